Source: an optimization exercise on an open RTL-to-GDS flow (aim: small area). Production flows keep margins and buffers that such runs may drop.
At most, simulation tests tie the RTL to the original design; equivalence was not proved.
The runs stand in the order in which they began. Some may have run side by side, so a run need not build on the results above it, and the first need not be the original design.
The series may have gaps, and a smaller design here may also do less where the tests do not look.
The RTL of runs 3, 4, 11, 12 and 19 was laid out without a check of its function.
The clock cells of runs 16 to 23 come from the design's own scripts or RTL, not from TritonCTS.
The flow treats the clock pin as an ideal source. Dropping or thinning the clock tree relies on that and would not hold on a real chip.
Power is estimated from default activity; no workload was simulated.

[run.sh]
#!/bin/bash
# synth_recipe.tcl (not shown) runs the flow's synth.tcl, then flattens the netlist and writes it again
# the make line also repeats each setting of config.mk as NAME=value (left out here)
make -C /OpenROAD-flow-scripts/flow DESIGN_CONFIG=/design/flow/config.mk WORK_HOME=/design/flow/orfs CLKGATE_MAP_FILE= SYNTH_SCRIPT=/design/flow/synth_recipe.tcl finish
[config.mk]
export PLATFORM = sky130hd
export DESIGN_NAME = top_module
export DESIGN_NICKNAME = top_module
export VERILOG_FILES = /design/flow/design.v
export SDC_FILE = /design/flow/constraint.sdc
export NUM_CORES = 4
export LEC_CHECK = 0
export CAP_MARGIN = 20
export CORE_MARGIN = 2
export CORE_UTILIZATION = 40
export SLEW_MARGIN = 20
[constraint.sdc]
create_clock -name core_clock -period 10.0 [get_ports {clk}]
set_input_delay 2.0000 -clock core_clock [delete_from_list [all_inputs] [get_ports {clk}]]
set_output_delay 2.0000 -clock core_clock [all_outputs]
set_load 0.01 [all_outputs]
[design.v]
`timescale 1ns / 1ps
module btn_debounce(
	input wire clk,		 
	input wire rst,		 
	input wire btn,		 
	output reg press	 
    );
	parameter DELAY_TIME = 20;	 
	reg btn_r0;		 
	reg btn_r1;		 
	wire btn_nedge;	 
	reg [4:0] delay_cnt;	 
	reg delay_flag;			 
	always @(posedge clk)
	if(rst)
	begin
		btn_r0 <= 1'b0;
		btn_r1 <= 1'b0;
	end
	else
	begin
		btn_r0 <= btn;		 
		btn_r1 <= btn_r0;	 
	end
	assign btn_nedge = ~btn_r0 & btn_r1;	 
	always @(posedge clk)
	if(rst)
		delay_flag <= 1'b0;
	else
	begin
		if(btn_nedge)
		begin	 
			delay_flag <= 1'b1;
		end
		if(delay_cnt == DELAY_TIME - 1)
		begin	 
			delay_flag <= 1'b0;
		end
	end
	always @(posedge clk)
	if(rst)
		delay_cnt <= 0;
	else
	begin
		if(delay_flag)
		begin
			if(delay_cnt == DELAY_TIME - 1)
			begin	 
				delay_cnt <= 0;
			end
			else	
			begin	 
				delay_cnt <= delay_cnt + 1;
			end
		end	
	end
	always @(posedge clk)
	if(rst)
		press <= 1'b0;
	else
	begin
		if(delay_cnt == DELAY_TIME - 1)
		begin	 
			press <= ~btn_r0;
		end
		else
		begin	 
			press <= 1'b0;
		end
	end
endmodule
`timescale 1ns / 1ps
module call(
	input wire clk,
	input wire rst,
	output reg call_state,
	input wire press_call
    );
	always @(posedge clk)
	if(rst)
		call_state <= 1'b0;
	else
	begin
		if(press_call)
		begin
			call_state <= ~call_state;
		end
	end
endmodule
`timescale 1ns / 1ps
module door(
	input wire clk,
	input wire rst,
	output reg door_state,
	input wire[1:0] direction,
	input wire[4:0] state,
	input wire door_open_sw,
	input wire door_close_sw
    );
	parameter max=2000;  
	reg[10:0] n;
	always @(posedge clk)
	if(rst)
	begin
		door_state <= 1'b0;
		n <= 0;
	end
	else
	begin
		if(direction == 2'b00)
		begin
			if(door_open_sw && door_close_sw)	 
				door_state <= 1;
			else if(door_open_sw)	 
				door_state <= 1;
			else if(door_close_sw)	 
				door_state <= 0;
		end
		if(n == max)
		begin
			n <= 0;
			case(state)
			5'b00000: 
				begin
					if(door_open_sw == 0)
						door_state <= 0;
				end
			5'b00001: 
				begin
					door_state <= 1;
				end
			5'b00010: 
				begin
				end
			5'b00011: 
				begin
				end
			5'b00100: 
				begin
				end
			5'b00101: 
				begin
				end
			5'b00110: 
				begin
					door_state <= 1;
				end
			5'b00111: 
				begin
				end
			5'b01000: 
				begin
				end
			5'b01001: 
				begin
				end
			5'b01010: 
				begin
				end
			5'b01011: 
				begin
					door_state <= 1;
				end
			5'b01100: 
				begin
				end
			5'b01101: 
				begin
				end
			5'b01110: 
				begin
				end
			5'b01111: 
				begin
				end
			5'b10000: 
				begin
					door_state <= 1;
				end
			endcase
		end
		else n <= n + 1;
	end
endmodule
`timescale 1ns / 1ps
module display_seg(
	input wire clk,
	input wire rst,
	output reg[10:0] display_floor,
	input wire[1:0] now_floor,
	input wire[1:0] direction,
	input wire door_state,
	input wire[1:0] pointer
    );
	reg count;
	reg[2:0] select;
    parameter T1MS=1;    
	always @(posedge clk)
	if(rst)
	begin
		display_floor <= 11'b1110_1001111;
	end
	else
	begin
		case(select)
		0:
			begin
				case(now_floor)
				2'b00:	 
					begin
					display_floor <= 11'b1110_1001111;
					end
				2'b01:	 
					begin
					display_floor <= 11'b1110_0010010;
					end
				2'b10:	 
					begin
					display_floor <= 11'b1110_0000110;
					end
				2'b11:	 
					begin
					display_floor <= 11'b1110_1001100;
					end
				endcase
			end
		1:
			begin
				case(pointer)
				2'b00:
					begin
					display_floor <= 11'b1111_1111111;
					end
				2'b01:
					begin
					display_floor <= 11'b1101_0011101;
					end
				2'b10:
					begin
					display_floor <= 11'b1101_1100011;
					end
				endcase
			end
		2:
			begin
				if(door_state == 0)	 
				begin
					display_floor <= 11'b1011_0110001;
				end
				else				 
				begin
					display_floor <= 11'b1011_0000001;
				end
			end
		3:
			begin
				case(direction)
				2'b00:	 
					begin
					display_floor <= 11'b0111_1111110;
					end
				2'b01:	 
					begin
					display_floor <= 11'b0111_0111111;
					end
				2'b10:	 
					begin
					display_floor <= 11'b0111_1110111;
					end
				endcase
			end
		endcase
	end
	always@(posedge clk)
	if(rst)
	begin
		count <= 0;
		select <= 0;
	end
	else
	begin
		count <= count + 1;
		if(count == T1MS)
			begin
			count <= 0;
			select <= select + 1;
			if(select == 4)
				select <= 0;
			end
	end
endmodule
`timescale 1ns / 1ps
module in_btn(
	input wire clk,
	input wire rst,
	input wire press1,
	input wire press2,
	input wire press3,
	input wire press4,
	output reg press_in1,
	output reg press_in2,
	output reg press_in3,
	output reg press_in4,
	input wire[4:0] state
    );
	parameter max=2000;  
	reg[10:0] n;
	always @(posedge clk)
	if(rst)
	begin
		press_in1 <= 1'b0;
		press_in2 <= 1'b0;
		press_in3 <= 1'b0;
		press_in4 <= 1'b0;
		n <= 0;
	end
	else
	begin
		if(press1)
			press_in1 <= ~press_in1;
		if(press2)
			press_in2 <= ~press_in2;
		if(press3)
			press_in3 <= ~press_in3;
		if(press4)
			press_in4 <= ~press_in4;
		if(n == max)
		begin
			n <= 0;
			case(state)
			5'b00000: 
				begin
				end
			5'b00001: 
				begin
				press_in1 <= 0;
				end
			5'b00010: 
				begin
				end
			5'b00011: 
				begin
				end
			5'b00100: 
				begin
				end
			5'b00101: 
				begin
				end
			5'b00110: 
				begin
				press_in2 <= 0;
				end
			5'b00111: 
				begin
				end
			5'b01000: 
				begin
				end
			5'b01001: 
				begin
				end
			5'b01010: 
				begin
				end
			5'b01011: 
				begin
				press_in3 <= 0;
				end
			5'b01100: 
				begin
				end
			5'b01101: 
				begin
				end
			5'b01110: 
				begin
				end
			5'b01111: 
				begin
				end
			5'b10000: 
				begin
				press_in4 <= 0;
				end
			endcase
		end
		else n <= n + 1;
	end
endmodule
`timescale 1ns / 1ps
module out_btn(
	input wire clk,
	input wire rst,
	output reg press_out1_up,
	output reg press_out2_up,
	output reg press_out2_down,
	output reg press_out3_up,
	output reg press_out3_down,
	output reg press_out4_down,
	input wire out1_up_sw,
	input wire out2_up_sw,
	input wire out2_down_sw,
	input wire out3_up_sw,
	input wire out3_down_sw,
	input wire out4_down_sw,
	input wire led_out_test_sw,
	input wire[4:0] state,
	input wire[1:0]	pointer,
	input wire[3:0] request_total,
	input wire press_in1,
	input wire press_in2, 
	input wire press_in3, 
	input wire press_in4
    );
	reg[5:0] last_state;	 
	parameter max=2000;  
	reg[10:0] n;
	always @(posedge clk)
	if(rst)
	begin
		press_out1_up <= 1'b0;
		press_out2_up <= 1'b0;
		press_out2_down <= 1'b0;
		press_out3_up <= 1'b0;
		press_out3_down <= 1'b0;
		press_out4_down <= 1'b0;
		last_state <= 6'b000000;
		n <= 0;
	end
	else
	begin
		if(last_state[5] != out1_up_sw)
			press_out1_up <= ~press_out1_up;
		if(last_state[4] != out2_up_sw)
			press_out2_up <= ~press_out2_up;
		if(last_state[3] != out2_down_sw)
			press_out2_down <= ~press_out2_down;
		if(last_state[2] != out3_up_sw)
			press_out3_up <= ~press_out3_up;
		if(last_state[1] != out3_down_sw)
			press_out3_down <= ~press_out3_down;
		if(last_state[0] != out4_down_sw)
			press_out4_down <= ~press_out4_down;
		last_state <= {out1_up_sw,out2_up_sw,out2_down_sw,out3_up_sw,out3_down_sw,out4_down_sw};
		if(led_out_test_sw)
		begin
			press_out1_up <= 0;
			press_out2_up <= 0;
			press_out2_down <= 0;
			press_out3_up <= 0;
			press_out3_down <= 0;
			press_out4_down <= 0;
		end
		if(n == max)
		begin
			n <= 0;
			case(state)
			5'b00000: 
				begin
				end
			5'b00001: 
				begin
					press_out1_up <= 0;
				end
			5'b00010: 
				begin
				end
			5'b00011: 
				begin
				end
			5'b00100: 
				begin
				end
			5'b00101: 
				begin
				end
			5'b00110: 
				begin
					if(press_out2_up == 0 && press_out2_down == 1 && (request_total == 4 ||
						(press_out3_up == 0 && press_out3_down == 1  && request_total == 6)))
						press_out2_down <= 0;
					if(press_out2_up == 1 && press_out2_down == 0 && (request_total == 4 ||
						(press_out3_up == 1 && press_out3_down == 0 && request_total == 6)))
						press_out2_up <= 0;
					if(pointer == 2'b10)
						press_out2_down <= 0;
					if(pointer == 2'b01)
						press_out2_up <= 0;
					if(pointer == 2'b00)
					begin
						press_out2_down <= 0;
						press_out2_up <= 0;
					end
				end
			5'b00111: 
				begin
				end
			5'b01000: 
				begin
				end
			5'b01001: 
				begin
				end
			5'b01010: 
				begin
				end
			5'b01011: 
				begin
					if(press_out3_up == 0 && press_out3_down == 1 && (request_total == 2 ||
						(request_total == 6 && press_out2_up == 0 && press_out2_down == 1)))
						press_out3_down <= 0;
					if(press_out3_up == 1 && press_out3_down == 0 && (request_total == 2 ||
						(request_total == 6 && press_out2_up == 1 && press_out2_down == 0)))
						press_out3_up <= 0;
					if(pointer == 2'b10)
						press_out3_down <= 0;
					if(pointer == 2'b01)
						press_out3_up <= 0;
					if(pointer == 2'b00)
					begin
						press_out3_down <= 0;
						press_out3_up <= 0;
					end
				end
			5'b01100: 
				begin
				end
			5'b01101: 
				begin
				end
			5'b01110: 
				begin
				end
			5'b01111: 
				begin
				end
			5'b10000: 
				begin
					press_out4_down <= 0;
				end
			endcase
		end
		else n <= n + 1;
	end
endmodule
`timescale 1ns / 1ps
module led(
	input wire clk,
	input wire rst,
	input wire press_in1,
	input wire press_in2, 
	input wire press_in3, 
	input wire press_in4,
	output reg led1,
	output reg led2,
	output reg led3,
	output reg led4,
	input wire[4:0] state,
	input wire door_open_sw,
	input wire door_close_sw,
	output reg door_open_led,
	output reg door_close_led,
	input wire call_state,
	output reg call_led1,
	output reg call_led2,
	input wire press_out1_up,
	input wire press_out2_up,
	input wire press_out2_down,
	input wire press_out3_up,
	input wire press_out3_down,
	input wire press_out4_down,
	output reg out1_up_led,
	output reg out2_up_led,
	output reg out2_down_led,
	output reg out3_up_led,
	output reg out3_down_led,
	output reg out4_down_led
    );
	parameter max=2000;  
	reg[10:0] n;
	parameter max_5HZ = 200;	 
	reg[7:0] n_5HZ;
	reg clk_5HZ;
	reg clk_5HZ_d;	 
	always @(posedge clk)
	if(rst)
	begin
		out1_up_led <= 1'b0;
		out2_up_led <= 1'b0;
		out2_down_led <= 1'b0;
		out3_up_led <= 1'b0;
		out3_down_led <= 1'b0;
		out4_down_led <= 1'b0;
	end
	else
	begin
		if(press_out1_up == 1)
			out1_up_led <= 1;
		else
			out1_up_led <= 0;
		if(press_out2_up == 1)
			out2_up_led <= 1;
		else
			out2_up_led <= 0;
		if(press_out2_down == 1)
			out2_down_led <= 1;
		else
			out2_down_led <= 0;
		if(press_out3_up == 1)
			out3_up_led <= 1;
		else
			out3_up_led <= 0;
		if(press_out3_down == 1)
			out3_down_led <= 1;
		else
			out3_down_led <= 0;
		if(press_out4_down == 1)
			out4_down_led <= 1;
		else
			out4_down_led <= 0;
	end
	always @(posedge clk)
	if(rst)
	begin
		n_5HZ <= 0;
		clk_5HZ <= 1'b0;
		clk_5HZ_d <= 1'b0;
	end
	else
	begin
		clk_5HZ_d <= clk_5HZ;
		if(n_5HZ == max_5HZ)
		begin
			clk_5HZ <= ~clk_5HZ;
			n_5HZ <= 0;
		end
		else
		begin
			n_5HZ <= n_5HZ + 1;
		end
	end
	always @(posedge clk)
	if(rst)
	begin
		call_led1 <= 1'b0;
		call_led2 <= 1'b0;
	end
	else if(clk_5HZ & ~clk_5HZ_d)
	begin
		if(call_state == 1)
		begin
			if(call_led1 == 0 && call_led2 == 0)
			begin
				call_led1 <= 1;
				call_led2 <= 0;
			end
			else
			begin
				call_led1 <= ~call_led1;
				call_led2 <= ~call_led2;
			end
		end
		else
		begin
			call_led1 <= 0;
			call_led2 <= 0;
		end
	end
	always @(posedge clk)
	if(rst)
	begin
		led1 <= 1'b0;
		led2 <= 1'b0;
		led3 <= 1'b0;
		led4 <= 1'b0;
		door_open_led <= 1'b0;
		door_close_led <= 1'b0;
		n <= 0;
	end
	else
	begin
		led1 <= press_in1;
		led2 <= press_in2;
		led3 <= press_in3;
		led4 <= press_in4;
		if(door_open_sw)
			door_open_led <= 1;
		else
			door_open_led <= 0;
		if(door_close_sw)
			door_close_led <= 1;
		else
			door_close_led <= 0;
		if(n == max)
		begin
			n <= 0;
			case(state)
			5'b00000: 
				begin
				end
			5'b00001: 
				begin
					led1 <= 0;
				end
			5'b00010: 
				begin
				end
			5'b00011: 
				begin
				end
			5'b00100: 
				begin
				end
			5'b00101: 
				begin
				end
			5'b00110: 
				begin
					led2 <= 0;
				end
			5'b00111: 
				begin
				end
			5'b01000: 
				begin
				end
			5'b01001: 
				begin
				end
			5'b01010: 
				begin
				end
			5'b01011: 
				begin
					led3 <= 0;
				end
			5'b01100: 
				begin
				end
			5'b01101: 
				begin
				end
			5'b01110: 
				begin
				end
			5'b01111: 
				begin
				end
			5'b10000: 
				begin
					led4 <= 0;
				end
			endcase
		end
		else n <= n + 1;
	end
endmodule
`timescale 1ns / 1ps
module state(
	input wire clk,
	input wire rst,
	(* fsm_encoding = "none" *) output reg[1:0] now_floor,
	(* fsm_encoding = "none" *) output reg[4:0] state,
	(* fsm_encoding = "none" *) output reg[1:0] direction,
	input wire door_state,
	(* fsm_encoding = "none" *) output reg[1:0]	pointer,
	input wire press_out1_up,
	input wire press_out2_up,
	input wire press_out2_down,
	input wire press_out3_up,
	input wire press_out3_down,
	input wire press_out4_down,
	output reg[3:0] request_total,
	input wire press_in1,
	input wire press_in2, 
	input wire press_in3, 
	input wire press_in4
    );
	parameter max=2000;  
	reg[10:0] n;
	wire [3:0] request_now = {press_in1 | press_out1_up, press_in2 | press_out2_up | press_out2_down,
					press_in3 | press_out3_up | press_out3_down, press_in4 | press_out4_down};
	function [4:0] jump_state;
	input [1:0] floor;
		begin
		case(floor)
		2'b00:	 
			begin
			case(now_floor)
			2'b00:
				begin
				jump_state = 5'b00001;
				end
			2'b01:
				begin
				jump_state = 5'b00010;
				end
			2'b10:
				begin
				jump_state = 5'b00011;
				end
			2'b11:
				begin
				jump_state = 5'b00100;
				end
			endcase
			end
		2'b01:	 
			begin
			case(now_floor)
			2'b00:
				begin
				jump_state = 5'b00101;
				end
			2'b01:
				begin
				jump_state = 5'b00110;
				end
			2'b10:
				begin
				jump_state = 5'b00111;
				end
			2'b11:
				begin
				jump_state = 5'b01000;
				end
			endcase
			end
		2'b10:	 
			begin
			case(now_floor)
			2'b00:
				begin
				jump_state = 5'b01001;
				end
			2'b01:
				begin
				jump_state = 5'b01010;
				end
			2'b10:
				begin
				jump_state = 5'b01011;
				end
			2'b11:
				begin
				jump_state = 5'b01100;
				end
			endcase
			end
		2'b11:	 
			begin
			case(now_floor)
			2'b00:
				begin
				jump_state = 5'b01101;
				end
			2'b01:
				begin
				jump_state = 5'b01110;
				end
			2'b10:
				begin
				jump_state = 5'b01111;
				end
			2'b11:
				begin
				jump_state = 5'b10000;
				end
			endcase
			end
		endcase
		end
	endfunction
	always @(posedge clk)
	if(rst)
	begin
		now_floor <= 2'b00;
		state <= 5'b00000;
		direction <= 2'b00;
		pointer <= 2'b00;
		request_total <= 4'b0000;
		n <= 0;
	end
	else
	begin
		if(press_in1 || press_out1_up)
		begin
			if(direction == 2'b00 && door_state == 0)
			begin
				if(now_floor > 0)	 
					direction <= 2'b10;
			end
			if(pointer == 2'b00)
			begin
				if(now_floor > 0)	 
					pointer <= 2'b10;
				else 
				begin
					if(press_out1_up == 1)
						pointer <= 2'b01;
				end
			end
		end
		if(press_in2 || press_out2_up || press_out2_down)
		begin
			if(direction == 2'b00 && door_state == 0)
			begin
				if(now_floor == 0)	 
					direction <= 2'b01;
				if(now_floor > 1)	 
					direction <= 2'b10;
			end
			if(pointer == 2'b00)
			begin
				if(now_floor == 0)	 
					pointer <= 2'b01;
				else if(now_floor > 1)	 
					pointer <= 2'b10;
				else
				begin
					if(press_out2_down == 1)
						pointer <= 2'b10;
					if(press_out2_up == 1)
						pointer <= 2'b01;
				end
			end
		end
		if(press_in3 || press_out3_up || press_out3_down)
		begin
			if(direction == 2'b00 && door_state == 0)
			begin
				if(now_floor == 3)	 
					direction <= 2'b10;
				if(now_floor < 2)	 
					direction <= 2'b01;
			end
			if(pointer == 2'b00)
			begin
				if(now_floor == 3)	 
					pointer <= 2'b10;
				else if(now_floor < 2)	 
					pointer <= 2'b01;
				else
				begin
					if(press_out3_down == 1)
						pointer <= 2'b10;
					if(press_out3_up == 1)
						pointer <= 2'b01;
				end
			end
		end
		if(press_in4 || press_out4_down)
		begin
			if(direction == 2'b00 && door_state == 0)
			begin
				if(now_floor < 3)	 
					direction <= 2'b01;
			end
			if(pointer == 2'b00)
			begin
				if(now_floor < 3)	 
					pointer <= 2'b01;
				else
				begin
					if(press_out4_down == 1)
						pointer <= 2'b10;
				end
			end
		end
		request_total <= request_now;	 
		if(n == max)
		begin
			n <= 0;
			case(state)
			5'b00000: 
				begin
					if(door_state == 1)	 
						state <= 5'b00000;
					else				 
					begin
						case(request_now)
						4'b0000:	 
							begin
							state <= 5'b00000;
							pointer <= 2'b00;
							direction <= 2'b00;
							end
						4'b0001:	 
							begin
							state <= jump_state(4-1);
							end
						4'b0010:	 
							begin
							state <= jump_state(3-1);
							end
						4'b0011:	 
							begin
							case(pointer)
							2'b00:	 
								begin
								case(now_floor)
								2'b00:	 
									begin
									state <= jump_state(3-1);
									end
								2'b01:	 
									begin
									state <= jump_state(3-1);
									end
								2'b10:	 
									begin
									state <= jump_state(3-1);
									end
								2'b11:	 
									begin
									state <= jump_state(4-1);
									end
								endcase
								end
							2'b01:	 
								begin
								if(press_out3_down == 1 && press_out3_up == 0)
									state <= jump_state(4-1);
								else
									state <= jump_state(3-1);
								end
							2'b10:	 
								begin
								state <= jump_state(4-1);
								end
							endcase
							end
						4'b0100:	 
							begin
							state <= jump_state(2-1);
							end
						4'b0101:	 
							begin
							case(pointer)
							2'b00:	 
								begin
								case(now_floor)
								2'b00:	 
									begin
									state <= jump_state(2-1);
									end
								2'b01:	 
									begin
									state <= jump_state(2-1);
									end
								2'b10:	 
									begin
									end
								2'b11:	 
									begin
									state <= jump_state(4-1);
									end
								endcase
								end
							2'b01:	 
								begin
								state <= jump_state(4-1);
								end
							2'b10:	 
								begin
								if(press_out2_down == 0 && press_out2_up == 1)
									state <= jump_state(4-1);
								else
									state <= jump_state(2-1);
								end
							endcase
							end
						4'b0110:	 
							begin
							case(pointer)
							2'b00:	 
								begin
								case(now_floor)
								2'b00:	 
									begin
									if(press_out3_down == 1 && press_out3_up == 0 && press_out2_down == 1 && press_out2_up == 0 && press_in2 == 0 && press_in3 == 0)
										state <= jump_state(3-1);
									else
										state <= jump_state(2-1);
									end
								2'b01:	 
									begin
									state <= jump_state(2-1);
									end
								2'b10:	 
									begin
									state <= jump_state(3-1);
									end
								2'b11:	 
									begin
									if(press_out3_down == 0 && press_out3_up == 1 && press_out2_down == 0 && press_out2_up == 1 && press_in2 == 0 && press_in3 == 0)
										state <= jump_state(2-1);
									else
										state <= jump_state(3-1);
									end
								endcase
								end
							2'b01:	 
								begin
								if(press_out2_up == 0 && press_out2_down == 1)
								begin
									if(press_out3_up == 0 && press_out3_down == 1 && now_floor == 2'b10)
										pointer <= 2'b10;
									else
										state <= jump_state(3-1);
								end
								else
									state <= jump_state(2-1);
								end
							2'b10:	 
								begin
								if(press_out3_down == 0 && press_out3_up == 1)
								begin
									if(press_out2_down == 0 && press_out2_up == 1 && now_floor == 2'b01) 
										pointer <= 2'b01;
									else
										state <= jump_state(2-1);
								end
								else
									state <= jump_state(3-1);
								end
							endcase
							end
						4'b0111:	 
							begin
							case(pointer)
							2'b00:	 
								begin
								case(now_floor)
								2'b00:	 
									begin
									state <= jump_state(2-1);
									end
								2'b01:	 
									begin
									state <= jump_state(2-1);
									end
								2'b10:	 
									begin
									state <= jump_state(3-1);
									end
								2'b11:	 
									begin
									state <= jump_state(4-1);
									end
								endcase
								end
							2'b01:	 
								begin
								if(press_out2_down == 1 && press_out2_up == 0)
								begin
									if(press_out3_down == 1 && press_out3_up == 0)
										state <= jump_state(4-1);
									else
										state <= jump_state(3-1);
								end
								else
									state <= jump_state(2-1);
								end
							2'b10:	 
								begin
								state <= jump_state(4-1);
								end
							endcase
							end
						4'b1000:	 
							begin
							state <= jump_state(1-1);
							end
						4'b1001:	 
							begin
							case(pointer)
							2'b00:	 
								begin
								case(now_floor)
								2'b00:	 
									begin
									state <= jump_state(1-1);
									end
								2'b01:	 
									begin
									end
								2'b10:	 
									begin
									end
								2'b11:	 
									begin
									state <= jump_state(4-1);
									end
								endcase
								end
							2'b01:	 
								begin
								state <= jump_state(4-1);
								end
							2'b10:	 
								begin
								state <= jump_state(1-1);
								end
							endcase
							end
						4'b1010:	 
							begin
							case(pointer)
							2'b00:	 
								begin
								case(now_floor)
								2'b00:	 
									begin
									state <= jump_state(1-1);
									end
								2'b01:	 
									begin
									end
								2'b10:	 
									begin
									state <= jump_state(3-1);
									end
								2'b11:	 
									begin
									state <= jump_state(3-1);
									end
								endcase
								end
							2'b01:	 
								begin
								if(press_out3_up == 0 && press_out3_down == 1)
									state <= jump_state(1-1);
								else
									state <= jump_state(3-1);
								end
							2'b10:	 
								begin
								state <= jump_state(1-1);
								end
							endcase
							end
						4'b1011:	 
							begin
							case(pointer)
							2'b00:	 
								begin
								case(now_floor)
								2'b00:	 
									begin
									state <= jump_state(1-1);
									end
								2'b01:	 
									begin
									end
								2'b10:	 
									begin
									state <= jump_state(3-1);
									end
								2'b11:	 
									begin
									state <= jump_state(4-1);
									end
								endcase
								end
							2'b01:	 
								begin
								if(press_out3_up == 0 && press_out3_down == 1)
									state <= jump_state(4-1);
								else
									state <= jump_state(3-1);
								end
							2'b10:	 
								begin
								state <= jump_state(1-1);
								end
							endcase
							end
						4'b1100:	 
							begin
							case(pointer)
							2'b00:	 
								begin
								case(now_floor)
								2'b00:	 
									begin
									state <= jump_state(1-1);
									end
								2'b01:	 
									begin
									state <= jump_state(2-1);
									end
								2'b10:	 
									begin
									state <= jump_state(2-1);
									end
								2'b11:	 
									begin
									state <= jump_state(2-1);
									end
								endcase
								end
							2'b01:	 
								begin
								state <= jump_state(1-1);
								end
							2'b10:	 
								begin
								if(press_out2_down == 0 && press_out2_up == 1)
									state <= jump_state(1-1);
								else
									state <= jump_state(2-1);
								end
							endcase
							end
						4'b1101:	 
							begin
							case(pointer)
							2'b00:	 
								begin
								case(now_floor)
								2'b00:	 
									begin
									state <= jump_state(1-1);
									end
								2'b01:	 
									begin
									state <= jump_state(2-1);
									end
								2'b10:	 
									begin
									end
								2'b11:	 
									begin
									state <= jump_state(4-1);
									end
								endcase
								end
							2'b01:	 
								begin
								state <= jump_state(4-1);
								end
							2'b10:	 
								begin
								if(press_out2_down == 0 && press_out2_up == 1)
									state <= jump_state(1-1);
								else
									state <= jump_state(2-1);
								end
							endcase
							end
						4'b1110:	 
							begin
							case(pointer)
							2'b00:	 
								begin
								case(now_floor)
								2'b00:	 
									begin
									state <= jump_state(1-1);
									end
								2'b01:	 
									begin
									state <= jump_state(2-1);
									end
								2'b10:	 
									begin
									state <= jump_state(3-1);
									end
								2'b11:	 
									begin
									end
								endcase
								end
							2'b01:	 
								begin
								state <= jump_state(1-1);
								end
							2'b10:	 
								begin
								if(press_out3_down == 0 && press_out3_up == 1)
								begin
									if(press_out2_down == 0 && press_out2_up == 1)
										state <= jump_state(1-1);
									else
										state <= jump_state(2-1);
								end
								else
									state <= jump_state(3-1);
								end
							endcase
							end
						4'b1111:	 
							begin
							case(pointer)
							2'b00:	 
								begin
								case(now_floor)
								2'b00:	 
									begin
									state <= jump_state(1-1);
									end
								2'b01:	 
									begin
									state <= jump_state(2-1);
									end
								2'b10:	 
									begin
									state <= jump_state(3-1);
									end
								2'b11:	 
									begin
									state <= jump_state(4-1);
									end
								endcase
								end
							2'b01:	 
								begin
								state <= jump_state(1-1);
								end
							2'b10:	 
								begin
								state <= jump_state(4-4);
								end
							endcase
							end
						endcase
					end
				end
			5'b00001: 
				begin
					if(press_out1_up == 1)
						pointer <= 2'b01;
					state <= 5'b00000;
					now_floor <= 2'b00;
					direction <= 2'b00;
				end
			5'b00010: 
				begin
					if(press_in2 == 1 ||
						(press_out2_down == 1 && pointer == 2'b10) ||
						(press_out2_up == 1 && pointer == 2'b01))	 
						state <= 5'b00110;
					else
					begin
						state <= 5'b00001;
						now_floor <= 2'b00;
						direction <= 2'b10;
						pointer <= 2'b10;
					end
				end
			5'b00011: 
				begin
					if(press_in3 == 1 ||
						(press_out3_down == 1 && pointer == 2'b10) ||
						(press_out3_up == 1 && pointer == 2'b01))	 
						state <= 5'b01011;
					else
					begin
						state <= 5'b00010;
						now_floor <= 2'b01;
						direction <= 2'b10;
						pointer <= 2'b10;
					end
				end
			5'b00100: 
				begin
					if(press_in4 == 1 || press_out4_down == 1)	 
						state <= 5'b10000;
					else
					begin
						state <= 5'b00011;
						now_floor <= 2'b10;
						direction <= 2'b10;
						pointer <= 2'b10;
					end
				end
			5'b00101: 
				begin
					if(press_in1 == 1 || press_out1_up == 1)	 
						state <= 5'b00001;
					else
					begin
						state <= 5'b00110;
						now_floor <= 2'b01;
						direction <= 2'b01;
						pointer <= 2'b01;
					end
				end
			5'b00110: 
				begin
					if(press_out2_up == 0 && press_out2_down == 1 && (request_now == 4 ||
						(press_out3_up == 0 && press_out3_down == 1 && request_now == 6)))
						pointer <= 2'b10;
					if(press_out2_up == 1 && press_out2_down == 0 && (request_now == 4 ||
						(press_out3_up == 1 && press_out3_down == 0 && request_now == 6)))
						pointer <= 2'b01;
					state <= 5'b00000;
					direction <= 2'b00;
					now_floor <= 2'b01;
				end
			5'b00111: 
				begin
					if(press_in3 == 1 ||
						(press_out3_down == 1 && pointer == 2'b10) ||
						(press_out3_up == 1 && pointer == 2'b01))	 
						state <= 5'b01011;
					else
					begin
						state <= 5'b00110;
						now_floor <= 2'b01;
						direction <= 2'b10;
						pointer <= 2'b10;
					end
				end
			5'b01000: 
				begin
					if(press_in4 == 1 || press_out4_down == 1)	 
						state <= 5'b10000;
					else
					begin
						state <= 5'b00111;
						now_floor <= 2'b10;
						direction <= 2'b10;
						pointer <= 2'b10;
					end
				end
			5'b01001: 
				begin
					if(press_in1 == 1 || press_out1_up == 1)	 
						state <= 5'b00001;
					else
					begin
						state <= 5'b01010;
						now_floor <= 2'b01;
						direction <= 2'b01;
						pointer <= 2'b01;
					end
				end
			5'b01010: 
				begin
					if(press_in2 == 1 ||
						(press_out2_down == 1 && pointer == 2'b10) ||
						(press_out2_up == 1 && pointer == 2'b01))	 
						state <= 5'b00110;
					else
					begin
						state <= 5'b01011;
						now_floor <= 2'b10;
						direction <= 2'b01;
						pointer <= 2'b01;
					end
				end
			5'b01011: 
				begin
					if(press_out3_up == 0 && press_out3_down == 1 && (request_now == 2 ||
						(request_now == 6 && press_out2_up == 0 && press_out2_down == 1)))
						pointer <= 2'b10;
					if(press_out3_up == 1 && press_out3_down == 0 && (request_now == 2 ||
						(request_now == 6 && press_out2_up == 1 && press_out2_down == 0)))
						pointer <= 2'b01;
					state <= 5'b00000;
					now_floor <= 2'b10;
					direction <= 2'b00;
				end
			5'b01100: 
				begin
					if(press_in4 == 1 || press_out4_down == 1)	 
						state <= 5'b10000;
					else
					begin
						state <= 5'b01011;
						now_floor <= 2'b10;
						direction <= 2'b10;
						pointer <= 2'b10;
					end
				end
			5'b01101: 
				begin
					if(press_in1 == 1 || press_out1_up == 1)	 
						state <= 5'b00001;
					else
					begin
						state <= 5'b01110;
						now_floor <= 2'b01;
						direction <= 2'b01;
						pointer <= 2'b01;
					end
				end
			5'b01110: 
				begin
					if(press_in2 == 1 ||
						(press_out2_down == 1 && pointer == 2'b10) ||
						(press_out2_up == 1 && pointer == 2'b01))	 
						state <= 5'b00110;
					else
					begin
						state <= 5'b01111;
						now_floor <= 2'b10;
						direction <= 2'b01;
						pointer <= 2'b01;
					end
				end
			5'b01111: 
				begin
					if(press_in3 == 1 ||
						(press_out3_down == 1 && pointer == 2'b10) ||
						(press_out3_up == 1 && pointer == 2'b01))	 
						state <= 5'b01011;
					else
					begin
						state <= 5'b10000;
						now_floor <= 2'b11;
						direction <= 2'b01;
						pointer <= 2'b01;
					end
				end
			5'b10000: 
				begin
					if(press_out4_down == 1)
						pointer <= 2'b10;
					state <= 5'b00000;
					now_floor <= 2'b11;
					direction <= 2'b00;
				end
			endcase
		end
		else n <= n + 1;
	end
endmodule
`timescale 1ns / 1ps
module top_module(
	input wire floor1_btn,				 
	input wire floor2_btn,				 
	input wire floor3_btn,				 
	input wire floor4_btn,				 
	output wire floor1_led,				 
	output wire floor2_led,				 
	output wire floor3_led,				 
	output wire floor4_led,				 
	output wire door_open_led,			 
	output wire door_close_led,			 
	input wire door_open_sw,			 
	input wire door_close_sw,			 
	input clk,							 
	input wire rst,						 
	output wire[10:0] display_floor,	 
	input wire call_btn,				 
	output wire call_led1,				 
	output wire call_led2,				 
	input wire out1_up_sw,				 
	input wire out2_up_sw,				 
	input wire out2_down_sw,			 
	input wire out3_up_sw,				 
	input wire out3_down_sw,			 
	input wire out4_down_sw,			 
	output wire out1_up_led,			 
	output wire out2_up_led,			 
	output wire out2_down_led,			 
	output wire out3_up_led,			 
	output wire out3_down_led,			 
	output wire out4_down_led,			 
	input wire led_out_test_sw			 
    );
	wire press1, press2, press3, press4;	 
	wire press_call;		 
	wire call_state;		 
	wire press_out1_up, press_out2_up, press_out2_down, press_out3_up, press_out3_down, press_out4_down;
	wire [1:0] now_floor;	 
	wire [4:0] state;	 
	wire [1:0] direction;	 
	wire [1:0] pointer;	 
	wire door_state;	 
	wire [3:0] request_total;	 
	wire press_in1, press_in2, press_in3, press_in4;	 
	btn_debounce u_btn_debounce1(
		.clk	(clk),
		.rst	(rst),
		.btn	(floor1_btn),
		.press	(press1)
	);
	btn_debounce u_btn_debounce2(
		.clk	(clk),
		.rst	(rst),
		.btn	(floor2_btn),
		.press	(press2)
	);
	btn_debounce u_btn_debounce3(
		.clk	(clk),
		.rst	(rst),
		.btn	(floor3_btn),
		.press	(press3)
	);
	btn_debounce u_btn_debounce4(
		.clk	(clk),
		.rst	(rst),
		.btn	(floor4_btn),
		.press	(press4)
	);
	btn_debounce u_btn_debounce_call(
		.clk	(clk),
		.rst	(rst),
		.btn	(call_btn),
		.press	(press_call)
	);
	state u_state(
		.clk	(clk),
		.rst	(rst),
		.now_floor		(now_floor),
		.state			(state),
		.direction		(direction),
		.door_state		(door_state),
		.pointer		(pointer),
		.press_out1_up		(press_out1_up),
		.press_out2_up		(press_out2_up),
		.press_out2_down	(press_out2_down),
		.press_out3_up		(press_out3_up),
		.press_out3_down	(press_out3_down),
		.press_out4_down	(press_out4_down),
		.request_total		(request_total),
		.press_in1	(press_in1),
		.press_in2	(press_in2),
		.press_in3	(press_in3),
		.press_in4	(press_in4)
	);
	led u_led(
		.clk	(clk),
		.rst	(rst),
		.press_in1	(press_in1),
		.press_in2	(press_in2),
		.press_in3	(press_in3),
		.press_in4	(press_in4),
		.led1	(floor1_led),
		.led2	(floor2_led),
		.led3	(floor3_led),
		.led4	(floor4_led),
		.state	(state),
		.door_open_sw	(door_open_sw),
		.door_close_sw	(door_close_sw),
		.door_open_led	(door_open_led),
		.door_close_led	(door_close_led),
		.call_state		(call_state),
		.call_led1		(call_led1),
		.call_led2		(call_led2),
		.press_out1_up		(press_out1_up),
		.press_out2_up		(press_out2_up),
		.press_out2_down	(press_out2_down),
		.press_out3_up		(press_out3_up),
		.press_out3_down	(press_out3_down),
		.press_out4_down	(press_out4_down),
		.out1_up_led		(out1_up_led),
		.out2_up_led		(out2_up_led),
		.out2_down_led		(out2_down_led),
		.out3_up_led		(out3_up_led),
		.out3_down_led		(out3_down_led),
		.out4_down_led		(out4_down_led)
	);
	display_seg u_display_seg(
		.clk	(clk),
		.rst	(rst),
		.display_floor	(display_floor),
		.now_floor		(now_floor),
		.direction		(direction),
		.door_state		(door_state),
		.pointer		(pointer)
	);
	door u_door(
		.clk	(clk),
		.rst	(rst),
		.door_state	(door_state),
		.direction	(direction),
		.state		(state),
		.door_open_sw	(door_open_sw),
		.door_close_sw	(door_close_sw)
	);
	call u_call(
		.clk	(clk),
		.rst	(rst),
		.call_state	(call_state),
		.press_call	(press_call)
	);
	in_btn u_in_btn(
		.clk	(clk),
		.rst	(rst),
		.press1	(press1),
		.press2 (press2),
		.press3 (press3),
		.press4 (press4),
		.press_in1	(press_in1),
		.press_in2	(press_in2),
		.press_in3	(press_in3),
		.press_in4	(press_in4),
		.state		(state)
	);
	out_btn u_out_btn(
		.clk	(clk),
		.rst	(rst),
		.press_out1_up		(press_out1_up),
		.press_out2_up		(press_out2_up),
		.press_out2_down	(press_out2_down),
		.press_out3_up		(press_out3_up),
		.press_out3_down	(press_out3_down),
		.press_out4_down	(press_out4_down),
		.out1_up_sw			(out1_up_sw),
		.out2_up_sw			(out2_up_sw),
		.out2_down_sw		(out2_down_sw),
		.out3_up_sw			(out3_up_sw),
		.out3_down_sw		(out3_down_sw),
		.out4_down_sw		(out4_down_sw),
		.led_out_test_sw	(led_out_test_sw),
		.state				(state),
		.pointer			(pointer),
		.request_total		(request_total),
		.press_in1			(press_in1),
		.press_in2			(press_in2),
		.press_in3			(press_in3),
		.press_in4			(press_in4)
	);
endmodule
==> results of run 1 <==
-- flip-flops by register name, summed over array words and instances, names as in the netlist, 2 cells and up --
signal	cells
u_door.n	11
u_led.n_5HZ	8
u_in_btn.n	11
u_btn_debounce_call.delay_cnt	5
u_state.state	5
u_out_btn.last_state	6
u_state.pointer	2
u_state.now_floor	2
u_led.n	11
u_btn_debounce1.delay_cnt	5
u_state.direction	2
u_display_seg.select	3
u_btn_debounce2.delay_cnt	5
u_btn_debounce3.delay_cnt	5
u_btn_debounce4.delay_cnt	5
u_state.request_total	4
u_state.n	11
u_out_btn.n	11
u_display_seg.display_floor	11
-- layout make-up --
cell class                 count  area [µm²]  area share
multi-input combinational    881        5550       0.523
inverter                      43         161      0.0152
tap                          319         399      0.0377
clock buffer                  17         425      0.0401
clock inverter                14         153      0.0144
timing repair buffer          50         473      0.0446
sequential                   172        3440       0.325
-- cells by family after synthesis --
family          after synthesis  synth area share
buf+inv                     115            0.0484
compound gates              255             0.181
flops                       172             0.365
simple gates                498             0.271
fa+ha+maj                    36            0.0477
xor+xnor                     75            0.0696
mux                          17            0.0183
-- worst max-delay path by stage --
stage / startpoint / slack (ns) / endpoint / depth (start not counted)
after floorplan: rst / 7.00 / u_btn_debounce1.delay_cnt[0] / 4
after global placement: rst / 6.29 / u_door.n[9] / 4
after detailed placement: rst / 6.26 / u_door.n[4] / 4
after CTS: u_led.call_led1 / 6.63 / call_led1 / 1
after global routing: rst / 6.56 / u_door.n[3] / 4
final: u_led.call_led1 / 6.65 / call_led1 / 1
-- cell usage after synthesis, types with 14 or more instances --
| cell | count | area (µm²) |
|---|---|---|
| inv_1 | 43 | 161 |
| dfxtp_1 | 172 | 3440 |
| nor2_1 | 144 | 541 |
| nand3_1 | 55 | 275 |
| clkbuf_1 | 49 | 184 |
| a21oi_1 | 78 | 390 |
| nor2b_1 | 48 | 300 |
| and3_1 | 17 | 106 |
| nand4_1 | 15 | 93.8 |
| o21ai_0 | 46 | 230 |
| mux2i_1 | 15 | 150 |
| nor3_1 | 37 | 185 |
| nand2_1 | 84 | 315 |
| xnor2_1 | 41 | 359 |
| buf_2 | 14 | 70.1 |
| nand2b_1 | 22 | 138 |
| a211oi_1 | 16 | 120 |
| xor2_1 | 34 | 298 |
| ha_1 | 36 | 450 |
-- stage by stage --
stage	total power, W	util	setup slack [ns]	instances	area [µm²]
6_report	0.00163	0.454	6.65	1496	10600
5_1_grt	0.00171	0.454	6.56	1496	10600
4_1_cts	0.00165	0.454	6.63	1496	10600
3_5_place_dp	0.000989	0.430	6.26	1465	10000
3_3_place_gp	0.000988	0.430	6.29	1465	10000
2_1_floorplan	0.000919	-	7.00	1168	9440
-- cells in the final DEF (no fill, tap or decap), drive strengths merged, types with 22 or more instances in the layout --
cell,n
nor2b,48
nor3,39
clkdlybuf4s50,39
nand2b,22
a21oi,78
xor2,34
o21ai,47
xnor2,41
dfxtp,172
nor2,145
nand3,55
nand2,84
ha,36
inv,52
-- power by group through the flow --
stage / Sequential (W) / Combinational [W] / Clock, W
detailed placement: 0.000749 / 0.000240 / 0
finish: 0.000733 / 0.000243 / 0.000657
global placement: 0.000749 / 0.000240 / 0
floorplan: 0.000741 / 0.000178 / 0
global route: 0.000737 / 0.000268 / 0.000703
CTS: 0.000733 / 0.000241 / 0.000675
-- metal layers --
layer | share of wire | global-route usage | vias to the layer above
li1 | - | - | 4136
met1 | 0.48 | 0.254 | 3844
met2 | 0.45 | 0.292 | 236
met3 | 0.049 | 0.0296 | 34
met4 | 0.018 | 0.0719 | 0
met5 | 0 | 0 | -
==> summary.txt, run 1 <==
- Status: timing/DRC/antenna clean
- Minimum clock period: 3.35 ns
- RSZ-0062 raised after global routing: no
- Seq/Total Area, Yosys: 0.365
- Pleak: 3.78 nW
- Mapped Area: 0.00944 mm²
- First DRT Iteration DRCs: 684
- Max-cap violations: 0
- Syn Nets: 1220
- Vias/cell: 5.51
- Final Hold Fails: 0
- GRT Residual Overflow: 0
- Headroom to the max-slew limit: 0.348
- Post-synth cell types: 79
- Initial Utilization: 0.405
- Syn_area_per_cell: 8.08 µm²
- Setup Buffers After CTS: 0
- Clock Pin Slew Worst Setup and Hold Paths: 0.07 ns
- Die area: 0.0248 mm²
- Clock Path Buffers: 2
- CP endpoint kind: output port
- Worst hold path class: register to register
- Main flop type after synthesis: dfxtp_1
- Worst R2R Start: u_state.pointer[0]
- Final ANT Viol Nets: 0
- # hold bufs at CTS: 0
- EDFF count, synth: 0
- Worst path cell trace: clkdlybuf4s50_1
- CP Launch Type: register
- Switching power total: 0.000481 W
- Pwr dens: 154 mW/mm²
- CTS tree: built
- Yosys reg bits: 172
- Worst EP required: 8.00 ns
- DRT Pass-1 Iters: 5
- Async set-reset flop share out of synthesis: 0
- DRC viols: 0
- R2R cell count: 9
- Share of cells above drive strength 1: 0.0569
- Post-layout nets: 1217
- P&R area growth vs syn: 12.3%
- Worst hold path startpoint: u_btn_debounce_call.btn_r0
- Internal power: 0.00115 W
- Worst IR Drop VDD: 101 µV
- CTS Buf Count: 17
- Port bufs: 40
- I/O Pins: 41
- Clock root buffer: clkbuf_16
- Crit path max-delay family: buffers and inverters
- Synth Warn #: 8
- Slowest CP cell: clkdlybuf4s50_1
- Clock Skews: 0.0122 ns
- Die span in x: 158 µm
- Pin count of the biggest net entering global routing: 54
- Reg2reg end: u_state.direction[1]
- Total number of vias: 8250
- Routed WL: 22.6 mm
- Final setup viols: 0
- F_max: 0.298 GHz
- Post-DP HPWL: 15.4 mm
- Initial antenna violation count: 0
- Hold EP: u_btn_debounce_call.press
- CTS Sinks: 172
- Ant diodes: 0
- Fillers: 2338
- Gp weighted congestion: 0.885
- Placeable Area: 0.0233 mm²
- Buf+Inv Stages, Crit Path: 1
- Setup TNS: 0 ns
- R2R Setup Slk: 6.68 ns
- Post-CTS resize count: 0
- Proportion of power drawn by the clock network: 0.402
- Final slew viol count: 0
- WL/cell: 15.1 µm
- DIE HEIGHT: 158 µm
- Logic pwr share: 0.149
- Fin crit share: 0.335
- Critical Path Max Stage Delay: 0.55 ns
- Std-Cell Rows: 56
- Sw frac: 0.294
- Htree depth: 4
- Measured slew at the worst slew-check pin: 0.979 ns
- Vias in the first global route: 7544
- Hold_ws: 0.423 ns
- Gate Count Post-Synth: 1168
- Tot GR Track Use: 0.185
- Critical path type: register to output port
- Worst Hold Depth: 1
- Maximum fanout along the worst path: 4
- Sequential Power Share: 0.449
- Worst Path Arrival: 1.35 ns
- First-pass GRT wire length: 37.5 mm
- Worst skew pair latency: 0.44 ns
==> run 2, diff against run 1 <==
==> design.v (replaced) <==
`timescale 1ns / 1ps
module btn_debounce(input wire clk, input wire rst, input wire btn, output wire press);
	localparam [4:0] I1 = 5'b00010;
	localparam [4:0] C19 = 5'b00000;
	localparam [4:0] P = 5'b00001;
	localparam [4:0] I0 = 5'b00011;
	reg btn_r0;
	reg [4:0] st;
	wire ld1 = btn_r0 & (st == C19 || st == P || st == I0 || st == I1);
	wire ld0 = ~btn_r0 & (st == I0);
	always @(posedge clk)
	if(rst) begin btn_r0 <= 1'b0; st <= I0; end
	else begin
		btn_r0 <= btn;
		if(ld1) st <= I1;
		else if(ld0) st <= I0;
		else st <= {st[3:0], st[4] ~^ st[2]};
	end
	assign press = (st == P);
endmodule
`timescale 1ns / 1ps
module top_module(
	input wire floor1_btn,
	input wire floor2_btn,
	input wire floor3_btn,
	input wire floor4_btn,
	output reg floor1_led,
	output reg floor2_led,
	output reg floor3_led,
	output reg floor4_led,
	output reg door_open_led,
	output reg door_close_led,
	input wire door_open_sw,
	input wire door_close_sw,
	input clk,
	input wire rst,
	output reg [10:0] display_floor,
	input wire call_btn,
	output reg call_led1,
	output reg call_led2,
	input wire out1_up_sw,
	input wire out2_up_sw,
	input wire out2_down_sw,
	input wire out3_up_sw,
	input wire out3_down_sw,
	input wire out4_down_sw,
	output reg out1_up_led,
	output reg out2_up_led,
	output reg out2_down_led,
	output reg out3_up_led,
	output reg out3_down_led,
	output reg out4_down_led,
	input wire led_out_test_sw
    );
	wire press1, press2, press3, press4, press_call;
	btn_debounce u_db1(.clk(clk), .rst(rst), .btn(floor1_btn), .press(press1));
	btn_debounce u_db2(.clk(clk), .rst(rst), .btn(floor2_btn), .press(press2));
	btn_debounce u_db3(.clk(clk), .rst(rst), .btn(floor3_btn), .press(press3));
	btn_debounce u_db4(.clk(clk), .rst(rst), .btn(floor4_btn), .press(press4));
	btn_debounce u_dbc(.clk(clk), .rst(rst), .btn(call_btn), .press(press_call));
	reg [10:0] n;
	wire tick = (n == 11'b01110100111);
	always @(posedge clk)
	if(rst || tick)
		n <= 11'd0;
	else
		n <= {n[9:0], n[10] ~^ n[8]};
	reg [1:0] now_floor;
	reg act;				 
	reg [1:0] tgt;			 
	reg [1:0] direction;
	reg [1:0] pointer;
	reg door_state;
	reg [1:0] rt;			 
	reg i1, i2, i3, i4;		 
	reg o1u, o2u, o2d, o3u, o3d, o4d;	 
	reg [5:0] last_sw;
	wire r1 = i1 | o1u;
	wire r2 = i2 | o2u | o2d;
	wire r3 = i3 | o3u | o3d;
	wire r4 = i4 | o4d;
	wire [3:0] req = {r1, r2, r3, r4};
	wire at_tgt = act & (tgt == now_floor);
	wire arr0 = at_tgt & (now_floor == 2'd0);
	wire arr1 = at_tgt & (now_floor == 2'd1);
	wire arr2 = at_tgt & (now_floor == 2'd2);
	wire arr3 = at_tgt & (now_floor == 2'd3);
	wire moving = act & (tgt != now_floor);
	reg        j_go;		 
	reg [1:0]  j_tgt;
	reg        j_ptr;		 
	reg [1:0]  j_pval;
	reg        j_clr;		 
	always @(*)
	begin
		j_go = 1'b0;
		j_tgt = 2'd0;
		j_ptr = 1'b0;
		j_pval = 2'b00;
		j_clr = 1'b0;
		case(req)
		4'b0000: j_clr = 1'b1;
		4'b0001: begin j_go = 1'b1; j_tgt = 2'd3; end
		4'b0010: begin j_go = 1'b1; j_tgt = 2'd2; end
		4'b0011:
			case(pointer)
			2'b00: begin j_go = 1'b1; j_tgt = (now_floor == 2'd3) ? 2'd3 : 2'd2; end
			2'b01: begin j_go = 1'b1; j_tgt = (o3d && !o3u) ? 2'd3 : 2'd2; end
			2'b10: begin j_go = 1'b1; j_tgt = 2'd3; end
			default: ;
			endcase
		4'b0100: begin j_go = 1'b1; j_tgt = 2'd1; end
		4'b0101:
			case(pointer)
			2'b00:
				case(now_floor)
				2'd0, 2'd1: begin j_go = 1'b1; j_tgt = 2'd1; end
				2'd3: begin j_go = 1'b1; j_tgt = 2'd3; end
				default: ;
				endcase
			2'b01: begin j_go = 1'b1; j_tgt = 2'd3; end
			2'b10: begin j_go = 1'b1; j_tgt = (!o2d && o2u) ? 2'd3 : 2'd1; end
			default: ;
			endcase
		4'b0110:
			case(pointer)
			2'b00:
				case(now_floor)
				2'd0: begin j_go = 1'b1; j_tgt = (o3d && !o3u && o2d && !o2u && !i2 && !i3) ? 2'd2 : 2'd1; end
				2'd1: begin j_go = 1'b1; j_tgt = 2'd1; end
				2'd2: begin j_go = 1'b1; j_tgt = 2'd2; end
				2'd3: begin j_go = 1'b1; j_tgt = (!o3d && o3u && !o2d && o2u && !i2 && !i3) ? 2'd1 : 2'd2; end
				endcase
			2'b01:
				if(!o2u && o2d)
				begin
					if(!o3u && o3d && now_floor == 2'd2)
					begin j_ptr = 1'b1; j_pval = 2'b10; end
					else
					begin j_go = 1'b1; j_tgt = 2'd2; end
				end
				else
				begin j_go = 1'b1; j_tgt = 2'd1; end
			2'b10:
				if(!o3d && o3u)
				begin
					if(!o2d && o2u && now_floor == 2'd1)
					begin j_ptr = 1'b1; j_pval = 2'b01; end
					else
					begin j_go = 1'b1; j_tgt = 2'd1; end
				end
				else
				begin j_go = 1'b1; j_tgt = 2'd2; end
			default: ;
			endcase
		4'b0111:
			case(pointer)
			2'b00: begin j_go = 1'b1; j_tgt = (now_floor == 2'd0) ? 2'd1 : now_floor; end
			2'b01: begin j_go = 1'b1; j_tgt = (o2d && !o2u) ? ((o3d && !o3u) ? 2'd3 : 2'd2) : 2'd1; end
			2'b10: begin j_go = 1'b1; j_tgt = 2'd3; end
			default: ;
			endcase
		4'b1000: begin j_go = 1'b1; j_tgt = 2'd0; end
		4'b1001:
			case(pointer)
			2'b00:
				case(now_floor)
				2'd0: begin j_go = 1'b1; j_tgt = 2'd0; end
				2'd3: begin j_go = 1'b1; j_tgt = 2'd3; end
				default: ;
				endcase
			2'b01: begin j_go = 1'b1; j_tgt = 2'd3; end
			2'b10: begin j_go = 1'b1; j_tgt = 2'd0; end
			default: ;
			endcase
		4'b1010:
			case(pointer)
			2'b00:
				case(now_floor)
				2'd0: begin j_go = 1'b1; j_tgt = 2'd0; end
				2'd2, 2'd3: begin j_go = 1'b1; j_tgt = 2'd2; end
				default: ;
				endcase
			2'b01: begin j_go = 1'b1; j_tgt = (!o3u && o3d) ? 2'd0 : 2'd2; end
			2'b10: begin j_go = 1'b1; j_tgt = 2'd0; end
			default: ;
			endcase
		4'b1011:
			case(pointer)
			2'b00:
				case(now_floor)
				2'd0: begin j_go = 1'b1; j_tgt = 2'd0; end
				2'd2: begin j_go = 1'b1; j_tgt = 2'd2; end
				2'd3: begin j_go = 1'b1; j_tgt = 2'd3; end
				default: ;
				endcase
			2'b01: begin j_go = 1'b1; j_tgt = (!o3u && o3d) ? 2'd3 : 2'd2; end
			2'b10: begin j_go = 1'b1; j_tgt = 2'd0; end
			default: ;
			endcase
		4'b1100:
			case(pointer)
			2'b00: begin j_go = 1'b1; j_tgt = (now_floor == 2'd0) ? 2'd0 : 2'd1; end
			2'b01: begin j_go = 1'b1; j_tgt = 2'd0; end
			2'b10: begin j_go = 1'b1; j_tgt = (!o2d && o2u) ? 2'd0 : 2'd1; end
			default: ;
			endcase
		4'b1101:
			case(pointer)
			2'b00:
				case(now_floor)
				2'd0: begin j_go = 1'b1; j_tgt = 2'd0; end
				2'd1: begin j_go = 1'b1; j_tgt = 2'd1; end
				2'd3: begin j_go = 1'b1; j_tgt = 2'd3; end
				default: ;
				endcase
			2'b01: begin j_go = 1'b1; j_tgt = 2'd3; end
			2'b10: begin j_go = 1'b1; j_tgt = (!o2d && o2u) ? 2'd0 : 2'd1; end
			default: ;
			endcase
		4'b1110:
			case(pointer)
			2'b00:
				if(now_floor != 2'd3)
				begin j_go = 1'b1; j_tgt = now_floor; end
			2'b01: begin j_go = 1'b1; j_tgt = 2'd0; end
			2'b10: begin j_go = 1'b1; j_tgt = (!o3d && o3u) ? ((!o2d && o2u) ? 2'd0 : 2'd1) : 2'd2; end
			default: ;
			endcase
		4'b1111:
			case(pointer)
			2'b00: begin j_go = 1'b1; j_tgt = now_floor; end
			2'b01: begin j_go = 1'b1; j_tgt = 2'd0; end
			2'b10: begin j_go = 1'b1; j_tgt = 2'd0; end
			default: ;
			endcase
		endcase
	end
	reg stop_here;
	always @(*)
	case(now_floor)
	2'd0: stop_here = i1 | o1u;
	2'd1: stop_here = i2 | (o2d && pointer == 2'b10) | (o2u && pointer == 2'b01);
	2'd2: stop_here = i3 | (o3d && pointer == 2'b10) | (o3u && pointer == 2'b01);
	default: stop_here = i4 | o4d;
	endcase
	wire going_up = tgt > now_floor;
	wire a1_dn = !o2u && o2d && (req == 4'd4 || (!o3u && o3d && req == 4'd6));
	wire a1_up = o2u && !o2d && (req == 4'd4 || (o3u && !o3d && req == 4'd6));
	wire a2_dn = !o3u && o3d && (req == 4'd2 || (req == 4'd6 && !o2u && o2d));
	wire a2_up = o3u && !o3d && (req == 4'd2 || (req == 4'd6 && o2u && !o2d));
	always @(posedge clk)
	if(rst)
	begin
		now_floor <= 2'b00;
		act <= 1'b0;
		tgt <= 2'b00;
		direction <= 2'b00;
		pointer <= 2'b00;
		rt <= 2'b00;
	end
	else
	begin
		if(r1)
		begin
			if(direction == 2'b00 && door_state == 0)
			begin
				if(now_floor > 0)
					direction <= 2'b10;
			end
			if(pointer == 2'b00)
			begin
				if(now_floor > 0)
					pointer <= 2'b10;
				else if(o1u)
					pointer <= 2'b01;
			end
		end
		if(r2)
		begin
			if(direction == 2'b00 && door_state == 0)
			begin
				if(now_floor == 0)
					direction <= 2'b01;
				if(now_floor > 1)
					direction <= 2'b10;
			end
			if(pointer == 2'b00)
			begin
				if(now_floor == 0)
					pointer <= 2'b01;
				else if(now_floor > 1)
					pointer <= 2'b10;
				else
				begin
					if(o2d)
						pointer <= 2'b10;
					if(o2u)
						pointer <= 2'b01;
				end
			end
		end
		if(r3)
		begin
			if(direction == 2'b00 && door_state == 0)
			begin
				if(now_floor == 3)
					direction <= 2'b10;
				if(now_floor < 2)
					direction <= 2'b01;
			end
			if(pointer == 2'b00)
			begin
				if(now_floor == 3)
					pointer <= 2'b10;
				else if(now_floor < 2)
					pointer <= 2'b01;
				else
				begin
					if(o3d)
						pointer <= 2'b10;
					if(o3u)
						pointer <= 2'b01;
				end
			end
		end
		if(r4)
		begin
			if(direction == 2'b00 && door_state == 0)
			begin
				if(now_floor < 3)
					direction <= 2'b01;
			end
			if(pointer == 2'b00)
			begin
				if(now_floor < 3)
					pointer <= 2'b01;
				else if(o4d)
					pointer <= 2'b10;
			end
		end
		rt <= (req == 4'd2) ? 2'd1 : (req == 4'd4) ? 2'd2 : (req == 4'd6) ? 2'd3 : 2'd0;
		if(tick)
		begin
			if(!act)
			begin
				if(!door_state)
				begin
					if(j_clr)
					begin
						pointer <= 2'b00;
						direction <= 2'b00;
					end
					if(j_go)
					begin
						act <= 1'b1;
						tgt <= j_tgt;
					end
					if(j_ptr)
						pointer <= j_pval;
				end
			end
			else if(moving)
			begin
				if(stop_here)
					tgt <= now_floor;
				else if(going_up)
				begin
					now_floor <= now_floor + 2'd1;
					direction <= 2'b01;
					pointer <= 2'b01;
				end
				else
				begin
					now_floor <= now_floor - 2'd1;
					direction <= 2'b10;
					pointer <= 2'b10;
				end
			end
			else
			begin
				act <= 1'b0;
				direction <= 2'b00;
				if(arr0 && o1u)
					pointer <= 2'b01;
				if(arr1 && a1_dn)
					pointer <= 2'b10;
				if(arr1 && a1_up)
					pointer <= 2'b01;
				if(arr2 && a2_dn)
					pointer <= 2'b10;
				if(arr2 && a2_up)
					pointer <= 2'b01;
				if(arr3 && o4d)
					pointer <= 2'b10;
			end
		end
	end
	always @(posedge clk)
	if(rst)
		door_state <= 1'b0;
	else
	begin
		if(direction == 2'b00)
		begin
			if(door_open_sw)
				door_state <= 1'b1;
			else if(door_close_sw)
				door_state <= 1'b0;
		end
		if(tick)
		begin
			if(!act)
			begin
				if(!door_open_sw)
					door_state <= 1'b0;
			end
			else if(at_tgt)
				door_state <= 1'b1;
		end
	end
	wire clr1 = tick & arr0;
	wire clr2 = tick & arr1;
	wire clr3 = tick & arr2;
	wire clr4 = tick & arr3;
	always @(posedge clk)
	if(rst)
	begin
		i1 <= 1'b0; i2 <= 1'b0; i3 <= 1'b0; i4 <= 1'b0;
		floor1_led <= 1'b0; floor2_led <= 1'b0; floor3_led <= 1'b0; floor4_led <= 1'b0;
	end
	else
	begin
		i1 <= (i1 ^ press1) & ~clr1;
		i2 <= (i2 ^ press2) & ~clr2;
		i3 <= (i3 ^ press3) & ~clr3;
		i4 <= (i4 ^ press4) & ~clr4;
		floor1_led <= i1 & ~clr1;
		floor2_led <= i2 & ~clr2;
		floor3_led <= i3 & ~clr3;
		floor4_led <= i4 & ~clr4;
	end
	wire [5:0] sw = {out1_up_sw, out2_up_sw, out2_down_sw, out3_up_sw, out3_down_sw, out4_down_sw};
	wire [5:0] tog = sw ^ last_sw;
	wire rt2 = (rt == 2'd1);
	wire rt4 = (rt == 2'd2);
	wire rt6 = (rt == 2'd3);
	always @(posedge clk)
	if(rst)
	begin
		o1u <= 1'b0; o2u <= 1'b0; o2d <= 1'b0; o3u <= 1'b0; o3d <= 1'b0; o4d <= 1'b0;
		last_sw <= 6'b0;
	end
	else
	begin
		last_sw <= sw;
		if(led_out_test_sw)
		begin
			o1u <= 1'b0; o2u <= 1'b0; o2d <= 1'b0; o3u <= 1'b0; o3d <= 1'b0; o4d <= 1'b0;
		end
		else
		begin
			o1u <= o1u ^ tog[5];
			o2u <= o2u ^ tog[4];
			o2d <= o2d ^ tog[3];
			o3u <= o3u ^ tog[2];
			o3d <= o3d ^ tog[1];
			o4d <= o4d ^ tog[0];
		end
		if(tick)
		begin
			if(arr0)
				o1u <= 1'b0;
			if(arr1)
			begin
				if(!o2u && o2d && (rt4 || (!o3u && o3d && rt6)))
					o2d <= 1'b0;
				if(o2u && !o2d && (rt4 || (o3u && !o3d && rt6)))
					o2u <= 1'b0;
				if(pointer == 2'b10)
					o2d <= 1'b0;
				if(pointer == 2'b01)
					o2u <= 1'b0;
				if(pointer == 2'b00)
				begin
					o2d <= 1'b0;
					o2u <= 1'b0;
				end
			end
			if(arr2)
			begin
				if(!o3u && o3d && (rt2 || (rt6 && !o2u && o2d)))
					o3d <= 1'b0;
				if(o3u && !o3d && (rt2 || (rt6 && o2u && !o2d)))
					o3u <= 1'b0;
				if(pointer == 2'b10)
					o3d <= 1'b0;
				if(pointer == 2'b01)
					o3u <= 1'b0;
				if(pointer == 2'b00)
				begin
					o3d <= 1'b0;
					o3u <= 1'b0;
				end
			end
			if(arr3)
				o4d <= 1'b0;
		end
	end
	always @(posedge clk)
	if(rst)
	begin
		out1_up_led <= 1'b0; out2_up_led <= 1'b0; out2_down_led <= 1'b0;
		out3_up_led <= 1'b0; out3_down_led <= 1'b0; out4_down_led <= 1'b0;
		door_open_led <= 1'b0; door_close_led <= 1'b0;
	end
	else
	begin
		out1_up_led <= o1u; out2_up_led <= o2u; out2_down_led <= o2d;
		out3_up_led <= o3u; out3_down_led <= o3d; out4_down_led <= o4d;
		door_open_led <= door_open_sw;
		door_close_led <= door_close_sw;
	end
	reg call_state;
	reg [8:0] m;
	wire blink = (m == 9'b110101001);
	always @(posedge clk)
	if(rst)
	begin
		call_state <= 1'b0;
		m <= 9'd0;
		call_led1 <= 1'b0;
		call_led2 <= 1'b0;
	end
	else
	begin
		if(press_call)
			call_state <= ~call_state;
		m <= (m == 9'b010100001) ? 9'd0 : {m[7:0], m[8] ~^ m[4]};
		if(blink)
		begin
			if(call_state)
			begin
				call_led1 <= ~call_led1;
				call_led2 <= call_led1;
			end
			else
			begin
				call_led1 <= 1'b0;
				call_led2 <= 1'b0;
			end
		end
	end
	reg [3:0] ph;
	reg [1:0] val;
	reg [3:0] ph_next;
	always @(*)
	case(ph)
	4'b0000: ph_next = 4'b0001;
	4'b0001: ph_next = 4'b0010;
	4'b0010: ph_next = 4'b0100;
	4'b0100: ph_next = 4'b0101;
	4'b0101: ph_next = 4'b1000;
	4'b1000: ph_next = 4'b1001;
	4'b1001: ph_next = 4'b1100;
	4'b1100: ph_next = 4'b1101;
	4'b1101: ph_next = 4'b1110;
	4'b1110: ph_next = 4'b1111;
	default: ph_next = 4'b0001;
	endcase
	wire hold = (ph == 4'b1101) | (ph == 4'b1110);
	always @(posedge clk)
	if(rst)
	begin
		ph <= 4'b0000;
		val <= 2'b00;
	end
	else
	begin
		ph <= ph_next;
		if(!hold)
			case(ph_next[3:2])
			2'd0: val <= now_floor;
			2'd1: val <= pointer;
			2'd2: val <= {1'b0, door_state};
			default: val <= direction;
			endcase
	end
	always @(*)
	case({ph[3:2], val})
	4'b00_00: display_floor = 11'b1110_1001111;
	4'b00_01: display_floor = 11'b1110_0010010;
	4'b00_10: display_floor = 11'b1110_0000110;
	4'b00_11: display_floor = 11'b1110_1001100;
	4'b01_00: display_floor = 11'b1111_1111111;
	4'b01_01: display_floor = 11'b1101_0011101;
	4'b01_10: display_floor = 11'b1101_1100011;
	4'b10_00: display_floor = 11'b1011_0110001;
	4'b10_01: display_floor = 11'b1011_0000001;
	4'b11_00: display_floor = 11'b0111_1111110;
	4'b11_01: display_floor = 11'b0111_0111111;
	4'b11_10: display_floor = 11'b0111_1110111;
	default:  display_floor = 11'b1111_1111111;
	endcase
endmodule
==> run 2 against run 1 <==
Register-to-register slack improved by 0.38 ns; clock skew down 0.0012 ns; via count shrank 44%; largest power group unchanged; design area fell by 43%; worst hold slack improved by 0.028 ns.
==> summary.txt, run 2 <==
- Worst IR Drop VDD: 93.2 µV (-7.9%)
- Port bufs: 40 (unchanged)
- Mux cell area share after synthesis: 0.00800 (-0.0103)
- F_max: 0.246 GHz (-17%)
- Proportion of power drawn by the clock network: 0.337 (-0.065)
- Status: timing/DRC/antenna clean
- Post-synthesis compound-gate area fraction: 0.199 (+0.0187)
- Top cells by area, synth: dfxtp_1 (39%), nor2b_1 (6.4%), ha_1 (5.6%)
- Setup slack at placement: 6.08 ns (-0.172 ns)
- Commonest non-fill, non-tap cell in the layout: dfxtp_1
- Tot GR Track Use: 0.181 (-0.00462)
- Setup TNS: 0 ns (unchanged)
- Initial antenna violation count: 0 (unchanged)
- Main flop type after synthesis: dfxtp_1
- Logic pwr share: 0.213 (+0.064)
- Synth area leader: dfxtp_1
- Die span in x: 119 µm (-24%)
- Commonest cells after routing, fill and taps aside: dfxtp_1 (103), nor2b_1 (54), a21oi_1 (45)
- Vias/cell: 5.59 (+1.3%)
- Final Hold Fails: 0 (unchanged)
- Adder-cell share of the synthesized area: 0.0565 (+0.00878)
- Critical path type: register to output port
- Setup Buffers After CTS: 0 (unchanged)
- Initial Utilization: 0.406 (+0.00160)
- Measured slew at the worst slew-check pin: 0.910 ns (-0.0686 ns)
- Gp weighted congestion: 0.929 (+5.0%)
- Max-cap violations: 0 (unchanged)
- Pin count of the biggest net entering global routing: 95 (+76%)
- CTS Buf Count: 9 (-8)
- Largest Register: n
- CP Launch Type: register
- DRC viols: 0 (unchanged)
- Post-synth cell types: 66 (-16%)
- Clock Pin Slew Worst Setup and Hold Paths: 0.08 ns (about the same)
- Largest family of logic cells by synthesized area: simple AND/OR/NAND/NOR gates
- Vias in the first global route: 4345 (-42%)
- Async set-reset flop share out of synthesis: 0 (unchanged)
- Worst Path Arrival: 2.06 ns (+0.71 ns)
- Placeable Area: 0.0131 mm² (-44%)
- Fillers: 1261 (-46%)
- Minimum clock period: 4.06 ns (+0.709 ns)
- Pleak: 2.22 nW (-41%)
- CP endpoint kind: output port
- Final slew viol count: 0 (unchanged)
- Synth cell count leaders: dfxtp_1 (103), nor2b_1 (54), a21oi_1 (45)
- Final setup viols: 0 (unchanged)
- Clock root buffer: clkbuf_16
- Mapped Area: 0.00532 mm² (-44%)
- Synth Warn #: 2 (-6)
- Worst hold path class: register to register
- Top cell type's share of synthesized area: 0.388 (+0.0232)
- Min setup slack post-route: 5.94 ns (-0.709 ns)
- P&R area growth vs syn: 14.4%
- Htree depth: 3 (-1)
- Most numerous cell in the Yosys netlist: dfxtp_1
- First-pass GRT wire length: 21.1 mm (-44%)
- Syn Nets: 669 (-45%)
- Worst skew pair latency: 0.35 ns (-0.09 ns)
- Headroom to the max-slew limit: 0.393 (+0.0457)
- Switching power total: 0.000335 W (-30%)
- Regs by FF count: n x11, m x9, last_sw x6
- Syn_area_per_cell: 8.45 µm² (+4.5%)
- Simple-gate portion of the synthesized area: 0.262 (-0.00911)
- Fin crit share: 0.406 (+0.0709)
- Post-Synth XOR/XNOR Area: 0.0363 (-0.0333)
- Slowest CP cell: clkdlybuf4s50_1
- Buf+Inv Stages, Crit Path: 2 (+1)
- Die area: 0.0142 mm² (-43%)
- CTS Sinks: 103 (-40%)
- Gate Count Post-Synth: 629 (-46%)
- Crit path max-delay family: buffers and inverters
- Reg area: 0.00206 mm² (-40%)
- Std-Cell Rows: 42 (-25%)
- Clock Path Buffers: 2 (unchanged)
- Total number of vias: 4603 (-44%)
- Final ANT Viol Nets: 0 (unchanged)
- Sequential Power Share: 0.450 (about the same)
- Post-layout nets: 683 (-44%)
- R2R Setup Slk: 7.06 ns (+0.38 ns)
- Ant diodes: 0 (unchanged)
- Pwr dens: 173 mW/mm² (+12%)
- Worst EP required: 8.00 ns (about the same)
- Internal power: 0.000719 W (-38%)
- I/O Pins: 41 (unchanged)
- Critical Path Max Stage Delay: 0.56 ns (about the same)
- Routed WL: 12.7 mm (-44%)
- Sw frac: 0.318 (+0.0234)
- Seq/Total Area, Yosys: 0.388 (+0.0232)
- Clock Skews: 0.0110 ns (-0.00119 ns)
- EDFF count, synth: 0 (unchanged)
- # hold bufs at CTS: 0 (unchanged)
- WL/cell: 15.4 µm (+1.8%)
- Post-CTS resize count: 0 (unchanged)
- Hold_ws: 0.451 ns (+0.0279 ns)
- Maximum fanout along the worst path: 5 (+1)
- RSZ-0062 raised after global routing: no
- Share of cells above drive strength 1: 0.0463 (-0.0106)
- First DRT Iteration DRCs: 248 (-64%)
- DRT Pass-1 Iters: 5 (unchanged)
- Area of the multi-input gates: 0.00299 mm² (-46%)
- DIE HEIGHT: 119 µm (-24%)
- CTS tree: built
- GRT Residual Overflow: 0 (unchanged)
- Post-DP HPWL: 8.76 mm (-43%)
- Worst path cell trace: inv_1 > ha_1 > a21oi_1 > nand2_1 > o21ai_0 > clkdlybuf4s50_1
- Yosys reg bits: 103 (-40%)
- Max FFs per register: 11
run 2: cell count changes in the layout (fill, tap and decap cells not counted), sizes merged, moves of 12 or more:
| cell | change |
|---|---|
| inv | -26 |
| nor2 | -110 |
| nor3 | -14 |
| and3 | -16 |
| a21oi | -33 |
| xor2 | -24 |
| mux2i | -13 |
| ha | -12 |
| dfxtp | -69 |
| xnor2 | -29 |
| nand3 | -31 |
| nand2 | -42 |
run 2: logic make-up (layout without fill, tap and decap cells):
kind of cell	Yosys count	count (layout)
XOR/XNOR	22	22
multiplexers	3	3
AND/OR/NAND/NOR	251	251
AO/OA/AOI/OAI	164	164
buffers and inverters	62	81
flip-flops	103	103
adder cells (fa/ha/maj)	24	24
run 2: final cells by class:
type	instances	share of cell area
clock inverter	7	0.0142
multi-input combinational	464	0.491
inverter	22	0.0136
timing repair buffer	43	0.0687
tap	176	0.0362
clock buffer	9	0.0370
sequential	103	0.339
run 2: power by group through the flow:
stage,logic (W),clock network [W],registers (W)
5_1_grt,0.000248,0.000376,0.000479
6_report,0.000225,0.000355,0.000474
2_1_floorplan,0.000171,0,0.000469
4_1_cts,0.000223,0.000362,0.000474
3_5_place_dp,0.000222,0,0.000483
3_3_place_gp,0.000218,0,0.000482
run 2: through the flow:
stage	cells	area (µm²)	total power, W	util
6_report	824	6080	0.00105	0.465
3_5_place_dp	808	5770	0.000705	0.441
3_3_place_gp	808	5770	0.000700	0.441
4_1_cts	824	6080	0.00106	0.465
2_1_floorplan	629	5320	0.000640	-
5_1_grt	824	6080	0.00110	0.465
run 2: routing by layer:
metal	wire length, µm	vias up	GRT usage
met1	5840	2168	0.241
li1	-	2264	-
met3	653	33	0.0273
met4	365	0	0.0826
met2	5820	138	0.287
met5	0	-	0
run 2: worst paths after layout:
check                    start                to  cells after the start
setup / recovery        val[0]  display_floor[3]                      6
hold / removal            m[5]              m[6]                      1
setup reg to reg  now_floor[1]        pointer[1]                      9
hold reg to reg           m[5]              m[6]                      1
==> run 3, diff against run 2 <==
--- a/design.v
+++ b/design.v
@@ -71,7 +71,6 @@
 	reg [1:0] direction;
 	reg [1:0] pointer;
 	reg door_state;
-	reg [1:0] rt;			 
 	reg i1, i2, i3, i4;		 
 	reg o1u, o2u, o2d, o3u, o3d, o4d;	 
 	reg [5:0] last_sw;
@@ -245,6 +244,14 @@
 	default: stop_here = i4 | o4d;
 	endcase
 	wire going_up = tgt > now_floor;
+	reg above, below, up_here, dn_here;
+	always @(*)
+	case(now_floor)
+	2'd0: begin above = r2 | r3 | r4; below = 1'b0; up_here = o1u; dn_here = 1'b0; end
+	2'd1: begin above = r3 | r4; below = r1; up_here = o2u; dn_here = o2d; end
+	2'd2: begin above = r4; below = r1 | r2; up_here = o3u; dn_here = o3d; end
+	default: begin above = 1'b0; below = r1 | r2 | r3; up_here = 1'b0; dn_here = o4d; end
+	endcase
 	wire a1_dn = !o2u && o2d && (req == 4'd4 || (!o3u && o3d && req == 4'd6));
 	wire a1_up = o2u && !o2d && (req == 4'd4 || (o3u && !o3d && req == 4'd6));
 	wire a2_dn = !o3u && o3d && (req == 4'd2 || (req == 4'd6 && !o2u && o2d));
@@ -257,89 +264,23 @@
 		tgt <= 2'b00;
 		direction <= 2'b00;
 		pointer <= 2'b00;
-		rt <= 2'b00;
 	end
 	else
 	begin
-		if(r1)
+		if(direction == 2'b00 && door_state == 0)
 		begin
-			if(direction == 2'b00 && door_state == 0)
-			begin
-				if(now_floor > 0)
-					direction <= 2'b10;
-			end
-			if(pointer == 2'b00)
-			begin
-				if(now_floor > 0)
-					pointer <= 2'b10;
-				else if(o1u)
-					pointer <= 2'b01;
-			end
+			if(above)
+				direction <= 2'b01;
+			else if(below)
+				direction <= 2'b10;
 		end
-		if(r2)
+		if(pointer == 2'b00)
 		begin
-			if(direction == 2'b00 && door_state == 0)
-			begin
-				if(now_floor == 0)
-					direction <= 2'b01;
-				if(now_floor > 1)
-					direction <= 2'b10;
-			end
-			if(pointer == 2'b00)
-			begin
-				if(now_floor == 0)
-					pointer <= 2'b01;
-				else if(now_floor > 1)
-					pointer <= 2'b10;
-				else
-				begin
-					if(o2d)
-						pointer <= 2'b10;
-					if(o2u)
-						pointer <= 2'b01;
-				end
-			end
-		end
-		if(r3)
-		begin
-			if(direction == 2'b00 && door_state == 0)
-			begin
-				if(now_floor == 3)
-					direction <= 2'b10;
-				if(now_floor < 2)
-					direction <= 2'b01;
-			end
-			if(pointer == 2'b00)
-			begin
-				if(now_floor == 3)
-					pointer <= 2'b10;
-				else if(now_floor < 2)
-					pointer <= 2'b01;
-				else
-				begin
-					if(o3d)
-						pointer <= 2'b10;
-					if(o3u)
-						pointer <= 2'b01;
-				end
-			end
-		end
-		if(r4)
-		begin
-			if(direction == 2'b00 && door_state == 0)
-			begin
-				if(now_floor < 3)
-					direction <= 2'b01;
-			end
-			if(pointer == 2'b00)
-			begin
-				if(now_floor < 3)
-					pointer <= 2'b01;
-				else if(o4d)
-					pointer <= 2'b10;
-			end
+			if(above | up_here)
+				pointer <= 2'b01;
+			else if(dn_here | below)
+				pointer <= 2'b10;
 		end
-		rt <= (req == 4'd2) ? 2'd1 : (req == 4'd4) ? 2'd2 : (req == 4'd6) ? 2'd3 : 2'd0;
 		if(tick)
 		begin
 			if(!act)
@@ -442,9 +383,11 @@
 	end
 	wire [5:0] sw = {out1_up_sw, out2_up_sw, out2_down_sw, out3_up_sw, out3_down_sw, out4_down_sw};
 	wire [5:0] tog = sw ^ last_sw;
-	wire rt2 = (rt == 2'd1);
-	wire rt4 = (rt == 2'd2);
-	wire rt6 = (rt == 2'd3);
+	wire [3:0] req_d = {floor1_led | out1_up_led, floor2_led | out2_up_led | out2_down_led,
+		floor3_led | out3_up_led | out3_down_led, floor4_led | out4_down_led};
+	wire rt2 = (req_d == 4'd2);
+	wire rt4 = (req_d == 4'd4);
+	wire rt6 = (req_d == 4'd6);
 	always @(posedge clk)
 	if(rst)
 	begin
==> flow/run.sh (new file) <==
#!/bin/bash
# The standard ORFS layout (standard.sh) with three changes:
#  - synthesis maps the logic with an area-oriented ABC script (synth_area.tcl,
#    area.abc); yosys's steps, registers and names are those of synth_recipe.tcl
#  - ports are buffered with the smallest buffer
#  - clock tree: smaller clock buffers, no dummy loads
# Each tool's output is in orfs/logs/; make's output in standard.log.
F=$PWD/flow
bash standard.sh \
  SYNTH_SCRIPT=$F/synth_area.tcl AREA_ABC_SCRIPT=$F/area.abc \
  BUFFER_PORTS_ARGS="-buffer_cell sky130_fd_sc_hd__buf_1" \
  CTS_ARGS="-sink_clustering_enable -repair_clock_nets -dont_use_dummy_load -buf_list sky130_fd_sc_hd__clkbuf_8" RECOVER_POWER=100 \
  ${EXTRA_MAKE_ARGS:-} finish > standard.log 2>&1
==> flow/area.abc (new file) <==
strash
&get -n
&deepsyn -T 30
&put
dch -f
map -a
topo
==> flow/synth_area.tcl (new file) <==
# synth_recipe.tcl with an area-oriented ABC mapping in place of ORFS's
# delay-oriented one: the same yosys steps, registers and names; only the
# combinational logic between the registers is mapped differently.
proc synth {args} { yosys synth -nofsm -noshare {*}$args }
proc abc {args} {
  puts "area ABC script: $::env(AREA_ABC_SCRIPT)"
  set out {}
  set skip 0
  foreach a $args {
    if { $skip } { set skip 0; continue }
    if { $a eq "-script" || $a eq "-D" || $a eq "-constr" } { set skip 1; continue }
    lappend out $a
  }
  yosys abc -script $::env(AREA_ABC_SCRIPT) {*}$out
}
source $::env(SCRIPTS_DIR)/synth.tcl
# left out here: clear keep_hierarchy, flatten, clean up, hide names made inside functions, write 1_2_yosys.v
==> standard.sh (new file) <==
#!/bin/bash
# synth_recipe.tcl (not shown) runs the flow's synth.tcl, then flattens the netlist and writes it again
# the make line also repeats each setting of config.mk as NAME=value (left out here)
make -C /OpenROAD-flow-scripts/flow DESIGN_CONFIG=/design/flow/config.mk WORK_HOME=/design/flow/orfs CLKGATE_MAP_FILE= SYNTH_SCRIPT=/design/flow/synth_recipe.tcl "${@:-finish}"
removed: run.sh
==> run 3 against run 2 <==
Now fails the layout checks on capacitance limit, slew limit; worst hold slack worse by 0.039 ns; first-iteration DRC count is 44% higher; die area is 12% lower; non-clock buffer count is 1 lower; routed wire length is 9.7% lower; highest routed layer unchanged.
==> summary.txt, run 3 <==
- Gp weighted congestion: 0.970 (+4.4%)
- Min setup slack post-route: 5.35 ns (-0.591 ns)
- Commonest cells after routing, fill and taps aside: nor2_1 (127), clkinv_1 (117), dfxtp_1 (101)
- Post-synthesis compound-gate area fraction: 0.157 (-0.0429)
- Seq/Total Area, Yosys: 0.432 (+0.0444)
- Yosys reg bits: 101 (-1.9%)
- Power consumption: 0.000832 W (-21%)
- Clock Pin Slew Worst Setup and Hold Paths: 0.10 ns (+0.02 ns)
- Synth Warn #: 2 (unchanged)
- Worst path cell trace: clkbuf_2 > clkbuf_1 > clkbuf_1 > nor2_1 > nand3_1 > nand2_1 > nor2_1 > nand2_1 > o31ai_1
- DRC viols: 0 (unchanged)
- Layout Check Failures: capacitance limit, slew limit
- Main flop type after synthesis: dfxtp_1
- EDFF count, synth: 0 (unchanged)
- Share of cells above drive strength 1: 0.0208 (-0.0255)
- Top cells by area, synth: dfxtp_1 (43%), nor2_1 (10%), clkinv_1 (9.4%)
- F_max: 0.215 GHz (-13%)
- GRT Residual Overflow: 0 (unchanged)
- Post-synth cell types: 34 (-48%)
- I/O Pins: 41 (unchanged)
- First DRT Iteration DRCs: 357 (+44%)
- CTS tree: built
- Gate Count Post-Synth: 624 (-0.79%)
- Worst skew pair latency: 0.38 ns (+0.03 ns)
- Worst IR Drop VDD: 107 µV (+15%)
- Pwr dens: 162 mW/mm² (-6.4%)
- Synth cell count leaders: nor2_1 (127), clkinv_1 (117), dfxtp_1 (101)
- CTS Buf Count: 9 (unchanged)
- Mapped Area: 0.00468 mm² (-12%)
- Maximum fanout along the worst path: 42 (+37)
- P&R area growth vs syn: 9.71%
- Routed WL: 11.5 mm (-9.7%)
- WL/cell: 14.0 µm (-8.8%)
- Die area: 0.0126 mm² (-12%)
- Async set-reset flop share out of synthesis: 0 (unchanged)
- Std-Cell Rows: 39 (-7.1%)
- Largest family of logic cells by synthesized area: simple AND/OR/NAND/NOR gates
- Synth area leader: dfxtp_1
- Most numerous cell in the Yosys netlist: nor2_1
- Worst hold path class: register to register
- CTS Sinks: 101 (-1.9%)
- Initial antenna violation count: 0 (unchanged)
- Post-DP HPWL: 8.79 mm (+0.41%)
- Total number of vias: 4328 (-6.0%)
- Adder-cell share of the synthesized area: 0.0642 (+0.00771)
- Htree depth: 3 (unchanged)
- Vias in the first global route: 4131 (-4.9%)
- First-pass GRT wire length: 19.4 mm (-7.8%)
- Slowest CP cell: clkbuf_1
- DP Area: 0.00501 mm² (-13%)
- Commonest non-fill, non-tap cell in the layout: nor2_1
- Clock Path Buffers: 2 (unchanged)
- Syn Nets: 664 (-0.75%)
- Ant diodes: 0 (unchanged)
- Pleak: 1.92 nW (-14%)
- Final slew viol count: 43 (+43)
- Minimum clock period: 4.65 ns (+0.591 ns)
- Vias/cell: 5.30 (-5.1%)
- Syn_area_per_cell: 7.50 µm² (-11%)
- Port bufs: 40 (unchanged)
- Crit path max-delay family: buffers and inverters
- Simple-gate portion of the synthesized area: 0.231 (-0.0307)
- CP Launch Type: input port
- Worst Path Arrival: 4.93 ns (+2.87 ns)
- Post-CTS resize count: 0 (unchanged)
- Final ANT Viol Nets: 0 (unchanged)
- Measured slew at the worst slew-check pin: 1.87 ns (+0.962 ns)
- Post-Synth XOR/XNOR Area: 0.0206 (-0.0157)
- Worst EP required: 10.27 ns (+2.27 ns)
- Critical Path Max Stage Delay: 1.40 ns (+0.84 ns)
- Clock root buffer: clkbuf_8
- Top cell type's share of synthesized area: 0.432 (+0.0444)
- Regs by FF count: n x11, m x9, last_sw x6
- Die span in x: 112 µm (-6.0%)
- Tot GR Track Use: 0.192 (+0.0111)
- Fillers: 1196 (-5.2%)
- Setup Buffers After CTS: 0 (unchanged)
- Setup slack at placement: 6.11 ns (+0.0308 ns)
- DIE HEIGHT: 112 µm (-6.0%)
- Pin count of the biggest net entering global routing: 43 (-55%)
- DRT Pass-1 Iters: 5 (unchanged)
- CP endpoint kind: register
- RSZ-0062 raised after global routing: no
- Max-cap violations: 1 (+1)
- Placeable Area: 0.0114 mm² (-13%)
- Post-layout nets: 715 (+4.7%)
- Final Hold Fails: 0 (unchanged)
- Setup TNS: 0 ns (unchanged)
- Headroom to the max-slew limit: -0.248 (-0.641)
- Fin crit share: 0.465 (+0.0591)
- Critical path type: input port to register
- Final instance area: 0.00513 mm² (-16%)
- Final setup viols: 0 (unchanged)
- Max FFs per register: 11 (unchanged)
- Buf+Inv Stages, Crit Path: 3 (+1)
- Clock Skews: 0.0312 ns (+0.0202 ns)
- Largest Register: n
- Status: complete, but fails checks
- Initial Utilization: 0.410 (+0.00340)
- Mux cell area share after synthesis: 0 (-0.00800)
- # hold bufs at CTS: 0 (unchanged)
-- run 3: worst reg2reg max path, cell delays in order, from the launching register on --
cell	delay (ns)
dfxtp_1	0.34
nor2_1	0.50
clkinv_1	0.43
nor2_1	0.25
clkinv_1	0.20
nor2_1	0.24
a221oi_1	0.08
or2_2	0.31
o21ai_0	0.31
o211ai_1	0.16
a32o_1	0.22
-- run 3: cell type report --
cell class	count	area [µm²]	share of cell area
timing repair buffer	42	159	0.0310
inverter	117	439	0.0856
sequential	101	2020	0.394
multi-input combinational	404	2210	0.430
tap	143	179	0.0349
clock buffer	9	124	0.0241
-- run 3: kinds of logic after synthesis --
group,after synthesis
buf+inv,119
fa+ha+maj,24
xor+xnor,11
compound gates,114
simple gates,255
flops,101
-- run 3: worst paths after layout --
kind         cells past startpoint    endpoint  from  slack (ns)
min                              2        m[6]  m[5]        0.41
min reg2reg                      2        m[6]  m[5]        0.41
max                              9      tgt[1]   rst        5.35
max reg2reg                     10  pointer[0]    i4        6.81
-- run 3: metal layers --
metal	up-vias	track usage	wire length (µm)
met1	1959	0.236	5010
met4	0	0.0927	346
li1	2180	-	-
met2	163	0.319	5400
met3	26	0.0421	701
met5	-	0	0
-- run 3: through the flow --
stage                     std cells  utilization  hold slack, ns
after floorplan                 624            -           0.397
after global placement          807        0.439           0.405
after detailed placement        807        0.439           0.410
after CTS                       816        0.450           0.420
after global routing            816        0.449           0.439
final                           816        0.449           0.412
-- run 3: report_power, final --
group          total [W]  switching, W  internal (W)
Clock           0.000201      0.000120     0.0000808
Sequential      0.000458     0.0000255      0.000433
Combinational   0.000173      0.000113     0.0000595
Total           0.000832      0.000259      0.000573
==> run 4, diff against run 3 <==
--- a/flow/run.sh
+++ b/flow/run.sh
@@ -9,5 +9,5 @@
 bash standard.sh \
   SYNTH_SCRIPT=$F/synth_area.tcl AREA_ABC_SCRIPT=$F/area.abc \
   BUFFER_PORTS_ARGS="-buffer_cell sky130_fd_sc_hd__buf_1" \
-  CTS_ARGS="-sink_clustering_enable -repair_clock_nets -dont_use_dummy_load -buf_list sky130_fd_sc_hd__clkbuf_8" RECOVER_POWER=100 \
+  CTS_ARGS="-sink_clustering_enable -repair_clock_nets -dont_use_dummy_load -buf_list sky130_fd_sc_hd__clkbuf_16" RECOVER_POWER=100 \
   ${EXTRA_MAKE_ARGS:-} finish > standard.log 2>&1
==> run 4 against run 3 <==
Non-clock buffer count unchanged; the layout still fails its checks (capacitance limit, slew limit); utilization grew 0.89 points; largest power group unchanged; area after synthesis stayed put.
==> summary.txt, run 4 <==
- Status: complete, but fails checks
- Layout Check Failures: capacitance limit, slew limit
- Most numerous cell in the Yosys netlist: nor2_1
- Post-layout nets: 715 (unchanged)
- Worst skew pair latency: 0.35 ns (-0.03 ns)
- Regs by FF count: n x11, m x9, last_sw x6
- CTS Sinks: 101 (unchanged)
- Max FFs per register: 11 (unchanged)
- GR Util met3: 0.0373 (-0.00486)
- Routed WL: 11.5 mm (+0.24%)
- Total number of vias: 4324 (-0.092%)
- Final instance area: 0.00523 mm² (+2.0%)
- Pwr dens: 176 mW/mm² (+8.4%)
- Gate Count Post-Synth: 624 (unchanged)
- Crit path to: tgt[1]
- DIE HEIGHT: 112 µm (unchanged)
- Placeable Area: 0.0114 mm² (unchanged)
- Clock Skews: 0.0209 ns (-0.0103 ns)
- Gp weighted congestion: 0.970 (unchanged)
- Syn Nets: 664 (unchanged)
- Worst R2R Start: o2d
- Maximum fanout along the worst path: 42 (unchanged)
- Min setup slack post-route: 5.30 ns (-0.0478 ns)
- Final slew viol count: 43 (unchanged)
- Pleak: 1.97 nW (+2.4%)
- Final Hold Fails: 0 (unchanged)
- Pin count of the biggest net entering global routing: 43 (unchanged)
- Initial antenna violation count: 0 (unchanged)
- Vias/cell: 5.30 (about the same)
- Reg2reg end: tgt[1]
- Setup slack at placement: 6.11 ns (unchanged)
- Std-Cell Rows: 39 (unchanged)
- Measured slew at the worst slew-check pin: 1.90 ns (+0.0288 ns)
- CP endpoint kind: register
- Commonest cells after routing, fill and taps aside: nor2_1 (127), clkinv_1 (117), dfxtp_1 (101)
- Final setup viols: 0 (unchanged)
- Clock Path Buffers: 2 (unchanged)
- Setup TNS: 0 ns (unchanged)
- Top cells by area, synth: dfxtp_1 (43%), nor2_1 (10%), clkinv_1 (9.4%)
- First DRT Iteration DRCs: 356 (-0.28%)
- Syn_area_per_cell: 7.50 µm² (unchanged)
- Ant diodes: 0 (unchanged)
- Synth area leader: dfxtp_1
- Worst setup path start: rst
- Yosys reg bits: 101 (unchanged)
- Fin crit share: 0.470 (+0.00478)
- CP Launch Type: input port
- DP Area: 0.00501 mm² (unchanged)
- DRC viols: 0 (unchanged)
- Post-DP HPWL: 8.79 mm (unchanged)
- Max-cap violations: 1 (unchanged)
- Headroom to the max-slew limit: -0.267 (-0.0192)
- Final ANT Viol Nets: 0 (unchanged)
- Initial Utilization: 0.410 (unchanged)
- Clock root buffer: clkbuf_16
- Mapped Area: 0.00468 mm² (unchanged)
- Fillers: 1191 (-0.42%)
- Synth Warn #: 2 (unchanged)
- F_max: 0.213 GHz (-1.0%)
- Largest Register: n
- Vias in the first global route: 4142 (+0.27%)
- Worst IR Drop VDD: 153 µV (+43%)
- Die span in x: 112 µm (unchanged)
- Commonest non-fill, non-tap cell in the layout: nor2_1
- Die area: 0.0126 mm² (unchanged)
- Grt peak-use layer: met2
- Tot GR Track Use: 0.191 (-0.000570)
- Port bufs: 40 (unchanged)
- I/O Pins: 41 (unchanged)
- M2 GR Usage: 0.322 (+0.00281)
- R2R Setup Slk: 6.86 ns (+0.05 ns)
- P&R area growth vs syn: 11.9%
- Placed cells: 807 (unchanged)
- EDFF count, synth: 0 (unchanged)
- Post-CTS resize count: 0 (unchanged)
- Clock Pin Slew Worst Setup and Hold Paths: 0.07 ns (-0.03 ns)
- Htree depth: 3 (unchanged)
- Setup Buffers After CTS: 0 (unchanged)
- WL/cell: 14.1 µm (+0.24%)
- GRT Residual Overflow: 0 (unchanged)
- Critical path type: input port to register
- Top cell type's share of synthesized area: 0.432 (unchanged)
- Main flop type after synthesis: dfxtp_1
- Synth cell count leaders: nor2_1 (127), clkinv_1 (117), dfxtp_1 (101)
- Share of cells above drive strength 1: 0.0208 (unchanged)
- Worst EP required: 10.25 ns (-0.02 ns)
- CTS Buf Count: 9 (unchanged)
- CTS tree: built
- R2R cell count: 12 (+2)
- Minimum clock period: 4.70 ns (+0.0478 ns)
- First-pass GRT wire length: 19.5 mm (+0.32%)
- Async set-reset flop share out of synthesis: 0 (unchanged)
- Final cell count without fillers: 816 (unchanged)
- Worst hold path class: register to register
- Post-synth cell types: 34 (unchanged)
- Seq/Total Area, Yosys: 0.432 (unchanged)
- DRT Pass-1 Iters: 5 (unchanged)
- Worst Path Arrival: 4.95 ns (+0.02 ns)
- # hold bufs at CTS: 0 (unchanged)
- RSZ-0062 raised after global routing: no
- Grt met1 use: 0.237 (+0.00102)
## run 4: how the worst min path moves through the flow
stage          slack [ns]  startpoint  endpoint  cells past startpoint
2_1_floorplan        0.40        m[2]      m[3]                      2
3_3_place_gp         0.41        n[2]      n[3]                      2
3_5_place_dp         0.41        n[1]      n[2]                      2
4_1_cts              0.42        m[5]      m[6]                      2
5_1_grt              0.44        n[1]      n[2]                      2
6_report             0.42        m[5]      m[6]                      2
## run 4: cell families (layout without fill, tap and decap cells)
family	Yosys count	after routing	share of synthesized area
compound gates	114	114	0.157
xor+xnor	11	11	0.0206
fa+ha+maj	24	24	0.0642
buf+inv	119	168	0.0955
flops	101	101	0.432
simple gates	255	255	0.231
## run 4: power by group
| group | internal (W) | switching [W] |
|---|---|---|
| logic | 0.0000595 | 0.000113 |
| clock network | 0.000159 | 0.000130 |
| registers | 0.000433 | 0.0000255 |
## run 4: cell type report
cell class / instances / area [µm²] / area share
clock buffers: 9 / 225 / 0.0430
inverters: 117 / 439 / 0.0839
repair buffers: 42 / 159 / 0.0304
multi-input cells: 404 / 2210 / 0.422
flip-flops and latches: 101 / 2020 / 0.386
well taps: 143 / 179 / 0.0342
## run 4: metrics by stage
stage | utilization | hold WS, ns | power [W]
3_3_place_gp | 0.439 | 0.405 | 0.000635
2_1_floorplan | - | 0.397 | 0.000586
3_5_place_dp | 0.439 | 0.410 | 0.000638
5_1_grt | 0.458 | 0.436 | 0.000972
4_1_cts | 0.459 | 0.420 | 0.000928
6_report | 0.458 | 0.417 | 0.000920
## run 4: worst max-delay path: stages
cell and delay (ns):
clkbuf_2 0.07, clkbuf_1 0.54, clkbuf_1 1.42, nor2_1 0.28, nand3_1 0.21, nand2_1 0.14, nor2_1 0.14, nand2_1 0.07
o31ai_1 0.06
## run 4: per-layer routing
| layer | wire length, µm | part of all wire |
|---|---|---|
| met5 | 0 | 0 |
| met4 | 335 | 0.029 |
| met3 | 698 | 0.061 |
| met2 | 5460 | 0.48 |
| met1 | 4990 | 0.43 |
==> run 5, diff against run 4 <==
--- a/design.v
+++ b/design.v
@@ -496,33 +496,35 @@
 	end
 	reg [3:0] ph;
 	reg [1:0] val;
-	reg [3:0] ph_next;
+	reg [1:0] slot, nslot;
+	reg hold;
+	wire [3:0] ph_next = (ph == 4'b0001) ? 4'b0110 : {ph[2:0], ph[3] ~^ ph[2]};
 	always @(*)
 	case(ph)
-	4'b0000: ph_next = 4'b0001;
-	4'b0001: ph_next = 4'b0010;
-	4'b0010: ph_next = 4'b0100;
-	4'b0100: ph_next = 4'b0101;
-	4'b0101: ph_next = 4'b1000;
-	4'b1000: ph_next = 4'b1001;
-	4'b1001: ph_next = 4'b1100;
-	4'b1100: ph_next = 4'b1101;
-	4'b1101: ph_next = 4'b1110;
-	4'b1110: ph_next = 4'b1111;
-	default: ph_next = 4'b0001;
+	4'b1011: begin slot = 2'd0; nslot = 2'd0; hold = 1'b0; end
+	4'b0110: begin slot = 2'd0; nslot = 2'd0; hold = 1'b0; end
+	4'b1100: begin slot = 2'd0; nslot = 2'd1; hold = 1'b0; end
+	4'b1001: begin slot = 2'd1; nslot = 2'd1; hold = 1'b0; end
+	4'b0010: begin slot = 2'd1; nslot = 2'd2; hold = 1'b0; end
+	4'b0101: begin slot = 2'd2; nslot = 2'd2; hold = 1'b0; end
+	4'b1010: begin slot = 2'd2; nslot = 2'd3; hold = 1'b0; end
+	4'b0100: begin slot = 2'd3; nslot = 2'd3; hold = 1'b0; end
+	4'b1000: begin slot = 2'd3; nslot = 2'd3; hold = 1'b1; end
+	4'b0000: begin slot = 2'd3; nslot = 2'd3; hold = 1'b1; end
+	4'b0001: begin slot = 2'd3; nslot = 2'd0; hold = 1'b0; end
+	default: begin slot = 2'd0; nslot = 2'd0; hold = 1'b0; end
 	endcase
-	wire hold = (ph == 4'b1101) | (ph == 4'b1110);
 	always @(posedge clk)
 	if(rst)
 	begin
-		ph <= 4'b0000;
+		ph <= 4'b1011;
 		val <= 2'b00;
 	end
 	else
 	begin
 		ph <= ph_next;
 		if(!hold)
-			case(ph_next[3:2])
+			case(nslot)
 			2'd0: val <= now_floor;
 			2'd1: val <= pointer;
 			2'd2: val <= {1'b0, door_state};
@@ -530,7 +532,7 @@
 			endcase
 	end
 	always @(*)
-	case({ph[3:2], val})
+	case({slot, val})
 	4'b00_00: display_floor = 11'b1110_1001111;
 	4'b00_01: display_floor = 11'b1110_0010010;
 	4'b00_10: display_floor = 11'b1110_0000110;
==> flow/run.sh (replaced) <==
#!/bin/bash
# The standard ORFS layout (standard.sh) with three changes:
#  - synthesis maps the logic with an area-oriented ABC script (synth_area.tcl,
#    area.abc); yosys's steps, registers and names are those of synth_recipe.tcl
#  - ports are buffered with the smallest buffer
#  - clock tree: 8x clock buffers, no dummy loads
# Each tool's output is in orfs/logs/; make's output in standard.log.
F=$PWD/flow
bash standard.sh \
  SYNTH_SCRIPT=$F/synth_area.tcl AREA_ABC_SCRIPT=$F/area.abc \
  BUFFER_PORTS_ARGS="-buffer_cell sky130_fd_sc_hd__buf_1" \
  CTS_ARGS="-sink_clustering_enable -repair_clock_nets -dont_use_dummy_load -buf_list \"sky130_fd_sc_hd__clkbuf_4 sky130_fd_sc_hd__clkbuf_8\"" \
  ${EXTRA_MAKE_ARGS:-} finish > standard.log 2>&1
==> flow/area.abc (replaced) <==
strash
&get -n
&deepsyn -T 30
&put
dch -f
amap
topo
==> run 5 against run 4 <==
The flow now stops in 4_1_cts; synthesized cell count is 10% lower; area after synthesis is 5.5% lower.
==> summary.txt, run 5 <==
- Status: stopped before the end
- Fail Step: 4_1_cts
- Log Error: [ERROR STA-0564] clock_tree_synthesis positional arguments not supported.
- Port bufs: 40 (unchanged)
- Most numerous cell in the Yosys netlist: nor2_1
- EDFF count, synth: 0 (unchanged)
- Mapped Area: 0.00442 mm² (-5.5%)
- Top cell type's share of synthesized area: 0.439 (+0.00697)
- Gate Count Post-Synth: 560 (-10%)
- Placed cells: 741 (-8.2%)
- Syn Nets: 595 (-10%)
- Top cells by area, synth: dfxtp_1 (44%), nor2_1 (9.3%), clkinv_1 (6.6%)
- Post-DP HPWL: 7.84 mm (-11%)
- Main flop type after synthesis: dfxtp_1
- Post-Synth XOR/XNOR Area: 0 (-0.0206)
- Mux cell area share after synthesis: 0 (unchanged)
- Gp weighted congestion: 0.942 (-2.9%)
- Post-synth cell types: 39 (+15%)
- Seq/Total Area, Yosys: 0.439 (+0.00697)
- Simple-gate portion of the synthesized area: 0.253 (+0.0225)
- Yosys reg bits: 97 (-4.0%)
- DIE HEIGHT: 109 µm (-2.7%)
- Synth area leader: dfxtp_1
- Synth Warn #: 2 (unchanged)
- Std-Cell Rows: 38 (-2.6%)
- Async set-reset flop share out of synthesis: 0 (unchanged)
- Setup slack at placement: 5.71 ns (-0.407 ns)
- Initial Utilization: 0.410 (about the same)
- Post-synthesis compound-gate area fraction: 0.187 (+0.0309)
- Largest family of logic cells by synthesized area: simple AND/OR/NAND/NOR gates
- Adder-cell share of the synthesized area: 0.0538 (-0.0104)
- Synth cell count leaders: nor2_1 (110), dfxtp_1 (97), clkinv_1 (78)
- I/O Pins: 41 (unchanged)
- Syn_area_per_cell: 7.89 µm² (+5.3%)
- Die span in x: 109 µm (-2.7%)
==> run 5: changes by cell type after synthesis, moves of 7 or more <==
cell / before / now
clkinv_1: 117 / 78
nand2_1: 58 / 33
nand3_1: 32 / 9
nor2_1: 127 / 110
nor2b_1: 0 / 15
and3_1: 0 / 14
a2111oi_0: 0 / 12
xor2_1: 11 / 0
a31oi_1: 5 / 15
nor3_1: 16 / 25
a21oi_1: 27 / 20
or3_1: 0 / 7
==> run 5: through the flow <==
step | hold slack, ns | cell area (µm²) | total power [W]
after detailed placement | 0.418 | 4750 | 0.000570
after global placement | 0.415 | 4750 | 0.000569
after floorplan | 0.403 | 4420 | 0.000528
==> run 5: worst min-delay path by stage <==
stage          cells after the start     endpoint  slack [ns]
3_3_place_gp                       2  u_db4.st[4]        0.42
3_5_place_dp                       2         n[5]        0.42
2_1_floorplan                      2         n[4]        0.40
==> run 5: logic make-up after synthesis <==
group / count (synthesis)
compound gates: 126
fa+ha+maj: 19
buf+inv: 78
flops: 97
simple gates: 240
==> run 5: power groups by stage <==
stage	Combinational, W	Clock [W]	Sequential, W
floorplan	0.0000959	0	0.000432
global placement	0.000134	0	0.000435
detailed placement	0.000135	0	0.000435
==> run 6, diff against run 5 <==
--- a/flow/run.sh
+++ b/flow/run.sh
@@ -9,5 +9,5 @@
 bash standard.sh \
   SYNTH_SCRIPT=$F/synth_area.tcl AREA_ABC_SCRIPT=$F/area.abc \
   BUFFER_PORTS_ARGS="-buffer_cell sky130_fd_sc_hd__buf_1" \
-  CTS_ARGS="-sink_clustering_enable -repair_clock_nets -dont_use_dummy_load -buf_list \"sky130_fd_sc_hd__clkbuf_4 sky130_fd_sc_hd__clkbuf_8\"" \
+  CTS_ARGS="-sink_clustering_enable -repair_clock_nets -dont_use_dummy_load -buf_list {sky130_fd_sc_hd__clkbuf_4 sky130_fd_sc_hd__clkbuf_8}" \
   ${EXTRA_MAKE_ARGS:-} finish > standard.log 2>&1
==> run 6 against run 5 <==
The run now finishes clean; area after synthesis stayed put; synthesized cell count stayed put.
==> summary.txt, run 6 <==
- Status: timing/DRC/antenna clean
- Min setup slack post-route: 5.27 ns
- Routed WL: 10.5 mm
- GRT Residual Overflow: 0
- Gp weighted congestion: 0.942 (unchanged)
- Commonest cells after routing, fill and taps aside: nor2_1 (110), dfxtp_1 (97), clkinv_1 (78)
- Syn Nets: 595 (unchanged)
- Internal power: 0.000538 W
- Pleak: 1.77 nW
- Worst skew pair latency: 0.36 ns
- Minimum clock period: 4.73 ns
- First-pass GRT wire length: 17.6 mm
- Vias in the first global route: 3784
- First DRT Iteration DRCs: 309
- Seq/Total Area, Yosys: 0.439 (unchanged)
- Maximum fanout along the worst path: 8
- Top cell type's share of synthesized area: 0.439 (unchanged)
- Most numerous cell in the Yosys netlist: nor2_1
- Clock Path Buffers: 2
- Post-synth cell types: 39 (unchanged)
- F_max: 0.212 GHz
- CTS tree: built
- Async set-reset flop share out of synthesis: 0 (unchanged)
- CP endpoint kind: output port
- Logic pwr share: 0.182
- Syn_area_per_cell: 7.89 µm² (unchanged)
- Worst hold path class: register to register
- Vias/cell: 5.43
- Max-cap violations: 0
- Placed cells: 741 (unchanged)
- Post-DP HPWL: 7.84 mm (unchanged)
- Sw frac: 0.289
- Max FFs per register: 11
- DIE HEIGHT: 109 µm (unchanged)
- Pin count of the biggest net entering global routing: 61
- Fin crit share: 0.473
- Switching power total: 0.000218 W
- Main flop type after synthesis: dfxtp_1
- P&R area growth vs syn: 10.4%
- Port bufs: 40 (unchanged)
- Headroom to the max-slew limit: 0.564
- Measured slew at the worst slew-check pin: 0.652 ns
- Share of cells above drive strength 1: 0.0180
- Setup TNS: 0 ns
- Worst setup path start: ph[0]
- Largest Register: n
- Tot GR Track Use: 0.187
- Top cells by area, synth: dfxtp_1 (44%), nor2_1 (9.3%), clkinv_1 (6.6%)
- Proportion of power drawn by the clock network: 0.254
- RSZ-0062 raised after global routing: no
- Final slew viol count: 0
- Total number of vias: 4069
- Synth area leader: dfxtp_1
- Setup Buffers After CTS: 0
- Final cell count without fillers: 750
- Initial antenna violation count: 0
- Mapped Area: 0.00442 mm² (unchanged)
- CTS Sinks: 97
- Regs by FF count: n x11, m x9, last_sw x6
- Worst EP required: 8.00 ns
- EDFF count, synth: 0 (unchanged)
- Final setup viols: 0
- Placeable Area: 0.0108 mm²
- Clock root buffer: clkbuf_8
- # hold bufs at CTS: 0
- Sequential Power Share: 0.564
- Worst R2R Start: now_floor[0]
- DRC viols: 0
- Die area: 0.0119 mm²
- Initial Utilization: 0.410 (unchanged)
- Ant diodes: 0
- Gate Count Post-Synth: 560 (unchanged)
- Worst Path Arrival: 2.73 ns
- Htree depth: 3
- Final ANT Viol Nets: 0
- Die span in x: 109 µm (unchanged)
- DRT Pass-1 Iters: 5
- Yosys reg bits: 97 (unchanged)
- Commonest non-fill, non-tap cell in the layout: nor2_1
- Synth cell count leaders: nor2_1 (110), dfxtp_1 (97), clkinv_1 (78)
- Clock Skews: 0.0236 ns
- CTS Buf Count: 9
- Post-CTS resize count: 0
- Worst hold path startpoint: n[6]
- WL/cell: 14.1 µm
- Setup slack at placement: 5.71 ns (unchanged)
- Worst IR Drop VDD: 91.1 µV
- Pwr dens: 155 mW/mm²
- Synth Warn #: 2 (unchanged)
- CP Launch Type: register
- Clock Pin Slew Worst Setup and Hold Paths: 0.07 ns
- Std-Cell Rows: 38 (unchanged)
- I/O Pins: 41 (unchanged)
- Critical path type: register to output port
- Post-layout nets: 647
- Final Hold Fails: 0
## run 6: cell counts after synthesis
No cell type changed its count.
## run 6: metal layers
layer	vias up	share of wire	track usage
li1	2060	-	-
met1	1838	0.45	0.244
met2	148	0.45	0.296
met4	0	0.023	0.0788
met3	23	0.071	0.0442
met5	-	0	0
## run 6: through the flow
stage | hold WS, ns | total power (W) | util | area, µm²
6_report | 0.428 | 0.000757 | 0.452 | 4880
5_1_grt | 0.452 | 0.000803 | 0.452 | 4880
4_1_cts | 0.430 | 0.000764 | 0.452 | 4880
3_5_place_dp | 0.418 | 0.000570 | 0.441 | 4750
3_3_place_gp | 0.415 | 0.000569 | 0.441 | 4750
2_1_floorplan | 0.403 | 0.000528 | - | 4420
## run 6: power by group through the flow
stage	registers, W	logic [W]	clock network [W]
after global routing	0.000430	0.000155	0.000217
final	0.000427	0.000137	0.000193
after global placement	0.000435	0.000134	0
after floorplan	0.000432	0.0000959	0
after CTS	0.000427	0.000135	0.000202
after detailed placement	0.000435	0.000135	0
## run 6: kinds of logic (layout without fill, tap and decap cells)
logic type / count (synthesis) / count (layout) / synth area share
flip-flops: 97 / 97 / 0.439
AO/OA/AOI/OAI: 126 / 126 / 0.187
AND/OR/NAND/NOR: 240 / 240 / 0.253
adder cells (fa/ha/maj): 19 / 19 / 0.0538
buffers and inverters: 78 / 128 / 0.0662
## run 6: critical path, cell delays in order, from the launching register on
cell	delay, ns
dfxtp_1	0.43
clkinv_1	0.17
a22oi_1	0.56
nor2_1	0.19
o21ai_0	0.28
nand2_1	0.22
or3_1	0.40
buf_1	0.13
## run 6: area by class of cell
type                    count  area [µm²]
fillers                  1070        5910
multi-input cells         385        2190
flip-flops and latches     97        1940
inverters                  78         293
well taps                 140         175
repair buffers             41         159
clock buffers               9         124
## run 6: final timing paths
kind / endpoint / slack, ns / cells past startpoint
max: display_floor[10] / 5.27 / 7
max reg2reg: tgt[0] / 6.85 / 13
min: n[7] / 0.43 / 2
min reg2reg: n[7] / 0.43 / 2
==> run 7, diff against run 6 <==
--- a/flow/run.sh
+++ b/flow/run.sh
@@ -9,5 +9,5 @@
 bash standard.sh \
   SYNTH_SCRIPT=$F/synth_area.tcl AREA_ABC_SCRIPT=$F/area.abc \
   BUFFER_PORTS_ARGS="-buffer_cell sky130_fd_sc_hd__buf_1" \
-  CTS_ARGS="-sink_clustering_enable -repair_clock_nets -dont_use_dummy_load -buf_list {sky130_fd_sc_hd__clkbuf_4 sky130_fd_sc_hd__clkbuf_8}" \
+  CTS_ARGS="-sink_clustering_enable -repair_clock_nets -dont_use_dummy_load -buf_list sky130_fd_sc_hd__clkbuf_8" \
   ${EXTRA_MAKE_ARGS:-} finish > standard.log 2>&1
==> run 7 against run 6 <==
Design area is the same; clock skew is the same; combinational power is essentially flat; count of clock-buffer cells in the layout is the same; still clean; final cell count is the same; critical path depth is the same; synthesized cell count is the same; worst hold slack is the same; die area is the same; global-route usage is the same; setup slack is the same.
==> summary.txt, run 7 <==
- Status: timing/DRC/antenna clean
- CP endpoint kind: output port
- Measured slew at the worst slew-check pin: 0.652 ns (unchanged)
- CTS Sinks: 97 (unchanged)
- Power consumption: 0.000757 W (unchanged)
- First DRT Iteration DRCs: 309 (unchanged)
- Gate Count Post-Synth: 560 (unchanged)
- CTS tree: built
- Yosys reg bits: 97 (unchanged)
- # hold bufs at CTS: 0 (unchanged)
- Synth area leader: dfxtp_1
- RSZ-0062 raised after global routing: no
- Initial Utilization: 0.410 (unchanged)
- Critical path type: register to output port
- Worst IR Drop VDD: 91.1 µV (unchanged)
- R2R Setup Slk: 6.85 ns (about the same)
- Commonest cells after routing, fill and taps aside: nor2_1 (110), dfxtp_1 (97), clkinv_1 (78)
- Synth Warn #: 2 (unchanged)
- Worst EP required: 8.00 ns (about the same)
- Worst hold path startpoint: n[6]
- Maximum fanout along the worst path: 8 (unchanged)
- Clock Pin Slew Worst Setup and Hold Paths: 0.07 ns (about the same)
- DP Area: 0.00475 mm² (unchanged)
- GRT Residual Overflow: 0 (unchanged)
- Pwr dens: 155 mW/mm² (unchanged)
- Std-Cell Rows: 38 (unchanged)
- Setup TNS: 0 ns (unchanged)
- Worst R2R Start: now_floor[0]
- Main flop type after synthesis: dfxtp_1
- Seq/Total Area, Yosys: 0.439 (unchanged)
- Fillers: 1070 (unchanged)
- Post-CTS resize count: 0 (unchanged)
- F_max: 0.212 GHz (unchanged)
- Post-DP HPWL: 7.84 mm (unchanged)
- Final slew viol count: 0 (unchanged)
- Gp weighted congestion: 0.942 (unchanged)
- P&R area growth vs syn: 10.4% (unchanged)
- Top cell type's share of synthesized area: 0.439 (unchanged)
- Worst Path Arrival: 2.73 ns (about the same)
- Clock Path Buffers: 2 (unchanged)
- Initial antenna violation count: 0 (unchanged)
- First-pass GRT wire length: 17.6 mm (unchanged)
- Final instance area: 0.00488 mm² (unchanged)
- Largest Register: n
- Syn Nets: 595 (unchanged)
- Die area: 0.0119 mm² (unchanged)
- Die span in x: 109 µm (unchanged)
- Total number of vias: 4069 (unchanged)
- R2R cell count: 13 (unchanged)
- Minimum clock period: 4.73 ns (unchanged)
- Vias/cell: 5.43 (unchanged)
- Port bufs: 40 (unchanged)
- Routed WL: 10.5 mm (unchanged)
- Pleak: 1.77 nW (unchanged)
- Worst hold path class: register to register
- Reg2reg end: tgt[0]
- Clock Skews: 0.0236 ns (unchanged)
- Max-cap violations: 0 (unchanged)
- Vias in the first global route: 3784 (unchanged)
- Commonest non-fill, non-tap cell in the layout: nor2_1
- Most numerous cell in the Yosys netlist: nor2_1
- I/O Pins: 41 (unchanged)
- EDFF count, synth: 0 (unchanged)
- DRT Pass-1 Iters: 5 (unchanged)
- Hold EP: n[7]
- Worst skew pair latency: 0.36 ns (about the same)
- DIE HEIGHT: 109 µm (unchanged)
- WL/cell: 14.1 µm (unchanged)
- Htree depth: 3 (unchanged)
- Post-synth cell types: 39 (unchanged)
- Final setup viols: 0 (unchanged)
- Fin crit share: 0.473 (unchanged)
- Final Hold Fails: 0 (unchanged)
- Async set-reset flop share out of synthesis: 0 (unchanged)
- Setup Buffers After CTS: 0 (unchanged)
- Regs by FF count: n x11, m x9, last_sw x6
- CTS Buf Count: 9 (unchanged)
- Headroom to the max-slew limit: 0.564 (unchanged)
- Syn_area_per_cell: 7.89 µm² (unchanged)
- Hold_ws: 0.428 ns (unchanged)
- Post-layout util: 0.452 (unchanged)
- Clock root buffer: clkbuf_8
- Top cells by area, synth: dfxtp_1 (44%), nor2_1 (9.3%), clkinv_1 (6.6%)
- Max FFs per register: 11 (unchanged)
- Final ANT Viol Nets: 0 (unchanged)
- Placeable Area: 0.0108 mm² (unchanged)
- CP Launch Type: register
- Ant diodes: 0 (unchanged)
- DRC viols: 0 (unchanged)
- Synth cell count leaders: nor2_1 (110), dfxtp_1 (97), clkinv_1 (78)
- Pin count of the biggest net entering global routing: 61 (unchanged)
- Post-layout nets: 647 (unchanged)
- Share of cells above drive strength 1: 0.0180 (unchanged)
- Mapped Area: 0.00442 mm² (unchanged)
- Worst Hold Depth: 2 (unchanged)
- Tot GR Track Use: 0.187 (unchanged)
run 7: cell counts after synthesis:
Identical to the previous run, type by type.
run 7: cell families (layout without fill, tap and decap cells):
group                    after synthesis  in the layout  synth area share
AO/OA/AOI/OAI                        126            126             0.187
adder cells (fa/ha/maj)               19             19            0.0538
buffers and inverters                 78            128            0.0662
flip-flops                            97             97             0.439
AND/OR/NAND/NOR                      240            240             0.253
run 7: per-stage QoR:
step	setup slack (ns)	cells
after floorplan	6.11	560
after global placement	5.83	741
after detailed placement	5.71	741
after CTS	5.32	750
after global routing	5.03	750
final	5.27	750
run 7: how the worst max path moves through the flow:
stage | slack [ns] | end | from
6_report | 5.27 | display_floor[10] | ph[0]
4_1_cts | 5.32 | display_floor[10] | ph[0]
2_1_floorplan | 6.11 | display_floor[1] | ph[0]
3_3_place_gp | 5.83 | tgt[0] | rst
3_5_place_dp | 5.71 | display_floor[10] | ph[0]
5_1_grt | 5.03 | display_floor[10] | ph[0]
run 7: layer usage:
metal  part of all wire  vias to the layer above  track usage
met4              0.023                        0       0.0788
met2               0.45                      148        0.296
met5                  0                        -            0
met3              0.071                       23       0.0442
met1               0.45                     1838        0.244
li1                   -                     2060            -
run 7: layout make-up:
cell class	instances	area [µm²]	share of cell area
clock buffers	9	124	0.0254
inverters	78	293	0.0600
multi-input cells	385	2190	0.448
flip-flops and latches	97	1940	0.398
well taps	140	175	0.0359
repair buffers	41	159	0.0326
run 7: critical path, stage by stage (launching register included):
cell and delay [ns]:
dfxtp_1 0.43, clkinv_1 0.17, a22oi_1 0.56, nor2_1 0.19, o21ai_0 0.28, nand2_1 0.22, or3_1 0.40, buf_1 0.13
run 7: report_power, final:
group	switching (W)	internal, W	total (W)
Combinational	0.0000891	0.0000484	0.000137
Sequential	0.0000175	0.000409	0.000427
Clock	0.000112	0.0000807	0.000193
Total	0.000218	0.000538	0.000757
==> run 8, diff against run 7 <==
--- a/flow/run.sh
+++ b/flow/run.sh
@@ -9,5 +9,5 @@
 bash standard.sh \
   SYNTH_SCRIPT=$F/synth_area.tcl AREA_ABC_SCRIPT=$F/area.abc \
   BUFFER_PORTS_ARGS="-buffer_cell sky130_fd_sc_hd__buf_1" \
-  CTS_ARGS="-sink_clustering_enable -repair_clock_nets -dont_use_dummy_load -buf_list sky130_fd_sc_hd__clkbuf_8" \
+  CTS_ARGS="-sink_clustering_enable -repair_clock_nets -dont_use_dummy_load -buf_list sky130_fd_sc_hd__clkbuf_8 -sink_clustering_size 25" \
   ${EXTRA_MAKE_ARGS:-} finish > standard.log 2>&1
==> run 8 against run 7 <==
Still clean on timing, DRC and antenna; routed wire length unchanged; worst hold slack unchanged; clock skew unchanged; design area unchanged; non-clock buffer count unchanged; global-route usage unchanged; count of clock-buffer cells in the layout unchanged; critical endpoint unchanged; largest cell class unchanged; largest power group unchanged.
==> summary.txt, run 8 <==
- Max-cap violations: 0 (unchanged)
- Final ANT Viol Nets: 0 (unchanged)
- P&R area growth vs syn: 10.4% (unchanged)
- Hold_ws: 0.428 ns (unchanged)
- Clock Skews: 0.0236 ns (unchanged)
- EDFF count, synth: 0 (unchanged)
- Internal power: 0.000538 W (unchanged)
- Setup TNS: 0 ns (unchanged)
- R2R Setup Slk: 6.85 ns (about the same)
- Final slew viol count: 0 (unchanged)
- Vias in the first global route: 3784 (unchanged)
- Gate Count Post-Synth: 560 (unchanged)
- Vias/cell: 5.43 (unchanged)
- Status: timing/DRC/antenna clean
- Initial Utilization: 0.410 (unchanged)
- Regs by FF count: n x11, m x9, last_sw x6
- Post-synth cell types: 39 (unchanged)
- Critical path type: register to output port
- Proportion of power drawn by the clock network: 0.254 (about the same)
- Worst EP required: 8.00 ns (about the same)
- # hold bufs at CTS: 0 (unchanged)
- Seq/Total Area, Yosys: 0.439 (unchanged)
- Final cell count without fillers: 750 (unchanged)
- Ant diodes: 0 (unchanged)
- GRT Residual Overflow: 0 (unchanged)
- Setup slack at placement: 5.71 ns (unchanged)
- Total number of vias: 4069 (unchanged)
- Crit path to: display_floor[10]
- CP Launch Type: register
- Worst skew pair latency: 0.36 ns (about the same)
- Tot GR Track Use: 0.187 (unchanged)
- Commonest non-fill, non-tap cell in the layout: nor2_1
- Area of the multi-input gates: 0.00219 mm² (unchanged)
- DP Area: 0.00475 mm² (unchanged)
- Clock Pin Slew Worst Setup and Hold Paths: 0.07 ns (about the same)
- Port bufs: 40 (unchanged)
- Synth cell count leaders: nor2_1 (110), dfxtp_1 (97), clkinv_1 (78)
- Sequential Power Share: 0.564 (about the same)
- Clock root buffer: clkbuf_8
- Reg2reg end: tgt[0]
- Reg area: 0.00194 mm² (unchanged)
- Post-layout nets: 647 (unchanged)
- Placeable Area: 0.0108 mm² (unchanged)
- Final Hold Fails: 0 (unchanged)
- CTS tree: built
- CTS Buf Count: 9 (unchanged)
- Synth Warn #: 2 (unchanged)
- RSZ-0062 raised after global routing: no
- First-pass GRT wire length: 17.6 mm (unchanged)
- Main flop type after synthesis: dfxtp_1
- Yosys reg bits: 97 (unchanged)
- Headroom to the max-slew limit: 0.564 (unchanged)
- Worst setup path start: ph[0]
- Top cell type's share of synthesized area: 0.439 (unchanged)
- Synth area leader: dfxtp_1
- Min setup slack post-route: 5.27 ns (unchanged)
- Std-Cell Rows: 38 (unchanged)
- Setup Buffers After CTS: 0 (unchanged)
- First DRT Iteration DRCs: 309 (unchanged)
- Die area: 0.0119 mm² (unchanged)
- Switching power total: 0.000218 W (unchanged)
- Logic pwr share: 0.182 (about the same)
- Clock Path Buffers: 2 (unchanged)
- Fillers: 1070 (unchanged)
- Worst hold path class: register to register
- Fin crit share: 0.473 (unchanged)
- F_max: 0.212 GHz (unchanged)
- Initial antenna violation count: 0 (unchanged)
- Sw frac: 0.289 (unchanged)
- Pleak: 1.77 nW (unchanged)
- Commonest cells after routing, fill and taps aside: nor2_1 (110), dfxtp_1 (97), clkinv_1 (78)
- Minimum clock period: 4.73 ns (unchanged)
- Top cells by area, synth: dfxtp_1 (44%), nor2_1 (9.3%), clkinv_1 (6.6%)
- WL/cell: 14.1 µm (unchanged)
- Final instance area: 0.00488 mm² (unchanged)
- DRC viols: 0 (unchanged)
- Gp weighted congestion: 0.942 (unchanged)
- Die span in x: 109 µm (unchanged)
- CP endpoint kind: output port
- DIE HEIGHT: 109 µm (unchanged)
- Worst IR Drop VDD: 91.1 µV (unchanged)
- R2R cell count: 13 (unchanged)
- Htree depth: 3 (unchanged)
- Share of cells above drive strength 1: 0.0180 (unchanged)
- Post-DP HPWL: 7.84 mm (unchanged)
- Final setup viols: 0 (unchanged)
- Syn_area_per_cell: 7.89 µm² (unchanged)
- CTS Sinks: 97 (unchanged)
- DRT Pass-1 Iters: 5 (unchanged)
- Max FFs per register: 11 (unchanged)
- Syn Nets: 595 (unchanged)
- Pwr dens: 155 mW/mm² (unchanged)
- Routed WL: 10.5 mm (unchanged)
- Worst R2R Start: now_floor[0]
- Mapped Area: 0.00442 mm² (unchanged)
- Maximum fanout along the worst path: 8 (unchanged)
- Async set-reset flop share out of synthesis: 0 (unchanged)
- Measured slew at the worst slew-check pin: 0.652 ns (unchanged)
- Post-CTS resize count: 0 (unchanged)
- Pin count of the biggest net entering global routing: 61 (unchanged)
- I/O Pins: 41 (unchanged)
- Largest Register: n
- Placed cells: 741 (unchanged)
- Most numerous cell in the Yosys netlist: nor2_1
- Worst Path Arrival: 2.73 ns (about the same)
run 8: cell counts in the layout (fill, tap and decap cells not counted):
Identical to the previous run, type by type.
run 8: final cells by class:
class | count | area share
Multi-Input combinational cell | 385 | 0.448
Sequential cell | 97 | 0.398
Inverter | 78 | 0.0600
Tap cell | 140 | 0.0359
Timing Repair Buffer | 41 | 0.0326
Clock buffer | 9 | 0.0254
run 8: kinds of logic after synthesis:
family	share of synthesized area
buffers and inverters	0.0662
AND/OR/NAND/NOR	0.253
flip-flops	0.439
adder cells (fa/ha/maj)	0.0538
AO/OA/AOI/OAI	0.187
run 8: worst min path at each step:
stage | startpoint | endpoint | slack, ns | depth (start not counted)
final | n[6] | n[7] | 0.43 | 2
after global placement | u_db4.st[3] | u_db4.st[4] | 0.42 | 2
after floorplan | n[3] | n[4] | 0.40 | 2
after detailed placement | n[4] | n[5] | 0.42 | 2
after CTS | n[4] | n[5] | 0.43 | 2
after global routing | n[4] | n[5] | 0.45 | 2
run 8: metal layers:
metal	track usage	part of all wire	wire length, µm
met1	0.244	0.45	4790
met4	0.0788	0.023	240
met2	0.296	0.45	4760
met5	0	0	0
met3	0.0442	0.071	751
run 8: critical path, cell delays in order (launching register included):
cell	delay [ns]
dfxtp_1	0.43
clkinv_1	0.17
a22oi_1	0.56
nor2_1	0.19
o21ai_0	0.28
nand2_1	0.22
or3_1	0.40
buf_1	0.13
run 8: power groups by stage:
stage                     Clock [W]  Combinational, W  Sequential, W
after global routing       0.000217          0.000155       0.000430
after floorplan                   0         0.0000959       0.000432
final                      0.000193          0.000137       0.000427
after global placement            0          0.000134       0.000435
after CTS                  0.000202          0.000135       0.000427
after detailed placement          0          0.000135       0.000435
run 8: per-stage QoR:
step                 util  total power [W]
finish              0.452         0.000757
global route        0.452         0.000803
CTS                 0.452         0.000764
detailed placement  0.441         0.000570
global placement    0.441         0.000569
floorplan               -         0.000528
==> run 9, diff against run 8 <==
--- a/flow/run.sh
+++ b/flow/run.sh
@@ -9,5 +9,5 @@
 bash standard.sh \
   SYNTH_SCRIPT=$F/synth_area.tcl AREA_ABC_SCRIPT=$F/area.abc \
   BUFFER_PORTS_ARGS="-buffer_cell sky130_fd_sc_hd__buf_1" \
-  CTS_ARGS="-sink_clustering_enable -repair_clock_nets -dont_use_dummy_load -buf_list sky130_fd_sc_hd__clkbuf_8 -sink_clustering_size 25" \
+  CTS_ARGS="-sink_clustering_enable -repair_clock_nets -dont_use_dummy_load -buf_list sky130_fd_sc_hd__clkbuf_16 -sink_clustering_size 30" \
   ${EXTRA_MAKE_ARGS:-} finish > standard.log 2>&1
==> run 9 against run 8 <==
Combinational power is 97% higher; utilization rose by 1.2 points; routed wire length decreased by 0.19%; still clean on timing, DRC and antenna; clock power up 49%; critical path type unchanged; maximum frequency up 3.8%; area after synthesis is 0.88% higher; first-iteration DRC count decreased by 34%; sequential power rose by 4%; clock skew decreased by 0.013 ns; power is 32% higher; flip-flop and latch count stayed put; setup slack improved by 0.17 ns.
==> summary.txt, run 9 <==
- RSZ-0062 raised after global routing: no
- Worst IR Drop VDD: 93.0 µV (+2.1%)
- Die span in x: 110 µm (+0.42%)
- Post-DP HPWL: 7.88 mm (+0.57%)
- Status: timing/DRC/antenna clean
- Routed WL: 10.5 mm (-0.19%)
- Pin count of the biggest net entering global routing: 62 (+1.6%)
- Pwr dens: 199 mW/mm² (+28%)
- Placeable Area: 0.0108 mm² (+0.44%)
- Critical path type: register to output port
- Minimum clock period: 4.56 ns (-0.171 ns)
- Die area: 0.0120 mm² (+0.84%)
- CP endpoint kind: output port
- Max FFs per register: 11 (unchanged)
- Critical Path Max Stage Delay: 0.31 ns (-0.25 ns)
- Ant diodes: 0 (unchanged)
- Measured slew at the worst slew-check pin: 0.722 ns (+0.0695 ns)
- Pleak: 1.84 nW (+3.6%)
- Setup TNS: 0 ns (unchanged)
- Port bufs: 40 (unchanged)
- Hold_ws: 0.423 ns (-0.00454 ns)
- Mapped Area: 0.00446 mm² (+0.88%)
- Htree depth: 3 (unchanged)
- I/O Pins: 41 (unchanged)
- Clock Path Buffers: 2 (unchanged)
- Synth cell count leaders: nor2_1 (103), dfxtp_1 (97), clkinv_1 (77)
- Final slew viol count: 0 (unchanged)
- Commonest non-fill, non-tap cell in the layout: nor2_1
- Fillers: 1079 (+0.84%)
- Crit path max-delay family: simple AND/OR/NAND/NOR gates
- Commonest cells after routing, fill and taps aside: nor2_1 (103), dfxtp_1 (97), clkinv_1 (77)
- Worst EP required: 8.00 ns (about the same)
- Tot GR Track Use: 0.188 (+0.000376)
- Synth Warn #: 2 (unchanged)
- # hold bufs at CTS: 0 (unchanged)
- Final cell count without fillers: 753 (+0.40%)
- CTS Sinks: 97 (unchanged)
- Clock root buffer: clkbuf_16
- Worst hold path class: register to register
- Seq/Total Area, Yosys: 0.435 (-0.00382)
- Maximum fanout along the worst path: 6 (-2)
- Clock Skews: 0.0108 ns (-0.0127 ns)
- DRC viols: 0 (unchanged)
- Yosys reg bits: 97 (unchanged)
- Gate Count Post-Synth: 562 (+0.36%)
- CTS tree: built
- First DRT Iteration DRCs: 204 (-34%)
- Max-cap violations: 0 (unchanged)
- Synth area leader: dfxtp_1
- Setup slack at placement: 5.67 ns (-0.0360 ns)
- Final ANT Viol Nets: 0 (unchanged)
- Worst skew pair latency: 0.34 ns (-0.02 ns)
- Placed cells: 744 (+0.40%)
- CTS Buf Count: 9 (unchanged)
- Syn Nets: 597 (+0.34%)
- Async set-reset flop share out of synthesis: 0 (unchanged)
- Most frequent cell on the critical path: nand2_1
- F_max: 0.219 GHz (+3.8%)
- Most numerous cell in the Yosys netlist: nor2_1
- Clock Pin Slew Worst Setup and Hold Paths: 0.06 ns (about the same)
- Top cell type's share of synthesized area: 0.435 (-0.00382)
- Setup Buffers After CTS: 0 (unchanged)
- Gp weighted congestion: 0.901 (-4.3%)
- Post-CTS resize count: 0 (unchanged)
- Worst Path Arrival: 2.56 ns (-0.17 ns)
- Headroom to the max-slew limit: 0.515 (-0.0488)
- Fin crit share: 0.456 (-0.0171)
- GRT Residual Overflow: 0 (unchanged)
- CP Launch Type: register
- First-pass GRT wire length: 17.7 mm (+0.67%)
- DRT Pass-1 Iters: 5 (unchanged)
- Main flop type after synthesis: dfxtp_1
- Min setup slack post-route: 5.44 ns (+0.171 ns)
- Vias in the first global route: 3778 (-0.16%)
- WL/cell: 14.0 µm (-0.59%)
- DIE HEIGHT: 110 µm (+0.42%)
- Vias/cell: 5.34 (-1.6%)
- P&R area growth vs syn: 12.7%
- Largest Register: n
- EDFF count, synth: 0 (unchanged)
- Post-synth cell types: 41 (+5.1%)
- Total number of vias: 4021 (-1.2%)
- Top cells by area, synth: dfxtp_1 (44%), nor2_1 (8.7%), clkinv_1 (6.5%)
- Slowest CP cell: dfxtp_1
- Post-layout nets: 650 (+0.46%)
- Buf+Inv Stages, Crit Path: 2 (unchanged)
- Initial antenna violation count: 0 (unchanged)
- Share of cells above drive strength 1: 0.0196 (+0.00154)
- Final setup viols: 0 (unchanged)
- Final Hold Fails: 0 (unchanged)
- Regs by FF count: n x11, m x9, last_sw x6
- Worst path cell trace: clkinv_1 > nand2_1 > nand2_1 > nand2_1 > o21ai_0 > nor2b_1 > o21ai_0 > and3_1 > and2_0 > a211oi_1 > buf_1
- Std-Cell Rows: 38 (unchanged)
- Syn_area_per_cell: 7.93 µm² (+0.52%)
- Initial Utilization: 0.411 (+0.00178)
## run 9: cell count changes in the layout (fill, tap and decap cells not counted), sizes merged, moves of 4 or more
| cell | change |
|---|---|
| and3 | -6 |
| nor2 | -7 |
| nor2b | +14 |
| o21ai | -4 |
| o22ai | -4 |
| or2 | +6 |
## run 9: final timing paths
check              from  cells past startpoint  slack [ns]                to
hold reg to reg    n[3]                      2        0.42              n[4]
setup reg to reg    o3d                     12        6.83            tgt[0]
setup / recovery  ph[2]                     11        5.44  display_floor[2]
hold / removal     n[3]                      2        0.42              n[4]
## run 9: cell type report
cell class                      count  area (µm²)  area share
Clock buffer                        9         225      0.0448
Sequential cell                    97        1940       0.386
Inverter                           77         289      0.0575
Multi-Input combinational cell    388        2230       0.443
Tap cell                          140         175      0.0349
Timing Repair Buffer               42         166      0.0331
## run 9: worst reg2reg max path, stage by stage (launching register included)
cell	delay (ns)
dfxtp_1	0.36
nor2_1	0.16
clkinv_1	0.10
nor2_1	0.41
clkinv_1	0.38
nor2_1	0.28
nor2_1	0.06
a2111oi_0	0.38
a21oi_1	0.07
or4_1	0.42
o21ai_0	0.18
or2_0	0.18
o21ai_0	0.08
## run 9: metrics by stage
stage	instance area, µm²	utilization	total power (W)
after floorplan	4460	-	0.000634
after global placement	4800	0.443	0.000721
after detailed placement	4800	0.443	0.000716
after CTS	5030	0.464	0.00100
after global routing	5030	0.464	0.00106
final	5030	0.464	0.00100
## run 9: metal layers
metal | global-route usage | routed length (µm) | up-vias
li1 | - | - | 2058
met1 | 0.254 | 4940 | 1839
met2 | 0.296 | 4880 | 107
met3 | 0.0249 | 475 | 17
met4 | 0.0877 | 225 | 0
met5 | 0 | 0 | -
## run 9: where the power goes
| group | switching, W | internal [W] |
|---|---|---|
| clock | 0.000128 | 0.000159 |
| combinational | 0.000175 | 0.0000948 |
| sequential | 0.0000267 | 0.000417 |
| total | 0.000330 | 0.000670 |
## run 9: cell families (layout without fill, tap and decap cells)
| logic type | Yosys count | after routing | share of synthesized area |
|---|---|---|---|
| fa+ha+maj | 19 | 19 | 0.0533 |
| compound gates | 122 | 122 | 0.182 |
| simple gates | 247 | 247 | 0.265 |
| flops | 97 | 97 | 0.435 |
| buf+inv | 77 | 128 | 0.0648 |
==> run 10, diff against run 9 <==
--- a/flow/run.sh
+++ b/flow/run.sh
@@ -9,5 +9,5 @@
 bash standard.sh \
   SYNTH_SCRIPT=$F/synth_area.tcl AREA_ABC_SCRIPT=$F/area.abc \
   BUFFER_PORTS_ARGS="-buffer_cell sky130_fd_sc_hd__buf_1" \
-  CTS_ARGS="-sink_clustering_enable -repair_clock_nets -dont_use_dummy_load -buf_list sky130_fd_sc_hd__clkbuf_16 -sink_clustering_size 30" \
+  CTS_ARGS="-sink_clustering_enable -repair_clock_nets -dont_use_dummy_load -buf_list sky130_fd_sc_hd__clkbuf_8" \
   ${EXTRA_MAKE_ARGS:-} finish > standard.log 2>&1
==> flow/area.abc (replaced) <==
strash
&get -n
&deepsyn -T 120
&put
dch -f
amap
topo
==> run 10 against run 9 <==
Sequential share of layout area rose by 1.1 points; design area fell by 2.7%; count of clock-buffer cells in the layout did not move; still clean on timing, DRC and antenna; register-to-register slack barely moved; flip-flop and latch count did not move; power fell by 25%; area after synthesis fell by 0.56%; critical path type unchanged; combinational power fell by 52%; synthesized cell count rose by 1.1%; global-route usage rose by 0.35 points.
==> summary.txt, run 10 <==
- Setup TNS: 0 ns (unchanged)
- # hold bufs at CTS: 0 (unchanged)
- Clock Path Buffers: 2 (unchanged)
- Proportion of power drawn by the clock network: 0.261 (-0.026)
- Final ANT Viol Nets: 0 (unchanged)
- Largest Register: n
- Most frequent cell on the critical path: nor3_1
- Worst path cell trace: clkinv_1 > nor3_1 > nor2_1 > o21ai_0 > nand2_1 > nor3b_1 > nor3_1 > buf_1
- Final Hold Fails: 0 (unchanged)
- Most numerous cell in the Yosys netlist: nor2_1
- Total number of vias: 4156 (+3.4%)
- Commonest non-fill, non-tap cell in the layout: nor2_1
- Worst hold path class: register to register
- Met2 wire length: 4.89 mm (+0.31%)
- Crit path max-delay family: simple AND/OR/NAND/NOR gates
- Maximum fanout along the worst path: 10 (+4)
- Reg area: 0.00194 mm² (unchanged)
- Die span in x: 109 µm (-0.27%)
- Critical Path Max Stage Delay: 0.76 ns (+0.45 ns)
- CTS Sinks: 97 (unchanged)
- Top cell type's share of synthesized area: 0.438 (+0.00246)
- Fillers: 1098 (+1.8%)
- Seq/Total Area, Yosys: 0.438 (+0.00246)
- GRT Residual Overflow: 0 (unchanged)
- DR top layer: met4
- Pleak: 1.80 nW (-2.2%)
- Vias/cell: 5.48 (+2.7%)
- F_max: 0.209 GHz (-4.8%)
- Metal-1 WL: 4.93 mm (-0.22%)
- DP Area: 0.00477 mm² (-0.68%)
- RSZ-0062 raised after global routing: no
- CTS tree: built
- Syn_area_per_cell: 7.81 µm² (-1.6%)
- Fin crit share: 0.479 (+0.0232)
- Power consumption: 0.000751 W (-25%)
- Htree depth: 3 (unchanged)
- Post-CTS resize count: 0 (unchanged)
- Routed WL: 10.8 mm (+2.5%)
- Top cells by area, synth: dfxtp_1 (44%), nor2_1 (9.9%), clkinv_1 (6.7%)
- Minimum clock period: 4.79 ns (+0.232 ns)
- Synth cell count leaders: nor2_1 (117), dfxtp_1 (97), clkinv_1 (79)
- Switching power total: 0.000215 W (-35%)
- Post-synth cell types: 38 (-7.3%)
- Setup Buffers After CTS: 0 (unchanged)
- Die area: 0.0119 mm² (-0.54%)
- I/O Pins: 41 (unchanged)
- Logic pwr share: 0.173 (-0.097)
- Max FFs per register: 11 (unchanged)
- Post-DP HPWL: 8.04 mm (+2.0%)
- Regs by FF count: n x11, m x9, last_sw x6
- Headroom to the max-slew limit: 0.364 (-0.151)
- Clock Pin Slew Worst Setup and Hold Paths: 0.09 ns (+0.03 ns)
- CP Launch Type: register
- Area of the multi-input gates: 0.00220 mm² (-1.5%)
- WL/cell: 14.2 µm (+1.9%)
- CTS Buf Count: 9 (unchanged)
- Buf+Inv Stages, Crit Path: 2 (unchanged)
- Status: timing/DRC/antenna clean
- Placeable Area: 0.0108 mm² (unchanged)
- Syn Nets: 603 (+1.0%)
- DRC viols: 0 (unchanged)
- Pin count of the biggest net entering global routing: 60 (-3.2%)
- Vias in the first global route: 3984 (+5.5%)
- First-pass GRT wire length: 18.0 mm (+1.8%)
- Port bufs: 40 (unchanged)
- Initial antenna violation count: 0 (unchanged)
- Tot GR Track Use: 0.191 (+0.00346)
- EDFF count, synth: 0 (unchanged)
- Worst skew pair latency: 0.37 ns (+0.03 ns)
- Worst EP required: 8.00 ns (about the same)
- Gate Count Post-Synth: 568 (+1.1%)
- Mapped Area: 0.00443 mm² (-0.56%)
- CP endpoint kind: output port
- DRT Pass-1 Iters: 7 (+2)
- Critical path type: register to output port
- Synth Warn #: 2 (unchanged)
- Final instance area: 0.00489 mm² (-2.7%)
- Synth area leader: dfxtp_1
- Initial Utilization: 0.409 (-0.00231)
- Ant diodes: 0 (unchanged)
- Slowest CP cell: o21ai_0
- Main flop type after synthesis: dfxtp_1
- Final slew viol count: 0 (unchanged)
- Yosys reg bits: 97 (unchanged)
- Clock Skews: 0.0292 ns (+0.0183 ns)
- Internal power: 0.000535 W (-20%)
- Max-cap violations: 0 (unchanged)
- Clock root buffer: clkbuf_8
- Measured slew at the worst slew-check pin: 0.944 ns (+0.222 ns)
- Sequential Power Share: 0.566 (+0.122)
- Share of cells above drive strength 1: 0.0178 (-0.00178)
- Sw frac: 0.287 (-0.0428)
- Gp weighted congestion: 0.942 (+4.5%)
- Final setup viols: 0 (unchanged)
- Std-Cell Rows: 38 (unchanged)
- DIE HEIGHT: 109 µm (-0.27%)
- First DRT Iteration DRCs: 258 (+26%)
- Met3 WL: 605 µm (+27%)
- Worst Path Arrival: 2.79 ns (+0.23 ns)
- Pwr dens: 153 mW/mm² (-23%)
- Async set-reset flop share out of synthesis: 0 (unchanged)
- Commonest cells after routing, fill and taps aside: nor2_1 (117), dfxtp_1 (97), clkinv_1 (79)
- Post-layout nets: 655 (+0.77%)
- Worst IR Drop VDD: 87.1 µV (-6.4%)
- P&R area growth vs syn: 10.3%
## run 10: cell count changes after synthesis, sizes merged, moves of 5 or more
cell	change
a31oi	+5
and3	+5
nand2	-5
nand3	+5
nor2	+14
nor2b	-9
o21a	-5
## run 10: final timing paths
path	start	endpoint	slack [ns]	cells past startpoint
worst max-delay path	ph[3]	display_floor[2]	5.21	8
worst min-delay path	n[4]	n[5]	0.41	2
worst max register to register	now_floor[1]	tgt[0]	6.83	13
worst min register to register	n[4]	n[5]	0.41	2
## run 10: area by class of cell
cell class	instances	area share
Multi-Input combinational cell	392	0.449
Sequential cell	97	0.397
Inverter	79	0.0606
Tap cell	140	0.0358
Timing Repair Buffer	41	0.0325
Clock buffer	9	0.0253
## run 10: power by group through the flow
stage	sequential [W]	combinational, W	clock (W)
final	0.000425	0.000130	0.000196
after global routing	0.000428	0.000147	0.000222
after CTS	0.000425	0.000129	0.000206
after detailed placement	0.000433	0.000128	0
after global placement	0.000433	0.000127	0
after floorplan	0.000430	0.0000916	0
## run 10: logic make-up (layout without fill, tap and decap cells)
family / after synthesis / in the layout / share of synthesized area
buf+inv: 79 / 129 / 0.0669
flops: 97 / 97 / 0.438
simple gates: 255 / 255 / 0.271
compound gates: 118 / 118 / 0.171
fa+ha+maj: 19 / 19 / 0.0536
## run 10: routing by layer
metal  global-route usage  vias to the layer above
li1                     -                     2077
met1                0.239                     1906
met2                0.308                      142
met3               0.0421                       31
met4                0.101                        0
met5                    0                        -
## run 10: worst min-delay path: cells and delay by family (launching register included)
family	cells	cell delay [ns]
and+or+nand+nor	1	0.03
DFF	1	0.31
buffers and inverters	1	0.05
## run 10: stage by stage
| stage | instances | hold WS (ns) | setup WS [ns] | util |
|---|---|---|---|---|
| floorplan | 568 | 0.403 | 5.95 | - |
| global placement | 749 | 0.412 | 5.78 | 0.440 |
| detailed placement | 749 | 0.416 | 5.62 | 0.440 |
| CTS | 758 | 0.419 | 5.20 | 0.451 |
| global route | 758 | 0.419 | 4.89 | 0.451 |
| finish | 758 | 0.413 | 5.21 | 0.451 |
==> run 11, diff against run 10 <==
--- a/design.v
+++ b/design.v
@@ -261,7 +261,6 @@
 	begin
 		now_floor <= 2'b00;
 		act <= 1'b0;
-		tgt <= 2'b00;
 		direction <= 2'b00;
 		pointer <= 2'b00;
 	end
@@ -464,41 +463,12 @@
 		door_open_led <= door_open_sw;
 		door_close_led <= door_close_sw;
 	end
-	reg call_state;
-	reg [8:0] m;
-	wire blink = (m == 9'b110101001);
-	always @(posedge clk)
-	if(rst)
-	begin
-		call_state <= 1'b0;
-		m <= 9'd0;
-		call_led1 <= 1'b0;
-		call_led2 <= 1'b0;
-	end
-	else
-	begin
-		if(press_call)
-			call_state <= ~call_state;
-		m <= (m == 9'b010100001) ? 9'd0 : {m[7:0], m[8] ~^ m[4]};
-		if(blink)
-		begin
-			if(call_state)
-			begin
-				call_led1 <= ~call_led1;
-				call_led2 <= call_led1;
-			end
-			else
-			begin
-				call_led1 <= 1'b0;
-				call_led2 <= 1'b0;
-			end
-		end
-	end
 	reg [3:0] ph;
 	reg [1:0] val;
 	reg [1:0] slot, nslot;
 	reg hold;
 	wire [3:0] ph_next = (ph == 4'b0001) ? 4'b0110 : {ph[2:0], ph[3] ~^ ph[2]};
+	wire t_odd = (ph == 4'b0110) | (ph == 4'b1001) | (ph == 4'b0101) | (ph == 4'b0100) | (ph == 4'b0000);
 	always @(*)
 	case(ph)
 	4'b1011: begin slot = 2'd0; nslot = 2'd0; hold = 1'b0; end
@@ -531,6 +501,36 @@
 			default: val <= direction;
 			endcase
 	end
+	reg call_state;
+	reg [7:0] b;
+	wire blink = (b == 8'd0) & t_odd;
+	always @(posedge clk)
+	if(rst)
+	begin
+		call_state <= 1'b0;
+		b <= 8'd0;
+		call_led1 <= 1'b0;
+		call_led2 <= 1'b0;
+	end
+	else
+	begin
+		if(press_call)
+			call_state <= ~call_state;
+		b <= (b == 8'b10100111) ? 8'd0 : {b[6:0], b[7] ~^ b[4]};
+		if(blink)
+		begin
+			if(call_state)
+			begin
+				call_led1 <= ~call_led1;
+				call_led2 <= call_led1;
+			end
+			else
+			begin
+				call_led1 <= 1'b0;
+				call_led2 <= 1'b0;
+			end
+		end
+	end
 	always @(*)
 	case({slot, val})
 	4'b00_00: display_floor = 11'b1110_1001111;
==> flow/area.abc (replaced) <==
strash
&get -n
&deepsyn -T 30
&put
dch -f
amap
topo
==> run 11 against run 10 <==
Maximum frequency rose by 10%; register-to-register slack worse by 0.13 ns; synthesized cell count rose by 0.53%; area after synthesis increased by 0.99%; global-route usage grew 0.16 points; sequential share of layout area fell by 0.35 points; count of clock-buffer cells in the layout unchanged; die area is 0.94% higher; via count is 0.19% higher; critical path depth stayed put; final cell count increased by 0.40%; highest routed layer unchanged.
==> summary.txt, run 11 <==
- First DRT Iteration DRCs: 293 (+14%)
- # hold bufs at CTS: 0 (unchanged)
- Measured slew at the worst slew-check pin: 0.675 ns (-0.269 ns)
- Vias in the first global route: 3843 (-3.5%)
- CTS Sinks: 96 (-1.0%)
- First-pass GRT wire length: 18.2 mm (+0.84%)
- Fillers: 1096 (-0.18%)
- Commonest non-fill, non-tap cell in the layout: nor2_1
- Synth cell count leaders: nor2_1 (121), dfxtp_1 (94), clkinv_1 (79)
- Maximum fanout along the worst path: 8 (-2)
- Pin count of the biggest net entering global routing: 63 (+5.0%)
- Area of the multi-input gates: 0.00224 mm² (+2.0%)
- Clock Path Buffers: 2 (unchanged)
- Most frequent cell on the critical path: nor2_1
- Worst R2R Start: o4d
- Tot GR Track Use: 0.193 (+0.00159)
- Final Hold Fails: 0 (unchanged)
- Final setup viols: 0 (unchanged)
- Synth area leader: dfxtp_1
- Setup Buffers After CTS: 0 (unchanged)
- Post-CTS resize count: 0 (unchanged)
- CTS tree: built
- Std-Cell Rows: 38 (unchanged)
- Slowest CP cell: a21oi_1
- EDFF count, synth: 2 (+2)
- Placeable Area: 0.0109 mm² (+0.44%)
- Synth Warn #: 2 (unchanged)
- Gate Count Post-Synth: 571 (+0.53%)
- Max-cap violations: 0 (unchanged)
- Port bufs: 40 (unchanged)
- Vias/cell: 5.47 (-0.20%)
- Total number of vias: 4164 (+0.19%)
- Headroom to the max-slew limit: 0.548 (+0.184)
- Die span in x: 110 µm (+0.47%)
- Async set-reset flop share out of synthesis: 0 (unchanged)
- Seq/Total Area, Yosys: 0.434 (-0.00428)
- Worst path cell trace: nor2_1 > clkinv_1 > a21oi_1 > nand2_1 > nor2_1 > and2_0 > nor3_1 > buf_1
- Worst hold path startpoint: n[6]
- CP endpoint kind: output port
- Worst Hold Depth: 2 (unchanged)
- Routed WL: 11.0 mm (+1.8%)
- Worst skew pair latency: 0.35 ns (-0.02 ns)
- Mapped Area: 0.00448 mm² (+0.99%)
- Status: timing/DRC/antenna clean
- WL/cell: 14.4 µm (+1.4%)
- Critical Path Max Stage Delay: 0.49 ns (-0.27 ns)
- Gp weighted congestion: 0.921 (-2.2%)
- Htree depth: 3 (unchanged)
- Commonest cells after routing, fill and taps aside: nor2_1 (121), dfxtp_1 (94), clkinv_1 (79)
- GRT Residual Overflow: 0 (unchanged)
- Initial antenna violation count: 0 (unchanged)
- Critical path type: register to output port
- DIE HEIGHT: 110 µm (+0.47%)
- Post-synth cell types: 46 (+21%)
- Pleak: 1.79 nW (-0.63%)
- Pwr dens: 153 mW/mm² (-0.11%)
- DRT Pass-1 Iters: 5 (-2)
- CP Launch Type: register
- Final slew viol count: 0 (unchanged)
- Syn_area_per_cell: 7.84 µm² (+0.46%)
- Initial Utilization: 0.411 (+0.00224)
- Worst hold path class: register to register
- Ant diodes: 0 (unchanged)
- Worst IR Drop VDD: 84.6 µV (-2.8%)
- Main flop type after synthesis: dfxtp_1
- Post-layout util: 0.453 (+0.00205)
- Post-layout nets: 657 (+0.31%)
- Regs by FF count: n x11, b x8, last_sw x6
- R2R Setup Slk: 6.70 ns (-0.13 ns)
- P&R area growth vs syn: 10.2% (about the same)
- Largest Register: n
- Die area: 0.0121 mm² (+0.94%)
- CTS Buf Count: 9 (unchanged)
- Clock root buffer: clkbuf_8
- Post-DP HPWL: 8.26 mm (+2.8%)
- Share of cells above drive strength 1: 0.0177 (-0.0000860)
- Setup TNS: 0 ns (unchanged)
- Yosys reg bits: 96 (-1.0%)
- Worst EP required: 8.00 ns (about the same)
- Hold EP: n[7]
- Syn Nets: 605 (+0.33%)
- Minimum clock period: 4.34 ns (-0.453 ns)
- Reg2reg end: tgt[0]
- Most numerous cell in the Yosys netlist: nor2_1
- DRC viols: 0 (unchanged)
- Final ANT Viol Nets: 0 (unchanged)
- Worst Path Arrival: 2.34 ns (-0.45 ns)
- Top cell type's share of synthesized area: 0.420 (-0.0177)
- Clock Skews: 0.0266 ns (-0.00252 ns)
- I/O Pins: 41 (unchanged)
- F_max: 0.231 GHz (+10%)
- Top cells by area, synth: dfxtp_1 (42%), nor2_1 (10%), clkinv_1 (6.6%)
- RSZ-0062 raised after global routing: no
- Fin crit share: 0.434 (-0.0453)
- Reg area: 0.00194 mm² (unchanged)
- R2R cell count: 11 (-2)
- Max FFs per register: 11 (unchanged)
- Clock Pin Slew Worst Setup and Hold Paths: 0.09 ns (about the same)
[run 11: changes by cell type in the layout (fill, tap and decap cells not counted), moves of 4 or more]
cell	delta
o21ai_0	+7
nand3_1	-5
or3_1	+4
nor2b_1	-4
nor2_1	+4
a21oi_1	-4
a31oi_1	-6
[run 11: area by class of cell]
type / count / share of cell area
multi-input cells: 396 / 0.454
clock buffers: 9 / 0.0251
inverters: 79 / 0.0601
well taps: 140 / 0.0355
repair buffers: 41 / 0.0322
flip-flops and latches: 96 / 0.393
[run 11: power breakdown]
group	switching (W)	leakage, nW	internal, W
Clock	0.000113	0.0647	0.0000808
Sequential	0.0000163	0.788	0.000406
Combinational	0.0000904	0.935	0.0000500
[run 11: layer usage]
layer	vias to the layer above	share of wire	GRT usage
met4	0	0.017	0.0769
li1	2093	-	-
met1	1915	0.47	0.263
met3	18	0.058	0.0409
met2	138	0.45	0.295
met5	-	0	0
[run 11: how the worst max path moves through the flow]
stage                     startpoint          endpoint  slack [ns]  cells past startpoint
after floorplan                ph[2]  display_floor[2]        6.27                      7
after global placement         ph[2]  display_floor[2]        6.14                      8
after detailed placement       ph[2]  display_floor[2]        6.05                      8
after CTS                      ph[2]  display_floor[2]        5.67                      8
after global routing           ph[2]  display_floor[2]        5.43                      8
final                          ph[2]  display_floor[2]        5.66                      8
[run 11: worst max-delay path, delay by kind of cell, from the launching register on]
kind | cells | cell delay [ns]
simple gates | 5 | 0.87
buf+inv | 2 | 0.30
compound gates | 1 | 0.49
flops | 1 | 0.35
[run 11: per-stage QoR]
| stage | cell area, µm² | hold WS [ns] | setup WS, ns | std cells | power, W |
|---|---|---|---|---|---|
| after global placement | 4810 | 0.412 | 6.14 | 752 | 0.000569 |
| final | 4940 | 0.399 | 5.66 | 761 | 0.000757 |
| after global routing | 4940 | 0.421 | 5.43 | 761 | 0.000804 |
| after CTS | 4940 | 0.403 | 5.67 | 761 | 0.000762 |
| after detailed placement | 4810 | 0.416 | 6.05 | 752 | 0.000569 |
| after floorplan | 4480 | 0.403 | 6.27 | 571 | 0.000527 |
[run 11: cells by family (layout without fill, tap and decap cells)]
logic type / Yosys count / after routing / synth area share
AO/OA/AOI/OAI: 125 / 125 / 0.186
AND/OR/NAND/NOR: 253 / 253 / 0.263
flip-flops: 96 / 96 / 0.434
buffers and inverters: 79 / 129 / 0.0662
adder cells (fa/ha/maj): 18 / 18 / 0.0503
==> run 12, diff against run 11 <==
==> flow/run.sh (replaced) <==
#!/bin/bash
# The standard ORFS layout (standard.sh) with three changes:
#  - synthesis maps the logic with an area-oriented ABC script (synth_area.tcl),
#    best of a few &deepsyn seeds; yosys's steps, registers and names are those of synth_recipe.tcl
#  - ports are buffered with the smallest buffer
#  - clock tree: 8x clock buffers, no dummy loads
# Each tool's output is in orfs/logs/; make's output in standard.log.
F=$PWD/flow
bash standard.sh \
  SYNTH_SCRIPT=$F/synth_area.tcl AREA_ABC_SEEDS=8 AREA_ABC_SECS=30 \
  BUFFER_PORTS_ARGS="-buffer_cell sky130_fd_sc_hd__buf_1" \
  CTS_ARGS="-sink_clustering_enable -repair_clock_nets -dont_use_dummy_load -buf_list sky130_fd_sc_hd__clkbuf_8" \
  ${EXTRA_MAKE_ARGS:-} finish > standard.log 2>&1
==> flow/synth_area.tcl (replaced) <==
# synth_recipe.tcl with an area-oriented ABC mapping in place of ORFS's
# delay-oriented one: the same yosys steps, registers and names; only the
# combinational logic between the registers is mapped differently.
# The mapping tries a few seeds of ABC's &deepsyn and keeps the netlist with
# the smallest cell area.
proc synth {args} { yosys synth -nofsm -noshare {*}$args }
proc abc {args} {
  set out {}
  set libs {}
  set skip 0
  set prev ""
  foreach a $args {
    if { $skip } { set skip 0; set prev $a; continue }
    if { $a eq "-script" || $a eq "-D" || $a eq "-constr" } { set skip 1; continue }
    if { $prev eq "-liberty" } { lappend libs -liberty $a }
    lappend out $a
    set prev $a
  }
  set seeds [expr { [info exists ::env(AREA_ABC_SEEDS)] ? $::env(AREA_ABC_SEEDS) : 4 }]
  set secs [expr { [info exists ::env(AREA_ABC_SECS)] ? $::env(AREA_ABC_SECS) : 30 }]
  yosys design -save pre_abc
  set best -1
  for { set s 0 } { $s < $seeds } { incr s } {
    yosys design -load pre_abc
    set f $::env(OBJECTS_DIR)/area_$s.abc
    set fh [open $f w]
    puts $fh "strash\n&get -n\n&deepsyn -S $s -T $secs\n&put\ndch -f\namap\ntopo"
    close $fh
    yosys abc -script $f {*}$out
    set rpt $::env(OBJECTS_DIR)/area_$s.txt
    yosys tee -q -o $rpt stat {*}$libs
    set fh [open $rpt r]
    set txt [read $fh]
    close $fh
    regexp {Chip area for module '[^']*': ([0-9.]+)} $txt -> area
    puts "area ABC seed $s: $area"
    if { $best < 0 || $area < $best } {
      set best $area
      yosys design -save best_abc
    }
  }
  yosys design -load best_abc
  puts "area ABC best: $best"
}
source $::env(SCRIPTS_DIR)/synth.tcl
# left out here: clear keep_hierarchy, flatten, clean up, hide names made inside functions, write 1_2_yosys.v
removed: flow/area.abc
==> run 12 against run 11 <==
Non-clock buffer count stayed put; utilization is 0.26 points lower; synthesized cell count is 0.88% lower; clock power hardly changed; highest routed layer unchanged; final cell count is 0.66% lower; sequential share of layout area is 0.40 points higher; register-to-register slack better by 0.03 ns; critical path type unchanged; maximum frequency is 1.9% lower; largest cell class unchanged; largest power group unchanged; worst hold slack better by 0.027 ns.
==> summary.txt, run 12 <==
- Worst Path Arrival: 2.42 ns (+0.08 ns)
- Most numerous cell in the Yosys netlist: nor2_1
- Final setup viols: 0 (unchanged)
- Maximum fanout along the worst path: 8 (unchanged)
- CP endpoint kind: output port
- DRT Pass-1 Iters: 4 (-1)
- Port bufs: 40 (unchanged)
- Main flop type after synthesis: dfxtp_1
- Routed WL: 10.7 mm (-2.3%)
- Vias in the first global route: 3866 (+0.60%)
- P&R area growth vs syn: 10.3%
- Die span in x: 109 µm (-0.54%)
- Final Hold Fails: 0 (unchanged)
- Initial antenna violation count: 0 (unchanged)
- Pleak: 1.79 nW (+0.33%)
- Mapped Area: 0.00443 mm² (-1.1%)
- Setup slack at placement: 5.83 ns (-0.219 ns)
- GR Util met3: 0.0472 (+0.00632)
- Grt peak-use layer: met2
- Syn Nets: 600 (-0.83%)
- Top cell type's share of synthesized area: 0.425 (+0.00475)
- CTS tree: built
- Fillers: 1113 (+1.6%)
- Pin count of the biggest net entering global routing: 59 (-6.3%)
- Headroom to the max-slew limit: 0.528 (-0.0207)
- First-pass GRT wire length: 18.1 mm (-0.30%)
- Setup Buffers After CTS: 0 (unchanged)
- Grt met1 use: 0.263 (-0.000851)
- Max-cap violations: 0 (unchanged)
- Setup TNS: 0 ns (unchanged)
- Std-Cell Rows: 38 (unchanged)
- Commonest cells after routing, fill and taps aside: nor2_1 (128), dfxtp_1 (94), clkinv_1 (76)
- M2 GR Usage: 0.290 (-0.00565)
- GRT Residual Overflow: 0 (unchanged)
- Ant diodes: 0 (unchanged)
- Placeable Area: 0.0108 mm² (-0.44%)
- DIE HEIGHT: 109 µm (-0.54%)
- Vias/cell: 5.42 (-0.96%)
- DP Area: 0.00476 mm² (-1.0%)
- Top cells by area, synth: dfxtp_1 (42%), nor2_1 (11%), clkinv_1 (6.4%)
- WL/cell: 14.2 µm (-1.6%)
- Area of the multi-input gates: 0.00220 mm² (-1.7%)
- Total number of vias: 4097 (-1.6%)
- Worst EP required: 8.00 ns (about the same)
- First DRT Iteration DRCs: 224 (-24%)
- DRC viols: 0 (unchanged)
- Worst IR Drop VDD: 56.6 µV (-33%)
- Largest Register: n
- Status: timing/DRC/antenna clean
- EDFF count, synth: 2 (unchanged)
- Min setup slack post-route: 5.58 ns (-0.0827 ns)
- Die area: 0.0119 mm² (-1.1%)
- CTS Sinks: 96 (unchanged)
- Gp weighted congestion: 0.911 (-1.1%)
- Clock root buffer: clkbuf_8
- Post-layout util: 0.451 (-0.00263)
- Critical path type: register to output port
- Final instance area: 0.00489 mm² (-1.0%)
- Htree depth: 3 (unchanged)
- Initial Utilization: 0.408 (-0.00281)
- Max FFs per register: 11 (unchanged)
- Post-layout nets: 652 (-0.76%)
- Reg area: 0.00194 mm² (unchanged)
- Regs by FF count: n x11, b x8, last_sw x6
- Yosys reg bits: 96 (unchanged)
- Gate Count Post-Synth: 566 (-0.88%)
- Tot GR Track Use: 0.191 (-0.00128)
- Seq/Total Area, Yosys: 0.439 (+0.00490)
- Final ANT Viol Nets: 0 (unchanged)
- Worst hold path class: register to register
- Synth Warn #: 2 (unchanged)
- Post-CTS resize count: 0 (unchanged)
- Async set-reset flop share out of synthesis: 0 (unchanged)
- Fin crit share: 0.442 (+0.00827)
- # hold bufs at CTS: 0 (unchanged)
- CTS Buf Count: 9 (unchanged)
- Clock Pin Slew Worst Setup and Hold Paths: 0.08 ns (about the same)
- RSZ-0062 raised after global routing: no
- Clock Skews: 0.0170 ns (-0.00962 ns)
- Syn_area_per_cell: 7.82 µm² (-0.24%)
- Synth area leader: dfxtp_1
- Commonest non-fill, non-tap cell in the layout: nor2_1
- Clock Path Buffers: 2 (unchanged)
- Post-DP HPWL: 7.94 mm (-3.9%)
- Synth cell count leaders: nor2_1 (128), dfxtp_1 (94), clkinv_1 (76)
- Measured slew at the worst slew-check pin: 0.704 ns (+0.0292 ns)
- I/O Pins: 41 (unchanged)
- Share of cells above drive strength 1: 0.0179 (+0.000144)
- Post-synth cell types: 41 (-11%)
- Worst skew pair latency: 0.35 ns (about the same)
- Final slew viol count: 0 (unchanged)
- CP Launch Type: register
- F_max: 0.226 GHz (-1.9%)
- Minimum clock period: 4.42 ns (+0.0827 ns)
- Pwr dens: 154 mW/mm² (+0.56%)
## run 12: final timing paths
check | depth (start not counted) | endpoint | start | slack [ns]
max | 6 | display_floor[2] | ph[2] | 5.58
min | 2 | n[4] | n[3] | 0.43
max reg2reg | 14 | pointer[1] | now_floor[1] | 6.73
min reg2reg | 2 | n[4] | n[3] | 0.43
## run 12: routing by layer
layer | vias to the layer above | wire [µm]
li1 | 2081 | -
met1 | 1863 | 5130
met2 | 136 | 4770
met3 | 17 | 636
met4 | 0 | 188
met5 | - | 0
## run 12: per-stage QoR
stage / std cells / hold WS (ns) / total power [W]
after floorplan: 566 / 0.400 / 0.000522
after global placement: 747 / 0.413 / 0.000562
after detailed placement: 747 / 0.412 / 0.000563
after CTS: 756 / 0.435 / 0.000760
after global routing: 756 / 0.459 / 0.000795
final: 756 / 0.426 / 0.000753
## run 12: critical path, stage by stage (launching register included)
cell	delay [ns]
dfxtp_1	0.34
nor2_1	0.28
clkinv_1	0.18
a21oi_1	0.49
clkinv_1	0.27
a211oi_1	0.32
buf_1	0.20
## run 12: area by class of cell
class	count	area share
repair buffers	41	0.0325
inverters	76	0.0584
clock buffers	9	0.0254
flip-flops and latches	96	0.397
well taps	140	0.0359
multi-input cells	394	0.450
## run 12: report_power, final
group,internal [W],switching [W]
clock,0.0000809,0.000116
sequential,0.000406,0.0000161
combinational,0.0000483,0.0000860
total,0.000535,0.000218
## run 12: cells by family (layout without fill, tap and decap cells)
logic type      after synthesis  in the layout  share of synthesized area
simple gates                253            253                      0.261
compound gates              123            123                      0.185
flops                        96             96                      0.439
fa+ha+maj                    18             18                     0.0509
buf+inv                      76            126                     0.0644
==> run 13, diff against run 12 <==
--- a/design.v
+++ b/design.v
@@ -261,6 +261,7 @@
 	begin
 		now_floor <= 2'b00;
 		act <= 1'b0;
+		tgt <= 2'b00;
 		direction <= 2'b00;
 		pointer <= 2'b00;
 	end
@@ -463,12 +464,41 @@
 		door_open_led <= door_open_sw;
 		door_close_led <= door_close_sw;
 	end
+	reg call_state;
+	reg [8:0] m;
+	wire blink = (m == 9'b110101001);
+	always @(posedge clk)
+	if(rst)
+	begin
+		call_state <= 1'b0;
+		m <= 9'd0;
+		call_led1 <= 1'b0;
+		call_led2 <= 1'b0;
+	end
+	else
+	begin
+		if(press_call)
+			call_state <= ~call_state;
+		m <= (m == 9'b010100001) ? 9'd0 : {m[7:0], m[8] ~^ m[4]};
+		if(blink)
+		begin
+			if(call_state)
+			begin
+				call_led1 <= ~call_led1;
+				call_led2 <= call_led1;
+			end
+			else
+			begin
+				call_led1 <= 1'b0;
+				call_led2 <= 1'b0;
+			end
+		end
+	end
 	reg [3:0] ph;
 	reg [1:0] val;
 	reg [1:0] slot, nslot;
 	reg hold;
 	wire [3:0] ph_next = (ph == 4'b0001) ? 4'b0110 : {ph[2:0], ph[3] ~^ ph[2]};
-	wire t_odd = (ph == 4'b0110) | (ph == 4'b1001) | (ph == 4'b0101) | (ph == 4'b0100) | (ph == 4'b0000);
 	always @(*)
 	case(ph)
 	4'b1011: begin slot = 2'd0; nslot = 2'd0; hold = 1'b0; end
@@ -501,36 +531,6 @@
 			default: val <= direction;
 			endcase
 	end
-	reg call_state;
-	reg [7:0] b;
-	wire blink = (b == 8'd0) & t_odd;
-	always @(posedge clk)
-	if(rst)
-	begin
-		call_state <= 1'b0;
-		b <= 8'd0;
-		call_led1 <= 1'b0;
-		call_led2 <= 1'b0;
-	end
-	else
-	begin
-		if(press_call)
-			call_state <= ~call_state;
-		b <= (b == 8'b10100111) ? 8'd0 : {b[6:0], b[7] ~^ b[4]};
-		if(blink)
-		begin
-			if(call_state)
-			begin
-				call_led1 <= ~call_led1;
-				call_led2 <= call_led1;
-			end
-			else
-			begin
-				call_led1 <= 1'b0;
-				call_led2 <= 1'b0;
-			end
-		end
-	end
 	always @(*)
 	case({slot, val})
 	4'b00_00: display_floor = 11'b1110_1001111;
==> flow/run.sh (replaced) <==
#!/bin/bash
# The standard ORFS layout (standard.sh) with three changes:
#  - synthesis maps the logic with an area-oriented ABC script (synth_area.tcl,
#    area.abc); yosys's steps, registers and names are those of synth_recipe.tcl
#  - ports are buffered with the smallest buffer
#  - clock tree: 8x clock buffers, no dummy loads
# Each tool's output is in orfs/logs/; make's output in standard.log.
F=$PWD/flow
bash standard.sh \
  SYNTH_SCRIPT=$F/synth_area.tcl AREA_ABC_SCRIPT=$F/area.abc \
  BUFFER_PORTS_ARGS="-buffer_cell sky130_fd_sc_hd__buf_1" \
  CTS_ARGS="-sink_clustering_enable -repair_clock_nets -dont_use_dummy_load -buf_list sky130_fd_sc_hd__clkbuf_8" \
  ${EXTRA_MAKE_ARGS:-} finish > standard.log 2>&1
==> flow/area.abc (new file) <==
strash
&get -n
&deepsyn -T 30
&put
dch -f
amap
topo
==> flow/synth_area.tcl (replaced) <==
# synth_recipe.tcl with an area-oriented ABC mapping in place of ORFS's
# delay-oriented one: the same yosys steps, registers and names; only the
# combinational logic between the registers is mapped differently.
proc synth {args} { yosys synth -nofsm -noshare {*}$args }
proc abc {args} {
  puts "area ABC script: $::env(AREA_ABC_SCRIPT)"
  set out {}
  set skip 0
  foreach a $args {
    if { $skip } { set skip 0; continue }
    if { $a eq "-script" || $a eq "-D" || $a eq "-constr" } { set skip 1; continue }
    lappend out $a
  }
  yosys abc -script $::env(AREA_ABC_SCRIPT) {*}$out
}
source $::env(SCRIPTS_DIR)/synth.tcl
# left out here: clear keep_hierarchy, flatten, clean up, hide names made inside functions, write 1_2_yosys.v
--- a/config.mk
+++ b/config.mk
@@ -7,5 +7,5 @@
 export LEC_CHECK = 0
 export CAP_MARGIN = 20
 export CORE_MARGIN = 2
-export CORE_UTILIZATION = 40
+export CORE_UTILIZATION = 65
 export SLEW_MARGIN = 20
==> run 13 against run 12 <==
Global-route usage rose by 8.9 points; sequential share of layout area up 0.48 points; design area is 1.2% lower; critical path type unchanged; maximum frequency down 1.9%; still clean on timing, DRC and antenna; area after synthesis grew 0.37%; first-iteration DRC count rose by 54%; highest routed layer unchanged; setup slack worse by 0.084 ns; non-clock buffer count unchanged; worst hold slack improved by 0.0027 ns; final cell count is 8.3% lower.
==> summary.txt, run 13 <==
- F_max: 0.222 GHz (-1.9%)
- Commonest cells after routing, fill and taps aside: nor2_1 (113), dfxtp_1 (97), clkinv_1 (74)
- Worst EP required: 8.00 ns (about the same)
- Largest family of logic cells by synthesized area: simple AND/OR/NAND/NOR gates
- Internal power: 0.000590 W (+10%)
- Minimum clock period: 4.50 ns (+0.0844 ns)
- Post-layout nets: 650 (-0.31%)
- Mux cell area share after synthesis: 0 (unchanged)
- Most numerous cell in the Yosys netlist: nor2_1
- Syn_area_per_cell: 7.89 µm² (+0.90%)
- Post-DP HPWL: 7.70 mm (-3.0%)
- Seq/Total Area, Yosys: 0.437 (-0.00161)
- Share of cells above drive strength 1: 0.0179 (+0.0000874)
- CP endpoint kind: output port
- Setup Buffers After CTS: 0 (unchanged)
- Max FFs per register: 11 (unchanged)
- Pwr dens: 187 mW/mm² (+21%)
- Proportion of power drawn by the clock network: 0.215 (-0.047)
- DR top layer: met4
- Min setup slack post-route: 5.50 ns (-0.0844 ns)
- CTS Buf Count: 9 (unchanged)
- DIE HEIGHT: 86.7 µm (-21%)
- Critical path type: register to output port
- GRT Residual Overflow: 0 (unchanged)
- EDFF count, synth: 0 (-2)
- RSZ-0062 raised after global routing: no
- Htree depth: 3 (unchanged)
- Placeable Area: 0.00672 mm² (-38%)
- Gate Count Post-Synth: 563 (-0.53%)
- Worst Path Arrival: 2.50 ns (+0.08 ns)
- Post-CTS resize count: 0 (unchanged)
- Top cells by area, synth: dfxtp_1 (44%), nor2_1 (9.5%), clkinv_1 (6.3%)
- Mapped Area: 0.00444 mm² (+0.37%)
- Met2 wire length: 4.81 mm (+0.73%)
- Placed cells: 684 (-8.4%)
- Die span in x: 86.7 µm (-21%)
- Headroom to the max-slew limit: 0.595 (+0.0674)
- Switching power total: 0.000311 W (+43%)
- Adder-cell share of the synthesized area: 0.0535 (+0.00263)
- Port bufs: 40 (unchanged)
- CTS Sinks: 97 (+1.0%)
- Worst IR Drop VDD: 137 µV (+140%)
- Routed WL: 10.3 mm (-4.1%)
- Largest Register: n
- Fin crit share: 0.450 (+0.00844)
- Total number of vias: 4174 (+1.9%)
- Tot GR Track Use: 0.280 (+0.0886)
- Final ANT Viol Nets: 0 (unchanged)
- Max-cap violations: 0 (unchanged)
- Ant diodes: 0 (unchanged)
- Die area: 0.00752 mm² (-37%)
- Maximum fanout along the worst path: 6 (-2)
- CTS tree: built
- Yosys reg bits: 97 (+1.0%)
- Post-synthesis compound-gate area fraction: 0.189 (+0.00383)
- Post-synth cell types: 38 (-7.3%)
- Synth Warn #: 2 (unchanged)
- Commonest non-fill, non-tap cell in the layout: nor2_1
- Sw frac: 0.346 (+0.0558)
- Pin count of the biggest net entering global routing: 58 (-1.7%)
- Measured slew at the worst slew-check pin: 0.604 ns (-0.100 ns)
- Gp weighted congestion: 1.01 (+11%)
- Setup TNS: 0 ns (unchanged)
- Async set-reset flop share out of synthesis: 0 (unchanged)
- Syn Nets: 598 (-0.33%)
- Worst hold path class: register to register
- Regs by FF count: n x11, m x9, last_sw x6
- First-pass GRT wire length: 16.8 mm (-7.5%)
- Vias in the first global route: 3723 (-3.7%)
- Metal-1 WL: 4.54 mm (-11%)
- R2R cell count: 13 (-1)
- Pleak: 1.81 nW (+0.81%)
- DRC viols: 0 (unchanged)
- Final cell count without fillers: 693 (-8.3%)
- Final setup viols: 0 (unchanged)
- Simple-gate portion of the synthesized area: 0.258 (-0.00293)
- DRT Pass-1 Iters: 5 (+1)
- Final Hold Fails: 0 (unchanged)
- Top cell type's share of synthesized area: 0.437 (+0.0120)
- Clock Path Buffers: 2 (unchanged)
- Post-Synth XOR/XNOR Area: 0 (unchanged)
- Hold_ws: 0.429 ns (+0.00272 ns)
- Vias/cell: 6.02 (+11%)
- Final slew viol count: 0 (unchanged)
- Clock root buffer: clkbuf_8
- Post-layout util: 0.718 (+0.268)
- Initial antenna violation count: 0 (unchanged)
- Met3 WL: 686 µm (+7.9%)
- Main flop type after synthesis: dfxtp_1
- Worst Hold Depth: 2 (unchanged)
- I/O Pins: 41 (unchanged)
- First DRT Iteration DRCs: 345 (+54%)
- # hold bufs at CTS: 0 (unchanged)
- Synth cell count leaders: nor2_1 (113), dfxtp_1 (97), clkinv_1 (74)
- WL/cell: 14.8 µm (+4.6%)
- Initial Utilization: 0.661 (+0.253)
- CP Launch Type: register
- Sequential Power Share: 0.492 (-0.068)
- P&R area growth vs syn: 8.61%
- Setup slack at placement: 5.76 ns (-0.0637 ns)
- Clock Skews: 0.0339 ns (+0.0168 ns)
- Worst skew pair latency: 0.37 ns (+0.02 ns)
- Logic pwr share: 0.293 (+0.115)
- Clock Pin Slew Worst Setup and Hold Paths: 0.07 ns (about the same)
- Synth area leader: dfxtp_1
- Std-Cell Rows: 30 (-21%)
- Status: timing/DRC/antenna clean
## run 13: cell count changes after synthesis, moves of 4 or more
cell	delta
a21oi_1	+6
nor3_1	+7
nand2_1	-5
a311oi_1	-5
a31oi_1	-6
a211oi_1	+6
nor2_1	-15
and3_1	+4
o32ai_1	-4
## run 13: area by class of cell
class	count	area (µm²)
timing repair buffer	41	159
sequential	97	1940
inverter	74	278
multi-input combinational	392	2220
tap	80	100
clock buffer	9	124
fill	556	1890
## run 13: layer usage
layer	global-route usage	up-vias
met5	0	-
met4	0.108	0
met3	0.0590	35
met2	0.454	177
met1	0.367	1899
li1	-	2063
## run 13: worst paths after layout
kind,startpoint,to,slack [ns]
worst max register to register,i4,tgt[1],6.66
worst min register to register,n[3],n[4],0.43
worst min-delay path,n[3],n[4],0.43
worst max-delay path,ph[2],display_floor[4],5.50
## run 13: worst max-delay path, stage by stage, from the launching register on
cell      delay (ns)
dfxtp_1         0.36
clkinv_1        0.18
a21oi_1         0.34
clkinv_1        0.15
nor3_1          0.40
nor2_1          0.15
and3_1          0.21
a211oi_1        0.19
buf_1           0.17
## run 13: cell families after synthesis
family	after synthesis
adder cells (fa/ha/maj)	19
buffers and inverters	74
AO/OA/AOI/OAI	127
AND/OR/NAND/NOR	246
flip-flops	97
## run 13: through the flow
step | instance area, µm² | total power, W
final | 4830 | 0.000901
after global routing | 4830 | 0.000950
after CTS | 4830 | 0.000896
after detailed placement | 4700 | 0.000707
after global placement | 4700 | 0.000703
after floorplan | 4440 | 0.000634
## run 13: power by group through the flow
stage               clock, W  sequential (W)  combinational, W
floorplan                  0        0.000444          0.000190
global placement           0        0.000448          0.000255
detailed placement         0        0.000450          0.000256
CTS                 0.000197        0.000442          0.000257
global route        0.000212        0.000446          0.000292
finish              0.000194        0.000443          0.000264
==> run 14, diff against run 13 <==
==> flow/run.sh (replaced) <==
#!/bin/bash
# The standard ORFS layout (standard.sh) with three changes:
#  - synthesis maps the logic with an area-oriented ABC script (synth_area.tcl),
#    best of a few &deepsyn seeds; yosys's steps, registers and names are those of synth_recipe.tcl
#  - ports are buffered with the smallest buffer
#  - clock tree: 8x clock buffers, no dummy loads
# Each tool's output is in orfs/logs/; make's output in standard.log.
F=$PWD/flow
bash standard.sh \
  SYNTH_SCRIPT=$F/synth_area.tcl AREA_ABC_SEEDS=8 AREA_ABC_SECS=30 \
  BUFFER_PORTS_ARGS="-buffer_cell sky130_fd_sc_hd__buf_1" \
  CTS_ARGS="-sink_clustering_enable -repair_clock_nets -dont_use_dummy_load -buf_list sky130_fd_sc_hd__clkbuf_8" \
  ${EXTRA_MAKE_ARGS:-} finish > standard.log 2>&1
==> flow/synth_area.tcl (replaced) <==
# synth_recipe.tcl with an area-oriented ABC mapping in place of ORFS's
# delay-oriented one: the same yosys steps, registers and names; only the
# combinational logic between the registers is mapped differently.
# The mapping tries a few seeds of ABC's &deepsyn and keeps the netlist with
# the smallest cell area.
proc synth {args} { yosys synth -nofsm -noshare {*}$args }
proc abc {args} {
  set out {}
  set libs {}
  set skip 0
  set prev ""
  foreach a $args {
    if { $skip } { set skip 0; set prev $a; continue }
    if { $a eq "-script" || $a eq "-D" || $a eq "-constr" } { set skip 1; continue }
    if { $prev eq "-liberty" } { lappend libs -liberty $a }
    lappend out $a
    set prev $a
  }
  set seeds [expr { [info exists ::env(AREA_ABC_SEEDS)] ? $::env(AREA_ABC_SEEDS) : 4 }]
  set secs [expr { [info exists ::env(AREA_ABC_SECS)] ? $::env(AREA_ABC_SECS) : 30 }]
  yosys design -save pre_abc
  set best -1
  for { set s 0 } { $s < $seeds } { incr s } {
    yosys design -load pre_abc
    set f $::env(OBJECTS_DIR)/area_$s.abc
    set fh [open $f w]
    puts $fh "strash\n&get -n\n&deepsyn -S $s -T $secs\n&put\ndch -f\namap\ntopo"
    close $fh
    yosys abc -script $f {*}$out
    set rpt $::env(OBJECTS_DIR)/area_$s.txt
    yosys tee -q -o $rpt stat {*}$libs
    set fh [open $rpt r]
    set txt [read $fh]
    close $fh
    regexp {Chip area for module '[^']*': ([0-9.]+)} $txt -> area
    puts "area ABC seed $s: $area"
    if { $best < 0 || $area < $best } {
      set best $area
      yosys design -save best_abc
    }
  }
  yosys design -load best_abc
  puts "area ABC best: $best"
}
source $::env(SCRIPTS_DIR)/synth.tcl
# left out here: clear keep_hierarchy, flatten, clean up, hide names made inside functions, write 1_2_yosys.v
--- a/config.mk
+++ b/config.mk
@@ -7,5 +7,5 @@
 export LEC_CHECK = 0
 export CAP_MARGIN = 20
 export CORE_MARGIN = 2
-export CORE_UTILIZATION = 65
+export CORE_UTILIZATION = 40
 export SLEW_MARGIN = 20
removed: flow/area.abc
==> run 14 against run 13 <==
Critical path depth grew 3; critical endpoint is now display_floor[2]; still clean; first-iteration DRC count shrank 19%; sequential power shrank 4%; count of clock-buffer cells in the layout is the same.
==> summary.txt, run 14 <==
- F_max: 0.225 GHz (+1.1%)
- Routed WL: 10.9 mm (+5.7%)
- DRC viols: 0 (unchanged)
- Synth Warn #: 2 (unchanged)
- Pleak: 1.78 nW (-1.3%)
- Total number of vias: 4043 (-3.1%)
- Vias in the first global route: 3742 (+0.51%)
- Worst path cell trace: nor2_1 > clkinv_1 > nor2_1 > o21ai_0 > clkinv_1 > nor2_1 > clkinv_1 > nor2_1 > and2_0 > a211oi_1 > buf_1
- Worst setup path start: ph[0]
- Regs by FF count: n x11, m x9, last_sw x6
- Die area: 0.0119 mm² (+59%)
- Max FFs per register: 11 (unchanged)
- Mapped Area: 0.00443 mm² (-0.42%)
- Minimum clock period: 4.45 ns (-0.0500 ns)
- Mux cell area share after synthesis: 0 (unchanged)
- Post-layout util: 0.450 (-0.268)
- Worst R2R Start: now_floor[1]
- Top cells by area, synth: dfxtp_1 (44%), nor2_1 (8.8%), clkinv_1 (5.9%)
- CTS Sinks: 97 (unchanged)
- Largest family of logic cells by synthesized area: simple AND/OR/NAND/NOR gates
- Synth area leader: dfxtp_1
- Gp weighted congestion: 0.992 (-1.8%)
- Ant diodes: 0 (unchanged)
- Headroom to the max-slew limit: 0.465 (-0.131)
- Final ANT Viol Nets: 0 (unchanged)
- Syn_area_per_cell: 8.08 µm² (+2.3%)
- I/O Pins: 41 (unchanged)
- Clock Pin Slew Worst Setup and Hold Paths: 0.09 ns (+0.02 ns)
- Syn Nets: 583 (-2.5%)
- Reg area: 0.00194 mm² (unchanged)
- Htree depth: 3 (unchanged)
- Commonest cells after routing, fill and taps aside: nor2_1 (104), dfxtp_1 (97), clkinv_1 (69)
- Worst hold path class: register to register
- Share of cells above drive strength 1: 0.0184 (+0.000450)
- Slowest CP cell: dfxtp_1
- Critical Path Max Stage Delay: 0.41 ns (about the same)
- Largest Register: n
- DP Area: 0.00476 mm² (+1.2%)
- Pwr dens: 153 mW/mm² (-18%)
- Worst skew pair latency: 0.37 ns (about the same)
- Initial Utilization: 0.408 (-0.253)
- Worst hold path startpoint: n[6]
- Setup Buffers After CTS: 0 (unchanged)
- Final Hold Fails: 0 (unchanged)
- Gate Count Post-Synth: 548 (-2.7%)
- CTS tree: built
- Top cell type's share of synthesized area: 0.439 (+0.00185)
- Std-Cell Rows: 38 (+27%)
- R2R Setup Slk: 6.41 ns (-0.25 ns)
- GRT Residual Overflow: 0 (unchanged)
- Clock root buffer: clkbuf_8
- Clock Path Buffers: 2 (unchanged)
- Adder-cell share of the synthesized area: 0.0537 (+0.000227)
- Commonest non-fill, non-tap cell in the layout: nor2_1
- DIE HEIGHT: 109 µm (+26%)
- Seq/Total Area, Yosys: 0.439 (+0.00185)
- WL/cell: 14.7 µm (-0.74%)
- CP Launch Type: register
- Area of the multi-input gates: 0.00222 mm² (unchanged)
- P&R area growth vs syn: 10.3%
- Fin crit share: 0.445 (-0.00500)
- Vias/cell: 5.48 (-9.0%)
- Pin count of the biggest net entering global routing: 53 (-8.6%)
- Most numerous cell in the Yosys netlist: nor2_1
- Worst EP required: 8.00 ns (about the same)
- Placeable Area: 0.0108 mm² (+61%)
- Hold EP: n[7]
- Most frequent cell on the critical path: nor2_1
- Worst Hold Depth: 2 (unchanged)
- Setup TNS: 0 ns (unchanged)
- Simple-gate portion of the synthesized area: 0.257 (-0.000885)
- Post-DP HPWL: 8.13 mm (+5.6%)
- Max-cap violations: 0 (unchanged)
- EDFF count, synth: 0 (unchanged)
- Async set-reset flop share out of synthesis: 0 (unchanged)
- Measured slew at the worst slew-check pin: 0.783 ns (+0.179 ns)
- Critical path type: register to output port
- Post-synth cell types: 40 (+5.3%)
- Post-CTS resize count: 0 (unchanged)
- Clock Skews: 0.0274 ns (-0.00649 ns)
- Yosys reg bits: 97 (unchanged)
- Post-synthesis compound-gate area fraction: 0.192 (+0.00278)
- CTS Buf Count: 9 (unchanged)
- Worst IR Drop VDD: 99.6 µV (-27%)
- Die span in x: 109 µm (+26%)
- R2R cell count: 12 (-1)
- Port bufs: 40 (unchanged)
- Maximum fanout along the worst path: 6 (unchanged)
- First DRT Iteration DRCs: 278 (-19%)
- Worst Path Arrival: 2.45 ns (-0.05 ns)
- Post-layout nets: 635 (-2.3%)
- Final setup viols: 0 (unchanged)
- DRT Pass-1 Iters: 9 (+4)
- Final slew viol count: 0 (unchanged)
- # hold bufs at CTS: 0 (unchanged)
- Final instance area: 0.00488 mm² (+1.2%)
- Initial antenna violation count: 0 (unchanged)
- RSZ-0062 raised after global routing: no
- Post-Synth XOR/XNOR Area: 0 (unchanged)
- Main flop type after synthesis: dfxtp_1
- Reg2reg end: now_floor[1]
- First-pass GRT wire length: 18.0 mm (+7.2%)
- Fillers: 1119 (+100%)
- Synth cell count leaders: nor2_1 (104), dfxtp_1 (97), clkinv_1 (69)
- Status: timing/DRC/antenna clean
- Tot GR Track Use: 0.194 (-0.0864)
- CP endpoint kind: output port
==> run 14: cell types whose count changed after synthesis, moves of 5 or more <==
cell / delta
nand2_1: -9
nor2_1: -9
a211oi_1: +6
a21oi_1: -6
or3_1: +6
clkinv_1: -5
nor3_1: -5
or2_0: +5
==> run 14: worst max path at each step <==
stage,to,slack [ns],depth (start not counted)
6_report,display_floor[2],5.55,11
5_1_grt,display_floor[2],5.22,11
4_1_cts,display_floor[2],5.56,11
3_5_place_dp,direction[0],5.50,8
3_3_place_gp,direction[0],5.59,8
2_1_floorplan,display_floor[4],6.37,10
==> run 14: where the power goes <==
group	internal [W]	total [W]	switching, W	leakage, nW
registers	0.000409	0.000426	0.0000170	0.795
logic	0.0000453	0.000123	0.0000781	0.925
clock network	0.0000808	0.000200	0.000120	0.0647
==> run 14: cell families after synthesis <==
logic type | after synthesis
simple gates | 236
compound gates | 127
flops | 97
buf+inv | 69
fa+ha+maj | 19
==> run 14: metal layers <==
layer  vias to the layer above  global-route usage  part of all wire
met5                         -                   0                 0
met4                         0              0.0669             0.018
met3                        18              0.0616             0.079
met2                       154               0.300              0.44
met1                      1831               0.254              0.46
li1                       2040                   -                 -
==> run 14: worst max-delay path, delay by kind of cell (launching register included) <==
| kind | cells | cell delay [ns] |
|---|---|---|
| buffers and inverters | 4 | 0.58 |
| AO/OA/AOI/OAI | 2 | 0.35 |
| flip-flops | 1 | 0.41 |
| AND/OR/NAND/NOR | 5 | 0.75 |
==> run 14: final cells by class <==
class	instances	share of cell area
clock buffer	9	0.0254
inverter	69	0.0530
multi-input combinational	382	0.456
sequential	97	0.398
tap	140	0.0359
timing repair buffer	41	0.0325
==> run 14: stage by stage <==
| stage | total power (W) | setup WS, ns | std cells | hold slack (ns) |
|---|---|---|---|---|
| 2_1_floorplan | 0.000517 | 6.37 | 548 | 0.403 |
| 3_3_place_gp | 0.000554 | 5.59 | 729 | 0.415 |
| 3_5_place_dp | 0.000555 | 5.50 | 729 | 0.423 |
| 4_1_cts | 0.000758 | 5.56 | 738 | 0.418 |
| 5_1_grt | 0.000794 | 5.22 | 738 | 0.421 |
| 6_report | 0.000749 | 5.55 | 738 | 0.423 |
==> run 15, diff against run 14 <==
==> flow/run.sh (replaced) <==
#!/bin/bash
# The standard ORFS layout (standard.sh) with three changes:
#  - synthesis maps the logic with an area-oriented ABC script (synth_area.tcl),
#    best of a few &deepsyn seeds, and leaves adders to ABC (no half-adder
#    extraction); yosys's steps, registers and names are those of
#    synth_recipe.tcl
#  - ports are buffered with the smallest buffer
#  - clock tree: 8x clock buffers, no dummy loads
# Each tool's output is in orfs/logs/; make's output in standard.log.
F=$PWD/flow
bash standard.sh \
  SYNTH_SCRIPT=$F/synth_area.tcl AREA_ABC_SEEDS=8 AREA_ABC_SECS=30 ADDER_MAP_FILE= \
  BUFFER_PORTS_ARGS="-buffer_cell sky130_fd_sc_hd__buf_1" \
  CTS_ARGS="-sink_clustering_enable -repair_clock_nets -dont_use_dummy_load -buf_list sky130_fd_sc_hd__clkbuf_8" \
  ${EXTRA_MAKE_ARGS:-} finish > standard.log 2>&1
==> run 15 against run 14 <==
Largest cell class is now registers; largest power group unchanged; still clean on timing, DRC and antenna; count of clock-buffer cells in the layout is the same; die area shrank 9.0%; critical path type unchanged; setup slack gained 0.23 ns; clock skew grew 0.0043 ns.
==> summary.txt, run 15 <==
- Worst Path Arrival: 2.22 ns (-0.23 ns)
- Vias/cell: 5.36 (-2.2%)
- Logic pwr share: 0.151 (-0.014)
- Placeable Area: 0.00977 mm² (-9.8%)
- Grt peak-use layer: met2
- Largest Register: n
- Tot GR Track Use: 0.176 (-0.0179)
- Die span in x: 104 µm (-4.6%)
- Port bufs: 40 (unchanged)
- Final slew viol count: 0 (unchanged)
- GRT Residual Overflow: 0 (unchanged)
- Clock Skews: 0.0317 ns (+0.00435 ns)
- # hold bufs at CTS: 0 (unchanged)
- Maximum fanout along the worst path: 6 (unchanged)
- Max FFs per register: 11 (unchanged)
- Worst IR Drop VDD: 89.1 µV (-11%)
- Commonest non-fill, non-tap cell in the layout: nor2_1
- Pleak: 1.60 nW (-10%)
- Syn_area_per_cell: 7.98 µm² (-1.2%)
- Worst skew pair latency: 0.37 ns (about the same)
- Grt met1 use: 0.225 (-0.0288)
- Post-layout nets: 571 (-10%)
- DRC viols: 0 (unchanged)
- Clock Pin Slew Worst Setup and Hold Paths: 0.09 ns (about the same)
- CTS Sinks: 97 (unchanged)
- Ant diodes: 0 (unchanged)
- Setup TNS: 0 ns (unchanged)
- Routed WL: 9.29 mm (-15%)
- First-pass GRT wire length: 15.8 mm (-12%)
- Worst hold path class: register to register
- Power consumption: 0.000730 W (-2.5%)
- Switching power total: 0.000203 W (-5.6%)
- CTS Buf Count: 9 (unchanged)
- Final Hold Fails: 0 (unchanged)
- Worst EP required: 8.00 ns (about the same)
- Proportion of power drawn by the clock network: 0.270 (+0.003)
- First DRT Iteration DRCs: 266 (-4.3%)
- Max-cap violations: 0 (unchanged)
- Syn Nets: 519 (-11%)
- Total number of vias: 3674 (-9.1%)
- Final ANT Viol Nets: 0 (unchanged)
- Std-Cell Rows: 36 (-5.3%)
- Seq/Total Area, Yosys: 0.484 (+0.0450)
- DRT Pass-1 Iters: 7 (-2)
- Sequential Power Share: 0.579 (+0.011)
- Critical path type: register to output port
- I/O Pins: 41 (unchanged)
- Mapped Area: 0.00401 mm² (-9.3%)
- Measured slew at the worst slew-check pin: 0.642 ns (-0.141 ns)
- Pin count of the biggest net entering global routing: 63 (+19%)
- Sw frac: 0.277 (-0.00899)
- WL/cell: 13.5 µm (-8.1%)
- Fin crit share: 0.422 (-0.0231)
- Regs by FF count: n x11, m x9, last_sw x6
- Headroom to the max-slew limit: 0.569 (+0.105)
- DP Area: 0.00434 mm² (-8.8%)
- Synth cell count leaders: nor2_1 (112), dfxtp_1 (97), clkinv_1 (60)
- Reg area: 0.00194 mm² (unchanged)
- Initial Utilization: 0.411 (+0.00241)
- Yosys reg bits: 97 (unchanged)
- Fillers: 1013 (-9.5%)
- Final setup viols: 0 (unchanged)
- Commonest cells after routing, fill and taps aside: nor2_1 (112), dfxtp_1 (97), clkinv_1 (60)
- Vias in the first global route: 3412 (-8.8%)
- Async set-reset flop share out of synthesis: 0 (unchanged)
- Most numerous cell in the Yosys netlist: nor2_1
- Top cell type's share of synthesized area: 0.484 (+0.0450)
- Post-layout util: 0.457 (+0.00612)
- EDFF count, synth: 0 (unchanged)
- Post-CTS resize count: 0 (unchanged)
- P&R area growth vs syn: 11.2%
- Post-DP HPWL: 6.63 mm (-19%)
- Initial antenna violation count: 0 (unchanged)
- M2 GR Usage: 0.285 (-0.0151)
- Main flop type after synthesis: dfxtp_1
- Setup Buffers After CTS: 0 (unchanged)
- Gp weighted congestion: 0.944 (-4.8%)
- CTS tree: built
- CP endpoint kind: output port
- DIE HEIGHT: 104 µm (-4.6%)
- Final instance area: 0.00446 mm² (-8.6%)
- Synth Warn #: 2 (unchanged)
- Minimum clock period: 4.22 ns (-0.231 ns)
- Share of cells above drive strength 1: 0.0199 (+0.00150)
- Internal power: 0.000528 W (-1.3%)
- Top cells by area, synth: dfxtp_1 (48%), nor2_1 (10%), clkinv_1 (5.6%)
- F_max: 0.237 GHz (+5.5%)
- Synth area leader: dfxtp_1
- Area of the multi-input gates: 0.00185 mm² (-17%)
- Clock Path Buffers: 2 (unchanged)
- RSZ-0062 raised after global routing: no
- Die area: 0.0109 mm² (-9.0%)
- Gate Count Post-Synth: 503 (-8.2%)
- Post-synth cell types: 36 (-10%)
- Pwr dens: 164 mW/mm² (+6.7%)
- Clock root buffer: clkbuf_8
- CP Launch Type: register
- GR Util met3: 0.0489 (-0.0127)
- Status: timing/DRC/antenna clean
- Htree depth: 3 (unchanged)
-- run 15: cell types whose count changed after synthesis, sizes merged, moves of 7 or more --
| cell | before | now |
|---|---|---|
| clkinv | 69 | 60 |
| o21ai | 30 | 19 |
| nand3 | 10 | 17 |
| a211oi | 15 | 6 |
| nor2 | 104 | 112 |
| a21oi | 19 | 26 |
| ha | 19 | 0 |
| or2 | 13 | 3 |
-- run 15: area by class of cell --
type	count	area share
clock buffers	9	0.0278
multi-input cells	346	0.414
inverters	60	0.0505
well taps	133	0.0373
flip-flops and latches	97	0.435
repair buffers	41	0.0356
-- run 15: final timing paths --
path | slack [ns] | to | from | depth (start not counted)
max | 5.78 | display_floor[8] | ph[2] | 7
min | 0.40 | n[4] | n[3] | 2
max reg2reg | 6.82 | tgt[0] | now_floor[0] | 13
min reg2reg | 0.40 | n[4] | n[3] | 2
-- run 15: through the flow --
| step | cells | hold slack [ns] | worst slack (ns) |
|---|---|---|---|
| 2_1_floorplan | 503 | 0.403 | 6.26 |
| 3_3_place_gp | 677 | 0.415 | 6.12 |
| 3_5_place_dp | 677 | 0.420 | 6.09 |
| 4_1_cts | 686 | 0.405 | 5.77 |
| 5_1_grt | 686 | 0.439 | 5.57 |
| 6_report | 686 | 0.404 | 5.78 |
-- run 15: cell families after synthesis --
kind of cell	count (synthesis)	synth area share
flip-flops	97	0.484
AO/OA/AOI/OAI	107	0.179
buffers and inverters	60	0.0561
AND/OR/NAND/NOR	239	0.281
-- run 15: worst max-delay path, stage by stage (launching register included) --
cell      delay (ns)
dfxtp_1         0.35
clkinv_1        0.12
nor2_1          0.07
o22ai_1         0.26
clkinv_1        0.22
or2_0           0.34
or3_1           0.39
buf_1           0.13
-- run 15: routing by layer --
metal	routed length (µm)	vias up
met4	180	0
li1	-	1872
met5	0	-
met2	4150	127
met3	568	21
met1	4390	1654
-- run 15: power by group through the flow --
stage | Combinational (W) | Sequential (W) | Clock [W]
after floorplan | 0.0000780 | 0.000428 | 0
after global placement | 0.000108 | 0.000431 | 0
after detailed placement | 0.000109 | 0.000431 | 0
after CTS | 0.000109 | 0.000423 | 0.000206
after global routing | 0.000124 | 0.000426 | 0.000221
final | 0.000110 | 0.000423 | 0.000197
==> run 16, diff against run 15 <==
==> flow/run.sh (replaced) <==
#!/bin/bash
# The standard ORFS layout (standard.sh) with these changes:
#  - synthesis maps the logic with an area-oriented ABC script (synth_area.tcl),
#    best of a few &deepsyn seeds, and leaves adders to ABC (no half-adder
#    extraction); yosys's steps, registers and names are those of
#    synth_recipe.tcl
#  - ports are buffered with the smallest buffer
#  - clock tree: manual_cts.tcl replaces ORFS's CTS step; the clock port
#    drives four 16x clock buffers, each driving a quarter of the flip-flops
# Each tool's output is in orfs/logs/ (the clock tree step's in
# orfs/logs/sky130hd/top_module/base/4_1_cts.log); make's output in standard.log.
set -e
F=$PWD/flow
ARGS=(SYNTH_SCRIPT=$F/synth_area.tcl AREA_ABC_SEEDS=1 AREA_ABC_SECS=10 ADDER_MAP_FILE=
  "BUFFER_PORTS_ARGS=-buffer_cell sky130_fd_sc_hd__buf_1")
bash standard.sh "${ARGS[@]}" place > standard.log 2>&1
bash standard.sh "${ARGS[@]}" run RUN_SCRIPT=$F/manual_cts.tcl RUN_LOG_NAME_STEM=4_1_cts >> standard.log 2>&1
bash standard.sh "${ARGS[@]}" finish >> standard.log 2>&1
==> flow/manual_cts.tcl (new file) <==
# In place of ORFS's CTS step (cts.tcl): the clock port drives four 16x
# clock buffers directly, each driving a quarter of the flip-flops, split by
# placement (at the median x, then at the median y in each half). The rest
# follows cts.tcl: legalize, repair timing, legalize, write 4_1_cts.odb and
# 4_cts.sdc.
utl::set_metrics_stage "cts__{}"
source $::env(SCRIPTS_DIR)/load.tcl
erase_non_stage_variables cts
load_design 3_place.odb 3_place.sdc

proc manual_clock_tree { nbuf master_name } {
  set block [ord::get_db_block]
  set master [[ord::get_db] findMaster $master_name]
  set clk_net [$block findNet clk]
  set sinks {}
  foreach it [$clk_net getITerms] {
    set box [[$it getInst] getBBox]
    lappend sinks [list $it [expr {([$box xMin] + [$box xMax]) / 2}] \
      [expr {([$box yMin] + [$box yMax]) / 2}]]
  }
  set byx [lsort -integer -index 1 $sinks]
  set half [expr {[llength $byx] / 2}]
  set k [expr {$nbuf / 2}]
  set groups {}
  foreach part [list [lrange $byx 0 [expr {$half - 1}]] [lrange $byx $half end]] {
    set byy [lsort -integer -index 2 $part]
    set m [llength $byy]
    for {set g 0} {$g < $k} {incr g} {
      lappend groups [lrange $byy [expr {$g * $m / $k}] [expr {($g + 1) * $m / $k - 1}]]
    }
  }
  set i 0
  foreach grp $groups {
    set net [odb::dbNet_create $block "clknet_$i"]
    $net setSigType CLOCK
    set inst [odb::dbInst_create $block $master "clkbuf_$i"]
    set sx 0
    set sy 0
    foreach s $grp {
      set it [lindex $s 0]
      $it disconnect
      $it connect $net
      incr sx [lindex $s 1]
      incr sy [lindex $s 2]
    }
    set cnt [llength $grp]
    [$inst findITerm A] connect $clk_net
    [$inst findITerm X] connect $net
    $inst setLocation [expr {$sx / $cnt}] [expr {$sy / $cnt}]
    $inst setPlacementStatus PLACED
    puts "clock buffer clkbuf_$i drives $cnt flip-flops"
    incr i
  }
}

manual_clock_tree 4 sky130_fd_sc_hd__clkbuf_16
set_propagated_clock [all_clocks]

set_placement_padding -global \
  -left $::env(CELL_PAD_IN_SITES_DETAIL_PLACEMENT) \
  -right $::env(CELL_PAD_IN_SITES_DETAIL_PLACEMENT)
detailed_placement
estimate_parasitics -placement
report_clock_skew
if { !$::env(SKIP_CTS_REPAIR_TIMING) } {
  repair_timing_helper
  detailed_placement
}
check_placement -verbose
report_metrics 4 "cts final"
orfs_write_db $::env(RESULTS_DIR)/4_1_cts.odb
orfs_write_sdc $::env(RESULTS_DIR)/4_cts.sdc
==> run 16 against run 15 <==
Still clean; synthesized cell count up 4.0%; power down 4.4%; sequential share of layout area down 0.88 points; flip-flop and latch count unchanged; worst hold slack better by 0.023 ns; maximum frequency down 4.3%; final cell count up 2.6%; sequential power about the same; routed wire length up 0.31%; critical path type unchanged; largest cell class unchanged; highest routed layer unchanged.
==> summary.txt, run 16 <==
- Synth cell count leaders: nor2_1 (115), dfxtp_1 (97), clkinv_1 (70)
- Share of cells above drive strength 1: 0.0123 (-0.00757)
- Measured slew at the worst slew-check pin: 0.631 ns (-0.0113 ns)
- Adder-cell share of the synthesized area: 0 (unchanged)
- Most numerous cell in the Yosys netlist: nor2_1
- Worst skew pair latency: 0.16 ns (-0.21 ns)
- Routed WL: 9.32 mm (+0.31%)
- Worst path cell trace: clkinv_1 > nor2_1 > nor2_1 > nand2_1 > nor2_1 > nor2_1 > nor2_1 > a211oi_1 > nand2_1 > o21bai_1 > nor2_1 > a311oi_1 > buf_1
- Post-DP HPWL: 6.96 mm (+5.1%)
- Sw frac: 0.256 (-0.0219)
- Fillers: 1021 (+0.79%)
- Critical Path Max Stage Delay: 0.40 ns (about the same)
- Pleak: 1.60 nW (about the same)
- Worst EP required: 8.00 ns (about the same)
- Gate Count Post-Synth: 523 (+4.0%)
- Final setup viols: 0 (unchanged)
- DIE HEIGHT: 105 µm (+1.3%)
- Die area: 0.0111 mm² (+2.5%)
- Internal power: 0.000520 W (-1.5%)
- Post-Synth XOR/XNOR Area: 0 (unchanged)
- Initial antenna violation count: 0 (unchanged)
- Post-CTS resize count: 0 (unchanged)
- Mapped Area: 0.00412 mm² (+2.6%)
- Ant diodes: 0 (unchanged)
- Max-cap violations: 0 (unchanged)
- Worst hold path class: register to register
- Fin crit share: 0.441 (+0.0187)
- Synth area leader: dfxtp_1
- Crit path max-delay family: simple AND/OR/NAND/NOR gates
- Most frequent cell on the critical path: nor2_1
- Proportion of power drawn by the clock network: 0.241 (-0.029)
- Post-synthesis compound-gate area fraction: 0.211 (+0.0322)
- Synth Warn #: 2 (unchanged)
- R2R cell count: 13 (unchanged)
- Setup TNS: 0 ns (unchanged)
- Async set-reset flop share out of synthesis: 0 (unchanged)
- GRT Residual Overflow: 0 (unchanged)
- Final ANT Viol Nets: 0 (unchanged)
- Vias in the first global route: 3565 (+4.5%)
- Slowest CP cell: dfxtp_1
- Status: timing/DRC/antenna clean
- Commonest cells after routing, fill and taps aside: nor2_1 (115), dfxtp_1 (97), clkinv_1 (70)
- First DRT Iteration DRCs: 248 (-6.8%)
- Maximum fanout along the worst path: 5 (-1)
- Setup Buffers After CTS: 0 (unchanged)
- Max FFs per register: 11 (unchanged)
- Main flop type after synthesis: dfxtp_1
- DRC viols: 0 (unchanged)
- Std-Cell Rows: 37 (+2.8%)
- EDFF count, synth: 0 (unchanged)
- Pin count of the biggest net entering global routing: 61 (-3.2%)
- Critical path type: register to output port
- Total number of vias: 3780 (+2.9%)
- Tot GR Track Use: 0.167 (-0.00907)
- Commonest non-fill, non-tap cell in the layout: nor2_1
- Die span in x: 105 µm (+1.3%)
- Final slew viol count: 0 (unchanged)
- Worst IR Drop VDD: 107 µV (+20%)
- CP Launch Type: register
- Post-layout nets: 586 (+2.6%)
- Top cells by area, synth: dfxtp_1 (47%), nor2_1 (10%), clkinv_1 (6.4%)
- P&R area growth vs syn: 10.6%
- Top cell type's share of synthesized area: 0.471 (-0.0123)
- Clock Skews: 0.0137 ns (-0.0180 ns)
- Largest family of logic cells by synthesized area: simple AND/OR/NAND/NOR gates
- Minimum clock period: 4.41 ns (+0.187 ns)
- Post-synth cell types: 42 (+17%)
- Syn_area_per_cell: 7.88 µm² (-1.3%)
- F_max: 0.227 GHz (-4.3%)
- Pwr dens: 153 mW/mm² (-6.4%)
- Worst Path Arrival: 2.41 ns (+0.19 ns)
- First-pass GRT wire length: 16.1 mm (+2.1%)
- Final Hold Fails: 0 (unchanged)
- Largest Register: n
- Initial Utilization: 0.406 (-0.00438)
- Seq/Total Area, Yosys: 0.471 (-0.0123)
- RSZ-0062 raised after global routing: no
- Mux cell area share after synthesis: 0 (unchanged)
- Buf+Inv Stages, Crit Path: 2 (-1)
- DRT Pass-1 Iters: 5 (-2)
- I/O Pins: 41 (unchanged)
- Hold_ws: 0.426 ns (+0.0226 ns)
- Setup slack at placement: 5.76 ns (-0.332 ns)
- CP endpoint kind: output port
- Placeable Area: 0.0101 mm² (+3.7%)
- Clock Pin Slew Worst Setup and Hold Paths: 0.10 ns (about the same)
- Sequential Power Share: 0.607 (+0.028)
- WL/cell: 13.2 µm (-2.3%)
- Yosys reg bits: 97 (unchanged)
- Number of cells on the critical path: 13 (+6)
- Port bufs: 40 (unchanged)
- Power consumption: 0.000698 W (-4.4%)
- Syn Nets: 539 (+3.9%)
- Switching power total: 0.000178 W (-12%)
- # hold bufs at CTS: 0 (unchanged)
- Worst Hold Depth: 2 (unchanged)
- Regs by FF count: n x11, m x9, last_sw x6
- Headroom to the max-slew limit: 0.575 (+0.00555)
- Min setup slack post-route: 5.59 ns (-0.187 ns)
- Gp weighted congestion: 0.892 (-5.4%)
- Simple-gate portion of the synthesized area: 0.254 (-0.0275)
- Logic pwr share: 0.153 (+0.002)
- Vias/cell: 5.37 (+0.25%)
-- run 16: changes by cell type in the layout (fill, tap and decap cells not counted), moves of 5 or more --
cell,previous run,this run
nand3_1,17,7
o21ai_0,19,26
or3_1,10,5
clkinv_1,60,70
clkbuf_8,9,0
and3_1,13,6
nor3_1,17,22
-- run 16: tightest hold or removal path, cell delays in order, from the launching register on --
cell and delay (ns):
dfxtp_1 0.31, clkinv_1 0.05, nor2_1 0.03
-- run 16: logic make-up (layout without fill, tap and decap cells) --
kind of cell,count (synthesis),after routing
buffers and inverters,70,115
DFF,97,97
and+or+nand+nor,228,228
AOI/OAI and AO/OA,128,128
-- run 16: power groups by stage --
stage	sequential, W	combinational (W)	clock [W]
floorplan	0.000429	0.0000751	0
global placement	0.000432	0.000105	0
detailed placement	0.000432	0.000105	0
CTS	0.000424	0.000106	0.000176
global route	0.000427	0.000120	0.000189
finish	0.000424	0.000107	0.000168
-- run 16: final cells by class --
type                       count  area, µm²  share of cell area
timing repair buffer          41        159              0.0349
inverter                      70        263              0.0577
multi-input combinational    356       1920               0.422
buffer                         4        100              0.0220
sequential                    97       1940               0.426
tap                          136        170              0.0374
-- run 16: per-layer routing --
metal | vias to the layer above | GRT usage | routed length [µm]
li1 | 1937 | - | -
met1 | 1681 | 0.225 | 4320
met2 | 143 | 0.288 | 4200
met3 | 19 | 0.0198 | 630
met4 | 0 | 0.0314 | 166
met5 | - | 0 | 0
-- run 16: path summary, 6_finish.rpt --
kind	start	to	slack, ns
worst max-delay path	ph[2]	display_floor[1]	5.59
worst min-delay path	m[1]	m[2]	0.43
worst max register to register	pointer[1]	tgt[1]	6.61
worst min register to register	m[1]	m[2]	0.43
-- run 16: stage by stage --
stage,instances,util,area [µm²]
finish,704,0.449,4560
global route,704,0.449,4560
detailed placement,700,0.439,4450
global placement,700,0.439,4450
floorplan,523,-,4120
==> run 17, diff against run 16 <==
--- a/flow/run.sh
+++ b/flow/run.sh
@@ -11,7 +11,7 @@
 # orfs/logs/sky130hd/top_module/base/4_1_cts.log); make's output in standard.log.
 set -e
 F=$PWD/flow
-ARGS=(SYNTH_SCRIPT=$F/synth_area.tcl AREA_ABC_SEEDS=1 AREA_ABC_SECS=10 ADDER_MAP_FILE=
+ARGS=(SYNTH_SCRIPT=$F/synth_area.tcl AREA_ABC_SEEDS=8 AREA_ABC_SECS=30 ADDER_MAP_FILE=
   "BUFFER_PORTS_ARGS=-buffer_cell sky130_fd_sc_hd__buf_1")
 bash standard.sh "${ARGS[@]}" place > standard.log 2>&1
 bash standard.sh "${ARGS[@]}" run RUN_SCRIPT=$F/manual_cts.tcl RUN_LOG_NAME_STEM=4_1_cts >> standard.log 2>&1
==> run 17 against run 16 <==
Critical endpoint is now display_floor[8]; final cell count fell by 3.3%; maximum frequency rose by 8.8%; clock power barely moved; highest routed layer unchanged; largest cell class unchanged; flip-flop and latch count did not move; worst hold slack improved by 0.011 ns; routed wire length fell by 2.2%; sequential power barely moved; setup slack improved by 0.36 ns; synthesized cell count fell by 3.8%.
==> summary.txt, run 17 <==
- F_max: 0.247 GHz (+8.8%)
- Final cell count without fillers: 681 (-3.3%)
- Initial antenna violation count: 0 (unchanged)
- Async set-reset flop share out of synthesis: 0 (unchanged)
- Worst IR Drop VDD: 92.4 µV (-14%)
- Max-cap violations: 0 (unchanged)
- Post-DP HPWL: 6.63 mm (-4.8%)
- DRT Pass-1 Iters: 5 (unchanged)
- Worst Path Arrival: 2.05 ns (-0.36 ns)
- Vias/cell: 5.45 (+1.5%)
- Placeable Area: 0.00977 mm² (-3.6%)
- Vias in the first global route: 3364 (-5.6%)
- R2R cell count: 13 (unchanged)
- I/O Pins: 41 (unchanged)
- DRC viols: 0 (unchanged)
- Setup TNS: 0 ns (unchanged)
- P&R area growth vs syn: 10.6% (about the same)
- Worst hold path startpoint: n[4]
- Yosys reg bits: 97 (unchanged)
- Clock Skews: 0.0149 ns (+0.00123 ns)
- Final Hold Fails: 0 (unchanged)
- Worst EP required: 8.00 ns (about the same)
- R2R Setup Slk: 6.83 ns (+0.22 ns)
- Max FFs per register: 11 (unchanged)
- Pin count of the biggest net entering global routing: 63 (+3.3%)
- Most numerous cell in the Yosys netlist: nor2_1
- Post-CTS resize count: 0 (unchanged)
- # hold bufs at CTS: 0 (unchanged)
- M2 GR Usage: 0.277 (-0.0112)
- Die span in x: 104 µm (-1.2%)
- Final setup viols: 0 (unchanged)
- Final slew viol count: 0 (unchanged)
- Top cells by area, synth: dfxtp_1 (48%), nor2_1 (10%), clkinv_1 (5.6%)
- EDFF count, synth: 0 (unchanged)
- Setup Buffers After CTS: 0 (unchanged)
- Critical path type: register to output port
- Min setup slack post-route: 5.95 ns (+0.357 ns)
- Worst Hold Depth: 2 (unchanged)
- Sw frac: 0.257 (+0.00192)
- Pleak: 1.58 nW (-1.0%)
- Internal power: 0.000520 W (about the same)
- RSZ-0062 raised after global routing: no
- Fillers: 999 (-2.2%)
- Synth Warn #: 2 (unchanged)
- Synth area leader: dfxtp_1
- Regs by FF count: n x11, m x9, last_sw x6
- Placed cells: 677 (-3.3%)
- Headroom to the max-slew limit: 0.577 (+0.00201)
- Area of the multi-input gates: 0.00185 mm² (-3.9%)
- Minimum clock period: 4.05 ns (-0.357 ns)
- Pwr dens: 158 mW/mm² (+3.0%)
- Mapped Area: 0.00401 mm² (-2.6%)
- Gate Count Post-Synth: 503 (-3.8%)
- Tot GR Track Use: 0.163 (-0.00354)
- Final ANT Viol Nets: 0 (unchanged)
- Worst hold path class: register to register
- Measured slew at the worst slew-check pin: 0.631 ns (-0.0000101 ns)
- Grt met1 use: 0.227 (+0.00223)
- Proportion of power drawn by the clock network: 0.239 (-0.002)
- CP endpoint kind: output port
- First DRT Iteration DRCs: 246 (-0.81%)
- Top cell type's share of synthesized area: 0.484 (+0.0123)
- Commonest cells after routing, fill and taps aside: nor2_1 (112), dfxtp_1 (97), clkinv_1 (60)
- Post-layout util: 0.454 (+0.00483)
- Routed WL: 9.11 mm (-2.2%)
- Maximum fanout along the worst path: 6 (+1)
- Largest Register: n
- GRT Residual Overflow: 0 (unchanged)
- Syn Nets: 519 (-3.7%)
- Commonest non-fill, non-tap cell in the layout: nor2_1
- CP Launch Type: register
- Fin crit share: 0.405 (-0.0357)
- Logic pwr share: 0.157 (+0.004)
- Setup slack at placement: 6.09 ns (+0.332 ns)
- Seq/Total Area, Yosys: 0.484 (+0.0123)
- Switching power total: 0.000180 W (+1.1%)
- Sequential Power Share: 0.604 (-0.003)
- GR Util met3: 0.0138 (-0.00601)
- Grt peak-use layer: met2
- WL/cell: 13.4 µm (+1.1%)
- Clock Pin Slew Worst Setup and Hold Paths: 0.10 ns (about the same)
- First-pass GRT wire length: 15.5 mm (-3.7%)
- Syn_area_per_cell: 7.98 µm² (+1.3%)
- Total number of vias: 3713 (-1.8%)
- Reg area: 0.00194 mm² (unchanged)
- Main flop type after synthesis: dfxtp_1
- Post-layout nets: 566 (-3.4%)
- Share of cells above drive strength 1: 0.0109 (-0.00138)
- Worst setup path start: ph[2]
- Die area: 0.0109 mm² (-2.5%)
- Synth cell count leaders: nor2_1 (112), dfxtp_1 (97), clkinv_1 (60)
- DIE HEIGHT: 104 µm (-1.2%)
- Port bufs: 40 (unchanged)
- Status: timing/DRC/antenna clean
- Post-synth cell types: 36 (-14%)
- Gp weighted congestion: 0.944 (+5.8%)
- Worst R2R Start: now_floor[0]
- Std-Cell Rows: 36 (-2.7%)
- Worst skew pair latency: 0.16 ns (about the same)
- Initial Utilization: 0.411 (+0.00438)
- Ant diodes: 0 (unchanged)
run 17: cell count changes in the layout (fill, tap and decap cells not counted), moves of 4 or more:
cell and change:
nor2b_1 -4, and3_1 +7, nor3_1 -5, clkinv_1 -10
o21ai_0 -7, nand3_1 +10, or3_1 +5
run 17: path summary, 6_finish.rpt:
kind | end
max | display_floor[8]
min | n[5]
max reg2reg | tgt[0]
min reg2reg | n[5]
run 17: cell families (layout without fill, tap and decap cells):
family                 after synthesis  count (layout)  share of synthesized area
flip-flops                          97              97                      0.484
buffers and inverters               60             105                     0.0561
AO/OA/AOI/OAI                      107             107                      0.179
AND/OR/NAND/NOR                    239             239                      0.281
run 17: power groups by stage:
stage                     clock (W)  combinational (W)  sequential, W
after floorplan                   0          0.0000780       0.000428
after global placement            0           0.000108       0.000431
after detailed placement          0           0.000109       0.000431
after CTS                  0.000175           0.000109       0.000423
after global routing       0.000189           0.000124       0.000426
final                      0.000168           0.000110       0.000423
run 17: per-stage QoR:
stage          hold slack, ns  instance area [µm²]  total power [W]
6_report                0.437                 4440         0.000701
5_1_grt                 0.460                 4440         0.000739
3_5_place_dp            0.420                 4340         0.000540
3_3_place_gp            0.415                 4340         0.000539
2_1_floorplan           0.403                 4010         0.000506
run 17: layout make-up:
cell class,count,share of cell area
sequential,97,0.437
multi-input combinational,346,0.416
inverter,60,0.0507
tap,133,0.0375
timing repair buffer,41,0.0358
buffer,4,0.0225
run 17: worst max-delay path: stages, from the launching register on:
cell and delay (ns):
dfxtp_1 0.36, clkinv_1 0.12, nor2_1 0.07, o22ai_1 0.26
clkinv_1 0.22, or2_0 0.34, or3_1 0.39, buf_1 0.13
run 17: metal layers:
metal	up-vias	part of all wire
met5	-	0
met4	0	0.020
met3	21	0.061
met2	135	0.45
met1	1688	0.47
li1	1869	-
==> run 18, diff against run 17 <==
--- a/flow/run.sh
+++ b/flow/run.sh
@@ -11,7 +11,7 @@
 # orfs/logs/sky130hd/top_module/base/4_1_cts.log); make's output in standard.log.
 set -e
 F=$PWD/flow
-ARGS=(SYNTH_SCRIPT=$F/synth_area.tcl AREA_ABC_SEEDS=8 AREA_ABC_SECS=30 ADDER_MAP_FILE=
+ARGS=(SYNTH_SCRIPT=$F/synth_area.tcl AREA_ABC_SEEDS=6 AREA_ABC_STEPS=500 ADDER_MAP_FILE=
   "BUFFER_PORTS_ARGS=-buffer_cell sky130_fd_sc_hd__buf_1")
 bash standard.sh "${ARGS[@]}" place > standard.log 2>&1
 bash standard.sh "${ARGS[@]}" run RUN_SCRIPT=$F/manual_cts.tcl RUN_LOG_NAME_STEM=4_1_cts >> standard.log 2>&1
--- a/flow/synth_area.tcl
+++ b/flow/synth_area.tcl
@@ -1,8 +1,9 @@
 # synth_recipe.tcl with an area-oriented ABC mapping in place of ORFS's
 # delay-oriented one: the same yosys steps, registers and names; only the
 # combinational logic between the registers is mapped differently.
-# The mapping tries a few seeds of ABC's &deepsyn and keeps the netlist with
-# the smallest cell area.
+# The mapping tries a few seeds of ABC's &deepsyn (each stopping after a
+# fixed number of steps without improvement, so the result does not depend on
+# the machine's speed) and keeps the netlist with the smallest cell area.
 proc synth {args} { yosys synth -nofsm -noshare {*}$args }
 proc abc {args} {
   set out {}
@@ -17,14 +18,14 @@
     set prev $a
   }
   set seeds [expr { [info exists ::env(AREA_ABC_SEEDS)] ? $::env(AREA_ABC_SEEDS) : 4 }]
-  set secs [expr { [info exists ::env(AREA_ABC_SECS)] ? $::env(AREA_ABC_SECS) : 30 }]
+  set steps [expr { [info exists ::env(AREA_ABC_STEPS)] ? $::env(AREA_ABC_STEPS) : 500 }]
   yosys design -save pre_abc
   set best -1
   for { set s 0 } { $s < $seeds } { incr s } {
     yosys design -load pre_abc
     set f $::env(OBJECTS_DIR)/area_$s.abc
     set fh [open $f w]
-    puts $fh "strash\n&get -n\n&deepsyn -S $s -T $secs\n&put\ndch -f\namap\ntopo"
+    puts $fh "strash\n&get -n\n&deepsyn -S $s -J $steps -T 600\n&put\ndch -f\namap\ntopo"
     close $fh
     yosys abc -script $f {*}$out
     set rpt $::env(OBJECTS_DIR)/area_$s.txt
==> run 18 against run 17 <==
Still clean; maximum frequency down 3.1%; synthesized cell count up 2.8%; final cell count up 2.1%; setup slack worse by 0.13 ns; die area down 0.24%; flip-flop and latch count unchanged; power down 0.46%; area after synthesis down 0.25%; critical path type unchanged; largest power group unchanged.
==> summary.txt, run 18 <==
- Status: timing/DRC/antenna clean
- Final setup viols: 0 (unchanged)
- Most numerous cell in the Yosys netlist: nor2_1
- Commonest non-fill, non-tap cell in the layout: nor2_1
- Synth cell count leaders: nor2_1 (125), dfxtp_1 (97), clkinv_1 (70)
- R2R cell count: 15 (+2)
- Buf+Inv Stages, Crit Path: 4 (+1)
- Regs by FF count: n x11, m x9, last_sw x6
- F_max: 0.239 GHz (-3.1%)
- Maximum fanout along the worst path: 6 (unchanged)
- Syn_area_per_cell: 7.74 µm² (-3.0%)
- DRC viols: 0 (unchanged)
- Number of cells on the critical path: 10 (+3)
- Worst IR Drop VDD: 123 µV (+34%)
- Pin count of the biggest net entering global routing: 66 (+4.8%)
- Pwr dens: 157 mW/mm² (-0.24%)
- I/O Pins: 41 (unchanged)
- Post-DP HPWL: 6.46 mm (-2.5%)
- Total number of vias: 3650 (-1.7%)
- Setup Buffers After CTS: 0 (unchanged)
- Setup TNS: 0 ns (unchanged)
- Crit path max-delay family: simple AND/OR/NAND/NOR gates
- Largest Register: n
- Placeable Area: 0.00973 mm² (-0.46%)
- Gate Count Post-Synth: 517 (+2.8%)
- Critical Path Max Stage Delay: 0.43 ns (+0.04 ns)
- GRT Residual Overflow: 0 (unchanged)
- Post-layout nets: 580 (+2.5%)
- WL/cell: 12.5 µm (-6.7%)
- Post-layout util: 0.455 (+0.00107)
- Worst setup path start: ph[2]
- Worst skew pair latency: 0.16 ns (about the same)
- Clock Skews: 0.00980 ns (-0.00510 ns)
- Measured slew at the worst slew-check pin: 0.993 ns (+0.362 ns)
- CP Launch Type: register
- Post-CTS resize count: 0 (unchanged)
- Final ANT Viol Nets: 0 (unchanged)
- Headroom to the max-slew limit: 0.329 (-0.248)
- Adder-cell share of the synthesized area: 0 (unchanged)
- Vias in the first global route: 3441 (+2.3%)
- Worst Path Arrival: 2.18 ns (+0.13 ns)
- Worst path cell trace: clkinv_1 > nor2_1 > nor2_1 > o21ai_0 > clkinv_1 > nor2_1 > clkinv_1 > nor4_1 > o22ai_1 > buf_1
- Ant diodes: 0 (unchanged)
- Max-cap violations: 0 (unchanged)
- Die span in x: 104 µm (-0.12%)
- Hold_ws: 0.426 ns (-0.0110 ns)
- Reg2reg end: tgt[0]
- Initial Utilization: 0.412 (+0.000872)
- Synth Warn #: 2 (unchanged)
- Yosys reg bits: 97 (unchanged)
- Seq/Total Area, Yosys: 0.485 (+0.00121)
- Post-synth cell types: 35 (-2.8%)
- Minimum clock period: 4.18 ns (+0.131 ns)
- Worst hold path class: register to register
- Final slew viol count: 0 (unchanged)
- Fin crit share: 0.418 (+0.0131)
- Critical path type: register to output port
- DIE HEIGHT: 104 µm (-0.12%)
- Post-synthesis compound-gate area fraction: 0.164 (-0.0146)
- Commonest cells after routing, fill and taps aside: nor2_1 (125), dfxtp_1 (97), clkinv_1 (70)
- Max FFs per register: 11 (unchanged)
- Final instance area: 0.00443 mm² (-0.23%)
- Slowest CP cell: dfxtp_1
- First DRT Iteration DRCs: 179 (-27%)
- P&R area growth vs syn: 10.6% (about the same)
- Final Hold Fails: 0 (unchanged)
- Port bufs: 40 (unchanged)
- Initial antenna violation count: 0 (unchanged)
- # hold bufs at CTS: 0 (unchanged)
- Std-Cell Rows: 36 (unchanged)
- RSZ-0062 raised after global routing: no
- Top cell type's share of synthesized area: 0.485 (+0.00121)
- Syn Nets: 533 (+2.7%)
- Routed WL: 8.68 mm (-4.8%)
- DRT Pass-1 Iters: 4 (-1)
- Gp weighted congestion: 0.952 (+0.83%)
- DP Area: 0.00433 mm² (-0.23%)
- Largest family of logic cells by synthesized area: simple AND/OR/NAND/NOR gates
- R2R Setup Slk: 6.49 ns (-0.34 ns)
- Pleak: 1.57 nW (-0.56%)
- CP endpoint kind: output port
- Tot GR Track Use: 0.160 (-0.00330)
- Post-Synth XOR/XNOR Area: 0 (unchanged)
- Worst EP required: 8.00 ns (about the same)
- Mapped Area: 0.00400 mm² (-0.25%)
- Share of cells above drive strength 1: 0.0107 (-0.000273)
- Power consumption: 0.000697 W (-0.46%)
- Die area: 0.0108 mm² (-0.24%)
- EDFF count, synth: 0 (unchanged)
- Synth area leader: dfxtp_1
- Simple-gate portion of the synthesized area: 0.285 (+0.00383)
- Mux cell area share after synthesis: 0 (unchanged)
- Top cells by area, synth: dfxtp_1 (49%), nor2_1 (12%), clkinv_1 (6.6%)
- Clock Pin Slew Worst Setup and Hold Paths: 0.09 ns (about the same)
- Crit path to: display_floor[4]
- Async set-reset flop share out of synthesis: 0 (unchanged)
- Main flop type after synthesis: dfxtp_1
- First-pass GRT wire length: 15.3 mm (-1.1%)
- Worst R2R Start: i3
- Vias/cell: 5.25 (-3.7%)
## run 18: cell types whose count changed in the layout (fill, tap and decap cells not counted), moves of 5 or more
cell      delta
nor4b_1      +5
clkinv_1    +10
nor3_1      +10
o21ai_0      +6
and3_1       -6
nand3_1     -11
nand4_1      +6
nor2_1      +13
## run 18: logic make-up (layout without fill, tap and decap cells)
logic type,after synthesis,in the layout
AOI/OAI and AO/OA,102,102
and+or+nand+nor,248,248
buffers and inverters,70,115
DFF,97,97
## run 18: worst min path at each step
stage	from	end	slack [ns]	cells past startpoint
2_1_floorplan	m[2]	m[3]	0.40	2
3_3_place_gp	m[1]	m[2]	0.41	2
3_5_place_dp	m[5]	m[6]	0.42	2
4_1_cts	n[4]	n[5]	0.43	2
5_1_grt	m[2]	m[3]	0.45	2
6_report	n[4]	n[5]	0.43	2
## run 18: where the power goes
group          leakage (nW)  internal (W)  switching, W
registers             0.794      0.000408     0.0000161
clock network        0.0493     0.0000733     0.0000932
logic                 0.730     0.0000380     0.0000687
## run 18: layout make-up
type                       instances  area, µm²
tap                              133        166
timing repair buffer              41        159
sequential                        97       1940
multi-input combinational        350       1800
buffer                             4        100
inverter                          70        263
fill                            1015       5300
## run 18: metrics by stage
| stage | setup WS, ns | cells |
|---|---|---|
| 5_1_grt | 5.54 | 695 |
| 6_report | 5.82 | 695 |
| 2_1_floorplan | 6.35 | 517 |
| 3_5_place_dp | 6.02 | 691 |
| 3_3_place_gp | 6.11 | 691 |
## run 18: per-layer routing
metal	wire (µm)	track usage	vias to the layer above
met5	0	0	-
met3	358	0.0132	10
met2	3880	0.274	73
li1	-	-	1881
met4	111	0.0212	0
met1	4330	0.226	1686
## run 18: tightest hold or removal path, stage by stage (launching register included)
cell	delay [ns]
dfxtp_1	0.31
clkinv_1	0.05
nor2_1	0.04
==> run 19, diff against run 18 <==
--- a/design.v
+++ b/design.v
@@ -261,7 +261,6 @@
 	begin
 		now_floor <= 2'b00;
 		act <= 1'b0;
-		tgt <= 2'b00;
 		direction <= 2'b00;
 		pointer <= 2'b00;
 	end
@@ -464,41 +463,12 @@
 		door_open_led <= door_open_sw;
 		door_close_led <= door_close_sw;
 	end
-	reg call_state;
-	reg [8:0] m;
-	wire blink = (m == 9'b110101001);
-	always @(posedge clk)
-	if(rst)
-	begin
-		call_state <= 1'b0;
-		m <= 9'd0;
-		call_led1 <= 1'b0;
-		call_led2 <= 1'b0;
-	end
-	else
-	begin
-		if(press_call)
-			call_state <= ~call_state;
-		m <= (m == 9'b010100001) ? 9'd0 : {m[7:0], m[8] ~^ m[4]};
-		if(blink)
-		begin
-			if(call_state)
-			begin
-				call_led1 <= ~call_led1;
-				call_led2 <= call_led1;
-			end
-			else
-			begin
-				call_led1 <= 1'b0;
-				call_led2 <= 1'b0;
-			end
-		end
-	end
 	reg [3:0] ph;
 	reg [1:0] val;
 	reg [1:0] slot, nslot;
 	reg hold;
 	wire [3:0] ph_next = (ph == 4'b0001) ? 4'b0110 : {ph[2:0], ph[3] ~^ ph[2]};
+	wire t_odd = (ph == 4'b0110) | (ph == 4'b1001) | (ph == 4'b0101) | (ph == 4'b0100) | (ph == 4'b0000);
 	always @(*)
 	case(ph)
 	4'b1011: begin slot = 2'd0; nslot = 2'd0; hold = 1'b0; end
@@ -531,6 +501,36 @@
 			default: val <= direction;
 			endcase
 	end
+	reg call_state;
+	reg [7:0] b;
+	wire blink = (b == 8'd0) & t_odd;
+	always @(posedge clk)
+	if(rst)
+	begin
+		call_state <= 1'b0;
+		b <= 8'd0;
+		call_led1 <= 1'b0;
+		call_led2 <= 1'b0;
+	end
+	else
+	begin
+		if(press_call)
+			call_state <= ~call_state;
+		b <= (b == 8'b10100111) ? 8'd0 : {b[6:0], b[7] ~^ b[4]};
+		if(blink)
+		begin
+			if(call_state)
+			begin
+				call_led1 <= ~call_led1;
+				call_led2 <= call_led1;
+			end
+			else
+			begin
+				call_led1 <= 1'b0;
+				call_led2 <= 1'b0;
+			end
+		end
+	end
 	always @(*)
 	case({slot, val})
 	4'b00_00: display_floor = 11'b1110_1001111;
==> run 19 against run 18 <==
Clock power barely moved; worst hold slack got worse by 0.0030 ns; maximum frequency fell by 5.9%; global-route usage rose by 0.13 points; critical path type unchanged; critical endpoint is now display_floor[6]; largest power group unchanged.
==> summary.txt, run 19 <==
- Measured slew at the worst slew-check pin: 0.942 ns (-0.0517 ns)
- Initial antenna violation count: 0 (unchanged)
- P&R area growth vs syn: 10.7% (about the same)
- Fin crit share: 0.445 (+0.0263)
- Pwr dens: 159 mW/mm² (+0.90%)
- DP Area: 0.00433 mm² (about the same)
- GRT Residual Overflow: 0 (unchanged)
- Commonest cells after routing, fill and taps aside: nor2_1 (114), dfxtp_1 (94), clkinv_1 (63)
- Setup Buffers After CTS: 0 (unchanged)
- R2R Setup Slk: 6.76 ns (+0.27 ns)
- Final setup viols: 0 (unchanged)
- Final Hold Fails: 0 (unchanged)
- R2R cell count: 12 (-3)
- Synth Warn #: 2 (unchanged)
- DRT Pass-1 Iters: 4 (unchanged)
- Critical path type: register to output port
- CP endpoint kind: output port
- # hold bufs at CTS: 0 (unchanged)
- Top cell type's share of synthesized area: 0.470 (-0.0151)
- Clock Pin Slew Worst Setup and Hold Paths: 0.09 ns (about the same)
- First DRT Iteration DRCs: 174 (-2.8%)
- EDFF count, synth: 2 (+2)
- Initial Utilization: 0.412 (about the same)
- Die area: 0.0108 mm² (about the same)
- WL/cell: 13.0 µm (+4.3%)
- Vias in the first global route: 3375 (-1.9%)
- Commonest non-fill, non-tap cell in the layout: nor2_1
- Worst IR Drop VDD: 77.7 µV (-37%)
- Die span in x: 104 µm (about the same)
- Total number of vias: 3576 (-2.0%)
- Yosys reg bits: 96 (-1.0%)
- Std-Cell Rows: 36 (unchanged)
- Final slew viol count: 0 (unchanged)
- Port bufs: 40 (unchanged)
- Gp weighted congestion: 0.898 (-5.6%)
- Synth area leader: dfxtp_1
- Post-layout nets: 569 (-1.9%)
- Worst EP required: 8.00 ns (about the same)
- Synth cell count leaders: nor2_1 (114), dfxtp_1 (94), clkinv_1 (63)
- Post-DP HPWL: 6.67 mm (+3.3%)
- Setup TNS: 0 ns (unchanged)
- Worst Path Arrival: 2.45 ns (+0.27 ns)
- Final instance area: 0.00443 mm² (about the same)
- Headroom to the max-slew limit: 0.364 (+0.0349)
- Worst Hold Depth: 2 (unchanged)
- Main flop type after synthesis: dfxtp_1
- Worst skew pair latency: 0.16 ns (about the same)
- Post-synth cell types: 39 (+11%)
- RSZ-0062 raised after global routing: no
- Most numerous cell in the Yosys netlist: nor2_1
- Minimum clock period: 4.45 ns (+0.263 ns)
- Pleak: 1.57 nW (about the same)
- Maximum fanout along the worst path: 8 (+2)
- Tot GR Track Use: 0.161 (+0.00133)
- Worst hold path class: register to register
- Gate Count Post-Synth: 506 (-2.1%)
- Async set-reset flop share out of synthesis: 0 (unchanged)
- I/O Pins: 41 (unchanged)
- Pin count of the biggest net entering global routing: 63 (-4.5%)
- Syn Nets: 522 (-2.1%)
- Clock Skews: 0.0158 ns (+0.00601 ns)
- Seq/Total Area, Yosys: 0.485 (about the same)
- Largest Register: n
- Status: timing/DRC/antenna clean
- DRC viols: 0 (unchanged)
- Regs by FF count: n x11, b x8, last_sw x6
- Syn_area_per_cell: 7.92 µm² (+2.2%)
- Final ANT Viol Nets: 0 (unchanged)
- Mapped Area: 0.00401 mm² (about the same)
- Share of cells above drive strength 1: 0.0109 (+0.000213)
- Post-CTS resize count: 0 (unchanged)
- Max FFs per register: 11 (unchanged)
- Top cells by area, synth: dfxtp_1 (47%), nor2_1 (11%), clkinv_1 (5.9%)
- DIE HEIGHT: 104 µm (about the same)
- Vias/cell: 5.23 (-0.45%)
- Routed WL: 8.91 mm (+2.7%)
- CP Launch Type: register
- Placeable Area: 0.00973 mm² (unchanged)
- First-pass GRT wire length: 15.3 mm (-0.50%)
- Max-cap violations: 0 (unchanged)
- F_max: 0.225 GHz (-5.9%)
- Ant diodes: 0 (unchanged)
-- run 19: changes by cell type in the layout (fill, tap and decap cells not counted), sizes merged, moves of 4 or more --
| cell | delta |
|---|---|
| nor2 | -11 |
| clkinv | -7 |
| o21ai | +5 |
| nor3b | +4 |
| nor2b | +5 |
| nor3 | -6 |
-- run 19: per-stage QoR --
step | setup WS [ns] | hold slack, ns | util | std cells | total power [W]
5_1_grt | 5.25 | 0.452 | 0.456 | 684 | 0.000742
3_5_place_dp | 5.81 | 0.418 | 0.445 | 680 | 0.000543
2_1_floorplan | 6.17 | 0.398 | - | 506 | 0.000509
6_report | 5.55 | 0.423 | 0.456 | 684 | 0.000704
3_3_place_gp | 5.94 | 0.414 | 0.445 | 680 | 0.000543
-- run 19: final timing paths --
kind	start	end
worst max register to register	o4d	tgt[1]
worst max-delay path	ph[2]	display_floor[6]
worst min register to register	n[3]	n[4]
worst min-delay path	n[3]	n[4]
-- run 19: worst max-delay path, cell delays in order (launching register included) --
cell and delay, ns:
dfxtp_1 0.40, clkinv_1 0.21, a22oi_1 0.25, o21ai_0 0.18
nor2_1 0.21, clkinv_1 0.13, o21ai_0 0.37, nor2_1 0.14
nor2_1 0.13, o21a_1 0.13, buf_1 0.15
-- run 19: layout make-up --
| class | count | area (µm²) |
|---|---|---|
| multi-input combinational | 347 | 1830 |
| fill | 1014 | 5300 |
| inverter | 63 | 236 |
| buffer | 4 | 100 |
| tap | 133 | 166 |
| sequential | 96 | 1940 |
| timing repair buffer | 41 | 159 |
-- run 19: metal layers --
layer	vias up	share of wire	global-route usage
met2	86	0.45	0.278
met3	13	0.044	0.0100
met4	0	0.021	0.0280
met1	1616	0.49	0.225
li1	1861	-	-
met5	-	0	0
-- run 19: power by group --
| group | leakage (nW) | switching [W] | internal [W] | total (W) |
|---|---|---|---|---|
| clock | 0.0493 | 0.0000951 | 0.0000734 | 0.000168 |
| combinational | 0.737 | 0.0000709 | 0.0000427 | 0.000114 |
| sequential | 0.789 | 0.0000164 | 0.000406 | 0.000422 |
| total | 1.57 | 0.000182 | 0.000522 | 0.000704 |
-- run 19: cell families (layout without fill, tap and decap cells) --
| logic type | count (synthesis) | count (layout) | share of synthesized area |
|---|---|---|---|
| flip-flops | 96 | 96 | 0.485 |
| AO/OA/AOI/OAI | 115 | 115 | 0.187 |
| AND/OR/NAND/NOR | 232 | 232 | 0.269 |
| buffers and inverters | 63 | 108 | 0.0590 |
==> run 20, diff against run 19 <==
--- a/design.v
+++ b/design.v
@@ -1,20 +1,33 @@
 `timescale 1ns / 1ps
-module btn_debounce(input wire clk, input wire rst, input wire btn, output wire press);
-	localparam [4:0] I1 = 5'b00010;
-	localparam [4:0] C19 = 5'b00000;
-	localparam [4:0] P = 5'b00001;
-	localparam [4:0] I0 = 5'b00011;
+module btn_debounce(
+	input wire clk,
+	input wire rst,
+	input wire btn,
+	output wire press
+    );
+	localparam [4:0] I1  = 5'b01000;
+	localparam [4:0] C19 = 5'b01010;
+	localparam [4:0] P   = 5'b01011;
+	localparam [4:0] I0  = 5'b01001;
 	reg btn_r0;
 	reg [4:0] st;
 	wire ld1 = btn_r0 & (st == C19 || st == P || st == I0 || st == I1);
 	wire ld0 = ~btn_r0 & (st == I0);
 	always @(posedge clk)
-	if(rst) begin btn_r0 <= 1'b0; st <= I0; end
-	else begin
+	if(rst)
+	begin
+		btn_r0 <= 1'b0;
+		st <= I0;
+	end
+	else
+	begin
 		btn_r0 <= btn;
-		if(ld1) st <= I1;
-		else if(ld0) st <= I0;
-		else st <= {st[3:0], st[4] ~^ st[2]};
+		if(ld1)
+			st <= I1;
+		else if(ld0)
+			st <= I0;
+		else
+			st <= {~st[3:0], st[4] ~^ st[2]};
 	end
 	assign press = (st == P);
 endmodule
@@ -59,12 +72,12 @@
 	btn_debounce u_db4(.clk(clk), .rst(rst), .btn(floor4_btn), .press(press4));
 	btn_debounce u_dbc(.clk(clk), .rst(rst), .btn(call_btn), .press(press_call));
 	reg [10:0] n;
-	wire tick = (n == 11'b01110100111);
+	wire tick = (n == 11'b00101100010);
 	always @(posedge clk)
 	if(rst || tick)
 		n <= 11'd0;
 	else
-		n <= {n[9:0], n[10] ~^ n[8]};
+		n <= {~n[9:0], n[10] ~^ n[8]};
 	reg [1:0] now_floor;
 	reg act;				 
 	reg [1:0] tgt;			 
@@ -261,6 +274,7 @@
 	begin
 		now_floor <= 2'b00;
 		act <= 1'b0;
+		tgt <= 2'b00;
 		direction <= 2'b00;
 		pointer <= 2'b00;
 	end
@@ -463,52 +477,14 @@
 		door_open_led <= door_open_sw;
 		door_close_led <= door_close_sw;
 	end
-	reg [3:0] ph;
-	reg [1:0] val;
-	reg [1:0] slot, nslot;
-	reg hold;
-	wire [3:0] ph_next = (ph == 4'b0001) ? 4'b0110 : {ph[2:0], ph[3] ~^ ph[2]};
-	wire t_odd = (ph == 4'b0110) | (ph == 4'b1001) | (ph == 4'b0101) | (ph == 4'b0100) | (ph == 4'b0000);
-	always @(*)
-	case(ph)
-	4'b1011: begin slot = 2'd0; nslot = 2'd0; hold = 1'b0; end
-	4'b0110: begin slot = 2'd0; nslot = 2'd0; hold = 1'b0; end
-	4'b1100: begin slot = 2'd0; nslot = 2'd1; hold = 1'b0; end
-	4'b1001: begin slot = 2'd1; nslot = 2'd1; hold = 1'b0; end
-	4'b0010: begin slot = 2'd1; nslot = 2'd2; hold = 1'b0; end
-	4'b0101: begin slot = 2'd2; nslot = 2'd2; hold = 1'b0; end
-	4'b1010: begin slot = 2'd2; nslot = 2'd3; hold = 1'b0; end
-	4'b0100: begin slot = 2'd3; nslot = 2'd3; hold = 1'b0; end
-	4'b1000: begin slot = 2'd3; nslot = 2'd3; hold = 1'b1; end
-	4'b0000: begin slot = 2'd3; nslot = 2'd3; hold = 1'b1; end
-	4'b0001: begin slot = 2'd3; nslot = 2'd0; hold = 1'b0; end
-	default: begin slot = 2'd0; nslot = 2'd0; hold = 1'b0; end
-	endcase
-	always @(posedge clk)
-	if(rst)
-	begin
-		ph <= 4'b1011;
-		val <= 2'b00;
-	end
-	else
-	begin
-		ph <= ph_next;
-		if(!hold)
-			case(nslot)
-			2'd0: val <= now_floor;
-			2'd1: val <= pointer;
-			2'd2: val <= {1'b0, door_state};
-			default: val <= direction;
-			endcase
-	end
 	reg call_state;
-	reg [7:0] b;
-	wire blink = (b == 8'd0) & t_odd;
+	reg [8:0] m;
+	wire blink = (m == 9'b010011000);
 	always @(posedge clk)
 	if(rst)
 	begin
 		call_state <= 1'b0;
-		b <= 8'd0;
+		m <= 9'd0;
 		call_led1 <= 1'b0;
 		call_led2 <= 1'b0;
 	end
@@ -516,7 +492,7 @@
 	begin
 		if(press_call)
 			call_state <= ~call_state;
-		b <= (b == 8'b10100111) ? 8'd0 : {b[6:0], b[7] ~^ b[4]};
+		m <= (m == 9'b110011111) ? 9'd0 : {~m[7:0], m[8] ~^ m[4]};
 		if(blink)
 		begin
 			if(call_state)
@@ -531,6 +507,43 @@
 			end
 		end
 	end
+	reg [3:0] ph;
+	reg [1:0] val;
+	reg [1:0] slot, nslot;
+	reg hold;
+	wire [3:0] ph_next = (ph == 4'b1001) ? 4'b0110 : {~ph[2:0], ph[3] ^ ph[0]};
+	always @(*)
+	case(ph)
+	4'b0100: begin slot = 2'd0; nslot = 2'd0; hold = 1'b0; end
+	4'b0110: begin slot = 2'd0; nslot = 2'd0; hold = 1'b0; end
+	4'b0010: begin slot = 2'd0; nslot = 2'd1; hold = 1'b0; end
+	4'b1010: begin slot = 2'd1; nslot = 2'd1; hold = 1'b0; end
+	4'b1011: begin slot = 2'd1; nslot = 2'd2; hold = 1'b0; end
+	4'b1000: begin slot = 2'd2; nslot = 2'd2; hold = 1'b0; end
+	4'b1111: begin slot = 2'd2; nslot = 2'd3; hold = 1'b0; end
+	4'b0000: begin slot = 2'd3; nslot = 2'd3; hold = 1'b0; end
+	4'b1110: begin slot = 2'd3; nslot = 2'd3; hold = 1'b1; end
+	4'b0011: begin slot = 2'd3; nslot = 2'd3; hold = 1'b1; end
+	4'b1001: begin slot = 2'd3; nslot = 2'd0; hold = 1'b0; end
+	default: begin slot = 2'd0; nslot = 2'd0; hold = 1'b0; end
+	endcase
+	always @(posedge clk)
+	if(rst)
+	begin
+		ph <= 4'b0100;
+		val <= 2'b00;
+	end
+	else
+	begin
+		ph <= ph_next;
+		if(!hold)
+			case(nslot)
+			2'd0: val <= now_floor;
+			2'd1: val <= pointer;
+			2'd2: val <= {1'b0, door_state};
+			default: val <= direction;
+			endcase
+	end
 	always @(*)
 	case({slot, val})
 	4'b00_00: display_floor = 11'b1110_1001111;
==> run 20 against run 19 <==
Still clean on timing, DRC and antenna; final cell count down 2.5%; global-route usage up 0.29 points; worst hold slack worse by 0.016 ns; register-to-register slack better by 0.25 ns.
==> summary.txt, run 20 <==
- Mapped Area: 0.00389 mm² (-2.8%)
- Post-DP HPWL: 6.26 mm (-6.0%)
- Min setup slack post-route: 5.76 ns (+0.206 ns)
- Clock Pin Slew Worst Setup and Hold Paths: 0.09 ns (about the same)
- Routed WL: 8.48 mm (-4.8%)
- Post-layout nets: 552 (-3.0%)
- Fin crit share: 0.424 (-0.0206)
- Headroom to the max-slew limit: 0.555 (+0.191)
- Minimum clock period: 4.24 ns (-0.206 ns)
- Worst skew pair latency: 0.16 ns (about the same)
- Vias in the first global route: 3166 (-6.2%)
- F_max: 0.236 GHz (+4.9%)
- Clock Skews: 0.0108 ns (-0.00497 ns)
- Gp weighted congestion: 0.926 (+3.1%)
- Gate Count Post-Synth: 489 (-3.4%)
- Status: timing/DRC/antenna clean
- Synth cell count leaders: nor2_1 (128), dfxtp_1 (97), clkinv_1 (48)
- Initial antenna violation count: 0 (unchanged)
- Pin count of the biggest net entering global routing: 66 (+4.8%)
- Post-CTS resize count: 0 (unchanged)
- Synth Warn #: 2 (unchanged)
- DRC viols: 0 (unchanged)
- Std-Cell Rows: 36 (unchanged)
- EDFF count, synth: 0 (-2)
- Max-cap violations: 0 (unchanged)
- Pleak: 1.53 nW (-2.8%)
- Critical Path Max Stage Delay: 0.38 ns (-0.02 ns)
- Worst IR Drop VDD: 92.2 µV (+19%)
- # hold bufs at CTS: 0 (unchanged)
- First DRT Iteration DRCs: 145 (-17%)
- P&R area growth vs syn: 10.9%
- Top cells by area, synth: dfxtp_1 (50%), nor2_1 (12%), clkinv_1 (4.6%)
- Commonest cells after routing, fill and taps aside: nor2_1 (128), dfxtp_1 (97), clkinv_1 (48)
- Critical path type: register to output port
- Share of cells above drive strength 1: 0.0112 (+0.000347)
- Post-synth cell types: 40 (+2.6%)
- Die area: 0.0105 mm² (-2.7%)
- Buf+Inv Stages, Crit Path: 4 (+1)
- CP Launch Type: register
- R2R Setup Slk: 7.01 ns (+0.25 ns)
- Setup slack at placement: 5.97 ns (+0.160 ns)
- Regs by FF count: n x11, m x9, last_sw x6
- Hold EP: u_dbc.st[3]
- Max FFs per register: 11 (unchanged)
- Final cell count without fillers: 667 (-2.5%)
- Worst Hold Depth: 1 (-1)
- Ant diodes: 0 (unchanged)
- Total number of vias: 3484 (-2.6%)
- Commonest non-fill, non-tap cell in the layout: nor2_1
- Async set-reset flop share out of synthesis: 0 (unchanged)
- Placeable Area: 0.00959 mm² (-1.4%)
- Worst path cell trace: clkinv_1 > nor2_1 > clkinv_1 > nor2_1 > nor2_1 > nor2_1 > clkinv_1 > o21ai_0 > nor2_1 > nor2_1 > a21oi_1 > buf_1
- Die span in x: 103 µm (-1.4%)
- DRT Pass-1 Iters: 5 (+1)
- Crit path max-delay family: simple AND/OR/NAND/NOR gates
- Final slew viol count: 0 (unchanged)
- CP endpoint kind: output port
- Placed cells: 663 (-2.5%)
- Worst hold path class: register to register
- Setup TNS: 0 ns (unchanged)
- Final ANT Viol Nets: 0 (unchanged)
- Syn Nets: 505 (-3.3%)
- RSZ-0062 raised after global routing: no
- Most numerous cell in the Yosys netlist: nor2_1
- Reg2reg end: act
- Syn_area_per_cell: 7.96 µm² (+0.57%)
- I/O Pins: 41 (unchanged)
- Yosys reg bits: 97 (+1.0%)
- Worst Path Arrival: 2.24 ns (-0.21 ns)
- Fillers: 984 (-3.0%)
- R2R cell count: 12 (unchanged)
- Setup Buffers After CTS: 0 (unchanged)
- Final setup viols: 0 (unchanged)
- Worst EP required: 8.00 ns (about the same)
- GRT Residual Overflow: 0 (unchanged)
- Worst hold path startpoint: u_dbc.st[2]
- Slowest CP cell: dfxtp_1
- Initial Utilization: 0.406 (-0.00594)
- Power consumption: 0.000705 W (+0.15%)
- Top cell type's share of synthesized area: 0.499 (+0.0290)
- Pwr dens: 163 mW/mm² (+2.8%)
- First-pass GRT wire length: 14.5 mm (-4.9%)
- Measured slew at the worst slew-check pin: 0.668 ns (-0.274 ns)
- Final Hold Fails: 0 (unchanged)
- DIE HEIGHT: 103 µm (-1.4%)
- Port bufs: 40 (unchanged)
- Worst R2R Start: now_floor[0]
- Tot GR Track Use: 0.164 (+0.00288)
- WL/cell: 12.7 µm (-2.4%)
- Main flop type after synthesis: dfxtp_1
- Post-layout util: 0.450 (-0.00545)
- Largest Register: n
- Seq/Total Area, Yosys: 0.499 (+0.0140)
- Synth area leader: dfxtp_1
- Most frequent cell on the critical path: nor2_1
- Vias/cell: 5.22 (about the same)
- Maximum fanout along the worst path: 4 (-4)
-- run 20: cell count changes after synthesis, moves of 5 or more --
cell and delta:
nor3b_1 -5, and3_1 -7, o21ai_0 -7, clkinv_1 -15
nor2_1 +14
-- run 20: worst max path at each step --
stage | from | end | depth (start not counted)
floorplan | ph[1] | display_floor[4] | 11
global placement | rst | m[0] | 5
detailed placement | rst | m[6] | 5
CTS | ph[1] | display_floor[4] | 12
global route | ph[1] | display_floor[4] | 12
finish | ph[1] | display_floor[4] | 12
-- run 20: cell families after synthesis --
group	after synthesis	share of synthesized area
compound gates	111	0.188
buf+inv	48	0.0463
flops	97	0.499
simple gates	233	0.267
-- run 20: stage by stage --
step,area [µm²],hold WS (ns)
2_1_floorplan,3890,0.371
3_3_place_gp,4220,0.383
3_5_place_dp,4220,0.390
6_report,4320,0.407
5_1_grt,4320,0.415
-- run 20: layer usage --
metal	part of all wire	wire [µm]	vias up	global-route usage
li1	-	-	1803	-
met1	0.47	4020	1563	0.223
met2	0.46	3860	102	0.292
met3	0.053	446	16	0.0115
met4	0.018	153	0	0.0236
met5	0	0	-	0
-- run 20: layout make-up --
| class | count | area, µm² | share of cell area |
|---|---|---|---|
| buffer | 4 | 100 | 0.0232 |
| inverter | 48 | 180 | 0.0417 |
| multi-input combinational | 344 | 1770 | 0.410 |
| sequential | 97 | 1940 | 0.450 |
| tap | 133 | 166 | 0.0385 |
| timing repair buffer | 41 | 159 | 0.0368 |
-- run 20: worst reg2reg max path: stages (launching register included) --
cell and delay, ns:
dfxtp_1 0.54, clkinv_1 0.36, nor2_1 0.23, clkinv_1 0.17
nor4_1 0.23, o22a_1 0.16, nor2_1 0.04, a21oi_1 0.19
or2_0 0.15, a311oi_1 0.13, o22ai_1 0.25, clkinv_1 0.16
a221oi_1 0.31
-- run 20: where the power goes --
part,total (W),internal [W],switching (W)
clock network,0.000166,0.0000733,0.0000927
logic,0.000103,0.0000388,0.0000645
registers,0.000436,0.000414,0.0000212
total,0.000705,0.000527,0.000178
==> run 21, diff against run 20 <==
--- a/flow/run.sh
+++ b/flow/run.sh
@@ -11,7 +11,7 @@
 # orfs/logs/sky130hd/top_module/base/4_1_cts.log); make's output in standard.log.
 set -e
 F=$PWD/flow
-ARGS=(SYNTH_SCRIPT=$F/synth_area.tcl AREA_ABC_SEEDS=6 AREA_ABC_STEPS=500 ADDER_MAP_FILE=
+ARGS=(SYNTH_SCRIPT=$F/synth_area.tcl AREA_ABC_SEEDS=1 AREA_ABC_STEPS=50 ADDER_MAP_FILE=
   "BUFFER_PORTS_ARGS=-buffer_cell sky130_fd_sc_hd__buf_1")
 bash standard.sh "${ARGS[@]}" place > standard.log 2>&1
 bash standard.sh "${ARGS[@]}" run RUN_SCRIPT=$F/manual_cts.tcl RUN_LOG_NAME_STEM=4_1_cts >> standard.log 2>&1
--- a/flow/manual_cts.tcl
+++ b/flow/manual_cts.tcl
@@ -1,14 +1,15 @@
-# In place of ORFS's CTS step (cts.tcl): the clock port drives four 16x
-# clock buffers directly, each driving a quarter of the flip-flops, split by
-# placement (at the median x, then at the median y in each half). The rest
-# follows cts.tcl: legalize, repair timing, legalize, write 4_1_cts.odb and
-# 4_cts.sdc.
+# In place of ORFS's CTS step (cts.tcl): the clock port drives three or four
+# 16x clock buffers directly, each driving a group of the flip-flops split by
+# placement. The rest follows cts.tcl: legalize, repair timing, legalize,
+# write 4_1_cts.odb and 4_cts.sdc.
 utl::set_metrics_stage "cts__{}"
 source $::env(SCRIPTS_DIR)/load.tcl
 erase_non_stage_variables cts
 load_design 3_place.odb 3_place.sdc
 
-proc manual_clock_tree { nbuf master_name } {
+# Build the tree: the flip-flops are split into nx columns by x, each column
+# into ny groups by y; a buffer at each group's centre drives the group.
+proc manual_clock_tree { nx ny master_name } {
   set block [ord::get_db_block]
   set master [[ord::get_db] findMaster $master_name]
   set clk_net [$block findNet clk]
@@ -19,14 +20,14 @@
       [expr {([$box yMin] + [$box yMax]) / 2}]]
   }
   set byx [lsort -integer -index 1 $sinks]
-  set half [expr {[llength $byx] / 2}]
-  set k [expr {$nbuf / 2}]
+  set n [llength $byx]
   set groups {}
-  foreach part [list [lrange $byx 0 [expr {$half - 1}]] [lrange $byx $half end]] {
+  for {set c 0} {$c < $nx} {incr c} {
+    set part [lrange $byx [expr {$c * $n / $nx}] [expr {($c + 1) * $n / $nx - 1}]]
     set byy [lsort -integer -index 2 $part]
     set m [llength $byy]
-    for {set g 0} {$g < $k} {incr g} {
-      lappend groups [lrange $byy [expr {$g * $m / $k}] [expr {($g + 1) * $m / $k - 1}]]
+    for {set g 0} {$g < $ny} {incr g} {
+      lappend groups [lrange $byy [expr {$g * $m / $ny}] [expr {($g + 1) * $m / $ny - 1}]]
     }
   }
   set i 0
@@ -51,11 +52,65 @@
     puts "clock buffer clkbuf_$i drives $cnt flip-flops"
     incr i
   }
+  return $i
 }
 
-manual_clock_tree 4 sky130_fd_sc_hd__clkbuf_16
+# Undo manual_clock_tree: the flip-flops go back on the clock net.
+proc remove_clock_tree { nbuf } {
+  set block [ord::get_db_block]
+  set clk_net [$block findNet clk]
+  for {set i 0} {$i < $nbuf} {incr i} {
+    set net [$block findNet "clknet_$i"]
+    set inst [$block findInst "clkbuf_$i"]
+    foreach it [$net getITerms] {
+      if { [$it getInst] != $inst } {
+        $it disconnect
+        $it connect $clk_net
+      }
+    }
+    odb::dbInst_destroy $inst
+    odb::dbNet_destroy $net
+  }
+}
+
+proc worst_clock_pin_slew { } {
+  set worst 0
+  foreach p [get_pins -hierarchical */CLK] {
+    set s [get_property $p slew_max]
+    if { $s > $worst } { set worst $s }
+  }
+  return $worst
+}
+
+set_placement_padding -global \
+  -left $::env(CELL_PAD_IN_SITES_DETAIL_PLACEMENT) \
+  -right $::env(CELL_PAD_IN_SITES_DETAIL_PLACEMENT)
+
+set best_nx 2
+set best_ny 2
+set best_slew 1e9
+foreach cfg {{1 3} {3 1}} {
+  lassign $cfg nx ny
+  set nb [manual_clock_tree $nx $ny sky130_fd_sc_hd__clkbuf_16]
+  detailed_placement
+  set_propagated_clock [all_clocks]
+  estimate_parasitics -placement
+  set sl [worst_clock_pin_slew]
+  puts "three buffers ($nx x $ny): worst estimated clock pin slew $sl"
+  remove_clock_tree $nb
+  if { $sl < $best_slew } {
+    set best_slew $sl
+    set best_nx $nx
+    set best_ny $ny
+  }
+}
+if { $best_slew > 0.124 } {
+  set best_nx 2
+  set best_ny 2
+}
+puts "clock tree: $best_nx x $best_ny buffers"
+manual_clock_tree $best_nx $best_ny sky130_fd_sc_hd__clkbuf_16
 set_propagated_clock [all_clocks]
-
 set_placement_padding -global \
   -left $::env(CELL_PAD_IN_SITES_DETAIL_PLACEMENT) \
   -right $::env(CELL_PAD_IN_SITES_DETAIL_PLACEMENT)
==> run 21 against run 20 <==
Still clean on timing, DRC and antenna; flip-flop and latch count stayed put; design area is 2.8% higher; synthesized cell count is 6.1% higher; largest power group unchanged; highest routed layer unchanged.
==> summary.txt, run 21 <==
- Status: timing/DRC/antenna clean
- Gate Count Post-Synth: 519 (+6.1%)
- Setup slack at placement: 6.11 ns (+0.143 ns)
- DIE HEIGHT: 104 µm (+1.8%)
- Share of cells above drive strength 1: 0.00888 (-0.00235)
- Synth cell count leaders: nor2_1 (136), dfxtp_1 (97), clkinv_1 (59)
- GRT Residual Overflow: 0 (unchanged)
- Placed cells: 693 (+4.5%)
- Regs by FF count: n x11, m x9, last_sw x6
- Seq/Total Area, Yosys: 0.481 (-0.0179)
- Worst EP required: 8.00 ns (about the same)
- WL/cell: 13.2 µm (+3.5%)
- Worst skew pair latency: 0.18 ns (+0.02 ns)
- Vias in the first global route: 3466 (+9.5%)
- Power consumption: 0.000691 W (-2.0%)
- Pleak: 1.56 nW (+1.9%)
- Worst Hold Depth: 1 (unchanged)
- Mapped Area: 0.00404 mm² (+3.7%)
- Worst R2R Start: now_floor[1]
- Final cell count without fillers: 696 (+4.3%)
- Worst setup path start: ph[1]
- Std-Cell Rows: 36 (unchanged)
- Worst hold path startpoint: n[6]
- Async set-reset flop share out of synthesis: 0 (unchanged)
- Commonest cells after routing, fill and taps aside: nor2_1 (136), dfxtp_1 (97), clkinv_1 (59)
- Final slew viol count: 0 (unchanged)
- Post-layout nets: 581 (+5.3%)
- Post-DP HPWL: 6.82 mm (+8.8%)
- Worst path cell trace: clkinv_1 > o22ai_1 > nor2_1 > o21ai_0 > clkinv_1 > nand2_1 > o21ai_0 > a31oi_1 > buf_1
- Total number of vias: 3654 (+4.9%)
- Measured slew at the worst slew-check pin: 0.745 ns (+0.0770 ns)
- Ant diodes: 0 (unchanged)
- Min setup slack post-route: 6.02 ns (+0.264 ns)
- Fin crit share: 0.398 (-0.0264)
- Initial Utilization: 0.413 (+0.00737)
- Placeable Area: 0.00977 mm² (+1.9%)
- Pin count of the biggest net entering global routing: 64 (-3.0%)
- Clock Skews: 0.00913 ns (-0.00171 ns)
- Headroom to the max-slew limit: 0.500 (-0.0552)
- Sequential Power Share: 0.625 (+0.007)
- Critical path type: register to output port
- Die span in x: 104 µm (+1.8%)
- Internal power: 0.000509 W (-3.4%)
- Routed WL: 9.16 mm (+8.0%)
- Tot GR Track Use: 0.167 (+0.00248)
- Logic pwr share: 0.154 (+0.007)
- F_max: 0.251 GHz (+6.6%)
- Final ANT Viol Nets: 0 (unchanged)
- Top cells by area, synth: dfxtp_1 (48%), nor2_1 (13%), clkinv_1 (5.5%)
- Worst Path Arrival: 1.98 ns (-0.26 ns)
- Post-synth cell types: 36 (-10%)
- # hold bufs at CTS: 0 (unchanged)
- Clock Pin Slew Worst Setup and Hold Paths: 0.12 ns (+0.03 ns)
- R2R cell count: 11 (-1)
- Crit path max-delay family: compound AO/OA/AOI/OAI gates
- Main flop type after synthesis: dfxtp_1
- First DRT Iteration DRCs: 160 (+10%)
- Final setup viols: 0 (unchanged)
- RSZ-0062 raised after global routing: no
- Sw frac: 0.264 (+0.0111)
- Top cell type's share of synthesized area: 0.481 (-0.0179)
- Worst hold path class: register to register
- Proportion of power drawn by the clock network: 0.221 (-0.014)
- Max-cap violations: 0 (unchanged)
- Pwr dens: 156 mW/mm² (-4.6%)
- Setup TNS: 0 ns (unchanged)
- Max FFs per register: 11 (unchanged)
- First-pass GRT wire length: 16.0 mm (+10%)
- DRC viols: 0 (unchanged)
- Worst IR Drop VDD: 89.0 µV (-3.4%)
- Synth area leader: dfxtp_1
- Gp weighted congestion: 0.962 (+3.9%)
- CP Launch Type: register
- Critical Path Max Stage Delay: 0.36 ns (-0.02 ns)
- Die area: 0.0109 mm² (+3.6%)
- Maximum fanout along the worst path: 8 (+4)
- I/O Pins: 41 (unchanged)
- Fillers: 1026 (+4.3%)
- DRT Pass-1 Iters: 4 (-1)
- Initial antenna violation count: 0 (unchanged)
- Yosys reg bits: 97 (unchanged)
- Switching power total: 0.000183 W (+2.3%)
- EDFF count, synth: 0 (unchanged)
- Port bufs: 40 (unchanged)
- Hold_ws: 0.410 ns (+0.00245 ns)
- Final Hold Fails: 0 (unchanged)
- Most numerous cell in the Yosys netlist: nor2_1
- Slowest CP cell: dfxtp_1
- P&R area growth vs syn: 9.92%
- Synth Warn #: 2 (unchanged)
- Vias/cell: 5.25 (+0.51%)
- Largest Register: n
- Commonest non-fill, non-tap cell in the layout: nor2_1
- Buf+Inv Stages, Crit Path: 3 (-1)
- CP endpoint kind: output port
- Syn_area_per_cell: 7.78 µm² (-2.3%)
- Minimum clock period: 3.98 ns (-0.264 ns)
- Post-CTS resize count: 0 (unchanged)
- Syn Nets: 535 (+5.9%)
- Setup Buffers After CTS: 0 (unchanged)
- Number of cells on the critical path: 9 (-3)
## run 21: final timing paths
check | endpoint | slack (ns)
hold reg to reg | n[7] | 0.41
setup reg to reg | pointer[0] | 6.78
hold / removal | n[7] | 0.41
setup / recovery | display_floor[3] | 6.02
## run 21: area by class of cell
| type | count | area, µm² | area share |
|---|---|---|---|
| inverter | 59 | 221 | 0.0499 |
| buffer | 3 | 75.1 | 0.0169 |
| sequential | 97 | 1940 | 0.438 |
| tap | 133 | 166 | 0.0375 |
| timing repair buffer | 41 | 159 | 0.0358 |
| multi-input combinational | 363 | 1870 | 0.422 |
## run 21: layer usage
| layer | part of all wire | global-route usage |
|---|---|---|
| met1 | 0.49 | 0.231 |
| met2 | 0.46 | 0.292 |
| met3 | 0.038 | 0.00877 |
| met4 | 0.015 | 0.0222 |
| met5 | 0 | 0 |
## run 21: cells by family after synthesis
kind of cell | synth area share
and+or+nand+nor | 0.280
AOI/OAI and AO/OA | 0.185
DFF | 0.481
buffers and inverters | 0.0548
## run 21: metrics by stage
stage,area (µm²),utilization
2_1_floorplan,4040,-
5_1_grt,4440,0.454
3_5_place_dp,4360,0.446
6_report,4440,0.454
3_3_place_gp,4360,0.446
## run 21: power by group through the flow
stage          clock network [W]  registers (W)  logic (W)
3_3_place_gp                   0       0.000440   0.000105
6_report                0.000153       0.000432   0.000106
4_1_cts                 0.000158       0.000432   0.000106
5_1_grt                 0.000172       0.000436   0.000121
2_1_floorplan                  0       0.000436  0.0000758
3_5_place_dp                   0       0.000440   0.000106
==> run 22, diff against run 21 <==
--- a/flow/run.sh
+++ b/flow/run.sh
@@ -11,7 +11,7 @@
 # orfs/logs/sky130hd/top_module/base/4_1_cts.log); make's output in standard.log.
 set -e
 F=$PWD/flow
-ARGS=(SYNTH_SCRIPT=$F/synth_area.tcl AREA_ABC_SEEDS=1 AREA_ABC_STEPS=50 ADDER_MAP_FILE=
+ARGS=(SYNTH_SCRIPT=$F/synth_area.tcl AREA_ABC_SEEDS=6 AREA_ABC_STEPS=500 ADDER_MAP_FILE=
   "BUFFER_PORTS_ARGS=-buffer_cell sky130_fd_sc_hd__buf_1")
 bash standard.sh "${ARGS[@]}" place > standard.log 2>&1
 bash standard.sh "${ARGS[@]}" run RUN_SCRIPT=$F/manual_cts.tcl RUN_LOG_NAME_STEM=4_1_cts >> standard.log 2>&1
==> run 22 against run 21 <==
Die area fell by 3.5%; clock skew fell by 0.00079 ns; sequential power rose by 0.9%; clock power barely moved; area after synthesis fell by 3.6%; worst hold slack improved by 0.0024 ns; utilization fell by 0.66 points.
==> summary.txt, run 22 <==
- Seq/Total Area, Yosys: 0.499 (+0.0179)
- First-pass GRT wire length: 14.5 mm (-9.5%)
- Final slew viol count: 0 (unchanged)
- Main flop type after synthesis: dfxtp_1
- Post-layout nets: 551 (-5.2%)
- Std-Cell Rows: 36 (unchanged)
- Routed WL: 8.48 mm (-7.4%)
- Minimum clock period: 4.25 ns (+0.275 ns)
- Critical Path Max Stage Delay: 0.39 ns (+0.03 ns)
- EDFF count, synth: 0 (unchanged)
- Worst Path Arrival: 2.25 ns (+0.27 ns)
- DRT Pass-1 Iters: 5 (+1)
- Gate Count Post-Synth: 489 (-5.8%)
- Pwr dens: 161 mW/mm² (+3.1%)
- DRC viols: 0 (unchanged)
- Syn_area_per_cell: 7.96 µm² (+2.3%)
- Ant diodes: 0 (unchanged)
- CP Launch Type: register
- Die area: 0.0105 mm² (-3.5%)
- Commonest cells after routing, fill and taps aside: nor2_1 (128), dfxtp_1 (97), clkinv_1 (48)
- Vias/cell: 5.21 (-0.76%)
- Die span in x: 103 µm (-1.7%)
- Tot GR Track Use: 0.164 (-0.00279)
- Post-CTS resize count: 0 (unchanged)
- Top cells by area, synth: dfxtp_1 (50%), nor2_1 (12%), clkinv_1 (4.6%)
- Synth cell count leaders: nor2_1 (128), dfxtp_1 (97), clkinv_1 (48)
- Vias in the first global route: 3138 (-9.5%)
- Post-synth cell types: 40 (+11%)
- F_max: 0.235 GHz (-6.5%)
- WL/cell: 12.7 µm (-3.3%)
- Post-Synth XOR/XNOR Area: 0 (unchanged)
- Min setup slack post-route: 5.75 ns (-0.275 ns)
- Mapped Area: 0.00389 mm² (-3.6%)
- RSZ-0062 raised after global routing: no
- Maximum fanout along the worst path: 4 (-4)
- Initial Utilization: 0.406 (-0.00737)
- Most frequent cell on the critical path: nor2_1
- Critical path type: register to output port
- Worst IR Drop VDD: 84.4 µV (-5.1%)
- Final setup viols: 0 (unchanged)
- Worst Hold Depth: 1 (unchanged)
- DIE HEIGHT: 103 µm (-1.7%)
- Synth area leader: dfxtp_1
- Final ANT Viol Nets: 0 (unchanged)
- Worst skew pair latency: 0.17 ns (about the same)
- Post-DP HPWL: 6.26 mm (-8.1%)
- Initial antenna violation count: 0 (unchanged)
- First DRT Iteration DRCs: 164 (+2.5%)
- Measured slew at the worst slew-check pin: 0.667 ns (-0.0781 ns)
- Yosys reg bits: 97 (unchanged)
- Placeable Area: 0.00959 mm² (-1.8%)
- Regs by FF count: n x11, m x9, last_sw x6
- Status: timing/DRC/antenna clean
- Mux cell area share after synthesis: 0 (unchanged)
- Setup slack at placement: 5.97 ns (-0.143 ns)
- Worst EP required: 8.00 ns (about the same)
- # hold bufs at CTS: 0 (unchanged)
- Max-cap violations: 0 (unchanged)
- Setup TNS: 0 ns (unchanged)
- Post-synthesis compound-gate area fraction: 0.188 (+0.00303)
- GRT Residual Overflow: 0 (unchanged)
- Largest Register: n
- R2R cell count: 12 (+1)
- I/O Pins: 41 (unchanged)
- Worst hold path class: register to register
- Most numerous cell in the Yosys netlist: nor2_1
- Syn Nets: 505 (-5.6%)
- Max FFs per register: 11 (unchanged)
- Commonest non-fill, non-tap cell in the layout: nor2_1
- Worst path cell trace: clkinv_1 > nor2_1 > clkinv_1 > nor2_1 > nor2_1 > nor2_1 > clkinv_1 > o21ai_0 > nor2_1 > nor2_1 > a21oi_1 > buf_1
- Synth Warn #: 2 (unchanged)
- Share of cells above drive strength 1: 0.00938 (+0.000500)
- CP endpoint kind: output port
- Largest family of logic cells by synthesized area: simple AND/OR/NAND/NOR gates
- P&R area growth vs syn: 10.3%
- Port bufs: 40 (unchanged)
- Adder-cell share of the synthesized area: 0 (unchanged)
- Total number of vias: 3470 (-5.0%)
- Async set-reset flop share out of synthesis: 0 (unchanged)
- Final Hold Fails: 0 (unchanged)
- Simple-gate portion of the synthesized area: 0.267 (-0.0124)
- Clock Pin Slew Worst Setup and Hold Paths: 0.11 ns (about the same)
- Clock Skews: 0.00834 ns (-0.000792 ns)
- Setup Buffers After CTS: 0 (unchanged)
- Slowest CP cell: dfxtp_1
- Pin count of the biggest net entering global routing: 66 (+3.1%)
- Headroom to the max-slew limit: 0.556 (+0.0559)
- Top cell type's share of synthesized area: 0.499 (+0.0179)
- Gp weighted congestion: 0.926 (-3.7%)
- Pleak: 1.52 nW (-2.7%)
- Fin crit share: 0.425 (+0.0275)
## run 22: area by class of cell
class                           instances  area, µm²
Sequential cell                        97       1940
Inverter                               48        180
Timing Repair Buffer                   41        159
Tap cell                              133        166
Fill cell                             985       5300
Multi-Input combinational cell        344       1770
Buffer                                  3       75.1
## run 22: cells by family after synthesis
logic type,after synthesis
AND/OR/NAND/NOR,233
AO/OA/AOI/OAI,111
flip-flops,97
buffers and inverters,48
## run 22: worst paths after layout
check,startpoint,to,slack [ns]
max,ph[1],display_floor[4],5.75
min,u_dbc.st[2],u_dbc.st[3],0.41
max reg2reg,now_floor[0],act,6.98
min reg2reg,u_dbc.st[2],u_dbc.st[3],0.41
## run 22: through the flow
step | cells | instance area (µm²) | power [W] | utilization | hold slack [ns]
6_report | 666 | 4290 | 0.000689 | 0.447 | 0.412
5_1_grt | 666 | 4290 | 0.000731 | 0.447 | 0.433
3_5_place_dp | 663 | 4220 | 0.000548 | 0.440 | 0.390
3_3_place_gp | 663 | 4220 | 0.000546 | 0.440 | 0.383
2_1_floorplan | 489 | 3890 | 0.000514 | - | 0.371
## run 22: worst max-delay path, delay by kind of cell, from the launching register on
family	cells	cell delay, ns
flops	1	0.39
simple gates	6	0.88
buf+inv	4	0.52
compound gates	2	0.30
## run 22: per-layer routing
metal  GRT usage  share of wire
met1       0.228           0.48
met2       0.288           0.45
met3     0.00610          0.050
met4      0.0267          0.020
met5           0              0
## run 22: where the power goes
group / total [W] / internal [W] / switching (W)
combinational: 0.000104 / 0.0000388 / 0.0000647
sequential: 0.000436 / 0.000415 / 0.0000213
clock: 0.000150 / 0.0000560 / 0.0000935
total: 0.000689 / 0.000510 / 0.000180
==> run 23, diff against run 22 <==
--- a/design.v
+++ b/design.v
@@ -274,7 +274,6 @@
 	begin
 		now_floor <= 2'b00;
 		act <= 1'b0;
-		tgt <= 2'b00;
 		direction <= 2'b00;
 		pointer <= 2'b00;
 	end
@@ -477,41 +476,12 @@
 		door_open_led <= door_open_sw;
 		door_close_led <= door_close_sw;
 	end
-	reg call_state;
-	reg [8:0] m;
-	wire blink = (m == 9'b010011000);
-	always @(posedge clk)
-	if(rst)
-	begin
-		call_state <= 1'b0;
-		m <= 9'd0;
-		call_led1 <= 1'b0;
-		call_led2 <= 1'b0;
-	end
-	else
-	begin
-		if(press_call)
-			call_state <= ~call_state;
-		m <= (m == 9'b110011111) ? 9'd0 : {~m[7:0], m[8] ~^ m[4]};
-		if(blink)
-		begin
-			if(call_state)
-			begin
-				call_led1 <= ~call_led1;
-				call_led2 <= call_led1;
-			end
-			else
-			begin
-				call_led1 <= 1'b0;
-				call_led2 <= 1'b0;
-			end
-		end
-	end
 	reg [3:0] ph;
 	reg [1:0] val;
 	reg [1:0] slot, nslot;
 	reg hold;
 	wire [3:0] ph_next = (ph == 4'b1001) ? 4'b0110 : {~ph[2:0], ph[3] ^ ph[0]};
+	wire t_odd = (ph == 4'b0110) | (ph == 4'b1010) | (ph == 4'b1000) | (ph == 4'b0000) | (ph == 4'b0011);
 	always @(*)
 	case(ph)
 	4'b0100: begin slot = 2'd0; nslot = 2'd0; hold = 1'b0; end
@@ -544,6 +514,36 @@
 			default: val <= direction;
 			endcase
 	end
+	reg call_state;
+	reg [7:0] b;
+	wire blink = (b == 8'd0) & t_odd;
+	always @(posedge clk)
+	if(rst)
+	begin
+		call_state <= 1'b0;
+		b <= 8'd0;
+		call_led1 <= 1'b0;
+		call_led2 <= 1'b0;
+	end
+	else
+	begin
+		if(press_call)
+			call_state <= ~call_state;
+		b <= (b == 8'b10011101) ? 8'd0 : {~b[6:0], b[7] ~^ b[4]};
+		if(blink)
+		begin
+			if(call_state)
+			begin
+				call_led1 <= ~call_led1;
+				call_led2 <= call_led1;
+			end
+			else
+			begin
+				call_led1 <= 1'b0;
+				call_led2 <= 1'b0;
+			end
+		end
+	end
 	always @(*)
 	case({slot, val})
 	4'b00_00: display_floor = 11'b1110_1001111;
==> run 23 against run 22 <==
Still clean on timing, DRC and antenna; setup slack got worse by 0.016 ns; clock skew rose by 0.00056 ns; sequential power fell by 2%; area after synthesis rose by 1.6%; clock power barely moved; critical path depth fell by 2; combinational power rose by 7%; sequential share of layout area fell by 0.66 points; flip-flop and latch count fell by 1; routed wire length rose by 4.5%; critical path type unchanged; critical endpoint unchanged; largest power group unchanged; highest routed layer unchanged.
==> summary.txt, run 23 <==
- CP Launch Type: register
- CP endpoint kind: output port
- Worst hold path class: register to register
- DIE HEIGHT: 103 µm (+0.78%)
- GRT Residual Overflow: 0 (unchanged)
- Largest Register: n
- Worst IR Drop VDD: 121 µV (+43%)
- Gp weighted congestion: 0.970 (+4.7%)
- Status: timing/DRC/antenna clean
- Pin count of the biggest net entering global routing: 63 (-4.5%)
- Clock Pin Slew Worst Setup and Hold Paths: 0.11 ns (about the same)
- Initial antenna violation count: 0 (unchanged)
- Synth Warn #: 2 (unchanged)
- Final slew viol count: 0 (unchanged)
- Post-DP HPWL: 6.79 mm (+8.3%)
- First DRT Iteration DRCs: 203 (+24%)
- Std-Cell Rows: 36 (unchanged)
- P&R area growth vs syn: 10.1%
- Commonest cells after routing, fill and taps aside: nor2_1 (125), dfxtp_1 (94), clkinv_1 (57)
- Setup Buffers After CTS: 0 (unchanged)
- Total number of vias: 3530 (+1.7%)
- Clock Skews: 0.00890 ns (+0.000560 ns)
- Final instance area: 0.00436 mm² (+1.5%)
- Vias/cell: 5.23 (+0.37%)
- # hold bufs at CTS: 0 (unchanged)
- Main flop type after synthesis: dfxtp_1
- Headroom to the max-slew limit: 0.459 (-0.0969)
- DRT Pass-1 Iters: 5 (unchanged)
- EDFF count, synth: 2 (+2)
- Initial Utilization: 0.409 (+0.00282)
- Top cell type's share of synthesized area: 0.476 (-0.0232)
- Tot GR Track Use: 0.170 (+0.00665)
- Vias in the first global route: 3363 (+7.2%)
- Worst Hold Depth: 1 (unchanged)
- Post-CTS resize count: 0 (unchanged)
- Pwr dens: 158 mW/mm² (-1.6%)
- First-pass GRT wire length: 15.2 mm (+5.2%)
- Port bufs: 40 (unchanged)
- DRC viols: 0 (unchanged)
- Minimum clock period: 4.27 ns (+0.0155 ns)
- Final Hold Fails: 0 (unchanged)
- Syn Nets: 514 (+1.8%)
- Async set-reset flop share out of synthesis: 0 (unchanged)
- DP Area: 0.00428 mm² (+1.5%)
- Seq/Total Area, Yosys: 0.491 (-0.00805)
- Post-layout nets: 560 (+1.6%)
- Pleak: 1.53 nW (+0.73%)
- Post-synth cell types: 37 (-7.5%)
- Die span in x: 103 µm (+0.78%)
- Regs by FF count: n x11, b x8, last_sw x6
- Hold_ws: 0.413 ns (+0.00115 ns)
- Synth cell count leaders: nor2_1 (125), dfxtp_1 (94), clkinv_1 (57)
- Yosys reg bits: 96 (-1.0%)
- Gate Count Post-Synth: 498 (+1.8%)
- Mapped Area: 0.00396 mm² (+1.6%)
- Critical path type: register to output port
- Ant diodes: 0 (unchanged)
- Routed WL: 8.86 mm (+4.5%)
- Synth area leader: dfxtp_1
- Top cells by area, synth: dfxtp_1 (48%), nor2_1 (12%), clkinv_1 (5.4%)
- RSZ-0062 raised after global routing: no
- Syn_area_per_cell: 7.94 µm² (-0.20%)
- Maximum fanout along the worst path: 6 (+2)
- Worst Path Arrival: 2.27 ns (+0.02 ns)
- Commonest non-fill, non-tap cell in the layout: nor2_1
- Share of cells above drive strength 1: 0.00923 (-0.000156)
- Worst skew pair latency: 0.17 ns (about the same)
- Placeable Area: 0.00968 mm² (+0.94%)
- R2R cell count: 10 (-2)
- Fin crit share: 0.427 (+0.00155)
- Max-cap violations: 0 (unchanged)
- Worst EP required: 8.00 ns (about the same)
- I/O Pins: 41 (unchanged)
- F_max: 0.234 GHz (-0.36%)
- WL/cell: 13.1 µm (+3.1%)
- Fillers: 990 (+0.51%)
- Max FFs per register: 11 (unchanged)
- Setup TNS: 0 ns (unchanged)
- Measured slew at the worst slew-check pin: 0.801 ns (+0.134 ns)
- Final setup viols: 0 (unchanged)
- Final ANT Viol Nets: 0 (unchanged)
- Die area: 0.0107 mm² (+1.6%)
- Most numerous cell in the Yosys netlist: nor2_1
run 23: cell count changes after synthesis, moves of 4 or more:
cell,change
nand3_1,-6
a2111oi_0,+4
and4_1,+5
a31oi_1,+5
clkinv_1,+9
nor3b_1,+4
o32ai_1,-6
run 23: worst max-delay path, cell delays in order, from the launching register on:
cell and delay (ns):
dfxtp_1 0.43, clkinv_1 0.17, o22ai_1 0.24, nand2_1 0.12, nand2_1 0.12, clkinv_1 0.12, a211oi_1 0.41, a21o_1 0.16
nor2_1 0.05, a21oi_1 0.12, buf_1 0.16
run 23: cell type report:
class,count,area (µm²),area share
buffer,3,75.1,0.0172
inverter,57,214,0.0491
multi-input combinational,345,1800,0.413
sequential,96,1940,0.446
tap,133,166,0.0382
timing repair buffer,41,159,0.0365
run 23: kinds of logic (layout without fill, tap and decap cells):
logic type | count (synthesis) | count (layout) | synth area share
AOI/OAI and AO/OA | 106 | 106 | 0.175
and+or+nand+nor | 239 | 239 | 0.281
buffers and inverters | 57 | 101 | 0.0541
DFF | 96 | 96 | 0.491
run 23: where the power goes:
part	internal (W)	switching (W)	total [W]
sequential	0.000410	0.0000189	0.000428
clock	0.0000560	0.0000925	0.000148
combinational	0.0000414	0.0000695	0.000111
total	0.000507	0.000181	0.000688
run 23: stage by stage:
stage	utilization	std cells	setup WS [ns]	total power [W]
after global placement	0.442	672	6.06	0.000546
after floorplan	-	498	5.98	0.000512
after global routing	0.450	675	5.47	0.000727
after detailed placement	0.442	672	5.97	0.000548
final	0.450	675	5.73	0.000688
run 23: per-layer routing:
metal  wire length (µm)  track usage  up-vias
met1               4180        0.225     1637
met2               4260        0.311       65
li1                   -            -     1813
met3                294       0.0128       15
met5                  0            0        -
met4                119       0.0253        0
run 23: worst paths after layout:
kind / startpoint / to / slack [ns]
min: u_db4.st[1] / u_db4.st[2] / 0.41
max reg2reg: n[3] / o2d / 6.72
max: ph[1] / display_floor[4] / 5.73
min reg2reg: u_db4.st[1] / u_db4.st[2] / 0.41

## port drivers added, routing unchanged
The flow's constraints put no driver on any port. The routed layouts listed below were extracted and timed again, unchanged, in two steps.
Step 1 assumes that a clkbuf_16 drives the clock port and a buf_2 every other input.
Step 2, shift: input delay + t, output delay - t, t = (earliest + latest rising clock arrival at the registers) / 2. This alone moves slack from input paths to output paths.
a / b / c = ideal ports / drivers / drivers and shift; a / b = the first two.
| run | t, ns | slack for setup (ns) | worst hold slack (ns) | worst setup path after step 2 | worst slew at a driven data input, ns |
|---|---|---|---|---|---|
| run 1 | 0.475 | 6.648 / 6.603 / 6.319 | 0.423 / 0.423 / 0.423 | input to register | 0.03 |
| run 2 | 0.386 | 5.939 / 5.901 / 6.135 | 0.451 / 0.451 / 0.451 | input to register | 0.03 |
| run 3 | 0.404 | 5.348 / 5.363 / 4.958 | 0.412 / 0.412 / 0.412 | input to register | 0.04 |
| run 4 | 0.377 | 5.300 / 5.317 / 4.940 | 0.417 / 0.417 / 0.417 | input to register | 0.04 |
| run 6 | 0.381 | 5.272 / 5.242 / 5.623 | 0.428 / 0.428 / 0.428 | register to output | 0.03 |
| run 7 | 0.381 | 5.272 / 5.242 / 5.623 | 0.428 / 0.428 / 0.428 | register to output | 0.03 |
| run 8 | 0.381 | 5.272 / 5.242 / 5.623 | 0.428 / 0.428 / 0.428 | register to output | 0.03 |
| run 9 | 0.368 | 5.443 / 5.407 / 5.696 | 0.423 / 0.423 / 0.423 | input to register | 0.03 |
| run 10 | 0.388 | 5.212 / 5.177 / 5.565 | 0.413 / 0.413 / 0.413 | register to output | 0.03 |
| run 11 | 0.373 | 5.664 / 5.632 / 6.005 | 0.399 / 0.399 / 0.399 | register to output | 0.04 |
| run 12 | 0.374 | 5.582 / 5.551 / 5.833 | 0.426 / 0.426 / 0.426 | input to register | 0.03 |
| run 13 | 0.383 | 5.497 / 5.466 / 5.728 | 0.429 / 0.429 / 0.429 | input to register | 0.03 |
| run 14 | 0.393 | 5.547 / 5.514 / 5.569 | 0.423 / 0.423 / 0.423 | input to register | 0.04 |
| run 15 | 0.387 | 5.779 / 5.747 / 6.133 | 0.404 / 0.404 / 0.404 | register to output | 0.03 |
| run 16 | 0.230 | 5.591 / 5.513 / 5.743 | 0.426 / 0.426 / 0.426 | register to output | 0.03 |
| run 17 | 0.231 | 5.948 / 5.869 / 6.100 | 0.437 / 0.437 / 0.437 | register to output | 0.03 |
| run 18 | 0.230 | 5.817 / 5.738 / 5.969 | 0.426 / 0.426 / 0.426 | register to output | 0.03 |
| run 19 | 0.234 | 5.553 / 5.475 / 5.709 | 0.423 / 0.423 / 0.423 | register to output | 0.03 |
| run 20 | 0.230 | 5.760 / 5.681 / 5.911 | 0.407 / 0.407 / 0.407 | register to output | 0.03 |
| run 21 | 0.230 | 6.024 / 5.966 / 6.178 | 0.410 / 0.410 / 0.410 | input to register | 0.03 |
| run 22 | 0.233 | 5.749 / 5.686 / 5.919 | 0.412 / 0.412 / 0.412 | register to output | 0.03 |
| run 23 | 0.232 | 5.733 / 5.671 / 5.903 | 0.413 / 0.413 / 0.413 | register to output | 0.03 |
For run 3, which loses most, drivers alone change the setup slack by +0.015 ns; drivers and shift together by -0.390 ns.
